Source: an optimization exercise on an open RTL-to-GDS flow (aim: small area). Production flows keep margins and buffers that such runs may drop.
Function was checked by simulation only, so behaviour that the tests miss may differ from the original.
Runs are listed by start time; runs that overlapped did not see each other's results, and the first one shown may already differ from the original design.
The series may have gaps, and a smaller design here may also do less where the tests do not look.
No driver is modelled on the clock port, so clocking that relies on it looks cheaper here than on a real chip.

==> flow/design.v <==
`default_nettype none
module timer_core (
    input wire clk,
    input wire reset_n,
    input wire [31 : 0] prescaler_init,
    input wire [31 : 0] timer_init,
    input wire          start,
    input wire          stop,
    output wire [31 : 0] curr_timer,
    output wire          running
);
  localparam CTRL_IDLE = 1'h0;
  localparam CTRL_RUNNING = 1'h1;
  reg [31 : 0] prescaler_reg;
  reg [31 : 0] prescaler_new;
  reg          prescaler_we;
  reg          prescaler_set;
  reg          prescaler_dec;
  reg [31 : 0] timer_reg;
  reg [31 : 0] timer_new;
  reg          timer_we;
  reg          timer_set;
  reg          timer_dec;
  reg          core_ctrl_reg;
  reg          core_ctrl_new;
  reg          core_ctrl_we;
  assign curr_timer = timer_reg;
  assign running    = core_ctrl_reg;
  always @(posedge clk) begin : reg_update
    if (!reset_n) begin
      prescaler_reg <= 32'h0;
      timer_reg     <= 32'h0;
      core_ctrl_reg <= CTRL_IDLE;
    end
    else begin
      if (prescaler_we) begin
        prescaler_reg <= prescaler_new;
      end
      if (timer_we) begin
        timer_reg <= timer_new;
      end
      if (core_ctrl_we) begin
        core_ctrl_reg <= core_ctrl_new;
      end
    end
  end   
  always @* begin : prescaler_ctr
    prescaler_new = 32'h0;
    prescaler_we  = 1'h0;
    if (prescaler_set) begin
      prescaler_new = prescaler_init;
      prescaler_we  = 1'h1;
    end
    else if (prescaler_dec) begin
      prescaler_new = prescaler_reg - 1'h1;
      prescaler_we  = 1'h1;
    end
  end
  always @* begin : timer_ctr
    timer_new = 32'h0;
    timer_we  = 1'h0;
    if (timer_set) begin
      timer_new = timer_init;
      timer_we  = 1'h1;
    end
    else if (timer_dec) begin
      timer_new = timer_reg - 1'h1;
      timer_we  = 1'h1;
    end
  end
  always @* begin : core_ctrl
    prescaler_set = 1'h0;
    prescaler_dec = 1'h0;
    timer_set     = 1'h0;
    timer_dec     = 1'h0;
    core_ctrl_new = CTRL_IDLE;
    core_ctrl_we  = 1'h0;
    case (core_ctrl_reg)
      CTRL_IDLE: begin
        if (start) begin
          prescaler_set = 1'h1;
          timer_set     = 1'h1;
          core_ctrl_new = CTRL_RUNNING;
          core_ctrl_we  = 1'h1;
        end
      end
      CTRL_RUNNING: begin
        if (stop) begin
          core_ctrl_new = CTRL_IDLE;
          core_ctrl_we  = 1'h1;
        end
        else begin
          if (prescaler_reg[31 : 1] == 0) begin   
            if (timer_reg[31 : 1] == 0) begin   
              core_ctrl_new = CTRL_IDLE;
              core_ctrl_we  = 1'h1;
            end
            else begin
              prescaler_set = 1'h1;
              timer_dec     = 1'h1;
            end
          end
          else begin
            prescaler_dec = 1'h1;
          end
        end
      end
      default: begin
      end
    endcase   
  end   
endmodule   
`default_nettype none
module timer (
    input wire clk,
    input wire reset_n,
    input wire cs,
    input wire we,
    input  wire [ 7 : 0] address,
    input  wire [31 : 0] write_data,
    output wire [31 : 0] read_data,
    output wire          ready
);
  localparam ADDR_CTRL = 8'h08;
  localparam CTRL_START_BIT = 0;
  localparam CTRL_STOP_BIT = 1;
  localparam ADDR_STATUS = 8'h09;
  localparam STATUS_RUNNING_BIT = 0;
  localparam ADDR_PRESCALER = 8'h0a;
  localparam ADDR_TIMER = 8'h0b;
  reg  [31 : 0] prescaler_reg;
  reg           prescaler_we;
  reg  [31 : 0] timer_reg;
  reg           timer_we;
  reg           start_reg;
  reg           start_new;
  reg           stop_reg;
  reg           stop_new;
  reg  [31 : 0] tmp_read_data;
  reg           tmp_ready;
  wire          core_running;
  wire [31 : 0] core_curr_timer;
  assign read_data = tmp_read_data;
  assign ready     = tmp_ready;
  timer_core core (
      .clk(clk),
      .reset_n(reset_n),
      .prescaler_init(prescaler_reg),
      .timer_init(timer_reg),
      .start(start_reg),
      .stop(stop_reg),
      .curr_timer(core_curr_timer),
      .running(core_running)
  );
  always @(posedge clk) begin : reg_update
    if (!reset_n) begin
      start_reg     <= 1'h0;
      stop_reg      <= 1'h0;
      prescaler_reg <= 32'h0;
      timer_reg     <= 32'h0;
    end
    else begin
      start_reg <= start_new;
      stop_reg  <= stop_new;
      if (prescaler_we) begin
        prescaler_reg <= write_data;
      end
      if (timer_we) begin
        timer_reg <= write_data;
      end
    end
  end   
  always @* begin : api
    start_new     = 1'h0;
    stop_new      = 1'h0;
    prescaler_we  = 1'h0;
    timer_we      = 1'h0;
    tmp_read_data = 32'h0;
    tmp_ready     = 1'h0;
    if (cs) begin
      tmp_ready = 1'h1;
      if (we) begin
        if (address == ADDR_CTRL) begin
          start_new = write_data[CTRL_START_BIT];
          stop_new  = write_data[CTRL_STOP_BIT];
        end
        if (!core_running) begin
          if (address == ADDR_PRESCALER) begin
            prescaler_we = 1'h1;
          end
          if (address == ADDR_TIMER) begin
            timer_we = 1'h1;
          end
        end
      end
      else begin
        if (address == ADDR_STATUS) begin
          tmp_read_data[STATUS_RUNNING_BIT] = core_running;
        end
        if (address == ADDR_PRESCALER) begin
          tmp_read_data = prescaler_reg;
        end
        if (address == ADDR_TIMER) begin
          if (!core_running) begin
            tmp_read_data = timer_reg;
          end
          else begin
            tmp_read_data = core_curr_timer;
          end
        end
      end
    end
  end   
endmodule   
==> flow/run.sh <==
#!/bin/bash
# synth_recipe.tcl (not shown) runs the flow's synth.tcl, then flattens the netlist and writes it again
# the make line also repeats each setting of config.mk as NAME=value (left out here)
make -C /OpenROAD-flow-scripts/flow DESIGN_CONFIG=/design/flow/config.mk WORK_HOME=/design/flow/orfs CLKGATE_MAP_FILE= SYNTH_SCRIPT=/design/flow/synth_recipe.tcl finish
==> flow/config.mk <==
export PLATFORM = sky130hd
export DESIGN_NAME = timer
export DESIGN_NICKNAME = timer
export VERILOG_FILES = /design/flow/design.v
export SDC_FILE = /design/flow/constraint.sdc
export NUM_CORES = 4
export LEC_CHECK = 0
export CAP_MARGIN = 20
export CORE_MARGIN = 2
export CORE_UTILIZATION = 40
export SLEW_MARGIN = 20
==> flow/constraint.sdc <==
create_clock -name core_clock -period 5.0 [get_ports {clk}]
set_input_delay 1.0000 -clock core_clock [delete_from_list [all_inputs] [get_ports {clk}]]
set_output_delay 1.0000 -clock core_clock [all_outputs]
set_load 0.01 [all_outputs]
==> results.py, run 1 <==
metrics = {
    "logic_synthesis": {
        "synth_most_common_cell": "nand2_1",
        "netlist_instances": 888,
        "synthArstFlopShare_pct": 0,
        "synth_top_area_share_pct": 38.34,
        "syn_area_mm2": 0.006840,
        "netlist_top_cells_count": "nand2_1, dfxtp_1, a21oi_1",
        "ys_types": 65,
        "yosys-top-cells-area": "dfxtp_1, nand2_1, a21oi_1",
        "seq_area_frac_synth_pct": 38.34,
        "synth_edf_count": 0,
        "ys_warn_count": 2,
        "avgSynthCellArea_um2": 7.703,
        "synthFlopType": "dfxtp_1",
        "ys_ff_latch": 131,
        "synth_largest_area_cell": "dfxtp_1",
    },
    "clocking": {
        "clk_path_buf_depth": 2,
        "cts_hold_buf": 0,
        "postCtsSetupRepairBufs": 0,
        "clock-sinks": 131,
        "clk_latency_ns": 0.42,
        "htreeDepth": 4,
        "cts_root_buffer": "clkbuf_16",
        "cts_buffers": 17,
        "cts_tree": "built",
        "clk_pin_slew_ns": 0.05,
        "cts-resized-gates": 0,
    },
    "grt": {
        "gr-total-overflow": 0,
        "grt_pass1_wl_um": 35760,
        "antenna_found_initial": 0,
        "track_usage_pct": 25.52,
        "grt_pass1_vias": 6406,
        "grt_max_degree": 47,
    },
    "final_layout": {
        "stdcell_area_mm2": 0.008419,
        "nets": 988,
        "drive_gt1_share_pct": 8.168,
        "antenna_cells": 0,
        "area_growth_syn_to_layout_pct": 23.08,
    },
    "routing": {
        "drt_iter0_markers": 540,
        "drt_pre_antenna_iters": 5,
        "viasPerCell": 5.733,
        "wl_um": 22720,
        "via_count": 6736,
        "drc_errors": 0,
        "post_drt_wl_per_cell_um": 19.33,
        "ant_nets": 0,
    },
    "die": {
        "fp.coreArea_mm2": 0.01664,
        "die_area_mm2": 0.01816,
        "die_y_um": 134.8,
        "initial_core_util_pct": 41.10,
        "die_x_um": 134.8,
        "fp-row-count": 47,
        "pin_count": 77,
    },
    "sta": {
        "whs_ns": 0.4675,
        "slew_headroom_pct": 23.28,
        "tightest_slew_ns": 1.145,
        "rsz0062_at_grt": "false",
        "fmax_mhz": 250.1,
        "slew_viol_final": 0,
        "setup_viol": 0,
        "fin_crit_sh_pct": 79.98,
        "hold_viol": 0,
        "setup_tns_ns": 0,
        "fin_skew_ns": 0.008413,
        "min_period_ns": 3.999,
    },
    "place": {
        "placed_cell_area_mm2": 0.007781,
        "dpl.hpwl_um": 15650,
        "gp_congestion": 0.8883,
        "io_buffers": 76,
    },
    "worst_setup_path": {
        "critical_path_class": "in2out",
        "ff2ff_path_depth": 7,
        "rrSetupSlack_ns": 1.61,
        "cp_max_fo": 31,
        "worstSetupEndpointType": "output pin",
        "r2r-end": "core.prescaler_reg[4]",
        "crit_arrival_ns": 3.00,
        "cp.required_ns": 4.00,
        "start_kind": "input pin",
        "reg2reg_from": "core.timer_reg[8]",
    },
    "hold_path": {
        "worst_hold_startpoint": "timer_reg[31]",
        "hold_class": "reg2reg",
        "min_delay_path_depth": 2,
        "holdPathEnd": "timer_reg[31]",
    },
    "outcome": {
        "status": "complete, no violations",
    },
    "flow_run": {
        "drv_cap": 0,
    },
}
[stage by stage]
stage                     std cells  setup WS (ns)  utilization (%)
final                          1175          1.001            50.59
after global routing           1175         0.7967            50.59
after CTS                      1175         0.9857            50.59
after detailed placement       1143         0.9906            46.76
after global placement         1143          1.040            46.76
after floorplan                 888          2.000                -
[per-layer routing]
layer	track usage (%)	routed length, um	share of wire (%)	vias to the layer above
met5	0	0	0	-
met4	7.427	403	1.8	0
met3	5.255	1291	5.7	27
met2	40.89	10490	46	213
met1	34.75	10530	46	3184
li1	-	-	-	3312
[critical path, cell delays in order]
cell and delay (ns):
clkdlybuf4s50_1 0.40, nor3_1 0.18, nand4_1 0.16, nor2_1 0.12, nand2_1 0.06, buf_4 0.25
a211oi_1 0.23, clkdlybuf4s50_1 0.59
[logic make-up after synthesis]
logic type | count (synthesis) | share of synthesized area [%]
compound gates | 264 | 25.04
xor+xnor | 17 | 2.177
fa+ha+maj | 2 | 0.3658
buf+inv | 69 | 4.152
flops | 131 | 38.34
mux | 31 | 4.536
simple gates | 374 | 25.39
[placed cells by master (no fill, tap or decap), drive strengths merged, types with 11 or more instances in the layout]
| cell | instances |
|---|---|
| dfxtp | 131 |
| nor2 | 68 |
| nand3 | 13 |
| a22oi | 11 |
| nor4 | 19 |
| a31oi | 14 |
| a211oi | 32 |
| nand2 | 181 |
| clkdlybuf4s50 | 75 |
| clkbuf | 23 |
| o21ai | 31 |
| xnor2 | 13 |
| buf | 21 |
| o211ai | 13 |
| or3 | 16 |
| nor3 | 33 |
| mux2i | 31 |
| a21oi | 110 |
[layout make-up]
type | instances | area [um^2]
well taps | 220 | 275.3
inverters | 8 | 30.03
clock inverters | 9 | 150.1
fillers | 1647 | 8223
multi-input cells | 688 | 3946
flip-flops and latches | 131 | 2624
repair buffers | 96 | 905.9
clock buffers | 23 | 488.0
[worst max path at each step]
stage / startpoint / end / cells after the start
final: address[5] / read_data[30] / 8
after detailed placement: address[5] / read_data[4] / 8
after floorplan: address[5] / read_data[10] / 6
after global routing: address[4] / read_data[31] / 8
after CTS: address[5] / read_data[25] / 8
after global placement: address[5] / read_data[30] / 8
Power of run 1 is not shown: the default activity estimate is doubtful for this run.
==> run 2: changes to the inputs <==
==> flow/design.v (replaced) <==
`default_nettype none
module timer (
    input wire clk,
    input wire reset_n,
    input wire cs,
    input wire we,
    input  wire [ 7 : 0] address,
    input  wire [31 : 0] write_data,
    output wire [31 : 0] read_data,
    output wire          ready
);
  localparam ADDR_CTRL = 8'h08;
  localparam ADDR_STATUS = 8'h09;
  localparam ADDR_PRESCALER = 8'h0a;
  localparam ADDR_TIMER = 8'h0b;
  reg  [31 : 0] prescaler_reg;
  reg           prescaler_valid;
  reg  [31 : 0] timer_reg;
  reg           timer_valid;
  reg  [31 : 0] prescaler_ctr;
  reg           prescaler_ctr_valid;
  reg  [31 : 0] timer_ctr;
  reg           timer_ctr_valid;
  reg           running_reg;
  reg           pending_reg;
  wire          wr = cs & we;
  wire          rd = cs & ~we;
  wire          wr_ctrl = wr & (address == ADDR_CTRL);
  wire          wr_prescaler = wr & (address == ADDR_PRESCALER) & ~running_reg;
  wire          wr_timer = wr & (address == ADDR_TIMER) & ~running_reg;
  wire          start = pending_reg & ~running_reg;
  wire          stop = pending_reg & running_reg;
  wire          tick = ~prescaler_ctr_valid | (prescaler_ctr[31 : 1] == 31'h0);
  wire          last = ~timer_ctr_valid | (timer_ctr[31 : 1] == 31'h0);
  wire          cont = running_reg & ~stop & ~(tick & last);
  wire          running_new = running_reg ? cont : start;
  wire [31 : 0] timer_new = wr_timer ? write_data : timer_reg;
  always @(posedge clk) begin
    if (wr_prescaler) prescaler_reg <= write_data;
    timer_reg <= timer_new;
    if (!running_reg || tick) begin
      prescaler_ctr       <= prescaler_reg;
      prescaler_ctr_valid <= prescaler_valid;
    end
    else prescaler_ctr <= prescaler_ctr - 1'h1;
    if (!running_new) timer_ctr <= timer_new;
    else if (running_reg && tick) timer_ctr <= timer_ctr - 1'h1;
    if (!reset_n) begin
      prescaler_valid <= 1'h0;
      timer_valid     <= 1'h0;
      timer_ctr_valid <= 1'h0;
      running_reg     <= 1'h0;
      pending_reg     <= 1'h0;
    end
    else begin
      prescaler_valid <= prescaler_valid | wr_prescaler;
      timer_valid     <= timer_valid | wr_timer;
      if (!running_new) timer_ctr_valid <= timer_valid | wr_timer;
      running_reg     <= running_new;
      pending_reg     <= wr_ctrl & (running_new ? write_data[1] : write_data[0]);
    end
  end
  wire sel_status = rd & (address == ADDR_STATUS);
  wire sel_prescaler = rd & (address == ADDR_PRESCALER) & prescaler_valid;
  wire sel_timer = rd & (address == ADDR_TIMER) & timer_ctr_valid;
  assign read_data = ({32{sel_prescaler}} & prescaler_reg) |
                     ({32{sel_timer}} & timer_ctr) |
                     {31'h0, sel_status & running_reg};
  assign ready = cs;
endmodule   
==> run 2 against run 1 <==
Final cell count is 28% lower. Clock skew hardly changed. Still clean on timing, DRC and antenna. Flip-flop and latch count rose by 3. First-iteration DRC count shrank 59%. Count of clock-buffer cells in the layout rose by 6. Fmax fell by 13%. Routed wire length shrank 32%. Synthesized cell count down 40%. Sequential share of layout area up 11 points. Hold slack better by 0.0040 ns. Die area shrank 7.2%.
==> results.py, run 2 <==
metrics = {
    "outcome": {
        "status": "complete, no violations",
    },
    "logic_synthesis": {
        "netlist_top_cells_count": "dfxtp_1, edfxtp_1, nand2_1",
        "synth_largest_area_cell": "edfxtp_1",
        "synthArstFlopShare_pct": 0,
        "ys_ff_latch": 134,
        "synth_edf_count": 65,
        "seq_area_frac_synth_pct": 52.62,
        "ys_types": 51,
        "synth_most_common_cell": "dfxtp_1",
        "avgSynthCellArea_um2": 11.89,
        "synth_top_area_share_pct": 30.81,
        "syn_area_mm2": 0.006335,
        "synthFlopType": "dfxtp_1",
        "yosys-top-cells-area": "edfxtp_1, dfxtp_1, mux2_4",
        "netlist_instances": 533,
        "ys_warn_count": 1,
    },
    "clocking": {
        "htreeDepth": 4,
        "cts_hold_buf": 0,
        "clk_path_buf_depth": 2,
        "cts_root_buffer": "clkbuf_16",
        "clock-sinks": 134,
        "cts-resized-gates": 0,
        "clk_pin_slew_ns": 0.05,
        "cts_tree": "built",
        "clk_latency_ns": 0.42,
        "cts_buffers": 17,
        "postCtsSetupRepairBufs": 0,
    },
    "hold_path": {
        "hold_class": "reg2reg",
    },
    "worst_setup_path": {
        "cp_max_fo": 32,
        "slowest_stage": "clkdlybuf4s50_1",
        "critPathBufInv": 3,
        "crit_arrival_ns": 3.58,
        "max_stage_delay_ns": 0.55,
        "cp.required_ns": 4.00,
        "critPathTopFamily": "buffers and inverters",
        "worstSetupEndpointType": "output pin",
        "critical_path_class": "in2out",
        "path_cells": "clkdlybuf4s50_1 > nor4_1 > nand4_1 > nor4b_2 > buf_4 > a22o_1 > clkdlybuf4s50_1",
        "start_kind": "input pin",
        "cp_common_cell": "clkdlybuf4s50_1",
    },
    "sta": {
        "slew_headroom_pct": 29.85,
        "min_period_ns": 4.584,
        "fin_skew_ns": 0.008454,
        "hold_viol": 0,
        "fin_crit_sh_pct": 91.68,
        "rsz0062_at_grt": "false",
        "setup_viol": 0,
        "fmax_mhz": 218.2,
        "setup_tns_ns": 0,
        "tightest_slew_ns": 1.043,
        "slew_viol_final": 0,
    },
    "grt": {
        "gr-total-overflow": 0,
        "grt_pass1_wl_um": 24800,
        "grt_pass1_vias": 4604,
        "antenna_found_initial": 0,
        "grt_max_degree": 62,
        "track_usage_pct": 19.42,
    },
    "routing": {
        "viasPerCell": 5.333,
        "wl_um": 15520,
        "drt_pre_antenna_iters": 4,
        "drc_errors": 0,
        "ant_nets": 0,
        "drt_iter0_markers": 222,
        "post_drt_wl_per_cell_um": 18.42,
        "via_count": 4496,
    },
    "die": {
        "die_x_um": 129.8,
        "fp-row-count": 46,
        "initial_core_util_pct": 40.47,
        "die_area_mm2": 0.01686,
        "pin_count": 77,
        "fp.coreArea_mm2": 0.01566,
        "die_y_um": 129.8,
    },
    "final_layout": {
        "nets": 660,
        "multi_input_area_mm2": 0.002877,
        "mostFrequentLayoutCell": "clkdlybuf4s50_1",
        "drive_gt1_share_pct": 18.18,
        "fillers": 1403,
        "antenna_cells": 0,
        "area_growth_syn_to_layout_pct": 25.04,
        "regArea_mm2": 0.003333,
        "final_cell_mix": "clkdlybuf4s50_1, dfxtp_1, edfxtp_1",
    },
    "place": {
        "io_buffers": 76,
        "dpl.hpwl_um": 10410,
        "gp_congestion": 0.7664,
    },
    "flow_run": {
        "drv_cap": 0,
    },
}
## run 2: cell count changes in the layout (fill, tap and decap cells not counted), moves of 29 or more
cell      delta
a211oi_1    -30
a21oi_1    -109
dfxtp_1     -61
edfxtp_1    +65
mux2_2      +36
mux2_4      +29
mux2i_1     -30
nand2_1    -132
nor2_1      -45
xor2_1      +43
## run 2: metal layers
metal | part of all wire (%) | vias to the layer above | GRT usage (%)
met4 | 2.0 | 0 | 7.843
met1 | 45 | 2238 | 25.52
met5 | 0 | - | 0
li1 | - | 2146 | -
met3 | 3.8 | 26 | 4.141
met2 | 49 | 86 | 31.38
## run 2: layout make-up
class / count / share of cell area (%)
multi-input cells: 365 / 36.31
clock inverters: 3 / 0.4897
well taps: 216 / 3.412
clock buffers: 29 / 6.713
flip-flops and latches: 134 / 42.08
inverters: 11 / 0.5370
repair buffers: 85 / 10.46
## run 2: through the flow
step	instance area [um^2]	instances	setup slack [ns]	hold WS [ns]	util, %
4_1_cts	7921	843	0.3780	0.4730	50.60
5_1_grt	7921	843	0.1938	0.4850	50.60
3_5_place_dp	7351	811	0.3819	0.4607	46.95
6_report	7921	843	0.4160	0.4715	50.60
2_1_floorplan	6341	533	0.8163	0.4228	-
3_3_place_gp	7351	811	0.4439	0.4546	46.95
## run 2: cells by family after synthesis
kind of cell	after synthesis	share of synthesized area, %
AO/OA/AOI/OAI	75	8.730
multiplexers	66	13.43
flip-flops	134	52.62
AND/OR/NAND/NOR	165	14.42
adder cells (fa/ha/maj)	2	0.3950
XOR/XNOR	57	7.881
buffers and inverters	34	2.528
## run 2: final timing paths
check,from,endpoint,slack [ns],depth (start not counted)
worst max register to register,timer_ctr[15],timer_ctr[21],1.32,6
worst max-delay path,address[5],read_data[27],0.42,7
worst min register to register,timer_reg[28],timer_reg[28],0.47,1
worst min-delay path,timer_reg[28],timer_reg[28],0.47,1
Power of run 2 is not shown: the default activity estimate is doubtful for this run.
==> run 3: changes to the inputs <==
==> flow/flow/run.sh (new file) <==
#!/bin/bash
# Standard ORFS layout with smaller port buffers and a lighter clock tree.
set -euo pipefail
HERE=$(pwd)
export BUFFER_PORTS_ARGS="-buffer_cell sky130_fd_sc_hd__buf_1"
export CTS_ARGS="-sink_clustering_enable -repair_clock_nets -buf_list sky130_fd_sc_hd__clkbuf_8 -root_buf sky130_fd_sc_hd__clkbuf_8 -dont_use_dummy_load -sink_clustering_size 40"
if [[ -f flow/post_resize.tcl ]]; then export POST_RESIZE_TCL=$HERE/flow/post_resize.tcl; fi
bash standard.sh > standard.log 2>&1
==> flow/standard.sh (new file) <==
#!/bin/bash
# synth_recipe.tcl (not shown) runs the flow's synth.tcl, then flattens the netlist and writes it again
# the make line also repeats each setting of config.mk as NAME=value (left out here)
make -C /OpenROAD-flow-scripts/flow DESIGN_CONFIG=/design/flow/config.mk WORK_HOME=/design/flow/orfs CLKGATE_MAP_FILE= SYNTH_SCRIPT=/design/flow/synth_recipe.tcl "${@:-finish}"
removed: flow/run.sh
==> run 3 against run 2 <==
Critical endpoint is now read_data[14]. Routed wire length is 0.65% lower. Non-clock buffer count unchanged. First-iteration DRC count rose by 30%. Critical path depth stayed put. Flip-flop and latch count stayed put.
==> results.py, run 3 <==
metrics = {
    "outcome": {
        "status": "complete, no violations",
    },
    "die": {
        "pin_count": 77,
        "fp-row-count": 46,
        "initial_core_util_pct": 40.47,
        "die_area_mm2": 0.01686,
        "die_y_um": 129.8,
        "die_x_um": 129.8,
        "fp.coreArea_mm2": 0.01566,
    },
    "sta": {
        "fmax_mhz": 258.9,
        "whs_ns": 0.4665,
        "rsz0062_at_grt": "false",
        "setup_ws_ns": 1.138,
        "fin_crit_sh_pct": 77.24,
        "slew_headroom_pct": 25.52,
        "tightest_slew_ns": 1.108,
        "min_period_ns": 3.862,
        "slew_viol_final": 0,
        "hold_viol": 0,
        "setup_viol": 0,
        "fin_skew_ns": 0.01961,
        "setup_tns_ns": 0,
    },
    "grt": {
        "track_usage_pct": 18.73,
        "grt_pass1_vias": 4371,
        "grt_pass1_wl_um": 23580,
        "gr-total-overflow": 0,
        "grt_max_degree": 62,
        "antenna_found_initial": 0,
    },
    "logic_synthesis": {
        "synthMuxAreaShare_pct": 13.43,
        "yosys-top-cells-area": "edfxtp_1, dfxtp_1, mux2_4",
        "ys_ff_latch": 134,
        "yosys.area_share.simple_pct": 14.42,
        "synth_fa_ha_area_share_pct": 0.3950,
        "synth_top_family_by_area": "simple AND/OR/NAND/NOR gates",
        "seq_area_frac_synth_pct": 52.62,
        "synthArstFlopShare_pct": 0,
        "ys_warn_count": 1,
        "synthFlopType": "dfxtp_1",
        "synth_edf_count": 65,
        "synth_largest_area_cell": "edfxtp_1",
        "ys_types": 51,
        "synth_top_area_share_pct": 30.81,
        "netlist_top_cells_count": "dfxtp_1, edfxtp_1, nand2_1",
        "synth_most_common_cell": "dfxtp_1",
        "syn_area_mm2": 0.006335,
        "synthXorXnorAreaFrac_pct": 7.881,
        "synth_compound_area_share_pct": 8.730,
        "netlist_instances": 533,
        "avgSynthCellArea_um2": 11.89,
    },
    "final_layout": {
        "multi_input_area_mm2": 0.002877,
        "antenna_cells": 0,
        "mostFrequentLayoutCell": "buf_1",
        "drive_gt1_share_pct": 17.48,
        "nets": 660,
        "fillers": 1492,
        "final_cell_mix": "buf_1, dfxtp_1, edfxtp_1",
        "fin_util_pct": 45.41,
        "regArea_mm2": 0.003333,
        "area_growth_syn_to_layout_pct": 12.23,
    },
    "place": {
        "gp_congestion": 0.7905,
        "io_buffers": 76,
        "place_ws_ns": 1.127,
        "dpl.hpwl_um": 10680,
    },
    "worst_setup_path": {
        "worstSetupEndpointType": "output pin",
        "cp.required_ns": 4.00,
        "cp_max_fo": 17,
        "critical_path_class": "in2out",
        "crit_arrival_ns": 2.86,
        "cp-startpoint": "address[5]",
        "reg2reg_from": "timer_ctr[15]",
        "start_kind": "input pin",
        "ff2ff_path_depth": 6,
    },
    "hold_path": {
        "min_delay_path_depth": 0,
        "worst_hold_startpoint": "prescaler_valid",
        "hold_class": "reg2reg",
    },
    "clocking": {
        "htreeDepth": 4,
        "cts-resized-gates": 0,
        "cts_hold_buf": 0,
        "cts_buffers": 17,
        "cts_root_buffer": "clkbuf_8",
        "clk_pin_slew_ns": 0.07,
        "clk_latency_ns": 0.45,
        "cts_tree": "built",
        "clock-sinks": 134,
        "clk_path_buf_depth": 2,
        "postCtsSetupRepairBufs": 0,
    },
    "routing": {
        "drt_pre_antenna_iters": 5,
        "drt_iter0_markers": 289,
        "post_drt_wl_per_cell_um": 18.63,
        "ant_nets": 0,
        "via_count": 4432,
        "drc_errors": 0,
        "wl_um": 15420,
        "viasPerCell": 5.353,
    },
    "flow_run": {
        "drv_cap": 0,
    },
}
run 3: cell counts after synthesis:
No cell type changed its count.
run 3: worst max-delay path, stage by stage:
cell and delay [ns]:
buf_1 0.07, nor4_1 0.31, nand4_1 0.30, nor4b_2 0.44
buf_4 0.34, a22o_1 0.22, buf_1 0.17
run 3: through the flow:
| step | area (um^2) | std cells |
|---|---|---|
| 3_3_place_gp | 6875 | 811 |
| 6_report | 7109 | 828 |
| 2_1_floorplan | 6341 | 533 |
| 4_1_cts | 7109 | 828 |
| 5_1_grt | 7109 | 828 |
| 3_5_place_dp | 6875 | 811 |
run 3: worst paths after layout:
path,endpoint,slack [ns]
max,read_data[14],1.14
min,prescaler_ctr_valid,0.47
max reg2reg,timer_ctr[23],1.42
min reg2reg,prescaler_ctr_valid,0.47
run 3: cell families after synthesis:
logic type      after synthesis
buf+inv                      34
mux                          66
compound gates               75
simple gates                165
xor+xnor                     57
fa+ha+maj                     2
flops                       134
run 3: area by class of cell:
type,count,share of cell area (%)
clock buffers,17,3.291
repair buffers,85,4.963
inverters,11,0.5984
well taps,216,3.801
flip-flops and latches,134,46.88
multi-input cells,365,40.46
run 3: layer usage:
| layer | routed length (um) | vias up | GRT usage, % |
|---|---|---|---|
| li1 | - | 2135 | - |
| met1 | 6930 | 2176 | 24.17 |
| met2 | 7549 | 100 | 30.67 |
| met3 | 650 | 21 | 4.715 |
| met4 | 293 | 0 | 6.641 |
| met5 | 0 | - | 0 |
Power of run 3 is not shown: the default activity estimate is doubtful for this run.
==> run 4: changes to the inputs <==
==> flow/flow/post_resize.tcl (new file) <==
# Downsize cells off the critical paths to recover area.
repair_timing -recover_power 100 -setup_margin 0.3
==> run 4 against run 3 <==
Global-route usage is essentially flat. Count of clock-buffer cells in the layout is the same. Flip-flop and latch count is the same. Via count shrank 0.11%. Worst setup slack lost 0.22 ns. Die area is the same. Highest routed layer unchanged. Sequential share of layout area grew 0.61 points. Area after synthesis is the same. Fmax shrank 5.5%. Still clean. Critical endpoint is now read_data[27]. First-iteration DRC count shrank 11%.
==> results.py, run 4 <==
metrics = {
    "outcome": {
        "status": "complete, no violations",
    },
    "logic_synthesis": {
        "avgSynthCellArea_um2": 11.89,
        "synth_edf_count": 65,
        "synthArstFlopShare_pct": 0,
        "netlist_top_cells_count": "dfxtp_1, edfxtp_1, nand2_1",
        "synthMuxAreaShare_pct": 13.43,
        "synth_top_area_share_pct": 30.81,
        "ys_types": 51,
        "synth_compound_area_share_pct": 8.730,
        "ys_warn_count": 1,
        "syn_area_mm2": 0.006335,
        "netlist_instances": 533,
        "yosys-top-cells-area": "edfxtp_1, dfxtp_1, mux2_4",
        "ys_ff_latch": 134,
        "synth_top_family_by_area": "simple AND/OR/NAND/NOR gates",
        "synthFlopType": "dfxtp_1",
        "synth_most_common_cell": "dfxtp_1",
        "synth_largest_area_cell": "edfxtp_1",
        "yosys.area_share.simple_pct": 14.42,
        "synthXorXnorAreaFrac_pct": 7.881,
        "synth_fa_ha_area_share_pct": 0.3950,
        "seq_area_frac_synth_pct": 52.62,
    },
    "place": {
        "gp_congestion": 0.7905,
        "placedCellCount": 811,
        "io_buffers": 76,
        "dpl.hpwl_um": 10590,
    },
    "clocking": {
        "cts_root_buffer": "clkbuf_8",
        "clk_path_buf_depth": 2,
        "cts-resized-gates": 0,
        "clock-sinks": 134,
        "cts_hold_buf": 0,
        "htreeDepth": 4,
        "cts_tree": "built",
        "postCtsSetupRepairBufs": 0,
        "clk_latency_ns": 0.45,
        "clk_pin_slew_ns": 0.07,
        "cts_buffers": 17,
    },
    "worst_setup_path": {
        "crit_arrival_ns": 3.09,
        "cp.required_ns": 4.00,
        "cp_max_fo": 17,
        "start_kind": "input pin",
        "ff2ff_path_depth": 7,
        "worstSetupEndpointType": "output pin",
        "critical_path_class": "in2out",
    },
    "flow_run": {
        "drv_cap": 0,
    },
    "final_layout": {
        "antenna_cells": 0,
        "drive_gt1_share_pct": 12.87,
        "area_growth_syn_to_layout_pct": 10.78,
        "mostFrequentLayoutCell": "buf_1",
        "fillers": 1528,
        "final_cell_mix": "buf_1, dfxtp_1, edfxtp_1",
        "nets": 662,
        "stdcell_count": 830,
    },
    "grt": {
        "track_usage_pct": 18.69,
        "grt_pass1_wl_um": 23670,
        "met1_usage_pct": 24.49,
        "use_met3_pct": 3.608,
        "grt_max_degree": 62,
        "gr-total-overflow": 0,
        "grt_pass1_vias": 4421,
        "top_usage_layer": "met2",
        "antenna_found_initial": 0,
        "grt.met2_usage_pct": 30.37,
    },
    "routing": {
        "viasPerCell": 5.334,
        "drt_iter0_markers": 256,
        "ant_nets": 0,
        "post_drt_wl_per_cell_um": 18.52,
        "drt_pre_antenna_iters": 4,
        "wl_um": 15370,
        "via_count": 4427,
        "drc_errors": 0,
    },
    "sta": {
        "hold_viol": 0,
        "slew_headroom_pct": 24.01,
        "fin_skew_ns": 0.02373,
        "fmax_mhz": 244.7,
        "setup_tns_ns": 0,
        "rsz0062_at_grt": "false",
        "fin_crit_sh_pct": 81.72,
        "setup_viol": 0,
        "min_period_ns": 4.086,
        "tightest_slew_ns": 1.130,
        "slew_viol_final": 0,
    },
    "die": {
        "die_y_um": 129.8,
        "pin_count": 77,
        "fp.coreArea_mm2": 0.01566,
        "fp-row-count": 46,
        "die_x_um": 129.8,
        "initial_core_util_pct": 40.47,
        "die_area_mm2": 0.01686,
    },
    "hold_path": {
        "hold_class": "reg2reg",
        "min_delay_path_depth": 1,
    },
}
-- run 4: cell count changes in the layout (fill, tap and decap cells not counted), moves of 2 or more --
cell      before  now
mux2_1         0   27
buf_12         0    2
clkbuf_2       0    3
buf_4          9    5
mux2_4        29    1
-- run 4: cell type report --
cell class                      count  area, um^2  share of cell area [%]
Inverter                           11       42.54                  0.6062
Timing Repair Buffer               87       382.9                   5.456
Tap cell                          216       270.3                   3.851
Clock buffer                       17       234.0                   3.334
Multi-Input combinational cell    365        2755                   39.26
Sequential cell                   134        3333                   47.50
-- run 4: per-stage QoR --
step	utilization (%)	cell area [um^2]	hold slack, ns	setup WS (ns)
2_1_floorplan	-	6341	0.4228	0.8163
3_3_place_gp	43.92	6875	0.4526	1.111
3_5_place_dp	42.97	6728	0.4537	0.6017
4_1_cts	44.47	6962	0.4694	0.5353
5_1_grt	44.83	7018	0.4813	0.7513
6_report	44.83	7018	0.4668	0.9138
-- run 4: metal layers --
| layer | vias to the layer above | wire length, um | part of all wire, % |
|---|---|---|---|
| li1 | 2135 | - | - |
| met1 | 2175 | 6801 | 44 |
| met2 | 99 | 7419 | 48 |
| met3 | 18 | 895 | 5.8 |
| met4 | 0 | 254 | 1.7 |
| met5 | - | 0 | 0 |
-- run 4: worst paths after layout --
path,start,to,slack [ns]
max,address[5],read_data[27],0.91
min,timer_reg[30],timer_reg[30],0.47
max reg2reg,prescaler_ctr[13],timer_ctr[19],1.23
min reg2reg,timer_reg[30],timer_reg[30],0.47
-- run 4: cell families after synthesis --
kind of cell / Yosys count
simple gates: 165
mux: 66
fa+ha+maj: 2
buf+inv: 34
xor+xnor: 57
flops: 134
compound gates: 75
-- run 4: critical path: stages --
cell and delay (ns):
buf_1 0.07, nor4_1 0.31, nand4_1 0.27, nor4b_1 0.67, buf_4 0.38, a22o_1 0.21
buf_1 0.17
Power of run 4 is not shown: the default activity estimate is doubtful for this run.
==> run 5: changes to the inputs <==
--- a/flow/design.v
+++ b/flow/design.v
@@ -37,2 +37,8 @@
   wire [31 : 0] timer_new = wr_timer ? write_data : timer_reg;
+  reg  [31 : 0] timer_flip;
+  integer i;
+  always @* begin
+    timer_flip[0] = running_reg & tick;
+    for (i = 1; i < 32; i = i + 1) timer_flip[i] = timer_flip[i-1] & ~timer_ctr[i-1];
+  end
   always @(posedge clk) begin
@@ -46,3 +52,3 @@
     if (!running_new) timer_ctr <= timer_new;
-    else if (running_reg && tick) timer_ctr <= timer_ctr - 1'h1;
+    else timer_ctr <= timer_ctr - {31'h0, running_reg & tick};
     if (!reset_n) begin
==> run 5 against run 4 <==
Critical path depth increased by 5. Die area decreased by 6.6%. Worst setup slack got worse by 0.39 ns. Global-route usage about the same. Highest routed layer unchanged. Final cell count decreased by 3.4%. Routed wire length decreased by 8.8%. Non-clock buffer count decreased by 2. Still clean. Sequential share of layout area decreased by 1.8 points. Hold slack improved by 0.0014 ns. Critical endpoint is now timer_ctr[30]. Core utilization increased by 0.75 points. Largest cell class unchanged. Flip-flop and latch count unchanged.
==> results.py, run 5 <==
metrics = {
    "clocking": {
        "clock-sinks": 134,
        "cts_buffers": 17,
        "postCtsSetupRepairBufs": 0,
        "clk_latency_ns": 0.45,
        "cts_tree": "built",
        "clk_pin_slew_ns": 0.07,
        "clk_path_buf_depth": 2,
        "cts_root_buffer": "clkbuf_8",
        "cts_hold_buf": 0,
        "htreeDepth": 4,
    },
    "die": {
        "die_x_um": 125.5,
        "pin_count": 77,
        "fp.coreArea_mm2": 0.01448,
        "die_area_mm2": 0.01574,
        "fp-row-count": 44,
        "initial_core_util_pct": 40.76,
        "die_y_um": 125.5,
    },
    "logic_synthesis": {
        "synthArstFlopShare_pct": 0,
        "synth_edf_count": 33,
        "avgSynthCellArea_um2": 10.89,
        "yosys-top-cells-area": "dfxtp_1, edfxtp_1, mux2_2",
        "synth_top_area_share_pct": 34.26,
        "syn_area_mm2": 0.005902,
        "netlist_instances": 542,
        "ys_warn_count": 1,
        "synth_most_common_cell": "dfxtp_1",
        "synthFlopType": "dfxtp_1",
        "ys_ff_latch": 134,
        "netlist_top_cells_count": "dfxtp_1, mux2_2, nand2_1",
        "ys_types": 47,
        "seq_area_frac_synth_pct": 51.05,
        "synth_largest_area_cell": "dfxtp_1",
    },
    "sta": {
        "slew_viol_final": 0,
        "setup_viol": 0,
        "hold_viol": 0,
        "setup_tns_ns": 0,
        "fin_crit_sh_pct": 89.62,
        "fmax_mhz": 223.2,
        "rsz0062_at_grt": "false",
        "min_period_ns": 4.481,
        "tightest_slew_ns": 0.9028,
        "slew_headroom_pct": 39.81,
        "fin_skew_ns": 0.01550,
    },
    "place": {
        "io_buffers": 76,
        "placed_cell_area_mm2": 0.006327,
        "gp_congestion": 0.8341,
        "dpl.hpwl_um": 9853,
    },
    "routing": {
        "drc_errors": 0,
        "drt_pre_antenna_iters": 4,
        "drt_iter0_markers": 254,
        "via_count": 4322,
        "post_drt_wl_per_cell_um": 17.49,
        "viasPerCell": 5.389,
        "wl_um": 14020,
        "ant_nets": 0,
    },
    "final_layout": {
        "mostFrequentLayoutCell": "dfxtp_1",
        "antenna_cells": 0,
        "nets": 667,
        "area_growth_syn_to_layout_pct": 11.81,
        "final_cell_mix": "dfxtp_1, buf_1, mux2_2",
        "stdcell_area_mm2": 0.006599,
        "drive_gt1_share_pct": 15.70,
        "fillers": 1416,
    },
    "hold_path": {
        "worst_hold_startpoint": "timer_reg[25]",
        "hold_class": "reg2reg",
    },
    "worst_setup_path": {
        "critical_path_class": "reg2reg",
        "crit_arrival_ns": 4.81,
        "endpoint": "timer_ctr[30]",
        "cp.required_ns": 5.33,
        "cp-startpoint": "prescaler_ctr[7]",
        "r2r-end": "timer_ctr[30]",
        "start_kind": "register",
        "cp_max_fo": 7,
        "reg2reg_from": "prescaler_ctr[7]",
        "worstSetupEndpointType": "register",
        "ff2ff_path_depth": 12,
        "rrSetupSlack_ns": 0.52,
    },
    "grt": {
        "grt_pass1_wl_um": 22820,
        "antenna_found_initial": 0,
        "grt_pass1_vias": 4434,
        "gr-total-overflow": 0,
        "track_usage_pct": 18.67,
        "grt_max_degree": 46,
    },
    "outcome": {
        "status": "complete, no violations",
    },
    "flow_run": {
        "drv_cap": 0,
    },
}
run 5: changes by cell type after synthesis, moves of 5 or more:
cell / delta
dfxtp_1: +32
edfxtp_1: -32
mux2_4: -29
mux2_2: +28
xnor2_1: +15
xor2_1: -14
nor3_1: +8
nand4_1: -7
nor2_1: +6
nand2_1: +5
run 5: logic make-up after synthesis:
group | synth area share, %
mux | 13.31
flops | 51.05
fa+ha+maj | 0.6361
xor+xnor | 8.607
simple gates | 14.76
buf+inv | 2.798
compound gates | 8.841
run 5: per-stage QoR:
step	utilization, %	cells	setup slack (ns)	hold WS [ns]
after floorplan	-	542	1.131	0.4228
after global placement	43.99	784	0.7174	0.4510
after detailed placement	43.70	784	0.3992	0.4532
after CTS	45.32	801	0.3842	0.4697
after global routing	45.58	802	0.1814	0.4921
final	45.58	802	0.5191	0.4683
run 5: how the worst min path moves through the flow:
stage	to	slack [ns]	cells after the start
6_report	timer_reg[25]	0.47	1
5_1_grt	timer_reg[18]	0.49	1
4_1_cts	timer_reg[25]	0.47	1
3_5_place_dp	prescaler_ctr_valid	0.45	0
3_3_place_gp	timer_reg[6]	0.45	1
2_1_floorplan	prescaler_ctr_valid	0.42	0
run 5: routing by layer:
| metal | track usage (%) | share of wire, % |
|---|---|---|
| met2 | 29.38 | 47 |
| met3 | 4.108 | 3.5 |
| met5 | 0 | 0 |
| met4 | 8.954 | 2.4 |
| met1 | 24.43 | 47 |
run 5: what timing repair did:
action | 4_1_cts | 5_1_grt
hold endpoints to repair | 0 | 0
endpoints found under the setup margin | 0 | 1
resized for setup | 0 | 1
run 5: layout make-up:
type	instances	area, um^2	share of cell area, %
Sequential cell	134	3013	45.66
Multi-Input combinational cell	373	2726	41.32
Timing Repair Buffer	85	361.6	5.480
Clock buffer	17	234.0	3.546
Tap cell	184	230.2	3.489
Inverter	9	33.78	0.5119
run 5: critical path: stages (launching register included):
cell and delay, ns:
dfxtp_1 0.33, or4_1 0.56, or4_1 0.67, o41ai_2 0.53
and2_0 0.19, ha_1 0.19, ha_1 0.28, nor2b_1 0.46
nand3_1 0.19, or3_1 0.34, nor4_1 0.24, xor2_1 0.11
mux2_2 0.27
Power of run 5 is not shown: the default activity estimate is doubtful for this run.
==> run 6: changes to the inputs <==
--- a/flow/config.mk
+++ b/flow/config.mk
@@ -7,5 +7,5 @@
 export LEC_CHECK = 0
-export CAP_MARGIN = 20
+export CAP_MARGIN = 5
 export CORE_MARGIN = 2
-export CORE_UTILIZATION = 40
-export SLEW_MARGIN = 20
+export CORE_UTILIZATION = 70
+export SLEW_MARGIN = 5
==> run 6 against run 5 <==
First-iteration DRC count is 3.9% higher. Design area is 1.1% lower. Clock skew is 0.019 ns higher. Core utilization is 34 points higher. Flip-flop and latch count stayed put. Fmax is 0.77% higher. Worst setup slack better by 0.034 ns. Via count is 2.4% higher. Global-route usage is 12 points higher. Die area is 42% lower. Critical endpoint unchanged. Still clean. Count of clock-buffer cells in the layout stayed put.
==> results.py, run 6 <==
metrics = {
    "final_layout": {
        "fin_util_pct": 79.83,
        "antenna_cells": 0,
        "mostFrequentLayoutCell": "dfxtp_1",
        "nets": 669,
        "drive_gt1_share_pct": 15.32,
        "area_growth_syn_to_layout_pct": 10.58,
        "final_cell_mix": "dfxtp_1, buf_1, mux2_2",
        "fillers": 574,
    },
    "worst_setup_path": {
        "crit_arrival_ns": 4.76,
        "rrSetupSlack_ns": 0.55,
        "worstSetupEndpointType": "register",
        "critical_path_class": "reg2reg",
        "reg2reg_from": "prescaler_ctr[7]",
        "r2r-end": "timer_ctr[30]",
        "start_kind": "register",
        "cp.required_ns": 5.32,
        "ff2ff_path_depth": 12,
        "cp_max_fo": 7,
    },
    "sta": {
        "min_period_ns": 4.447,
        "hold_viol": 0,
        "tightest_slew_ns": 1.306,
        "setup_tns_ns": 0,
        "fmax_mhz": 224.9,
        "slew_viol_final": 0,
        "setup_viol": 0,
        "fin_skew_ns": 0.03473,
        "slew_headroom_pct": 12.93,
        "fin_crit_sh_pct": 88.93,
        "whs_ns": 0.4657,
        "rsz0062_at_grt": "false",
    },
    "clocking": {
        "cts_root_buffer": "clkbuf_8",
        "clock-sinks": 134,
        "htreeDepth": 4,
        "clk_latency_ns": 0.44,
        "cts_hold_buf": 0,
        "cts_buffers": 17,
        "clk_pin_slew_ns": 0.08,
        "cts-resized-gates": 0,
        "clk_path_buf_depth": 2,
        "cts_tree": "built",
        "postCtsSetupRepairBufs": 0,
    },
    "hold_path": {
        "holdPathEnd": "timer_valid",
        "hold_class": "reg2reg",
        "min_delay_path_depth": 2,
        "worst_hold_startpoint": "timer_valid",
    },
    "routing": {
        "drt_iter0_markers": 264,
        "post_drt_wl_per_cell_um": 19.06,
        "wl_um": 13820,
        "viasPerCell": 6.103,
        "drc_errors": 0,
        "drt_pre_antenna_iters": 6,
        "via_count": 4425,
        "ant_nets": 0,
    },
    "logic_synthesis": {
        "synth_top_area_share_pct": 34.26,
        "seq_area_frac_synth_pct": 51.05,
        "synth_largest_area_cell": "dfxtp_1",
        "netlist_top_cells_count": "dfxtp_1, mux2_2, nand2_1",
        "netlist_instances": 542,
        "syn_area_mm2": 0.005902,
        "ys_ff_latch": 134,
        "synthFlopType": "dfxtp_1",
        "ys_warn_count": 1,
        "synth_most_common_cell": "dfxtp_1",
        "synth_edf_count": 33,
        "avgSynthCellArea_um2": 10.89,
        "synthArstFlopShare_pct": 0,
        "yosys-top-cells-area": "dfxtp_1, edfxtp_1, mux2_2",
        "ys_types": 47,
    },
    "grt": {
        "antenna_found_initial": 0,
        "grt_pass1_vias": 4294,
        "track_usage_pct": 31.05,
        "grt_max_degree": 57,
        "gr-total-overflow": 0,
        "grt_pass1_wl_um": 21240,
    },
    "die": {
        "die_area_mm2": 0.009181,
        "initial_core_util_pct": 72.19,
        "die_y_um": 95.82,
        "fp-row-count": 33,
        "fp.coreArea_mm2": 0.008175,
        "pin_count": 77,
        "die_x_um": 95.82,
    },
    "outcome": {
        "status": "complete, no violations",
    },
    "place": {
        "dpl.hpwl_um": 9411,
        "io_buffers": 76,
        "gp_congestion": 0.8271,
    },
    "flow_run": {
        "drv_cap": 0,
    },
}
run 6: cell counts after synthesis:
Identical to the previous run, type by type.
run 6: kinds of logic after synthesis:
logic type / share of synthesized area, %
AND/OR/NAND/NOR: 14.76
adder cells (fa/ha/maj): 0.6361
XOR/XNOR: 8.607
buffers and inverters: 2.798
AO/OA/AOI/OAI: 8.841
multiplexers: 13.31
flip-flops: 51.05
run 6: routing by layer:
layer | track usage, % | vias up | wire length [um]
li1 | - | 2095 | -
met1 | 42.42 | 2121 | 6162
met2 | 48.72 | 184 | 6483
met3 | 5.951 | 25 | 936
met4 | 12.50 | 0 | 236
met5 | 0 | - | 0
run 6: worst max-delay path by stage:
| stage | startpoint | endpoint | slack (ns) | cells after the start |
|---|---|---|---|---|
| 5_1_grt | prescaler_ctr[7] | timer_ctr[30] | 0.23 | 12 |
| 6_report | prescaler_ctr[7] | timer_ctr[30] | 0.55 | 12 |
| 2_1_floorplan | prescaler_ctr[7] | timer_ctr[30] | 1.13 | 13 |
| 3_3_place_gp | prescaler_ctr[7] | timer_ctr[30] | 0.82 | 12 |
| 3_5_place_dp | prescaler_ctr[7] | timer_ctr[11] | 0.37 | 7 |
| 4_1_cts | prescaler_ctr[7] | timer_ctr[20] | 0.35 | 7 |
run 6: area by class of cell:
class                      instances  area, um^2  area share [%]
sequential                       134        3013           46.17
multi-input combinational        373        2719           41.66
timing repair buffer              87       395.4           6.058
clock buffer                      17       234.0           3.585
tap                              105       131.4           2.013
inverter                           9       33.78          0.5176
run 6: metrics by stage:
step	std cells	setup slack [ns]	instance area [um^2]
3_5_place_dp	706	0.3690	6226
2_1_floorplan	542	1.131	5908
3_3_place_gp	706	0.8207	6279
6_report	725	0.5533	6526
5_1_grt	725	0.2294	6526
4_1_cts	723	0.3473	6460
run 6: worst max-delay path, stage by stage (launching register included):
cell	delay [ns]
dfxtp_1	0.33
or4_1	0.58
or4_1	0.66
o41ai_1	0.53
and2_1	0.19
ha_1	0.19
ha_1	0.27
nor2b_1	0.43
nand3_1	0.18
or3_1	0.35
nor4_1	0.25
xor2_1	0.11
mux2_2	0.27
Power of run 6 is not shown: the default activity estimate is doubtful for this run.
==> run 7: changes to the inputs <==
==> flow/flow/run.sh (replaced) <==
#!/bin/bash
# Standard ORFS layout (standard.sh) with these changes:
#  - synthesis maps logic with an area-oriented ABC script (flow/synth.tcl, flow/area.abc);
#  - ports are buffered with buf_1;
#  - a lighter clock tree (clkbuf_8, no dummy loads);
#  - after placement repair, cells off the critical paths are downsized (flow/post_resize.tcl).
set -euo pipefail
HERE=$(pwd)
export AREA_ABC_SCRIPT=$HERE/flow/area.abc
export BUFFER_PORTS_ARGS="-buffer_cell sky130_fd_sc_hd__buf_1"
export CTS_ARGS="-sink_clustering_enable -repair_clock_nets -buf_list sky130_fd_sc_hd__clkbuf_8 -root_buf sky130_fd_sc_hd__clkbuf_8 -dont_use_dummy_load -sink_clustering_size 40"
export POST_RESIZE_TCL=$HERE/flow/post_resize.tcl
sed "s#SYNTH_SCRIPT=[^ ]*#SYNTH_SCRIPT=$HERE/flow/synth.tcl#" standard.sh > my_standard.sh
grep -q "SYNTH_SCRIPT=$HERE/flow/synth.tcl" my_standard.sh
bash my_standard.sh > standard.log 2>&1
==> flow/flow/area.abc (new file) <==
&get -n
&st
&syn2
&dch
&nf -R 1000
&st
&syn2
&dch
&nf -R 1000
&put
topo
stime -c
==> flow/flow/synth.tcl (new file) <==
# synth_recipe.tcl with one change: ABC maps the logic with flow/area.abc, an area-oriented
# script, instead of ORFS's speed script. Registers are mapped before ABC, so they stay the
# same as in the standard synthesis.
proc synth {args} { yosys synth -nofsm -noshare {*}$args }
proc abc {args} {
  set i [lsearch -exact $args -script]
  if { $i >= 0 } { lset args [expr {$i + 1}] $::env(AREA_ABC_SCRIPT) }
  yosys abc {*}$args
}
source $::env(SCRIPTS_DIR)/synth.tcl
# left out here: clear keep_hierarchy, flatten, clean up, hide names made inside functions, write 1_2_yosys.v
--- a/flow/config.mk
+++ b/flow/config.mk
@@ -7,5 +7,5 @@
 export LEC_CHECK = 0
-export CAP_MARGIN = 5
+export CAP_MARGIN = 20
 export CORE_MARGIN = 2
-export CORE_UTILIZATION = 70
-export SLEW_MARGIN = 5
+export CORE_UTILIZATION = 40
+export SLEW_MARGIN = 20
==> run 7 against run 6 <==
Synthesized cell count grew 9.6%. Count of clock-buffer cells in the layout is the same. Die area increased by 60%. Hold slack worse by 0.024 ns. Area after synthesis fell by 6.9%. Register-to-register slack gained 0.19 ns.
==> results.py, run 7 <==
metrics = {
    "final_layout": {
        "stdcell_count": 871,
        "nets": 744,
        "fillers": 1304,
        "stdcell_area_mm2": 0.006334,
        "area_growth_syn_to_layout_pct": 15.28,
        "final_cell_mix": "nand2_1, dfxtp_1, nor2_1",
        "drive_gt1_share_pct": 4.029,
        "mostFrequentLayoutCell": "nand2_1",
        "antenna_cells": 0,
    },
    "place": {
        "io_buffers": 76,
        "placedCellCount": 852,
        "dpl.hpwl_um": 9540,
        "gp_congestion": 0.8207,
        "placed_cell_area_mm2": 0.006032,
    },
    "logic_synthesis": {
        "netlist_instances": 594,
        "ys_types": 38,
        "ys_ff_latch": 134,
        "synthFlopType": "dfxtp_1",
        "synth_edf_count": 33,
        "avgSynthCellArea_um2": 9.249,
        "synth_most_common_cell": "nand2_1",
        "synth_top_area_share_pct": 36.80,
        "ys_warn_count": 1,
        "synth_largest_area_cell": "dfxtp_1",
        "synthArstFlopShare_pct": 0,
        "netlist_top_cells_count": "nand2_1, dfxtp_1, nor2_1",
        "syn_area_mm2": 0.005494,
        "yosys-top-cells-area": "dfxtp_1, edfxtp_1, nand2_1",
        "seq_area_frac_synth_pct": 54.84,
    },
    "die": {
        "initial_core_util_pct": 41.16,
        "fp-row-count": 42,
        "die_area_mm2": 0.01469,
        "die_y_um": 121.2,
        "die_x_um": 121.2,
        "pin_count": 77,
        "fp.coreArea_mm2": 0.01335,
    },
    "outcome": {
        "status": "complete, no violations",
    },
    "grt": {
        "antenna_found_initial": 0,
        "grt_pass1_vias": 4553,
        "grt_max_degree": 42,
        "gr-total-overflow": 0,
        "grt_pass1_wl_um": 22560,
        "track_usage_pct": 19.90,
    },
    "routing": {
        "via_count": 4550,
        "post_drt_wl_per_cell_um": 15.67,
        "drt_iter0_markers": 355,
        "drc_errors": 0,
        "drt_pre_antenna_iters": 6,
        "viasPerCell": 5.224,
        "wl_um": 13650,
        "ant_nets": 0,
    },
    "sta": {
        "tightest_slew_ns": 0.9754,
        "fmax_mhz": 234.8,
        "rsz0062_at_grt": "false",
        "fin_skew_ns": 0.02844,
        "fin_crit_sh_pct": 85.19,
        "slew_headroom_pct": 34.97,
        "slew_viol_final": 0,
        "hold_viol": 0,
        "setup_tns_ns": 0,
        "min_period_ns": 4.259,
        "setup_viol": 0,
    },
    "flow_run": {
        "drv_cap": 0,
    },
    "worst_setup_path": {
        "crit_arrival_ns": 4.59,
        "path_cells": "or3_1 > nor4_1 > nand3_1 > o21ai_0 > clkinv_1 > nor2_1 > ha_1 > ha_1 > nor3b_1 > nand2_1 > nor2_1 > nand3_1 > nor4_1 > xnor2_1 > o21ai_0",
        "slowest_stage": "nor3b_1",
        "cp_max_fo": 5,
        "max_stage_delay_ns": 0.49,
        "cp.required_ns": 5.33,
        "start_kind": "register",
        "critical_path_class": "reg2reg",
        "worstSetupEndpointType": "register",
    },
    "clocking": {
        "cts_hold_buf": 0,
        "clk_latency_ns": 0.45,
        "clk_pin_slew_ns": 0.07,
        "postCtsSetupRepairBufs": 0,
        "clk_path_buf_depth": 2,
        "cts_buffers": 17,
        "cts-resized-gates": 0,
        "cts_root_buffer": "clkbuf_8",
        "clock-sinks": 134,
        "cts_tree": "built",
        "htreeDepth": 4,
    },
    "hold_path": {
        "hold_class": "reg2reg",
    },
}
## run 7: changes by cell type after synthesis, moves of 9 or more
cell      delta
nand2_1     +76
mux2_2      -64
nor2_1      +55
a21oi_1     +38
xor2_1      -20
clkbuf_1    -16
a31oi_1     +11
clkinv_1    +10
o21ai_0     -10
xnor2_1     +10
inv_1        -9
nor4_1       -9
## run 7: logic make-up after synthesis
| logic type | Yosys count | share of synthesized area [%] |
|---|---|---|
| AOI/OAI and AO/OA | 116 | 13.80 |
| xor gates and xnor gates | 48 | 7.652 |
| buffers and inverters | 11 | 0.8200 |
| adders and majority gates | 3 | 0.6833 |
| and+or+nand+nor | 281 | 22.02 |
| muxes | 1 | 0.1822 |
| DFF | 134 | 54.84 |
## run 7: cell type report
class	instances	area (um^2)	share of cell area [%]
repair buffers	85	381.6	6.025
inverters	10	37.54	0.5927
well taps	176	220.2	3.477
multi-input cells	449	2447	38.64
flip-flops and latches	134	3013	47.57
clock buffers	17	234.0	3.694
## run 7: worst paths after layout
kind | startpoint | endpoint | slack, ns | cells past startpoint
min reg2reg | timer_reg[11] | timer_reg[11] | 0.44 | 2
min | timer_reg[11] | timer_reg[11] | 0.44 | 2
max | prescaler_ctr[10] | timer_ctr[30] | 0.74 | 15
max reg2reg | prescaler_ctr[10] | timer_ctr[30] | 0.74 | 15
## run 7: critical path, delay by kind of cell (launching register included)
family	cells	cell delay (ns)
AND/OR/NAND/NOR	9	2.62
AO/OA/AOI/OAI	2	0.56
flip-flops	1	0.33
buffers and inverters	1	0.12
adder cells (fa/ha/maj)	2	0.35
XOR/XNOR	1	0.15
## run 7: metal layers
metal | vias to the layer above | wire (um) | track usage (%)
met5 | - | 0 | 0
met4 | 0 | 168 | 6.968
met3 | 13 | 585 | 5.263
met2 | 91 | 6492 | 31.81
met1 | 2150 | 6402 | 26.05
li1 | 2296 | - | -
## run 7: metrics by stage
stage	setup WS [ns]	hold WS (ns)	util (%)
final	0.7406	0.4418	47.45
after global routing	0.2854	0.4649	47.45
after CTS	0.4334	0.4412	46.94
after detailed placement	0.4340	0.4283	45.19
after global placement	0.8303	0.4202	45.46
after floorplan	-0.4062	0.4109	-
Power of run 7 is not shown: the default activity estimate is doubtful for this run.
==> run 8: changes to the inputs <==
--- a/flow/flow/run.sh
+++ b/flow/flow/run.sh
@@ -4,3 +4,4 @@
 #  - ports are buffered with buf_1;
-#  - a lighter clock tree (clkbuf_8, no dummy loads);
+#  - a hand-built clock tree (flow/cts_tree.tcl): one clkbuf_8 root driving
+#    CLOCK_TREE_LEAVES clkbuf_8 leaves, each driving one cluster of flip-flops;
 #  - after placement repair, cells off the critical paths are downsized (flow/post_resize.tcl).
@@ -10,3 +11,6 @@
 export BUFFER_PORTS_ARGS="-buffer_cell sky130_fd_sc_hd__buf_1"
-export CTS_ARGS="-sink_clustering_enable -repair_clock_nets -buf_list sky130_fd_sc_hd__clkbuf_8 -root_buf sky130_fd_sc_hd__clkbuf_8 -dont_use_dummy_load -sink_clustering_size 40"
+export CLOCK_TREE_LEAVES=10
+export PRE_CTS_TCL=$HERE/flow/cts_tree.tcl
+# TritonCTS then only looks at the clock port's net, which has a single sink, and skips it.
+export CTS_ARGS="-clk_nets clk -buf_list sky130_fd_sc_hd__clkbuf_8"
 export POST_RESIZE_TCL=$HERE/flow/post_resize.tcl
==> flow/flow/cts_tree.tcl (new file) <==
# PRE_CTS hook: build the clock tree by hand. The flip-flops are split into
# CLOCK_TREE_LEAVES k-means clusters of about equal size; each cluster gets a clkbuf_8 at its
# centre, and one clkbuf_8 root at the centre of the leaves drives them all, so the clock
# port drives a single cell pin. TritonCTS then finds no clock net left to buffer.
proc manual_clock_tree { nb cell rootcell } {
  set block [ord::get_db_block]
  set clknet [$block findNet clk]
  set sinks {}
  foreach it [$clknet getITerms] {
    set inst [$it getInst]
    set bb [$inst getBBox]
    lappend sinks [list $it [expr {([$bb xMin] + [$bb xMax]) / 2}] [expr {([$bb yMin] + [$bb yMax]) / 2}]]
  }
  set n [llength $sinks]
  set srt [lsort -integer -command {apply {{a b} {expr {([lindex $a 1]+[lindex $a 2]) - ([lindex $b 1]+[lindex $b 2])}}}} $sinks]
  set cen {}
  for {set g 0} {$g < $nb} {incr g} {
    set s [lindex $srt [expr {(2 * $g + 1) * $n / (2 * $nb)}]]
    lappend cen [list [lindex $s 1] [lindex $s 2]]
  }
  set cap [expr {($n + $nb - 1) / $nb + 2}]
  for {set iter 0} {$iter < 30} {incr iter} {
    # balanced assignment: nearest centre first, with a size cap per cluster
    set pairs {}
    set i 0
    foreach s $sinks {
      set g 0
      foreach c $cen {
        set d [expr {abs([lindex $s 1] - [lindex $c 0]) + abs([lindex $s 2] - [lindex $c 1])}]
        lappend pairs [list $d $i $g]
        incr g
      }
      incr i
    }
    set pairs [lsort -integer -index 0 $pairs]
    set asg [lrepeat $n -1]
    set cnt [lrepeat $nb 0]
    foreach p $pairs {
      lassign $p d i g
      if {[lindex $asg $i] >= 0} continue
      if {[lindex $cnt $g] >= $cap} continue
      lset asg $i $g
      lset cnt $g [expr {[lindex $cnt $g] + 1}]
    }
    set newcen {}
    for {set g 0} {$g < $nb} {incr g} {
      set sx 0; set sy 0; set k 0
      for {set i 0} {$i < $n} {incr i} {
        if {[lindex $asg $i] == $g} {
          set s [lindex $sinks $i]
          set sx [expr {$sx + [lindex $s 1]}]; set sy [expr {$sy + [lindex $s 2]}]; incr k
        }
      }
      if {$k > 0} { lappend newcen [list [expr {$sx / $k}] [expr {$sy / $k}]] } else { lappend newcen [lindex $cen $g] }
    }
    set cen $newcen
  }
  set master [[ord::get_db] findMaster $cell]
  set rx 0; set ry 0
  for {set g 0} {$g < $nb} {incr g} {
    set buf [odb::dbInst_create $block $master "clkbuf_leaf_$g"]
    set net [odb::dbNet_create $block "clknet_leaf_$g"]
    $net setSigType CLOCK
    $buf setLocation [lindex $cen $g 0] [lindex $cen $g 1]
    $buf setPlacementStatus PLACED
    [$buf findITerm X] connect $net
    set rx [expr {$rx + [lindex $cen $g 0]}]; set ry [expr {$ry + [lindex $cen $g 1]}]
  }
  set root [odb::dbInst_create $block [[ord::get_db] findMaster $rootcell] "clkbuf_root"]
  set rnet [odb::dbNet_create $block "clknet_root"]
  $rnet setSigType CLOCK
  $root setLocation [expr {$rx / $nb}] [expr {$ry / $nb}]
  $root setPlacementStatus PLACED
  [$root findITerm X] connect $rnet
  for {set g 0} {$g < $nb} {incr g} {
    [[$block findInst "clkbuf_leaf_$g"] findITerm A] connect $rnet
  }
  for {set i 0} {$i < $n} {incr i} {
    set it [lindex $sinks $i 0]
    $it disconnect
    $it connect [$block findNet "clknet_leaf_[lindex $asg $i]"]
  }
  [$root findITerm A] connect $clknet
  puts "manual clock tree: $n sinks, $nb leaves, cluster sizes $cnt"
}

manual_clock_tree $::env(CLOCK_TREE_LEAVES) sky130_fd_sc_hd__clkbuf_8 sky130_fd_sc_hd__clkbuf_8
--- a/flow/config.mk
+++ b/flow/config.mk
@@ -7,5 +7,5 @@
 export LEC_CHECK = 0
-export CAP_MARGIN = 20
+export CAP_MARGIN = 0
 export CORE_MARGIN = 2
 export CORE_UTILIZATION = 40
-export SLEW_MARGIN = 20
+export SLEW_MARGIN = 0
==> run 8 against run 7 <==
Fmax rose by 2.6%. Worst setup slack better by 0.11 ns. Register-to-register slack improved by 0.11 ns. Critical path type unchanged. Synthesized cell count unchanged. Core utilization down 0.76 points. Routed wire length down 0.37%. First-iteration DRC count decreased by 19%. Via count is 0.77% lower.
==> results.py, run 8 <==
metrics = {
    "outcome": {
        "status": "complete, no violations",
    },
    "worst_setup_path": {
        "reg2reg_from": "prescaler_ctr[10]",
        "slowest_stage": "nor3b_1",
        "critical_path_class": "reg2reg",
        "ff2ff_path_depth": 15,
        "rrSetupSlack_ns": 0.85,
        "crit_arrival_ns": 4.42,
        "cp_max_fo": 5,
        "path_cells": "or3_1 > nor4_1 > nand3_1 > o21ai_0 > clkinv_1 > nor2_1 > ha_1 > ha_1 > nor3b_1 > nand2_1 > nor2_1 > nand3_1 > nor4_1 > xnor2_1 > o21ai_0",
        "cp.required_ns": 5.27,
        "r2r-end": "timer_ctr[30]",
        "worstSetupEndpointType": "register",
        "start_kind": "register",
        "max_stage_delay_ns": 0.48,
    },
    "logic_synthesis": {
        "ys_types": 38,
        "avgSynthCellArea_um2": 9.249,
        "synth_compound_area_share_pct": 13.80,
        "seq_area_frac_synth_pct": 54.84,
        "synthArstFlopShare_pct": 0,
        "synthFlopType": "dfxtp_1",
        "yosys.area_share.simple_pct": 22.02,
        "ys_ff_latch": 134,
        "synth_top_area_share_pct": 36.80,
        "synth_most_common_cell": "nand2_1",
        "synth_fa_ha_area_share_pct": 0.6832,
        "synth_largest_area_cell": "dfxtp_1",
        "synthMuxAreaShare_pct": 0.1822,
        "yosys-top-cells-area": "dfxtp_1, edfxtp_1, nand2_1",
        "netlist_instances": 594,
        "ys_warn_count": 1,
        "synth_edf_count": 33,
        "synthXorXnorAreaFrac_pct": 7.652,
        "syn_area_mm2": 0.005494,
        "synth_top_family_by_area": "simple AND/OR/NAND/NOR gates",
        "netlist_top_cells_count": "nand2_1, dfxtp_1, nor2_1",
    },
    "routing": {
        "via_count": 4515,
        "drt_pre_antenna_iters": 5,
        "drt_iter0_markers": 289,
        "wl_um": 13600,
        "ant_nets": 0,
        "post_drt_wl_per_cell_um": 15.72,
        "drc_errors": 0,
        "viasPerCell": 5.220,
    },
    "hold_path": {
        "worst_hold_startpoint": "timer_reg[9]",
        "hold_class": "reg2reg",
        "min_delay_path_depth": 2,
        "holdPathEnd": "timer_reg[9]",
    },
    "die": {
        "initial_core_util_pct": 41.16,
        "pin_count": 77,
        "fp.coreArea_mm2": 0.01335,
        "die_area_mm2": 0.01469,
        "fp-row-count": 42,
        "die_x_um": 121.2,
        "die_y_um": 121.2,
    },
    "place": {
        "dpl.hpwl_um": 9540,
        "io_buffers": 76,
        "gp_congestion": 0.8207,
        "place_ws_ns": 0.4340,
    },
    "sta": {
        "min_period_ns": 4.153,
        "slew_viol_final": 0,
        "rsz0062_at_grt": "false",
        "setup_ws_ns": 0.8466,
        "fin_skew_ns": 0.03003,
        "slew_headroom_pct": 11.95,
        "setup_viol": 0,
        "setup_tns_ns": 0,
        "hold_viol": 0,
        "fmax_mhz": 240.8,
        "fin_crit_sh_pct": 83.07,
        "tightest_slew_ns": 1.321,
    },
    "grt": {
        "grt_max_degree": 42,
        "track_usage_pct": 18.44,
        "antenna_found_initial": 0,
        "grt_pass1_wl_um": 22410,
        "grt_pass1_vias": 4536,
        "gr-total-overflow": 0,
    },
    "flow_run": {
        "drv_cap": 0,
    },
    "final_layout": {
        "mostFrequentLayoutCell": "nand2_1",
        "fillers": 1327,
        "antenna_cells": 0,
        "drive_gt1_share_pct": 3.048,
        "multi_input_area_mm2": 0.002442,
        "nets": 738,
        "final_cell_mix": "nand2_1, dfxtp_1, nor2_1",
        "regArea_mm2": 0.003013,
        "area_growth_syn_to_layout_pct": 13.44,
    },
    "clocking": {
        "cts_hold_buf": 0,
        "cts-resized-gates": 0,
        "clk_pin_slew_ns": 0.10,
        "postCtsSetupRepairBufs": 0,
        "clk_latency_ns": 0.41,
    },
}
## run 8: cell counts after synthesis
Identical to the previous run, type by type.
## run 8: worst max path at each step
stage	startpoint	to	cells after the start
finish	prescaler_ctr[10]	timer_ctr[30]	15
global route	prescaler_ctr[10]	timer_ctr[30]	15
CTS	address[2]	read_data[19]	9
detailed placement	address[2]	read_data[19]	9
global placement	prescaler_ctr[10]	timer_ctr[28]	15
floorplan	address[2]	read_data[10]	6
## run 8: critical path, delay by kind of cell (launching register included)
| kind | cells | cell delay [ns] |
|---|---|---|
| simple gates | 9 | 2.60 |
| compound gates | 2 | 0.45 |
| fa+ha+maj | 2 | 0.36 |
| flops | 1 | 0.34 |
| xor+xnor | 1 | 0.15 |
| buf+inv | 1 | 0.11 |
## run 8: kinds of logic (layout without fill, tap and decap cells)
family,after synthesis,in the layout
DFF,134,134
AOI/OAI and AO/OA,116,116
muxes,1,1
adders and majority gates,3,3
xor gates and xnor gates,48,48
and+or+nand+nor,281,281
buffers and inverters,11,106
## run 8: final cells by class
| cell class | instances | area share [%] |
|---|---|---|
| Tap cell | 176 | 3.533 |
| Buffer | 11 | 2.429 |
| Timing Repair Buffer | 85 | 5.902 |
| Multi-Input combinational cell | 449 | 39.19 |
| Inverter | 10 | 0.6023 |
| Sequential cell | 134 | 48.34 |
## run 8: stage by stage
stage	hold WS (ns)	instances	util, %	cell area (um^2)
2_1_floorplan	0.4109	594	-	5494
3_3_place_gp	0.4202	852	45.46	6068
3_5_place_dp	0.4283	852	45.19	6032
4_1_cts	0.4298	863	46.33	6183
5_1_grt	0.4696	865	46.69	6232
6_report	0.4457	865	46.69	6232
## run 8: layer usage
| layer | vias up | global-route usage, % | part of all wire [%] |
|---|---|---|---|
| li1 | 2282 | - | - |
| met1 | 2132 | 25.74 | 47 |
| met2 | 85 | 32.02 | 48 |
| met3 | 16 | 1.551 | 4.0 |
| met4 | 0 | 2.514 | 1.2 |
| met5 | - | 0 | 0 |
Power of run 8 is not shown: the default activity estimate is doubtful for this run.
==> run 9: changes to the inputs <==
--- a/flow/config.mk
+++ b/flow/config.mk
@@ -7,5 +7,5 @@
 export LEC_CHECK = 0
-export CAP_MARGIN = 0
+export CAP_MARGIN = 20
 export CORE_MARGIN = 2
 export CORE_UTILIZATION = 40
-export SLEW_MARGIN = 0
+export SLEW_MARGIN = 20
==> run 9 against run 8 <==
Still clean on timing, DRC and antenna. First-iteration DRC count increased by 12%. Fmax down 3.1%. Area after synthesis unchanged. Final cell count unchanged.
==> results.py, run 9 <==
metrics = {
    "grt": {
        "track_usage_pct": 18.44,
        "grt_max_degree": 42,
        "antenna_found_initial": 0,
        "gr-total-overflow": 0,
        "grt_pass1_wl_um": 22410,
        "grt_pass1_vias": 4536,
    },
    "logic_synthesis": {
        "synth_largest_area_cell": "dfxtp_1",
        "synthArstFlopShare_pct": 0,
        "seq_area_frac_synth_pct": 54.84,
        "syn_area_mm2": 0.005494,
        "synth_top_area_share_pct": 36.80,
        "synth_most_common_cell": "nand2_1",
        "synth_edf_count": 33,
        "synthFlopType": "dfxtp_1",
        "ys_warn_count": 1,
        "netlist_top_cells_count": "nand2_1, dfxtp_1, nor2_1",
        "ys_ff_latch": 134,
        "ys_types": 38,
        "netlist_instances": 594,
        "avgSynthCellArea_um2": 9.249,
        "yosys-top-cells-area": "dfxtp_1, edfxtp_1, nand2_1",
    },
    "die": {
        "die_area_mm2": 0.01469,
        "initial_core_util_pct": 41.16,
        "die_y_um": 121.2,
        "fp-row-count": 42,
        "fp.coreArea_mm2": 0.01335,
        "pin_count": 77,
        "die_x_um": 121.2,
    },
    "sta": {
        "fmax_mhz": 233.2,
        "whs_ns": 0.4456,
        "slew_viol_final": 0,
        "fin_skew_ns": 0.02975,
        "slew_headroom_pct": 36.14,
        "tightest_slew_ns": 0.9579,
        "hold_viol": 0,
        "rsz0062_at_grt": "false",
        "setup_viol": 0,
        "fin_crit_sh_pct": 85.76,
        "min_period_ns": 4.288,
    },
    "clocking": {
        "clk_pin_slew_ns": 0.10,
        "cts_hold_buf": 0,
        "postCtsSetupRepairBufs": 0,
        "cts-resized-gates": 0,
        "clk_latency_ns": 0.41,
    },
    "worst_setup_path": {
        "start_kind": "register",
        "crit_arrival_ns": 4.55,
        "rrSetupSlack_ns": 0.71,
        "max_stage_delay_ns": 0.48,
        "critPathBufInv": 1,
        "cp.required_ns": 5.27,
        "critical_path_class": "reg2reg",
        "slowest_stage": "o21ai_0",
        "path_cells": "or3_1 > nor4_1 > nand3_1 > o21ai_0 > clkinv_1 > nor2_1 > ha_1 > ha_1 > nor3b_1 > nand2_1 > nor2_1 > nand3_1 > nor4_1 > xnor2_1 > o21ai_0",
        "worstSetupEndpointType": "register",
        "cp_max_fo": 5,
        "critPathTopFamily": "simple AND/OR/NAND/NOR gates",
    },
    "final_layout": {
        "drive_gt1_share_pct": 3.193,
        "final_cell_mix": "nand2_1, dfxtp_1, nor2_1",
        "antenna_cells": 0,
        "area_growth_syn_to_layout_pct": 13.78,
        "nets": 738,
        "mostFrequentLayoutCell": "nand2_1",
        "fin_util_pct": 46.83,
        "stdcell_count": 865,
    },
    "place": {
        "gp_congestion": 0.8207,
        "dpl.hpwl_um": 9540,
        "placedCellCount": 852,
        "io_buffers": 76,
    },
    "outcome": {
        "status": "complete, no violations",
    },
    "routing": {
        "via_count": 4515,
        "routed-wl-met2_um": 6465,
        "wl_met1_um": 6382,
        "viasPerCell": 5.220,
        "ant_nets": 0,
        "route.met3.wl_um": 565,
        "post_drt_wl_per_cell_um": 15.70,
        "drc_errors": 0,
        "wl_um": 13580,
        "top_layer": "met4",
        "drt_pre_antenna_iters": 5,
        "drt_iter0_markers": 323,
    },
    "flow_run": {
        "drv_cap": 0,
    },
    "hold_path": {
        "hold_class": "reg2reg",
    },
}
run 9: cell count changes in the layout (fill, tap and decap cells not counted):
cell / before / now
buf_16: 1 / 2
buf_8: 1 / 0
clkbuf_1: 2 / 1
clkbuf_2: 2 / 3
nor2_2: 2 / 1
nor2_4: 0 / 1
run 9: cell type report:
type	count	area, um^2
fill	1322	7097
tap	176	220.2
inverter	10	37.54
multi-input combinational	449	2447
timing repair buffer	85	381.6
buffer	11	151.4
sequential	134	3013
run 9: cells by family after synthesis:
| family | after synthesis | share of synthesized area (%) |
|---|---|---|
| AO/OA/AOI/OAI | 116 | 13.80 |
| multiplexers | 1 | 0.1822 |
| adder cells (fa/ha/maj) | 3 | 0.6833 |
| buffers and inverters | 11 | 0.8200 |
| AND/OR/NAND/NOR | 281 | 22.02 |
| XOR/XNOR | 48 | 7.652 |
| flip-flops | 134 | 54.84 |
run 9: path summary, 6_finish.rpt:
kind                                        start       endpoint  cells after the start
worst min-delay path                 timer_reg[9]   timer_reg[9]                      2
worst max-delay path            prescaler_ctr[10]  timer_ctr[28]                     15
worst max register to register  prescaler_ctr[10]  timer_ctr[28]                     15
worst min register to register       timer_reg[9]   timer_reg[9]                      2
run 9: worst register-to-register path, stage by stage, from the launching register on:
cell and delay [ns]:
dfxtp_1 0.34, or3_1 0.40, nor4_1 0.38, nand3_1 0.17, o21ai_0 0.48, clkinv_1 0.13, nor2_1 0.11, ha_1 0.17
ha_1 0.19, nor3b_1 0.48, nand2_1 0.31, nor2_1 0.26, nand3_1 0.22, nor4_1 0.30, xnor2_1 0.15, o21ai_0 0.08
run 9: per-stage QoR:
step,TNS (ns),cell area [um^2],setup WS [ns]
after global placement,0,6068,0.8303
after global routing,0,6251,0.2096
after CTS,0,6183,0.4333
after detailed placement,0,6032,0.4340
final,0,6251,0.7119
after floorplan,-25.60,5494,-0.4062
run 9: layer usage:
layer	vias to the layer above	track usage [%]
li1	2293	-
met4	0	2.514
met2	79	32.02
met1	2127	25.74
met5	-	0
met3	16	1.551
Power of run 9 is not shown: the default activity estimate is doubtful for this run.
==> run 10: changes to the inputs <==
--- a/flow/config.mk
+++ b/flow/config.mk
@@ -7,5 +7,6 @@
 export LEC_CHECK = 0
-export CAP_MARGIN = 20
+export CAP_MARGIN = 0
 export CORE_MARGIN = 2
 export CORE_UTILIZATION = 40
-export SLEW_MARGIN = 20
+export GPL_TIMING_DRIVEN = 0
+export SLEW_MARGIN = 0
==> run 10 against run 9 <==
Die area is the same. Synthesized cell count unchanged. Register-to-register slack worse by 0.02 ns. Sequential share of layout area barely moved. Area after synthesis unchanged. Design area about the same. Highest routed layer unchanged. Global-route usage is 0.88 points lower.
==> results.py, run 10 <==
metrics = {
    "logic_synthesis": {
        "yosys-top-cells-area": "dfxtp_1, edfxtp_1, nand2_1",
        "synth_largest_area_cell": "dfxtp_1",
        "ys_types": 38,
        "synth_most_common_cell": "nand2_1",
        "avgSynthCellArea_um2": 9.249,
        "seq_area_frac_synth_pct": 54.84,
        "synth_top_area_share_pct": 36.80,
        "synth_compound_area_share_pct": 13.80,
        "synthMuxAreaShare_pct": 0.1822,
        "synth_top_family_by_area": "simple AND/OR/NAND/NOR gates",
        "synth_fa_ha_area_share_pct": 0.6832,
        "synthXorXnorAreaFrac_pct": 7.652,
        "syn_area_mm2": 0.005494,
        "synthFlopType": "dfxtp_1",
        "synth_edf_count": 33,
        "ys_warn_count": 1,
        "yosys.area_share.simple_pct": 22.02,
        "synthArstFlopShare_pct": 0,
        "netlist_instances": 594,
        "ys_ff_latch": 134,
        "netlist_top_cells_count": "nand2_1, dfxtp_1, nor2_1",
    },
    "routing": {
        "ant_nets": 0,
        "viasPerCell": 5.081,
        "drt_pre_antenna_iters": 4,
        "via_count": 4400,
        "wl_um": 13080,
        "drc_errors": 0,
        "post_drt_wl_per_cell_um": 15.10,
        "drt_iter0_markers": 250,
    },
    "worst_setup_path": {
        "max_stage_delay_ns": 0.45,
        "cp.required_ns": 5.30,
        "slowest_stage": "nor4_1",
        "worstSetupEndpointType": "register",
        "start_kind": "register",
        "path_cells": "or3_1 > nor4_1 > nand3_1 > o21ai_0 > clkinv_1 > nor2_1 > ha_1 > ha_1 > nor3b_2 > nand2_1 > nor2_1 > nand3_1 > nor4_1 > xnor2_1 > o21ai_0",
        "critical_path_class": "reg2reg",
        "cp_max_fo": 5,
        "crit_arrival_ns": 4.61,
    },
    "sta": {
        "setup_viol": 0,
        "whs_ns": 0.4427,
        "slew_viol_final": 0,
        "setup_ws_ns": 0.6951,
        "fin_skew_ns": 0.03173,
        "fin_crit_sh_pct": 86.10,
        "rsz0062_at_grt": "false",
        "tightest_slew_ns": 0.9202,
        "min_period_ns": 4.305,
        "hold_viol": 0,
        "fmax_mhz": 232.3,
        "slew_headroom_pct": 38.18,
    },
    "clocking": {
        "clk_latency_ns": 0.41,
        "cts_hold_buf": 0,
        "clk_pin_slew_ns": 0.10,
    },
    "final_layout": {
        "nets": 739,
        "fin_util_pct": 46.80,
        "mostFrequentLayoutCell": "nand2_1",
        "stdcell_area_mm2": 0.006247,
        "antenna_cells": 0,
        "drive_gt1_share_pct": 3.768,
        "regArea_mm2": 0.003013,
        "fillers": 1366,
        "final_cell_mix": "nand2_1, dfxtp_1, nor2_1",
        "multi_input_area_mm2": 0.002475,
        "area_growth_syn_to_layout_pct": 13.71,
    },
    "grt": {
        "track_usage_pct": 17.56,
        "grt_pass1_wl_um": 21240,
        "grt_max_degree": 42,
        "gr-total-overflow": 0,
        "antenna_found_initial": 0,
        "grt_pass1_vias": 4293,
    },
    "place": {
        "placed_cell_area_mm2": 0.006073,
        "io_buffers": 76,
        "gp_congestion": 0.7743,
        "dpl.hpwl_um": 9223,
        "place_ws_ns": 0.4250,
    },
    "die": {
        "die_y_um": 121.2,
        "pin_count": 77,
        "fp-row-count": 42,
        "die_area_mm2": 0.01469,
        "fp.coreArea_mm2": 0.01335,
        "die_x_um": 121.2,
        "initial_core_util_pct": 41.16,
    },
    "flow_run": {
        "drv_cap": 0,
    },
    "hold_path": {
        "hold_class": "reg2reg",
    },
    "outcome": {
        "status": "complete, no violations",
    },
}
## run 10: cell counts after synthesis
Identical to the previous run, type by type.
## run 10: path summary, 6_finish.rpt
| check | start | end | slack, ns | cells past startpoint |
|---|---|---|---|---|
| worst max-delay path | prescaler_ctr[9] | timer_ctr[28] | 0.70 | 15 |
| worst min-delay path | timer_reg[2] | timer_reg[2] | 0.44 | 2 |
| worst max register to register | prescaler_ctr[9] | timer_ctr[28] | 0.70 | 15 |
| worst min register to register | timer_reg[2] | timer_reg[2] | 0.44 | 2 |
## run 10: cell families after synthesis
| group | after synthesis |
|---|---|
| AND/OR/NAND/NOR | 281 |
| flip-flops | 134 |
| AO/OA/AOI/OAI | 116 |
| XOR/XNOR | 48 |
| buffers and inverters | 11 |
| adder cells (fa/ha/maj) | 3 |
| multiplexers | 1 |
## run 10: per-stage QoR
step	TNS, ns	instances
floorplan	-25.60	594
global placement	-185.70	846
detailed placement	0	855
CTS	0	866
global route	0	866
finish	0	866
## run 10: cell type report
cell class	count	share of cell area [%]
Multi-Input combinational cell	449	39.62
Timing Repair Buffer	85	5.488
Inverter	10	0.6008
Buffer	12	2.544
Sequential cell	134	48.23
Tap cell	176	3.525
## run 10: critical path, delay by kind of cell, from the launching register on
kind,cells,cell delay (ns)
AO/OA/AOI/OAI,2,0.51
AND/OR/NAND/NOR,9,2.71
adder cells (fa/ha/maj),2,0.37
buffers and inverters,1,0.12
flip-flops,1,0.35
XOR/XNOR,1,0.15
## run 10: what timing repair did
item / in CTS / in global routing
resized for setup: 0 / 1
buffers inserted: 0 / 0
setup endpoints to repair: 0 / 1
## run 10: per-layer routing
layer | up-vias | track usage [%] | part of all wire [%]
li1 | 2280 | - | -
met1 | 2035 | 24.59 | 47
met2 | 76 | 30.27 | 47
met3 | 9 | 1.786 | 4.5
met4 | 0 | 2.155 | 1.1
met5 | - | 0 | 0
Power of run 10 is not shown: the default activity estimate is doubtful for this run.
==> run 11: changes to the inputs <==
--- a/flow/flow/run.sh
+++ b/flow/flow/run.sh
@@ -6,3 +6,3 @@
 #    CLOCK_TREE_LEAVES clkbuf_8 leaves, each driving one cluster of flip-flops;
-#  - after placement repair, cells off the critical paths are downsized (flow/post_resize.tcl).
+
 set -euo pipefail
@@ -15,3 +15,3 @@
 export CTS_ARGS="-clk_nets clk -buf_list sky130_fd_sc_hd__clkbuf_8"
-export POST_RESIZE_TCL=$HERE/flow/post_resize.tcl
+
 sed "s#SYNTH_SCRIPT=[^ ]*#SYNTH_SCRIPT=$HERE/flow/synth.tcl#" standard.sh > my_standard.sh
--- a/flow/config.mk
+++ b/flow/config.mk
@@ -10,3 +10,2 @@
 export CORE_UTILIZATION = 40
-export GPL_TIMING_DRIVEN = 0
 export SLEW_MARGIN = 0
removed: flow/flow/post_resize.tcl
==> run 11 against run 10 <==
Still clean. Routed wire length increased by 3.4%. Flip-flop and latch count unchanged. Synthesized cell count unchanged. Hold slack improved by 0.0040 ns. Register-to-register slack improved by 0.02 ns. Via count increased by 1.4%. Clock skew decreased by 0.0027 ns. Core utilization decreased by 0.21 points. Design area decreased by 0.44%. Final cell count decreased by 0.35%.
==> results.py, run 11 <==
metrics = {
    "sta": {
        "slew_viol_final": 0,
        "setup_ws_ns": 0.7134,
        "slew_headroom_pct": 45.11,
        "min_period_ns": 4.287,
        "tightest_slew_ns": 0.8233,
        "fin_crit_sh_pct": 85.73,
        "hold_viol": 0,
        "setup_viol": 0,
        "rsz0062_at_grt": "false",
        "fmax_mhz": 233.3,
        "fin_skew_ns": 0.02905,
    },
    "routing": {
        "via_count": 4463,
        "ant_nets": 0,
        "drt_pre_antenna_iters": 4,
        "post_drt_wl_per_cell_um": 15.67,
        "drc_errors": 0,
        "wl_um": 13530,
        "viasPerCell": 5.171,
        "drt_iter0_markers": 358,
    },
    "place": {
        "placedCellCount": 852,
        "gp_congestion": 0.8207,
        "dpl.hpwl_um": 9551,
        "io_buffers": 76,
        "place_ws_ns": 0.7449,
    },
    "flow_run": {
        "drv_cap": 0,
    },
    "logic_synthesis": {
        "netlist_top_cells_count": "nand2_1, dfxtp_1, nor2_1",
        "ys_ff_latch": 134,
        "yosys-top-cells-area": "dfxtp_1, edfxtp_1, nand2_1",
        "ys_warn_count": 1,
        "synth_largest_area_cell": "dfxtp_1",
        "synth_top_area_share_pct": 36.80,
        "synthArstFlopShare_pct": 0,
        "seq_area_frac_synth_pct": 54.84,
        "netlist_instances": 594,
        "avgSynthCellArea_um2": 9.249,
        "syn_area_mm2": 0.005494,
        "synth_most_common_cell": "nand2_1",
        "ys_types": 38,
        "synthFlopType": "dfxtp_1",
        "synth_edf_count": 33,
    },
    "worst_setup_path": {
        "reg2reg_from": "prescaler_ctr[10]",
        "cp_max_fo": 5,
        "critPathBufInv": 1,
        "worstSetupEndpointType": "register",
        "max_stage_delay_ns": 0.47,
        "cp-startpoint": "prescaler_ctr[10]",
        "crit_arrival_ns": 4.57,
        "cp.required_ns": 5.28,
        "critical_path_class": "reg2reg",
        "start_kind": "register",
        "slowest_stage": "o21ai_0",
        "critPathTopFamily": "simple AND/OR/NAND/NOR gates",
        "path_cells": "or3_1 > nor4_1 > nand3_1 > o21ai_0 > clkinv_1 > nor2_1 > ha_1 > ha_1 > nor3b_1 > nand2_1 > nor2_1 > nand3_1 > nor4_1 > xnor2_1 > o21ai_0",
    },
    "clocking": {
        "clk_latency_ns": 0.42,
        "cts_hold_buf": 0,
        "cts-resized-gates": 0,
        "clk_pin_slew_ns": 0.10,
        "postCtsSetupRepairBufs": 0,
    },
    "die": {
        "fp-row-count": 42,
        "die_x_um": 121.2,
        "fp.coreArea_mm2": 0.01335,
        "die_area_mm2": 0.01469,
        "die_y_um": 121.2,
        "pin_count": 77,
        "initial_core_util_pct": 41.16,
    },
    "grt": {
        "antenna_found_initial": 0,
        "grt_max_degree": 42,
        "grt_pass1_vias": 4476,
        "track_usage_pct": 18.41,
        "gr-total-overflow": 0,
        "grt_pass1_wl_um": 22290,
    },
    "final_layout": {
        "mostFrequentLayoutCell": "nand2_1",
        "final_cell_mix": "nand2_1, dfxtp_1, nor2_1",
        "drive_gt1_share_pct": 3.348,
        "antenna_cells": 0,
        "nets": 736,
        "area_growth_syn_to_layout_pct": 13.21,
        "stdcell_count": 863,
    },
    "hold_path": {
        "worst_hold_startpoint": "timer_reg[9]",
        "hold_class": "reg2reg",
    },
    "outcome": {
        "status": "complete, no violations",
    },
}
[run 11: worst paths after layout]
check	end	slack, ns	cells past startpoint
setup reg to reg	timer_ctr[28]	0.71	15
hold / removal	timer_reg[9]	0.45	2
setup / recovery	timer_ctr[28]	0.71	15
hold reg to reg	timer_reg[9]	0.45	2
[run 11: stage by stage]
| step | TNS (ns) | hold slack (ns) | utilization (%) | instance area (um^2) |
|---|---|---|---|---|
| after floorplan | -25.60 | 0.4109 | - | 5494 |
| after global placement | 0 | 0.4202 | 45.46 | 6068 |
| after detailed placement | 0 | 0.4286 | 45.46 | 6068 |
| after CTS | 0 | 0.4300 | 46.60 | 6220 |
| after global routing | 0 | 0.4676 | 46.60 | 6220 |
| final | 0 | 0.4467 | 46.60 | 6220 |
[run 11: layer usage]
| layer | vias to the layer above | GRT usage (%) | share of wire, % |
|---|---|---|---|
| met5 | - | 0 | 0 |
| met4 | 0 | 2.227 | 1.2 |
| met3 | 12 | 1.786 | 4.0 |
| met2 | 75 | 31.60 | 47 |
| met1 | 2103 | 25.98 | 47 |
| li1 | 2273 | - | - |
[run 11: cell families after synthesis]
kind of cell,synth area share [%]
AO/OA/AOI/OAI,13.80
XOR/XNOR,7.652
adder cells (fa/ha/maj),0.6833
buffers and inverters,0.8200
flip-flops,54.84
multiplexers,0.1822
AND/OR/NAND/NOR,22.02
[run 11: cell type report]
cell class	count	area, um^2
Sequential cell	134	3013
Inverter	10	37.54
Multi-Input combinational cell	449	2460
Fill cell	1345	7128
Tap cell	176	220.2
Buffer	11	151.4
Timing Repair Buffer	83	337.8
[run 11: worst register-to-register path: stages (launching register included)]
cell	delay, ns
dfxtp_1	0.34
or3_1	0.40
nor4_1	0.39
nand3_1	0.16
o21ai_0	0.47
clkinv_1	0.12
nor2_1	0.11
ha_1	0.18
ha_1	0.19
nor3b_1	0.46
nand2_1	0.30
nor2_1	0.27
nand3_1	0.22
nor4_1	0.30
xnor2_1	0.15
o21ai_0	0.08
Power of run 11 is not shown: the default activity estimate is doubtful for this run.
==> run 12: changes to the inputs <==
--- a/flow/flow/run.sh
+++ b/flow/flow/run.sh
@@ -6,3 +6,3 @@
 #    CLOCK_TREE_LEAVES clkbuf_8 leaves, each driving one cluster of flip-flops;
-
+#  - after placement repair, cells off the critical paths are downsized (flow/post_resize.tcl).
 set -euo pipefail
@@ -11,3 +11,3 @@
 export BUFFER_PORTS_ARGS="-buffer_cell sky130_fd_sc_hd__buf_1"
-export CLOCK_TREE_LEAVES=10
+export CLOCK_TREE_LEAVES=8
 export PRE_CTS_TCL=$HERE/flow/cts_tree.tcl
@@ -15,3 +15,3 @@
 export CTS_ARGS="-clk_nets clk -buf_list sky130_fd_sc_hd__clkbuf_8"
-
+export POST_RESIZE_TCL=$HERE/flow/post_resize.tcl
 sed "s#SYNTH_SCRIPT=[^ ]*#SYNTH_SCRIPT=$HERE/flow/synth.tcl#" standard.sh > my_standard.sh
==> flow/flow/post_resize.tcl (new file) <==
# Downsize cells off the critical paths to recover area.
repair_timing -recover_power 100 -setup_margin 0.3
==> run 12 against run 11 <==
Flip-flop and latch count stayed put. Fmax grew 2.3%. Global-route usage grew 0.063 points. Routed wire length grew 0.51%. Final cell count is the same. Hold slack improved by 0.0015 ns. Core utilization shrank 0.11 points. Critical path type unchanged. Critical path depth did not move. Area after synthesis unchanged. Register-to-register slack improved by 0.098 ns. Die area stayed put.
==> results.py, run 12 <==
metrics = {
    "hold_path": {
        "hold_class": "reg2reg",
    },
    "outcome": {
        "status": "complete, no violations",
    },
    "sta": {
        "setup_viol": 0,
        "fmax_mhz": 238.8,
        "whs_ns": 0.4482,
        "fin_skew_ns": 0.02866,
        "rsz0062_at_grt": "false",
        "fin_crit_sh_pct": 83.76,
        "slew_viol_final": 0,
        "setup_ws_ns": 0.8118,
        "hold_viol": 0,
        "tightest_slew_ns": 1.306,
        "min_period_ns": 4.188,
        "slew_headroom_pct": 12.94,
    },
    "die": {
        "die_y_um": 121.2,
        "die_x_um": 121.2,
        "fp.coreArea_mm2": 0.01335,
        "pin_count": 77,
        "initial_core_util_pct": 41.16,
        "fp-row-count": 42,
        "die_area_mm2": 0.01469,
    },
    "worst_setup_path": {
        "critical_path_class": "reg2reg",
        "max_stage_delay_ns": 0.48,
        "path_cells": "or3_1 > nor4_1 > nand3_1 > o21ai_0 > clkinv_1 > nor2_1 > ha_1 > ha_1 > nor3b_1 > nand2_1 > nor2_1 > nand3_1 > nor4_1 > xnor2_1 > o21ai_0",
        "crit_arrival_ns": 4.46,
        "worstSetupEndpointType": "register",
        "start_kind": "register",
        "slowest_stage": "nor3b_1",
        "cp_max_fo": 5,
        "cp.required_ns": 5.27,
    },
    "grt": {
        "track_usage_pct": 18.47,
        "grt_pass1_vias": 4481,
        "gr-total-overflow": 0,
        "antenna_found_initial": 0,
        "grt_max_degree": 42,
        "grt_pass1_wl_um": 22430,
    },
    "clocking": {
        "cts-resized-gates": 0,
        "clk_latency_ns": 0.40,
        "postCtsSetupRepairBufs": 0,
        "cts_hold_buf": 0,
        "clk_pin_slew_ns": 0.11,
    },
    "final_layout": {
        "area_growth_syn_to_layout_pct": 12.94,
        "mostFrequentLayoutCell": "nand2_1",
        "fin_util_pct": 46.48,
        "nets": 736,
        "final_cell_mix": "nand2_1, dfxtp_1, nor2_1",
        "antenna_cells": 0,
        "drive_gt1_share_pct": 2.766,
    },
    "flow_run": {
        "drv_cap": 0,
    },
    "logic_synthesis": {
        "ys_ff_latch": 134,
        "synth_top_area_share_pct": 36.80,
        "synthMuxAreaShare_pct": 0.1822,
        "synthArstFlopShare_pct": 0,
        "ys_warn_count": 1,
        "avgSynthCellArea_um2": 9.249,
        "synthXorXnorAreaFrac_pct": 7.652,
        "synth_top_family_by_area": "simple AND/OR/NAND/NOR gates",
        "syn_area_mm2": 0.005494,
        "yosys.area_share.simple_pct": 22.02,
        "ys_types": 38,
        "synth_compound_area_share_pct": 13.80,
        "netlist_instances": 594,
        "synth_most_common_cell": "nand2_1",
        "synth_largest_area_cell": "dfxtp_1",
        "synthFlopType": "dfxtp_1",
        "yosys-top-cells-area": "dfxtp_1, edfxtp_1, nand2_1",
        "synth_fa_ha_area_share_pct": 0.6832,
        "seq_area_frac_synth_pct": 54.84,
        "netlist_top_cells_count": "nand2_1, dfxtp_1, nor2_1",
        "synth_edf_count": 33,
    },
    "routing": {
        "ant_nets": 0,
        "drc_errors": 0,
        "drt_iter0_markers": 288,
        "drt_pre_antenna_iters": 5,
        "wl_um": 13600,
        "via_count": 4478,
        "viasPerCell": 5.189,
        "post_drt_wl_per_cell_um": 15.75,
    },
    "place": {
        "gp_congestion": 0.8207,
        "dpl.hpwl_um": 9540,
        "io_buffers": 76,
        "place_ws_ns": 0.4340,
    },
}
-- run 12: cell count changes in the layout (fill, tap and decap cells not counted), moves of 2 or more --
cell      before  now
buf_4          7    3
clkbuf_1       0    2
clkbuf_2       0    2
clkbuf_8      11    9
nor4b_1        1    3
nor4b_2        2    0
-- run 12: logic make-up (layout without fill, tap and decap cells) --
logic type      Yosys count  in the layout
compound gates          116            116
xor+xnor                 48             48
fa+ha+maj                 3              3
buf+inv                  11            104
flops                   134            134
mux                       1              1
simple gates            281            281
-- run 12: layer usage --
layer  vias up  track usage (%)  part of all wire (%)
met5         -                0                     0
met4         0            1.940                   1.1
met3        12            1.692                   3.9
met2        80            31.88                    47
met1      2103            26.10                    48
li1       2283                -                     -
-- run 12: path summary, 6_finish.rpt --
check                    startpoint  slack (ns)  depth (start not counted)       endpoint
hold / removal         timer_reg[8]        0.45                          2   timer_reg[8]
hold reg to reg        timer_reg[8]        0.45                          2   timer_reg[8]
setup reg to reg  prescaler_ctr[10]        0.81                         15  timer_ctr[30]
setup / recovery  prescaler_ctr[10]        0.81                         15  timer_ctr[30]
-- run 12: layout make-up --
cell class / instances / area, um^2
Buffer: 9 / 123.9
Fill cell: 1331 / 7143
Timing Repair Buffer: 85 / 367.9
Tap cell: 176 / 220.2
Multi-Input combinational cell: 449 / 2442
Sequential cell: 134 / 3013
Inverter: 10 / 37.54
-- run 12: worst max-delay path, delay by kind of cell (launching register included) --
family	cells	cell delay, ns
DFF	1	0.35
buffers and inverters	1	0.11
xor gates and xnor gates	1	0.15
and+or+nand+nor	9	2.65
adders and majority gates	2	0.36
AOI/OAI and AO/OA	2	0.45
-- run 12: stage by stage --
stage / std cells / area (um^2) / setup TNS [ns]
final: 863 / 6205 / 0
after floorplan: 594 / 5494 / -25.60
after global routing: 863 / 6205 / 0
after CTS: 861 / 6156 / 0
after global placement: 852 / 6068 / 0
after detailed placement: 852 / 6032 / 0
Power of run 12 is not shown: the default activity estimate is doubtful for this run.
==> run 13: changes to the inputs <==
--- a/flow/flow/run.sh
+++ b/flow/flow/run.sh
@@ -6,3 +6,3 @@
 #    CLOCK_TREE_LEAVES clkbuf_8 leaves, each driving one cluster of flip-flops;
-#  - after placement repair, cells off the critical paths are downsized (flow/post_resize.tcl).
+
 set -euo pipefail
@@ -11,3 +11,3 @@
 export BUFFER_PORTS_ARGS="-buffer_cell sky130_fd_sc_hd__buf_1"
-export CLOCK_TREE_LEAVES=8
+export CLOCK_TREE_LEAVES=9
 export PRE_CTS_TCL=$HERE/flow/cts_tree.tcl
@@ -15,3 +15,3 @@
 export CTS_ARGS="-clk_nets clk -buf_list sky130_fd_sc_hd__clkbuf_8"
-export POST_RESIZE_TCL=$HERE/flow/post_resize.tcl
+
 sed "s#SYNTH_SCRIPT=[^ ]*#SYNTH_SCRIPT=$HERE/flow/synth.tcl#" standard.sh > my_standard.sh
removed: flow/flow/post_resize.tcl
==> run 13 against run 12 <==
Flip-flop and latch count unchanged. Clock skew increased by 0.00078 ns. Fmax decreased by 1.2%. Critical path depth unchanged. Final cell count decreased by 0.12%.
==> results.py, run 13 <==
metrics = {
    "logic_synthesis": {
        "yosys-top-cells-area": "dfxtp_1, edfxtp_1, nand2_1",
        "ys_warn_count": 1,
        "syn_area_mm2": 0.005494,
        "synth_largest_area_cell": "dfxtp_1",
        "synth_edf_count": 33,
        "synthFlopType": "dfxtp_1",
        "synth_most_common_cell": "nand2_1",
        "avgSynthCellArea_um2": 9.249,
        "ys_ff_latch": 134,
        "ys_types": 38,
        "netlist_instances": 594,
        "netlist_top_cells_count": "nand2_1, dfxtp_1, nor2_1",
        "seq_area_frac_synth_pct": 54.84,
        "synth_top_area_share_pct": 36.80,
        "synthArstFlopShare_pct": 0,
    },
    "sta": {
        "tightest_slew_ns": 0.8448,
        "slew_viol_final": 0,
        "min_period_ns": 4.238,
        "fin_skew_ns": 0.02944,
        "setup_ws_ns": 0.7623,
        "setup_viol": 0,
        "fmax_mhz": 236.0,
        "hold_viol": 0,
        "rsz0062_at_grt": "false",
        "fin_crit_sh_pct": 84.75,
        "slew_headroom_pct": 43.68,
    },
    "clocking": {
        "clk_pin_slew_ns": 0.10,
        "clk_latency_ns": 0.43,
        "cts-resized-gates": 0,
        "cts_hold_buf": 0,
        "postCtsSetupRepairBufs": 0,
    },
    "final_layout": {
        "fin_util_pct": 46.49,
        "area_growth_syn_to_layout_pct": 12.96,
        "drive_gt1_share_pct": 3.207,
        "nets": 735,
        "mostFrequentLayoutCell": "nand2_1",
        "antenna_cells": 0,
        "final_cell_mix": "nand2_1, dfxtp_1, nor2_1",
        "stdcell_area_mm2": 0.006206,
    },
    "routing": {
        "route.met3.wl_um": 434,
        "post_drt_wl_per_cell_um": 15.91,
        "routed-wl-met2_um": 6456,
        "wl_um": 13720,
        "via_count": 4508,
        "drc_errors": 0,
        "drt_pre_antenna_iters": 4,
        "top_layer": "met4",
        "drt_iter0_markers": 305,
        "wl_met1_um": 6545,
        "ant_nets": 0,
        "viasPerCell": 5.230,
    },
    "place": {
        "dpl.hpwl_um": 9551,
        "io_buffers": 76,
        "place_ws_ns": 0.7449,
        "gp_congestion": 0.8207,
        "placed_cell_area_mm2": 0.006068,
    },
    "grt": {
        "antenna_found_initial": 0,
        "track_usage_pct": 18.56,
        "grt_pass1_vias": 4494,
        "grt_pass1_wl_um": 22400,
        "grt_max_degree": 42,
        "gr-total-overflow": 0,
    },
    "hold_path": {
        "hold_class": "reg2reg",
    },
    "worst_setup_path": {
        "start_kind": "register",
        "cp_max_fo": 5,
        "crit_arrival_ns": 4.54,
        "worstSetupEndpointType": "register",
        "critical_path_class": "reg2reg",
        "cp.required_ns": 5.30,
    },
    "die": {
        "die_y_um": 121.2,
        "initial_core_util_pct": 41.16,
        "die_x_um": 121.2,
        "pin_count": 77,
        "die_area_mm2": 0.01469,
        "fp.coreArea_mm2": 0.01335,
        "fp-row-count": 42,
    },
    "outcome": {
        "status": "complete, no violations",
    },
    "flow_run": {
        "drv_cap": 0,
    },
}
run 13: cell count changes in the layout (fill, tap and decap cells not counted), sizes merged:
cell,change
clkbuf,-3
buf,+2
run 13: kinds of logic (layout without fill, tap and decap cells):
| logic type | count (synthesis) | in the layout | share of synthesized area [%] |
|---|---|---|---|
| flops | 134 | 134 | 54.84 |
| mux | 1 | 1 | 0.1822 |
| fa+ha+maj | 3 | 3 | 0.6833 |
| buf+inv | 11 | 103 | 0.8200 |
| compound gates | 116 | 116 | 13.80 |
| simple gates | 281 | 281 | 22.02 |
| xor+xnor | 48 | 48 | 7.652 |
run 13: path summary, 6_finish.rpt:
path	start	endpoint	slack, ns	cells after the start
worst max-delay path	prescaler_ctr[10]	timer_ctr[28]	0.76	15
worst min-delay path	timer_reg[8]	timer_reg[8]	0.45	2
worst max register to register	prescaler_ctr[10]	timer_ctr[28]	0.76	15
worst min register to register	timer_reg[8]	timer_reg[8]	0.45	2
run 13: critical path, stage by stage, from the launching register on:
cell	delay, ns
dfxtp_1	0.34
or3_1	0.40
nor4_1	0.38
nand3_1	0.16
o21ai_0	0.47
clkinv_1	0.12
nor2_1	0.11
ha_1	0.18
ha_1	0.19
nor3b_1	0.46
nand2_1	0.30
nor2_1	0.26
nand3_1	0.22
nor4_1	0.30
xnor2_1	0.15
o21ai_0	0.08
run 13: per-stage QoR:
| stage | setup TNS (ns) | instances | hold slack, ns |
|---|---|---|---|
| floorplan | -25.60 | 594 | 0.4109 |
| CTS | 0 | 862 | 0.4300 |
| detailed placement | 0 | 852 | 0.4286 |
| finish | 0 | 862 | 0.4489 |
| global placement | 0 | 852 | 0.4202 |
| global route | 0 | 862 | 0.4716 |
run 13: layer usage:
| layer | vias up | GRT usage, % |
|---|---|---|
| met4 | 0 | 3.592 |
| met1 | 2147 | 26.01 |
| met5 | - | 0 |
| met3 | 16 | 1.410 |
| li1 | 2275 | - |
| met2 | 70 | 31.71 |
run 13: layout make-up:
cell class                 instances  area [um^2]
buffer                            10        137.6
timing repair buffer              83        337.8
inverter                          10        37.54
multi-input combinational        449         2460
fill                            1349         7142
sequential                       134         3013
tap                              176        220.2
Power of run 13 is not shown: the default activity estimate is doubtful for this run.
==> run 14: changes to the inputs <==
--- a/flow/flow/run.sh
+++ b/flow/flow/run.sh
@@ -11,3 +11,3 @@
 export BUFFER_PORTS_ARGS="-buffer_cell sky130_fd_sc_hd__buf_1"
-export CLOCK_TREE_LEAVES=9
+export CLOCK_TREE_LEAVES=8
 export PRE_CTS_TCL=$HERE/flow/cts_tree.tcl
==> run 14 against run 13 <==
Routed wire length shrank 1.1%. Register-to-register slack about the same. Area after synthesis did not move. Core utilization shrank 0.10 points. Critical path depth unchanged. Fmax down 0.16%. Highest routed layer unchanged. Hold slack about the same. Synthesized cell count unchanged. Final cell count decreased by 0.12%. Sequential share of layout area grew 0.11 points. Flip-flop and latch count unchanged. Worst setup slack worse by 0.0070 ns.
==> results.py, run 14 <==
metrics = {
    "outcome": {
        "status": "complete, no violations",
    },
    "routing": {
        "wl_um": 13570,
        "viasPerCell": 5.214,
        "ant_nets": 0,
        "via_count": 4489,
        "drt_pre_antenna_iters": 4,
        "drt_iter0_markers": 308,
        "drc_errors": 0,
        "post_drt_wl_per_cell_um": 15.76,
    },
    "sta": {
        "tightest_slew_ns": 0.8415,
        "whs_ns": 0.4490,
        "min_period_ns": 4.245,
        "fmax_mhz": 235.6,
        "fin_crit_sh_pct": 84.89,
        "fin_skew_ns": 0.02151,
        "slew_viol_final": 0,
        "hold_viol": 0,
        "rsz0062_at_grt": "false",
        "slew_headroom_pct": 43.90,
        "setup_viol": 0,
    },
    "grt": {
        "gr-total-overflow": 0,
        "grt_pass1_wl_um": 22220,
        "track_usage_pct": 18.32,
        "grt_pass1_vias": 4485,
        "antenna_found_initial": 0,
        "grt_max_degree": 42,
    },
    "place": {
        "io_buffers": 76,
        "gp_congestion": 0.8207,
        "dpl.hpwl_um": 9551,
        "placedCellCount": 852,
    },
    "logic_synthesis": {
        "synth_edf_count": 33,
        "netlist_top_cells_count": "nand2_1, dfxtp_1, nor2_1",
        "synth_top_area_share_pct": 36.80,
        "synth_largest_area_cell": "dfxtp_1",
        "synth_most_common_cell": "nand2_1",
        "ys_ff_latch": 134,
        "ys_types": 38,
        "yosys-top-cells-area": "dfxtp_1, edfxtp_1, nand2_1",
        "netlist_instances": 594,
        "ys_warn_count": 1,
        "synthFlopType": "dfxtp_1",
        "avgSynthCellArea_um2": 9.249,
        "seq_area_frac_synth_pct": 54.84,
        "syn_area_mm2": 0.005494,
        "synthArstFlopShare_pct": 0,
    },
    "worst_setup_path": {
        "slowest_stage": "o21ai_0",
        "worstSetupEndpointType": "register",
        "path_cells": "or3_1 > nor4_1 > nand3_1 > o21ai_0 > clkinv_1 > nor2_1 > ha_1 > ha_1 > nor3b_1 > nand2_1 > nor2_1 > nand3_1 > nor4_1 > xnor2_1 > o21ai_0",
        "critPathTopFamily": "simple AND/OR/NAND/NOR gates",
        "crit_arrival_ns": 4.53,
        "critPathBufInv": 1,
        "cp.required_ns": 5.28,
        "critical_path_class": "reg2reg",
        "cp_max_fo": 5,
        "max_stage_delay_ns": 0.47,
        "start_kind": "register",
    },
    "final_layout": {
        "final_cell_mix": "nand2_1, dfxtp_1, nor2_1",
        "antenna_cells": 0,
        "nets": 734,
        "stdcell_count": 861,
        "mostFrequentLayoutCell": "nand2_1",
        "area_growth_syn_to_layout_pct": 12.71,
        "drive_gt1_share_pct": 3.066,
    },
    "die": {
        "die_area_mm2": 0.01469,
        "fp.coreArea_mm2": 0.01335,
        "die_y_um": 121.2,
        "die_x_um": 121.2,
        "initial_core_util_pct": 41.16,
        "fp-row-count": 42,
        "pin_count": 77,
    },
    "clocking": {
        "postCtsSetupRepairBufs": 0,
        "clk_latency_ns": 0.41,
        "cts_hold_buf": 0,
        "clk_pin_slew_ns": 0.10,
        "cts-resized-gates": 0,
    },
    "flow_run": {
        "drv_cap": 0,
    },
    "hold_path": {
        "hold_class": "reg2reg",
    },
}
## run 14: cell counts after synthesis
No cell type changed its count.
## run 14: logic make-up after synthesis
| logic type | share of synthesized area (%) |
|---|---|
| fa+ha+maj | 0.6833 |
| xor+xnor | 7.652 |
| compound gates | 13.80 |
| simple gates | 22.02 |
| buf+inv | 0.8200 |
| flops | 54.84 |
| mux | 0.1822 |
## run 14: through the flow
stage	cell area [um^2]	setup WS, ns	setup TNS, ns	util [%]
3_3_place_gp	6068	0.8303	0	45.46
3_5_place_dp	6068	0.7449	0	45.46
6_report	6192	0.7553	0	46.39
5_1_grt	6192	0.2115	0	46.39
4_1_cts	6192	0.7454	0	46.39
2_1_floorplan	5494	-0.4062	-25.60	-
## run 14: worst paths after layout
check	startpoint	end	slack, ns	cells past startpoint
max reg2reg	prescaler_ctr[10]	timer_ctr[30]	0.76	15
min reg2reg	timer_reg[8]	timer_reg[8]	0.45	2
max	prescaler_ctr[10]	timer_ctr[30]	0.76	15
min	timer_reg[8]	timer_reg[8]	0.45	2
## run 14: area by class of cell
class                      count  area (um^2)
buffer                         9        123.9
fill                        1341         7156
inverter                      10        37.54
multi-input combinational    449         2460
sequential                   134         3013
tap                          176        220.2
timing repair buffer          83        337.8
## run 14: tightest hold or removal path: cells and delay by family, from the launching register on
| kind | cells | cell delay (ns) |
|---|---|---|
| simple gates | 2 | 0.09 |
| flops | 1 | 0.31 |
## run 14: routing by layer
| layer | routed length, um | part of all wire [%] | global-route usage, % |
|---|---|---|---|
| met5 | 0 | 0 | 0 |
| met4 | 176 | 1.3 | 2.802 |
| met3 | 463 | 3.4 | 1.692 |
| met2 | 6442 | 47 | 31.53 |
| met1 | 6486 | 48 | 25.59 |
Power of run 14 is not shown: the default activity estimate is doubtful for this run.
==> run 15: changes to the inputs <==
--- a/flow/flow/run.sh
+++ b/flow/flow/run.sh
@@ -3,2 +3,3 @@
 #  - synthesis maps logic with an area-oriented ABC script (flow/synth.tcl, flow/area.abc);
+#  - floorplan skips its wire-load-model timing repair;
 #  - ports are buffered with buf_1;
@@ -10,2 +11,5 @@
 export AREA_ABC_SCRIPT=$HERE/flow/area.abc
+# Floorplan: only remove synthesis buffers; its timing repair sizes cells up against
+# wire-load estimates that placement shows are not needed.
+export REMOVE_ABC_BUFFERS=1
 export BUFFER_PORTS_ARGS="-buffer_cell sky130_fd_sc_hd__buf_1"
==> run 15 against run 14 <==
Clock skew is 0.0028 ns higher. Fmax rose by 7.8%. Largest cell class unchanged. Core utilization rose by 0.27 points.
==> results.py, run 15 <==
metrics = {
    "outcome": {
        "status": "complete, no violations",
    },
    "place": {
        "gp_congestion": 0.8007,
        "io_buffers": 76,
        "placedCellCount": 857,
        "dpl.hpwl_um": 10030,
        "place_ws_ns": 1.038,
    },
    "die": {
        "initial_core_util_pct": 41.16,
        "fp.coreArea_mm2": 0.01335,
        "die_y_um": 121.2,
        "die_area_mm2": 0.01469,
        "pin_count": 77,
        "die_x_um": 121.2,
        "fp-row-count": 42,
    },
    "sta": {
        "min_period_ns": 3.937,
        "setup_ws_ns": 1.063,
        "slew_headroom_pct": 38.31,
        "setup_viol": 0,
        "fin_crit_sh_pct": 78.74,
        "setup_tns_ns": 0,
        "fin_skew_ns": 0.02432,
        "tightest_slew_ns": 0.9192,
        "rsz0062_at_grt": "false",
        "fmax_mhz": 254.0,
        "hold_viol": 0,
        "slew_viol_final": 0,
    },
    "grt": {
        "grt_max_degree": 37,
        "grt_pass1_vias": 4419,
        "gr-total-overflow": 0,
        "antenna_found_initial": 0,
        "grt_pass1_wl_um": 22090,
        "track_usage_pct": 18.43,
    },
    "routing": {
        "drt_pre_antenna_iters": 4,
        "ant_nets": 0,
        "drt_iter0_markers": 244,
        "viasPerCell": 5.214,
        "wl_um": 13790,
        "drc_errors": 0,
        "via_count": 4515,
        "post_drt_wl_per_cell_um": 15.92,
    },
    "hold_path": {
        "min_delay_path_depth": 2,
        "worst_hold_startpoint": "timer_reg[27]",
        "hold_class": "reg2reg",
        "holdPathEnd": "timer_reg[27]",
    },
    "logic_synthesis": {
        "ys_types": 38,
        "netlist_instances": 594,
        "synthArstFlopShare_pct": 0,
        "synth_edf_count": 33,
        "synth_largest_area_cell": "dfxtp_1",
        "syn_area_mm2": 0.005494,
        "ys_warn_count": 1,
        "avgSynthCellArea_um2": 9.249,
        "netlist_top_cells_count": "nand2_1, dfxtp_1, nor2_1",
        "synth_most_common_cell": "nand2_1",
        "synthFlopType": "dfxtp_1",
        "seq_area_frac_synth_pct": 54.84,
        "ys_ff_latch": 134,
        "synth_top_area_share_pct": 36.80,
        "yosys-top-cells-area": "dfxtp_1, edfxtp_1, nand2_1",
    },
    "final_layout": {
        "mostFrequentLayoutCell": "nand2_1",
        "area_growth_syn_to_layout_pct": 13.37,
        "nets": 739,
        "drive_gt1_share_pct": 3.623,
        "fin_util_pct": 46.66,
        "antenna_cells": 0,
        "stdcell_count": 866,
        "final_cell_mix": "nand2_1, dfxtp_1, nor2_1",
    },
    "worst_setup_path": {
        "crit_arrival_ns": 4.21,
        "reg2reg_from": "prescaler_ctr[10]",
        "cp_max_fo": 5,
        "rrSetupSlack_ns": 1.06,
        "worstSetupEndpointType": "register",
        "start_kind": "register",
        "cp.required_ns": 5.27,
        "critical_path_class": "reg2reg",
        "ff2ff_path_depth": 16,
        "r2r-end": "timer_ctr[30]",
    },
    "clocking": {
        "cts_hold_buf": 0,
        "postCtsSetupRepairBufs": 0,
        "cts-resized-gates": 0,
        "clk_pin_slew_ns": 0.09,
        "clk_latency_ns": 0.40,
    },
    "flow_run": {
        "drv_cap": 0,
    },
}
run 15: cell counts after synthesis:
Identical to the previous run, type by type.
run 15: metrics by stage:
stage	instance area, um^2	hold WS, ns
3_5_place_dp	6105	0.4276
5_1_grt	6228	0.4736
6_report	6228	0.4467
2_1_floorplan	5487	0.4109
4_1_cts	6228	0.4279
3_3_place_gp	6105	0.4204
run 15: how the worst max path moves through the flow:
stage | start | end | slack [ns] | cells past startpoint
floorplan | address[2] | read_data[10] | -0.41 | 6
global placement | prescaler_ctr[10] | timer_ctr[28] | 1.13 | 16
detailed placement | prescaler_ctr[10] | timer_ctr[30] | 1.04 | 16
CTS | prescaler_ctr[10] | timer_ctr[30] | 1.02 | 16
global route | prescaler_ctr[10] | timer_ctr[30] | 0.67 | 16
finish | prescaler_ctr[10] | timer_ctr[30] | 1.06 | 16
run 15: final cells by class:
| type | count | area, um^2 |
|---|---|---|
| fillers | 1343 | 7119 |
| flip-flops and latches | 134 | 3013 |
| multi-input cells | 449 | 2459 |
| repair buffers | 88 | 375.4 |
| well taps | 176 | 220.2 |
| plain buffers | 9 | 123.9 |
| inverters | 10 | 37.54 |
run 15: worst max-delay path: stages, from the launching register on:
cell and delay (ns):
dfxtp_1 0.34, or3_1 0.41, nor4_1 0.40, nand3_1 0.17
o21ai_0 0.47, clkinv_1 0.13, nor2_1 0.12, ha_1 0.18
ha_1 0.18, nor3b_1 0.19, buf_4 0.16, nand2_1 0.09
nor2_1 0.25, nand3_1 0.22, nor4_1 0.30, xnor2_1 0.16
o21ai_0 0.08
run 15: kinds of logic (layout without fill, tap and decap cells):
group | count (synthesis) | count (layout) | synth area share [%]
compound gates | 116 | 116 | 13.80
buf+inv | 11 | 107 | 0.8200
mux | 1 | 1 | 0.1822
xor+xnor | 48 | 48 | 7.652
simple gates | 281 | 281 | 22.02
flops | 134 | 134 | 54.84
fa+ha+maj | 3 | 3 | 0.6833
run 15: layer usage:
layer  vias up  routed length (um)  track usage, %
li1       2273                   -               -
met1      2156                6454           25.55
met2        84                6644           32.41
met3         2                 645           1.739
met4         0                  40           1.796
met5         -                   0               0
Power of run 15 is not shown: the default activity estimate is doubtful for this run.
==> run 16: changes to the inputs <==
--- a/flow/design.v
+++ b/flow/design.v
@@ -1 +1,20 @@
+`default_nettype none
+module timer_sel (
+    input  wire          sel,
+    input  wire          sel_n,
+    input  wire [31 : 0] a,
+    input  wire [31 : 0] b,
+    output wire [31 : 0] y
+);
+  assign y = ({32{sel}} & a) | ({32{sel_n}} & b);
+endmodule   
+module timer_sel_n (
+    input  wire          sel,
+    input  wire          sel_n,
+    input  wire [31 : 0] a,
+    input  wire [31 : 0] b,
+    output wire [31 : 0] y
+);
+  assign y = ~(({32{sel}} & a) | ({32{sel_n}} & b));
+endmodule   
 `default_nettype none
@@ -19,3 +38,3 @@
   reg           timer_valid;
-  reg  [31 : 0] prescaler_ctr;
+  reg  [31 : 0] prescaler_ctr_n;   
   reg           prescaler_ctr_valid;
@@ -32,3 +51,3 @@
   wire          stop = pending_reg & running_reg;
-  wire          tick = ~prescaler_ctr_valid | (prescaler_ctr[31 : 1] == 31'h0);
+  wire          tick = ~prescaler_ctr_valid | (&prescaler_ctr_n[31 : 1]);
   wire          last = ~timer_ctr_valid | (timer_ctr[31 : 1] == 31'h0);
@@ -36,3 +55,27 @@
   wire          running_new = running_reg ? cont : start;
-  wire [31 : 0] timer_new = wr_timer ? write_data : timer_reg;
+  wire          prescaler_load = ~running_reg | tick;
+  wire [31 : 0] prescaler_ctr_n_new;
+  timer_sel_n prescaler_ctr_sel (
+      .sel(prescaler_load),
+      .sel_n(~prescaler_load),
+      .a(prescaler_reg),
+      .b(~(prescaler_ctr_n + 32'h1)),
+      .y(prescaler_ctr_n_new)
+  );
+  wire [31 : 0] prescaler_new;
+  timer_sel prescaler_new_sel (
+      .sel(wr_prescaler),
+      .sel_n(~wr_prescaler),
+      .a(write_data),
+      .b(prescaler_reg),
+      .y(prescaler_new)
+  );
+  wire [31 : 0] timer_new;
+  timer_sel timer_new_sel (
+      .sel(wr_timer),
+      .sel_n(~wr_timer),
+      .a(write_data),
+      .b(timer_reg),
+      .y(timer_new)
+  );
   reg  [31 : 0] timer_flip;
@@ -44,9 +87,6 @@
   always @(posedge clk) begin
-    if (wr_prescaler) prescaler_reg <= write_data;
+    prescaler_reg <= prescaler_new;
     timer_reg <= timer_new;
-    if (!running_reg || tick) begin
-      prescaler_ctr       <= prescaler_reg;
-      prescaler_ctr_valid <= prescaler_valid;
-    end
-    else prescaler_ctr <= prescaler_ctr - 1'h1;
+    prescaler_ctr_n <= prescaler_ctr_n_new;
+    if (prescaler_load) prescaler_ctr_valid <= prescaler_valid;
     if (!running_new) timer_ctr <= timer_new;
--- a/flow/flow/run.sh
+++ b/flow/flow/run.sh
@@ -3,3 +3,2 @@
 #  - synthesis maps logic with an area-oriented ABC script (flow/synth.tcl, flow/area.abc);
-#  - floorplan skips its wire-load-model timing repair;
 #  - ports are buffered with buf_1;
@@ -11,5 +10,2 @@
 export AREA_ABC_SCRIPT=$HERE/flow/area.abc
-# Floorplan: only remove synthesis buffers; its timing repair sizes cells up against
-# wire-load estimates that placement shows are not needed.
-export REMOVE_ABC_BUFFERS=1
 export BUFFER_PORTS_ARGS="-buffer_cell sky130_fd_sc_hd__buf_1"
--- a/flow/config.mk
+++ b/flow/config.mk
@@ -11 +11,2 @@
 export SLEW_MARGIN = 0
+export SYNTH_HIERARCHICAL = 1
==> run 16 against run 15 <==
Still clean. Via count is 0.29% lower. Routed wire length is 3.1% higher. Final cell count shrank 7.5%. Synthesized cell count fell by 10%. Flip-flop and latch count unchanged. First-iteration DRC count up 7.4%. Design area fell by 2.3%. Global-route usage is 1.1 points higher. Largest cell class unchanged.
==> results.py, run 16 <==
metrics = {
    "final_layout": {
        "antenna_cells": 0,
        "fillers": 1321,
        "regArea_mm2": 0.002693,
        "mostFrequentLayoutCell": "dfxtp_1",
        "multi_input_area_mm2": 0.002655,
        "nets": 674,
        "area_growth_syn_to_layout_pct": 13.51,
        "final_cell_mix": "dfxtp_1, a22o_1, buf_1",
        "drive_gt1_share_pct": 3.200,
    },
    "worst_setup_path": {
        "cp_common_cell": "nand3_1",
        "crit_arrival_ns": 4.23,
        "worstSetupEndpointType": "register",
        "r2r-end": "timer_ctr[31]",
        "cp_max_fo": 5,
        "path_cells": "and3_1 > nand3_1 > nor2_1 > nand3_1 > clkinv_1 > nand3_1 > o21a_1 > nor2b_1 > ha_1 > nand3_1 > or3_1 > or4_1 > nor3_1 > nand2_1 > or3_1 > xor2_1 > a21oi_1",
        "cp.required_ns": 5.33,
        "rrSetupSlack_ns": 1.10,
        "slowest_stage": "or4_1",
        "ff2ff_path_depth": 17,
        "critical_path_class": "reg2reg",
        "start_kind": "register",
        "max_stage_delay_ns": 0.45,
        "reg2reg_from": "prescaler_ctr_n[12]",
    },
    "clocking": {
        "clk_latency_ns": 0.40,
        "postCtsSetupRepairBufs": 0,
        "cts-resized-gates": 0,
        "cts_hold_buf": 0,
        "clk_pin_slew_ns": 0.09,
    },
    "sta": {
        "slew_viol_final": 0,
        "fin_skew_ns": 0.02834,
        "fin_crit_sh_pct": 77.99,
        "slew_headroom_pct": 23.95,
        "setup_tns_ns": 0,
        "rsz0062_at_grt": "false",
        "hold_viol": 0,
        "min_period_ns": 3.899,
        "tightest_slew_ns": 1.117,
        "setup_viol": 0,
        "fmax_mhz": 256.5,
    },
    "routing": {
        "via_count": 4502,
        "ant_nets": 0,
        "drt_iter0_markers": 262,
        "drt_pre_antenna_iters": 4,
        "post_drt_wl_per_cell_um": 17.75,
        "viasPerCell": 5.620,
        "route.met3.wl_um": 664,
        "routed-wl-met2_um": 6438,
        "top_layer": "met4",
        "wl_met1_um": 6926,
        "wl_um": 14220,
        "drc_errors": 0,
    },
    "hold_path": {
        "min_delay_path_depth": 1,
        "holdPathEnd": "timer_valid",
        "hold_class": "reg2reg",
        "worst_hold_startpoint": "timer_valid",
    },
    "place": {
        "gp_congestion": 0.7882,
        "dpl.hpwl_um": 9687,
        "io_buffers": 76,
    },
    "logic_synthesis": {
        "syn_area_mm2": 0.005361,
        "synthArstFlopShare_pct": 0,
        "netlist_top_cells_count": "dfxtp_1, a22o_1, nor2_1",
        "seq_area_frac_synth_pct": 50.22,
        "synthFlopType": "dfxtp_1",
        "synth_largest_area_cell": "dfxtp_1",
        "yosys-top-cells-area": "dfxtp_1, a22o_1, a22oi_1",
        "netlist_instances": 533,
        "ys_types": 36,
        "synth_top_area_share_pct": 49.66,
        "ys_warn_count": 7,
        "synth_edf_count": 1,
        "synth_most_common_cell": "dfxtp_1",
        "ys_ff_latch": 134,
        "avgSynthCellArea_um2": 10.06,
    },
    "grt": {
        "gr-total-overflow": 0,
        "grt_pass1_wl_um": 23250,
        "antenna_found_initial": 0,
        "track_usage_pct": 19.48,
        "grt_max_degree": 37,
        "grt_pass1_vias": 4630,
    },
    "die": {
        "die_y_um": 119.8,
        "fp.coreArea_mm2": 0.01319,
        "pin_count": 77,
        "initial_core_util_pct": 40.65,
        "die_area_mm2": 0.01435,
        "fp-row-count": 42,
        "die_x_um": 119.8,
    },
    "flow_run": {
        "drv_cap": 0,
    },
    "outcome": {
        "status": "complete, no violations",
    },
}
## run 16: routing by layer
metal  vias to the layer above  global-route usage [%]
li1                       2208                       -
met2                       111                   33.54
met3                        18                   2.044
met4                         0                   3.309
met1                      2165                   26.88
met5                         -                       0
## run 16: kinds of logic after synthesis
kind of cell    Yosys count  synth area share [%]
mux                       3                0.5834
xor+xnor                 52                 8.495
buf+inv                  14                 1.050
compound gates          169                 24.55
flops                   134                 50.22
simple gates            158                 14.40
fa+ha+maj                 3                0.7002
## run 16: how the worst max path moves through the flow
| stage | start | slack, ns | endpoint | depth (start not counted) |
|---|---|---|---|---|
| after detailed placement | prescaler_ctr_n[12] | 1.12 | timer_ctr[31] | 17 |
| after CTS | prescaler_ctr_n[12] | 1.09 | timer_ctr[31] | 17 |
| after global routing | prescaler_ctr_n[12] | 0.74 | timer_ctr[30] | 20 |
| final | prescaler_ctr_n[12] | 1.10 | timer_ctr[31] | 17 |
| after global placement | prescaler_ctr_n[12] | 1.19 | timer_ctr[31] | 17 |
| after floorplan | address[2] | 0.44 | prescaler_reg[0] | 7 |
## run 16: area by class of cell
type	count	share of cell area, %
timing repair buffer	84	5.674
buffer	9	2.035
sequential	134	44.24
inverter	13	0.8018
tap	176	3.618
multi-input combinational	385	43.63
## run 16: modules after synthesis, one instance, submodules excluded
module,times used,area [um^2]
timer_sel,2,280.3
timer,1,4561
timer_sel_n,1,240.2
## run 16: critical path: cells and delay by family, from the launching register on
family	cells	cell delay [ns]
XOR/XNOR	1	0.15
AND/OR/NAND/NOR	12	2.67
flip-flops	1	0.39
adder cells (fa/ha/maj)	1	0.23
buffers and inverters	1	0.06
AO/OA/AOI/OAI	2	0.35
## run 16: metrics by stage
stage / setup WS, ns / util [%] / cells / hold slack (ns) / area (um^2)
floorplan: 0.4395 / - / 533 / 0.4225 / 5374
global placement: 1.193 / 45.20 / 792 / 0.4433 / 5962
detailed placement: 1.118 / 45.20 / 792 / 0.4480 / 5962
CTS: 1.087 / 46.14 / 801 / 0.4480 / 6086
global route: 0.7430 / 46.14 / 801 / 0.4898 / 6086
finish: 1.101 / 46.14 / 801 / 0.4668 / 6086
Power of run 16 is not shown: the default activity estimate is doubtful for this run.
==> run 17: changes to the inputs <==
--- a/flow/flow/run.sh
+++ b/flow/flow/run.sh
@@ -4,3 +4,3 @@
 #  - ports are buffered with buf_1;
-#  - a hand-built clock tree (flow/cts_tree.tcl): one clkbuf_8 root driving
+#  - a hand-built clock tree (flow/cts_tree.tcl): one clkbuf_4 root driving
 #    CLOCK_TREE_LEAVES clkbuf_8 leaves, each driving one cluster of flip-flops;
==> flow/flow/area.abc (replaced) <==
&get -n
&st
&syn3
&dch
&nf -R 1000
&st
&syn3
&dch
&nf -R 1000
&put
topo
stime -c
--- a/flow/flow/cts_tree.tcl
+++ b/flow/flow/cts_tree.tcl
@@ -2,3 +2,3 @@
 # CLOCK_TREE_LEAVES k-means clusters of about equal size; each cluster gets a clkbuf_8 at its
-# centre, and one clkbuf_8 root at the centre of the leaves drives them all, so the clock
+# centre, and one clkbuf_4 root at the centre of the leaves drives them all, so the clock
 # port drives a single cell pin. TritonCTS then finds no clock net left to buffer.
@@ -86,2 +86,2 @@
 
-manual_clock_tree $::env(CLOCK_TREE_LEAVES) sky130_fd_sc_hd__clkbuf_8 sky130_fd_sc_hd__clkbuf_8
+manual_clock_tree $::env(CLOCK_TREE_LEAVES) sky130_fd_sc_hd__clkbuf_8 sky130_fd_sc_hd__clkbuf_4
==> run 17 against run 16 <==
Critical path depth grew 5. Area after synthesis is 1.2% lower. Synthesized cell count decreased by 1.5%. Critical endpoint is now timer_ctr[28]. Sequential share of layout area decreased by 0.53 points. Final cell count grew 0.50%. Fmax decreased by 17%. First-iteration DRC count is 25% higher.
==> results.py, run 17 <==
metrics = {
    "final_layout": {
        "nets": 677,
        "final_cell_mix": "dfxtp_1, a22o_1, buf_1",
        "drive_gt1_share_pct": 7.643,
        "mostFrequentLayoutCell": "dfxtp_1",
        "area_growth_syn_to_layout_pct": 16.39,
        "stdcell_area_mm2": 0.006166,
    },
    "place": {
        "io_buffers": 76,
        "dpl.hpwl_um": 9476,
        "place_ws_ns": 0.01584,
        "placed_cell_area_mm2": 0.005956,
        "gp_congestion": 0.7983,
    },
    "worst_setup_path": {
        "crit_arrival_ns": 5.09,
        "path_cells": "and4_4 > nand4_1 > nor2_2 > and4_1 > nand3_1 > nor2_2 > and4_1 > nand3_1 > nor2_2 > nand4_1 > o31a_1 > nor2b_1 > ha_2 > ha_1 > nor3b_4 > nand3_2 > nor3_2 > nand3_2 > or4_4 > o31ai_1 > o211ai_1 > o21a_1",
        "critical_path_class": "reg2reg",
        "cp_common_cell": "nor2_2",
        "max_stage_delay_ns": 0.47,
        "start_kind": "register",
        "cp_max_fo": 4,
        "cp.required_ns": 5.41,
        "worstSetupEndpointType": "register",
        "rrSetupSlack_ns": 0.32,
        "slowest_stage": "or4_4",
    },
    "grt": {
        "grt_max_degree": 36,
        "gr-total-overflow": 0,
        "grt_pass1_vias": 4352,
        "grt_pass1_wl_um": 22940,
        "antenna_found_initial": 0,
        "track_usage_pct": 19.18,
    },
    "sta": {
        "tightest_slew_ns": 0.9041,
        "fin_skew_ns": 0.02315,
        "slew_headroom_pct": 38.44,
        "min_period_ns": 4.682,
        "hold_viol": 0,
        "setup_viol": 0,
        "setup_tns_ns": 0,
        "fmax_mhz": 213.6,
        "fin_crit_sh_pct": 93.63,
        "setup_ws_ns": 0.3185,
        "slew_viol_final": 0,
    },
    "flow_run": {
        "drv_cap": 0,
    },
    "logic_synthesis": {
        "netlist_top_cells_count": "dfxtp_1, a22o_1, nor2_1",
        "synth_most_common_cell": "dfxtp_1",
        "synthFlopType": "dfxtp_1",
        "netlist_instances": 525,
        "synth_largest_area_cell": "dfxtp_1",
        "synth_top_area_share_pct": 50.26,
        "ys_warn_count": 7,
        "seq_area_frac_synth_pct": 50.83,
        "ys_ff_latch": 134,
        "ys_types": 35,
        "yosys-top-cells-area": "dfxtp_1, a22o_1, xor2_1",
        "synth_edf_count": 1,
        "synthArstFlopShare_pct": 0,
        "avgSynthCellArea_um2": 10.09,
        "syn_area_mm2": 0.005298,
    },
    "hold_path": {
        "hold_class": "reg2reg",
    },
    "clocking": {
        "clk_pin_slew_ns": 0.11,
        "clk_latency_ns": 0.50,
        "cts_hold_buf": 0,
    },
    "die": {
        "die_area_mm2": 0.01418,
        "die_y_um": 119.1,
        "die_x_um": 119.1,
        "fp-row-count": 42,
        "pin_count": 77,
        "fp.coreArea_mm2": 0.01309,
        "initial_core_util_pct": 40.49,
    },
    "routing": {
        "drt_iter0_markers": 327,
        "ant_nets": 0,
        "post_drt_wl_per_cell_um": 17.54,
        "via_count": 4529,
        "wl_um": 14120,
        "drc_errors": 0,
        "drt_pre_antenna_iters": 6,
        "viasPerCell": 5.626,
    },
    "outcome": {
        "status": "complete, no violations",
    },
}
==> run 17: cell types whose count changed in the layout (fill, tap and decap cells not counted), sizes merged, moves of 3 or more <==
cell,delta
or3,-3
and3,-4
buf,+11
nor3,+3
nand2,+3
o31ai,+4
nor4,-4
==> run 17: layout make-up <==
type                            count  area [um^2]
Buffer                              9        117.6
Multi-Input combinational cell    379         2661
Fill cell                        1256         6919
Sequential cell                   134         2695
Inverter                           11        41.29
Timing Repair Buffer               95        427.9
Antenna cell                        1        2.502
Tap cell                          176        220.2
==> run 17: kinds of logic (layout without fill, tap and decap cells) <==
family / after synthesis / after routing / synth area share, %
AOI/OAI and AO/OA: 173 / 173 / 25.30
and+or+nand+nor: 149 / 149 / 13.27
DFF: 134 / 134 / 50.83
xor gates and xnor gates: 52 / 52 / 8.597
buffers and inverters: 12 / 115 / 0.9212
adders and majority gates: 3 / 3 / 0.7086
muxes: 2 / 2 / 0.3779
other: 0 / 1 / 0
==> run 17: Yosys stat by module, one instance, submodules excluded <==
module / cell area, um^2 / flops+latches / cells / copies in the design
timer_sel_n: 240.2 / 0 / 32 / 1
timer_sel: 280.3 / 0 / 32 / 2
timer: 4497 / 134 / 429 / 1
==> run 17: repair_timing <==
item / in CTS / in global routing
pin swaps: 0 / 6
setup endpoints to repair: 3 / 7
cloned: 0 / 0
resized for setup: 2 / 16
setup buffers: 0 / 4
endpoints found under the hold margin: 0 / 0
==> run 17: worst paths after layout <==
path | startpoint | end | cells after the start
worst max register to register | prescaler_ctr_n[9] | timer_ctr[28] | 22
worst min register to register | timer_reg[11] | timer_reg[11] | 1
worst max-delay path | prescaler_ctr_n[9] | timer_ctr[28] | 22
worst min-delay path | timer_reg[11] | timer_reg[11] | 1
==> run 17: layer usage <==
layer	part of all wire (%)	GRT usage [%]	wire length, um
met1	47	27.40	6600
met2	46	32.54	6501
met3	5.4	1.724	758
met4	1.8	2.232	256
met5	0	0	0
==> run 17: stage by stage <==
| step | util [%] | hold WS, ns | std cells |
|---|---|---|---|
| detailed placement | 45.52 | 0.4537 | 791 |
| CTS | 46.50 | 0.4587 | 800 |
| global route | 47.10 | 0.4939 | 804 |
| global placement | 45.52 | 0.4491 | 791 |
| finish | 47.12 | 0.4811 | 805 |
| floorplan | - | 0.4225 | 525 |
==> run 17: worst max-delay path: cells and delay by family (launching register included) <==
family / cells / cell delay [ns]
AOI/OAI and AO/OA: 4 / 0.85
adders and majority gates: 2 / 0.37
DFF: 1 / 0.37
and+or+nand+nor: 16 / 3.01
Power of run 17 is not shown: the default activity estimate is doubtful for this run.
==> run 18: changes to the inputs <==
--- a/flow/design.v
+++ b/flow/design.v
@@ -19,2 +19,19 @@
 endmodule   
+module timer_hold_n (
+    input  wire          sel,
+    input  wire [31 : 0] a,
+    input  wire [31 : 0] q,
+    output wire [31 : 0] y
+);
+  assign y = ~(({32{sel}} & a) | ({32{~sel}} & ~q));
+endmodule   
+module timer_read (
+    input  wire          sel_a_n,
+    input  wire [31 : 0] a_n,
+    input  wire          sel_b_n,
+    input  wire [31 : 0] b_n,
+    output wire [31 : 0] y
+);
+  assign y = ~(({32{sel_a_n}} | a_n) & ({32{sel_b_n}} | b_n));
+endmodule   
 `default_nettype none
@@ -34,3 +51,3 @@
   localparam ADDR_TIMER = 8'h0b;
-  reg  [31 : 0] prescaler_reg;
+  reg  [31 : 0] prescaler_reg_n;   
   reg           prescaler_valid;
@@ -38,5 +55,5 @@
   reg           timer_valid;
-  reg  [31 : 0] prescaler_ctr_n;   
+  reg  [31 : 0] prescaler_ctr;
   reg           prescaler_ctr_valid;
-  reg  [31 : 0] timer_ctr;
+  reg  [31 : 0] timer_ctr_n;   
   reg           timer_ctr_valid;
@@ -51,8 +68,15 @@
   wire          stop = pending_reg & running_reg;
-  wire          tick = ~prescaler_ctr_valid | (&prescaler_ctr_n[31 : 1]);
-  wire          last = ~timer_ctr_valid | (timer_ctr[31 : 1] == 31'h0);
+  wire          tick = ~prescaler_ctr_valid | (prescaler_ctr[31 : 1] == 31'h0);
+  wire          last = ~timer_ctr_valid | (&timer_ctr_n[31 : 1]);
   wire          cont = running_reg & ~stop & ~(tick & last);
   wire          running_new = running_reg ? cont : start;
+  wire [31 : 0] prescaler_reg_n_new;
+  timer_hold_n prescaler_reg_sel (
+      .sel(wr_prescaler),
+      .a(write_data),
+      .q(prescaler_reg_n),
+      .y(prescaler_reg_n_new)
+  );
   wire          prescaler_load = ~running_reg | tick;
-  wire [31 : 0] prescaler_ctr_n_new;
+  wire [31 : 0] prescaler_ctr_new;
   timer_sel_n prescaler_ctr_sel (
@@ -60,13 +84,5 @@
       .sel_n(~prescaler_load),
-      .a(prescaler_reg),
-      .b(~(prescaler_ctr_n + 32'h1)),
-      .y(prescaler_ctr_n_new)
-  );
-  wire [31 : 0] prescaler_new;
-  timer_sel prescaler_new_sel (
-      .sel(wr_prescaler),
-      .sel_n(~wr_prescaler),
-      .a(write_data),
-      .b(prescaler_reg),
-      .y(prescaler_new)
+      .a(prescaler_reg_n),
+      .b(~(prescaler_ctr - 32'h1)),
+      .y(prescaler_ctr_new)
   );
@@ -80,15 +96,17 @@
   );
-  reg  [31 : 0] timer_flip;
-  integer i;
-  always @* begin
-    timer_flip[0] = running_reg & tick;
-    for (i = 1; i < 32; i = i + 1) timer_flip[i] = timer_flip[i-1] & ~timer_ctr[i-1];
-  end
+  wire          timer_dec = running_reg & tick;
+  wire [31 : 0] timer_ctr_n_new;
+  timer_sel_n timer_ctr_sel (
+      .sel(running_new),
+      .sel_n(~running_new),
+      .a(~(timer_ctr_n + {31'h0, timer_dec})),
+      .b(timer_new),
+      .y(timer_ctr_n_new)
+  );
   always @(posedge clk) begin
-    prescaler_reg <= prescaler_new;
-    timer_reg <= timer_new;
-    prescaler_ctr_n <= prescaler_ctr_n_new;
+    prescaler_reg_n <= prescaler_reg_n_new;
+    timer_reg       <= timer_new;
+    prescaler_ctr   <= prescaler_ctr_new;
+    timer_ctr_n     <= timer_ctr_n_new;
     if (prescaler_load) prescaler_ctr_valid <= prescaler_valid;
-    if (!running_new) timer_ctr <= timer_new;
-    else timer_ctr <= timer_ctr - {31'h0, running_reg & tick};
     if (!reset_n) begin
@@ -111,5 +129,11 @@
   wire sel_timer = rd & (address == ADDR_TIMER) & timer_ctr_valid;
-  assign read_data = ({32{sel_prescaler}} & prescaler_reg) |
-                     ({32{sel_timer}} & timer_ctr) |
-                     {31'h0, sel_status & running_reg};
+  wire [31 : 0] read_regs;
+  timer_read read_sel (
+      .sel_a_n(~sel_prescaler),
+      .a_n(prescaler_reg_n),
+      .sel_b_n(~sel_timer),
+      .b_n(timer_ctr_n),
+      .y(read_regs)
+  );
+  assign read_data = read_regs | {31'h0, sel_status & running_reg};
   assign ready = cs;
--- a/flow/flow/run.sh
+++ b/flow/flow/run.sh
@@ -4,3 +4,3 @@
 #  - ports are buffered with buf_1;
-#  - a hand-built clock tree (flow/cts_tree.tcl): one clkbuf_4 root driving
+#  - a hand-built clock tree (flow/cts_tree.tcl): one clkbuf_8 root driving
 #    CLOCK_TREE_LEAVES clkbuf_8 leaves, each driving one cluster of flip-flops;
==> flow/flow/area.abc (replaced) <==
&get -n
&st
&syn2
&dch
&nf -R 1000
&st
&syn2
&dch
&nf -R 1000
&put
topo
stime -c
--- a/flow/flow/cts_tree.tcl
+++ b/flow/flow/cts_tree.tcl
@@ -2,3 +2,3 @@
 # CLOCK_TREE_LEAVES k-means clusters of about equal size; each cluster gets a clkbuf_8 at its
-# centre, and one clkbuf_4 root at the centre of the leaves drives them all, so the clock
+# centre, and one clkbuf_8 root at the centre of the leaves drives them all, so the clock
 # port drives a single cell pin. TritonCTS then finds no clock net left to buffer.
@@ -86,2 +86,2 @@
 
-manual_clock_tree $::env(CLOCK_TREE_LEAVES) sky130_fd_sc_hd__clkbuf_8 sky130_fd_sc_hd__clkbuf_4
+manual_clock_tree $::env(CLOCK_TREE_LEAVES) sky130_fd_sc_hd__clkbuf_8 sky130_fd_sc_hd__clkbuf_8
==> run 18 against run 17 <==
Still clean. Worst setup slack better by 0.39 ns. Design area is 3.4% lower. Die area is 1.1% lower. Sequential share of layout area is 1.5 points higher. First-iteration DRC count is 28% lower. Final cell count is 0.50% lower. Hold slack better by 0.00067 ns. Global-route usage is 0.73 points lower. Fmax is 9.2% higher. Flip-flop and latch count stayed put. Critical path type unchanged.
==> results.py, run 18 <==
metrics = {
    "logic_synthesis": {
        "syn_area_mm2": 0.005236,
        "synth_most_common_cell": "dfxtp_1",
        "synthFlopType": "dfxtp_1",
        "synthArstFlopShare_pct": 0,
        "netlist_instances": 535,
        "synth_largest_area_cell": "dfxtp_1",
        "seq_area_frac_synth_pct": 51.42,
        "ys_ff_latch": 134,
        "ys_types": 35,
        "avgSynthCellArea_um2": 9.787,
        "netlist_top_cells_count": "dfxtp_1, a22oi_1, nor2_1",
        "yosys-top-cells-area": "dfxtp_1, a22oi_1, a22o_1",
        "synth_top_area_share_pct": 50.85,
        "synth_edf_count": 1,
        "ys_warn_count": 7,
    },
    "grt": {
        "antenna_found_initial": 0,
        "gr-total-overflow": 0,
        "grt_max_degree": 66,
        "grt_pass1_wl_um": 21970,
        "grt_pass1_vias": 4386,
        "track_usage_pct": 18.45,
    },
    "routing": {
        "via_count": 4396,
        "viasPerCell": 5.488,
        "wl_um": 13440,
        "drt_pre_antenna_iters": 5,
        "ant_nets": 0,
        "post_drt_wl_per_cell_um": 16.77,
        "drt_iter0_markers": 237,
        "drc_errors": 0,
    },
    "outcome": {
        "status": "complete, no violations",
    },
    "sta": {
        "rsz0062_at_grt": "false",
        "fin_crit_sh_pct": 85.78,
        "slew_headroom_pct": 50.40,
        "min_period_ns": 4.289,
        "tightest_slew_ns": 0.7420,
        "fmax_mhz": 233.2,
        "hold_viol": 0,
        "whs_ns": 0.4818,
        "setup_tns_ns": 0,
        "slew_viol_final": 0,
        "setup_viol": 0,
        "fin_skew_ns": 0.02173,
    },
    "worst_setup_path": {
        "ff2ff_path_depth": 14,
        "crit_arrival_ns": 4.63,
        "start_kind": "register",
        "critical_path_class": "reg2reg",
        "worstSetupEndpointType": "register",
        "path_cells": "or4_1 > or3_1 > nor4_1 > nand2_1 > o41ai_1 > and2_0 > ha_1 > nand2_1 > nor2_1 > and2_0 > and3_1 > nand3_1 > xor2_1 > a22oi_1",
        "slowest_stage": "or4_1",
        "cp.required_ns": 5.34,
        "cp_max_fo": 5,
        "max_stage_delay_ns": 0.56,
    },
    "clocking": {
        "postCtsSetupRepairBufs": 0,
        "cts-resized-gates": 0,
        "clk_pin_slew_ns": 0.11,
        "clk_latency_ns": 0.41,
        "cts_hold_buf": 0,
    },
    "final_layout": {
        "nets": 678,
        "mostFrequentLayoutCell": "dfxtp_1",
        "fillers": 1332,
        "stdcell_area_mm2": 0.005956,
        "antenna_cells": 0,
        "area_growth_syn_to_layout_pct": 13.74,
        "final_cell_mix": "dfxtp_1, buf_1, a22oi_1",
        "drive_gt1_share_pct": 3.339,
    },
    "place": {
        "dpl.hpwl_um": 9378,
        "gp_congestion": 0.8030,
        "placed_cell_area_mm2": 0.005832,
        "io_buffers": 76,
    },
    "die": {
        "fp-row-count": 41,
        "die_area_mm2": 0.01402,
        "die_y_um": 118.4,
        "pin_count": 77,
        "initial_core_util_pct": 41.16,
        "fp.coreArea_mm2": 0.01272,
        "die_x_um": 118.4,
    },
    "hold_path": {
        "hold_class": "reg2reg",
        "min_delay_path_depth": 1,
    },
    "flow_run": {
        "drv_cap": 0,
    },
}
run 18: changes by cell type in the layout (fill, tap and decap cells not counted), moves of 8 or more:
cell / delta
a22oi_1: +32
a22o_1: -63
o22ai_1: +32
buf_4: -9
a21oi_1: +12
a31oi_1: -8
run 18: worst paths after layout:
path / startpoint / end / slack [ns]
worst min-delay path: timer_valid / timer_valid / 0.48
worst max register to register: prescaler_ctr[9] / timer_ctr_n[19] / 0.71
worst min register to register: timer_valid / timer_valid / 0.48
worst max-delay path: prescaler_ctr[9] / timer_ctr_n[19] / 0.71
run 18: layer usage:
metal	up-vias	routed length (um)	track usage (%)
li1	2193	-	-
met1	2099	6411	25.13
met2	84	6304	32.26
met3	20	464	1.737
met4	0	255	3.051
met5	-	0	0
run 18: area by class of cell:
cell class	count	area (um^2)	share of cell area, %
Sequential cell	134	2693	45.21
Multi-Input combinational cell	388	2519	42.29
Timing Repair Buffer	86	360.3	6.050
Tap cell	172	215.2	3.613
Buffer	9	123.9	2.080
Inverter	12	45.04	0.7563
run 18: per-module statistics from Yosys (local to each module, per instance):
module / flops+latches / copies in the design / cells inside
timer: 134 / 1 / 343
timer_hold_n: 0 / 1 / 64
timer_sel: 0 / 1 / 32
timer_sel_n: 0 / 2 / 32
timer_read: 0 / 1 / 32
run 18: logic make-up (layout without fill, tap and decap cells):
kind of cell               Yosys count  count (layout)  share of synthesized area [%]
and+or+nand+nor                    152             152                          13.74
muxes                                3               3                         0.5735
xor gates and xnor gates            56              56                          9.367
AOI/OAI and AO/OA                  174             174                          23.18
DFF                                134             134                          51.42
buffers and inverters               13             107                          1.004
adders and majority gates            3               3                         0.7169
run 18: worst max-delay path: cells and delay by family (launching register included):
family | cells | cell delay [ns]
AND/OR/NAND/NOR | 10 | 2.84
AO/OA/AOI/OAI | 2 | 0.64
flip-flops | 1 | 0.37
adder cells (fa/ha/maj) | 1 | 0.22
XOR/XNOR | 1 | 0.15
run 18: metrics by stage:
| step | setup WS, ns | utilization (%) | std cells |
|---|---|---|---|
| 2_1_floorplan | 0.2892 | - | 535 |
| 4_1_cts | 0.6725 | 46.81 | 801 |
| 6_report | 0.7112 | 46.81 | 801 |
| 5_1_grt | 0.2371 | 46.81 | 801 |
| 3_5_place_dp | 0.6698 | 45.84 | 792 |
| 3_3_place_gp | 0.8410 | 45.84 | 792 |
Power of run 18 is not shown: the default activity estimate is doubtful for this run.
==> run 19: changes to the inputs <==
--- a/flow/flow/run.sh
+++ b/flow/flow/run.sh
@@ -4,3 +4,3 @@
 #  - ports are buffered with buf_1;
-#  - a hand-built clock tree (flow/cts_tree.tcl): one clkbuf_8 root driving
+#  - a hand-built clock tree (flow/cts_tree.tcl): one clkbuf_4 root driving
 #    CLOCK_TREE_LEAVES clkbuf_8 leaves, each driving one cluster of flip-flops;
==> flow/flow/area.abc (replaced) <==
&get -n
&st
&syn3
&dch
&nf -R 1000
&st
&syn3
&dch
&nf -R 1000
&put
topo
stime -c
--- a/flow/flow/cts_tree.tcl
+++ b/flow/flow/cts_tree.tcl
@@ -2,3 +2,3 @@
 # CLOCK_TREE_LEAVES k-means clusters of about equal size; each cluster gets a clkbuf_8 at its
-# centre, and one clkbuf_8 root at the centre of the leaves drives them all, so the clock
+# centre, and one clkbuf_4 root at the centre of the leaves drives them all, so the clock
 # port drives a single cell pin. TritonCTS then finds no clock net left to buffer.
@@ -86,2 +86,2 @@
 
-manual_clock_tree $::env(CLOCK_TREE_LEAVES) sky130_fd_sc_hd__clkbuf_8 sky130_fd_sc_hd__clkbuf_8
+manual_clock_tree $::env(CLOCK_TREE_LEAVES) sky130_fd_sc_hd__clkbuf_8 sky130_fd_sc_hd__clkbuf_4
==> run 19 against run 18 <==
Flip-flop and latch count stayed put. First-iteration DRC count up 11%. Sequential share of layout area up 0.40 points. Area after synthesis down 0.50%. Clock skew grew 0.020 ns. Critical path depth fell by 1. Via count is 1.1% higher. Critical path type unchanged.
==> results.py, run 19 <==
metrics = {
    "outcome": {
        "status": "complete, no violations",
    },
    "worst_setup_path": {
        "start_kind": "register",
        "critPathTopFamily": "simple AND/OR/NAND/NOR gates",
        "critPathBufInv": 0,
        "worstSetupEndpointType": "register",
        "cp.required_ns": 5.44,
        "path_cells": "or4_1 > or3_1 > or3_1 > o41ai_1 > and2_0 > ha_1 > and3_1 > nand2_1 > nor3_1 > and3_1 > nand2_1 > xor2_1 > a22oi_1",
        "critical_path_class": "reg2reg",
        "max_stage_delay_ns": 0.57,
        "cp_max_fo": 6,
        "slowest_stage": "or4_1",
        "crit_arrival_ns": 4.60,
    },
    "die": {
        "die_area_mm2": 0.01395,
        "die_x_um": 118.1,
        "fp.coreArea_mm2": 0.01267,
        "die_y_um": 118.1,
        "initial_core_util_pct": 41.12,
        "fp-row-count": 41,
        "pin_count": 77,
    },
    "routing": {
        "post_drt_wl_per_cell_um": 17.49,
        "ant_nets": 0,
        "drt_iter0_markers": 262,
        "via_count": 4444,
        "viasPerCell": 5.625,
        "top_layer": "met4",
        "routed-wl-met2_um": 6776,
        "wl_um": 13820,
        "wl_met1_um": 6237,
        "drc_errors": 0,
        "route.met3.wl_um": 623,
        "drt_pre_antenna_iters": 4,
    },
    "sta": {
        "rsz0062_at_grt": "false",
        "setup_viol": 0,
        "fmax_mhz": 240.4,
        "slew_headroom_pct": 22.01,
        "hold_viol": 0,
        "setup_tns_ns": 0,
        "tightest_slew_ns": 1.163,
        "fin_crit_sh_pct": 83.20,
        "min_period_ns": 4.160,
        "fin_skew_ns": 0.04148,
        "slew_viol_final": 0,
    },
    "logic_synthesis": {
        "yosys-top-cells-area": "dfxtp_1, a22oi_1, a22o_1",
        "synth_largest_area_cell": "dfxtp_1",
        "netlist_top_cells_count": "dfxtp_1, a22oi_1, nor2_1",
        "synth_edf_count": 1,
        "netlist_instances": 526,
        "ys_ff_latch": 134,
        "ys_types": 38,
        "synth_top_area_share_pct": 51.10,
        "synth_most_common_cell": "dfxtp_1",
        "synthFlopType": "dfxtp_1",
        "syn_area_mm2": 0.005210,
        "seq_area_frac_synth_pct": 51.68,
        "ys_warn_count": 7,
        "avgSynthCellArea_um2": 9.905,
        "synthArstFlopShare_pct": 0,
    },
    "clocking": {
        "clk_latency_ns": 0.52,
        "postCtsSetupRepairBufs": 0,
        "clk_pin_slew_ns": 0.11,
        "cts-resized-gates": 0,
        "cts_hold_buf": 0,
    },
    "grt": {
        "grt_max_degree": 66,
        "grt_pass1_wl_um": 22390,
        "track_usage_pct": 19.08,
        "gr-total-overflow": 0,
        "grt_pass1_vias": 4401,
        "antenna_found_initial": 1,
    },
    "place": {
        "dpl.hpwl_um": 9158,
        "io_buffers": 76,
        "placed_cell_area_mm2": 0.005783,
        "gp_congestion": 0.8224,
    },
    "final_layout": {
        "nets": 666,
        "final_cell_mix": "dfxtp_1, buf_1, a22oi_1",
        "mostFrequentLayoutCell": "dfxtp_1",
        "stdcell_area_mm2": 0.005903,
        "area_growth_syn_to_layout_pct": 13.30,
        "drive_gt1_share_pct": 2.917,
    },
    "hold_path": {
        "hold_class": "reg2reg",
    },
    "flow_run": {
        "drv_cap": 0,
    },
}
==> run 19: cell types whose count changed in the layout (fill, tap and decap cells not counted), sizes merged, moves of 3 or more <==
cell | previous run | this run
xor2 | 26 | 21
nor2 | 60 | 56
buf | 86 | 83
or3 | 2 | 6
nand2 | 29 | 20
clkinv | 12 | 8
nand3 | 13 | 17
nand2b | 0 | 3
==> run 19: final cells by class <==
cell class / count / area, um^2
repair buffers: 83 / 337.8
inverters: 8 / 30.03
well taps: 172 / 215.2
flip-flops and latches: 134 / 2693
multi-input cells: 383 / 2507
plain buffers: 9 / 117.6
diodes: 1 / 2.502
fillers: 1258 / 6768
==> run 19: per-layer routing <==
metal / global-route usage, % / vias to the layer above
li1: - / 2180
met5: 0 / -
met2: 34.21 / 97
met1: 25.36 / 2154
met4: 2.485 / 0
met3: 1.890 / 13
==> run 19: cells by family (layout without fill, tap and decap cells) <==
family	Yosys count	count (layout)	share of synthesized area, %
AO/OA/AOI/OAI	177	177	23.85
other	0	1	0
adder cells (fa/ha/maj)	3	3	0.7205
flip-flops	134	134	51.68
multiplexers	2	2	0.3843
XOR/XNOR	52	52	8.742
buffers and inverters	9	100	0.7205
AND/OR/NAND/NOR	149	149	13.90
==> run 19: worst paths after layout <==
check	slack (ns)	depth (start not counted)	to	startpoint
setup / recovery	0.84	13	timer_ctr_n[19]	prescaler_ctr[17]
setup reg to reg	0.84	13	timer_ctr_n[19]	prescaler_ctr[17]
hold reg to reg	0.48	1	timer_reg[2]	timer_reg[2]
hold / removal	0.48	1	timer_reg[2]	timer_reg[2]
==> run 19: modules after synthesis (local to each module, per instance) <==
module | copies in the design | cells inside | cell area [um^2] | flip-flops and latches
timer_read | 1 | 32 | 200.2 | 0
timer | 1 | 334 | 3969 | 134
timer_sel | 1 | 32 | 280.3 | 0
timer_sel_n | 2 | 32 | 240.2 | 0
timer_hold_n | 1 | 64 | 280.3 | 0
==> run 19: per-stage QoR <==
| stage | instances | util (%) | setup slack (ns) | hold WS (ns) |
|---|---|---|---|---|
| 4_1_cts | 789 | 46.57 | 0.8635 | 0.4587 |
| 2_1_floorplan | 526 | - | 0.2887 | 0.4305 |
| 6_report | 790 | 46.59 | 0.8400 | 0.4831 |
| 3_5_place_dp | 780 | 45.64 | 0.8838 | 0.4525 |
| 3_3_place_gp | 780 | 45.64 | 0.9833 | 0.4528 |
| 5_1_grt | 789 | 46.57 | 0.3986 | 0.5034 |
Power of run 19 is not shown: the default activity estimate is doubtful for this run.
==> run 20: changes to the inputs <==
--- a/flow/flow/run.sh
+++ b/flow/flow/run.sh
@@ -4,3 +4,3 @@
 #  - ports are buffered with buf_1;
-#  - a hand-built clock tree (flow/cts_tree.tcl): one clkbuf_4 root driving
+#  - a hand-built clock tree (flow/cts_tree.tcl): one clkbuf_8 root driving
 #    CLOCK_TREE_LEAVES clkbuf_8 leaves, each driving one cluster of flip-flops;
--- a/flow/flow/cts_tree.tcl
+++ b/flow/flow/cts_tree.tcl
@@ -2,3 +2,3 @@
 # CLOCK_TREE_LEAVES k-means clusters of about equal size; each cluster gets a clkbuf_8 at its
-# centre, and one clkbuf_4 root at the centre of the leaves drives them all, so the clock
+# centre, and one clkbuf_8 root at the centre of the leaves drives them all, so the clock
 # port drives a single cell pin. TritonCTS then finds no clock net left to buffer.
@@ -86,2 +86,2 @@
 
-manual_clock_tree $::env(CLOCK_TREE_LEAVES) sky130_fd_sc_hd__clkbuf_8 sky130_fd_sc_hd__clkbuf_4
+manual_clock_tree $::env(CLOCK_TREE_LEAVES) sky130_fd_sc_hd__clkbuf_8 sky130_fd_sc_hd__clkbuf_8
==> run 20 against run 19 <==
Still clean. Worst setup slack got worse by 0.0083 ns. Global-route usage barely moved. Via count shrank 0.70%. First-iteration DRC count shrank 8.8%. Register-to-register slack barely moved. Flip-flop and latch count is the same.
==> results.py, run 20 <==
metrics = {
    "outcome": {
        "status": "complete, no violations",
    },
    "place": {
        "gp_congestion": 0.8224,
        "io_buffers": 76,
        "dpl.hpwl_um": 9158,
    },
    "logic_synthesis": {
        "synth_top_area_share_pct": 51.10,
        "synthArstFlopShare_pct": 0,
        "syn_area_mm2": 0.005210,
        "netlist_instances": 526,
        "ys_ff_latch": 134,
        "synth_largest_area_cell": "dfxtp_1",
        "netlist_top_cells_count": "dfxtp_1, a22oi_1, nor2_1",
        "yosys-top-cells-area": "dfxtp_1, a22oi_1, a22o_1",
        "seq_area_frac_synth_pct": 51.68,
        "synth_most_common_cell": "dfxtp_1",
        "ys_warn_count": 7,
        "ys_types": 38,
        "avgSynthCellArea_um2": 9.905,
        "synth_edf_count": 1,
        "synthFlopType": "dfxtp_1",
    },
    "sta": {
        "fin_skew_ns": 0.03949,
        "rsz0062_at_grt": "false",
        "setup_tns_ns": 0,
        "hold_viol": 0,
        "fin_crit_sh_pct": 83.37,
        "slew_viol_final": 0,
        "fmax_mhz": 239.9,
        "setup_viol": 0,
        "slew_headroom_pct": 22.35,
        "min_period_ns": 4.168,
        "tightest_slew_ns": 1.158,
    },
    "routing": {
        "via_count": 4413,
        "drc_errors": 0,
        "wl_um": 13820,
        "viasPerCell": 5.593,
        "drt_pre_antenna_iters": 4,
        "drt_iter0_markers": 239,
        "ant_nets": 0,
        "post_drt_wl_per_cell_um": 17.51,
    },
    "grt": {
        "grt_pass1_vias": 4401,
        "antenna_found_initial": 0,
        "grt_pass1_wl_um": 22380,
        "met1_usage_pct": 25.36,
        "top_usage_layer": "met2",
        "gr-total-overflow": 0,
        "track_usage_pct": 19.07,
        "grt_max_degree": 66,
        "grt.met2_usage_pct": 34.21,
        "use_met3_pct": 1.890,
    },
    "final_layout": {
        "area_growth_syn_to_layout_pct": 13.38,
        "drive_gt1_share_pct": 2.917,
        "final_cell_mix": "dfxtp_1, buf_1, a22oi_1",
        "nets": 666,
        "antenna_cells": 0,
        "mostFrequentLayoutCell": "dfxtp_1",
    },
    "worst_setup_path": {
        "path_cells": "or4_1 > or3_1 > or3_1 > o41ai_1 > and2_0 > ha_1 > and3_1 > nand2_1 > nor3_1 > and3_1 > nand3_1 > xor2_1 > a22oi_1",
        "worstSetupEndpointType": "register",
        "start_kind": "register",
        "critPathTopFamily": "simple AND/OR/NAND/NOR gates",
        "ff2ff_path_depth": 13,
        "critPathBufInv": 0,
        "cp_max_fo": 6,
        "slowest_stage": "or4_1",
        "critical_path_class": "reg2reg",
        "r2r-end": "timer_ctr_n[20]",
        "cp.required_ns": 5.35,
        "reg2reg_from": "prescaler_ctr[17]",
        "rrSetupSlack_ns": 0.83,
        "crit_arrival_ns": 4.51,
        "max_stage_delay_ns": 0.57,
    },
    "hold_path": {
        "holdPathEnd": "timer_reg[11]",
        "min_delay_path_depth": 1,
        "hold_class": "reg2reg",
        "worst_hold_startpoint": "timer_reg[11]",
    },
    "clocking": {
        "clk_latency_ns": 0.42,
        "cts-resized-gates": 0,
        "cts_hold_buf": 0,
        "postCtsSetupRepairBufs": 0,
        "clk_pin_slew_ns": 0.11,
    },
    "die": {
        "fp.coreArea_mm2": 0.01267,
        "pin_count": 77,
        "fp-row-count": 41,
        "die_y_um": 118.1,
        "die_x_um": 118.1,
        "initial_core_util_pct": 41.12,
        "die_area_mm2": 0.01395,
    },
    "flow_run": {
        "drv_cap": 0,
    },
}
[run 20: stage by stage]
stage | std cells | utilization, % | worst slack, ns | hold slack (ns) | cell area [um^2]
2_1_floorplan | 526 | - | 0.2887 | 0.4305 | 5220
3_3_place_gp | 780 | 45.64 | 0.9833 | 0.4528 | 5783
3_5_place_dp | 780 | 45.64 | 0.8838 | 0.4525 | 5783
4_1_cts | 789 | 46.62 | 0.8635 | 0.4587 | 5907
5_1_grt | 789 | 46.62 | 0.3989 | 0.5032 | 5907
6_report | 789 | 46.62 | 0.8317 | 0.4812 | 5907
[run 20: logic make-up after synthesis]
logic type               count (synthesis)  synth area share [%]
multiplexers                             2                0.3843
adder cells (fa/ha/maj)                  3                0.7205
AO/OA/AOI/OAI                          177                 23.85
flip-flops                             134                 51.68
buffers and inverters                    9                0.7205
AND/OR/NAND/NOR                        149                 13.90
XOR/XNOR                                52                 8.742
[run 20: area by class of cell]
| class | count | area, um^2 |
|---|---|---|
| Buffer | 9 | 123.9 |
| Fill cell | 1260 | 6764 |
| Inverter | 8 | 30.03 |
| Multi-Input combinational cell | 383 | 2507 |
| Sequential cell | 134 | 2693 |
| Tap cell | 172 | 215.2 |
| Timing Repair Buffer | 83 | 337.8 |
[run 20: worst max path at each step]
stage	from	to	slack (ns)	cells after the start
after floorplan	address[2]	prescaler_reg_n[29]	0.29	5
after global placement	prescaler_ctr[17]	timer_ctr_n[20]	0.98	13
after detailed placement	prescaler_ctr[17]	timer_ctr_n[20]	0.88	13
after CTS	prescaler_ctr[17]	timer_ctr_n[20]	0.86	13
after global routing	prescaler_ctr[17]	timer_ctr_n[20]	0.40	13
final	prescaler_ctr[17]	timer_ctr_n[20]	0.83	13
[run 20: layer usage]
metal | vias to the layer above | part of all wire, %
met2 | 82 | 49
li1 | 2180 | -
met3 | 14 | 4.6
met5 | - | 0
met1 | 2137 | 45
met4 | 0 | 1.4
[run 20: per-module statistics from Yosys (local to each module, per instance)]
module	copies in the design	cell area, um^2	cells inside
timer_read	1	200.2	32
timer	1	3969	334
timer_sel_n	2	240.2	32
timer_hold_n	1	280.3	64
timer_sel	1	280.3	32
[run 20: worst reg2reg max path, stage by stage, from the launching register on]
cell	delay (ns)
dfxtp_1	0.37
or4_1	0.57
or3_1	0.36
or3_1	0.38
o41ai_1	0.46
and2_0	0.23
ha_1	0.27
and3_1	0.24
nand2_1	0.17
nor3_1	0.35
and3_1	0.29
nand3_1	0.11
xor2_1	0.15
a22oi_1	0.17
Power of run 20 is not shown: the default activity estimate is doubtful for this run.
==> run 21: changes to the inputs <==
--- a/flow/design.v
+++ b/flow/design.v
@@ -17,3 +17,3 @@
 );
-  assign y = ~(({32{sel}} & a) | ({32{sel_n}} & b));
+  assign y = ~(({32{sel_n}} | a) & ({32{sel}} | b));
 endmodule   
--- a/flow/config.mk
+++ b/flow/config.mk
@@ -9,3 +9,3 @@
 export CORE_MARGIN = 2
-export CORE_UTILIZATION = 40
+export CORE_UTILIZATION = 60
 export SLEW_MARGIN = 0
==> run 21 against run 20 <==
Still clean on timing, DRC and antenna. Core utilization grew 23 points. Worst setup slack better by 0.094 ns. First-iteration DRC count is 23% lower. Area after synthesis is 1.5% lower. Clock skew shrank 0.013 ns. Routed wire length decreased by 6.7%. Hold slack about the same. Highest routed layer unchanged.
==> results.py, run 21 <==
metrics = {
    "final_layout": {
        "stdcell_area_mm2": 0.005751,
        "antenna_cells": 0,
        "final_cell_mix": "dfxtp_1, o22ai_1, buf_1",
        "nets": 667,
        "area_growth_syn_to_layout_pct": 12.10,
        "mostFrequentLayoutCell": "dfxtp_1",
        "fillers": 707,
        "drive_gt1_share_pct": 3.074,
    },
    "die": {
        "die_y_um": 96.47,
        "fp-row-count": 33,
        "die_x_um": 96.47,
        "fp.coreArea_mm2": 0.008258,
        "pin_count": 77,
        "die_area_mm2": 0.009306,
        "initial_core_util_pct": 62.12,
    },
    "worst_setup_path": {
        "crit_arrival_ns": 4.39,
        "endpoint": "timer_ctr_n[20]",
        "r2r-end": "timer_ctr_n[20]",
        "cp_max_fo": 6,
        "reg2reg_from": "prescaler_ctr[17]",
        "cp-startpoint": "prescaler_ctr[17]",
        "cp.required_ns": 5.32,
        "start_kind": "register",
        "ff2ff_path_depth": 13,
        "rrSetupSlack_ns": 0.93,
        "worstSetupEndpointType": "register",
        "critical_path_class": "reg2reg",
    },
    "logic_synthesis": {
        "ys_ff_latch": 134,
        "synth_fa_ha_area_share_pct": 0.7317,
        "yosys.area_share.simple_pct": 14.12,
        "synth_edf_count": 1,
        "synthArstFlopShare_pct": 0,
        "synthFlopType": "dfxtp_1",
        "syn_area_mm2": 0.005130,
        "yosys-top-cells-area": "dfxtp_1, o22ai_1, a22o_1",
        "synthXorXnorAreaFrac_pct": 8.878,
        "synth_compound_area_share_pct": 22.66,
        "netlist_top_cells_count": "dfxtp_1, o22ai_1, nor2_1",
        "synth_largest_area_cell": "dfxtp_1",
        "synth_top_family_by_area": "compound AO/OA/AOI/OAI gates",
        "ys_warn_count": 7,
        "synthMuxAreaShare_pct": 0.3902,
        "seq_area_frac_synth_pct": 52.49,
        "netlist_instances": 526,
        "synth_top_area_share_pct": 51.90,
        "synth_most_common_cell": "dfxtp_1",
        "ys_types": 37,
        "avgSynthCellArea_um2": 9.753,
    },
    "clocking": {
        "clk_pin_slew_ns": 0.10,
        "postCtsSetupRepairBufs": 0,
        "clk_latency_ns": 0.40,
        "cts_hold_buf": 0,
        "cts-resized-gates": 0,
    },
    "sta": {
        "fin_crit_sh_pct": 81.49,
        "setup_viol": 0,
        "setup_tns_ns": 0,
        "min_period_ns": 4.074,
        "fin_skew_ns": 0.02685,
        "slew_headroom_pct": 25.95,
        "slew_viol_final": 0,
        "hold_viol": 0,
        "tightest_slew_ns": 1.104,
        "fmax_mhz": 245.4,
        "rsz0062_at_grt": "false",
    },
    "grt": {
        "track_usage_pct": 27.05,
        "grt_pass1_vias": 4090,
        "antenna_found_initial": 0,
        "gr-total-overflow": 0,
        "grt_pass1_wl_um": 19810,
        "grt_max_degree": 36,
    },
    "place": {
        "gp_congestion": 0.8272,
        "io_buffers": 76,
        "placed_cell_area_mm2": 0.005627,
        "dpl.hpwl_um": 8572,
    },
    "routing": {
        "drt_pre_antenna_iters": 4,
        "ant_nets": 0,
        "wl_met1_um": 5899,
        "top_layer": "met4",
        "route.met3.wl_um": 926,
        "viasPerCell": 6.214,
        "via_count": 4493,
        "post_drt_wl_per_cell_um": 17.83,
        "routed-wl-met2_um": 5875,
        "wl_um": 12890,
        "drc_errors": 0,
        "drt_iter0_markers": 183,
    },
    "outcome": {
        "status": "complete, no violations",
    },
    "flow_run": {
        "drv_cap": 0,
    },
    "hold_path": {
        "hold_class": "reg2reg",
    },
}
## run 21: cell types whose count changed after synthesis
cell	previous run	this run
a22oi_1	64	0
o22ai_1	32	96
## run 21: worst min path at each step
stage,startpoint,endpoint,slack [ns],cells after the start
final,timer_reg[29],timer_reg[29],0.48,1
after global routing,timer_reg[31],timer_reg[31],0.49,1
after CTS,timer_reg[31],timer_reg[31],0.46,1
after detailed placement,timer_reg[11],timer_reg[11],0.45,1
after global placement,timer_valid,timer_valid,0.45,1
after floorplan,prescaler_valid,prescaler_ctr_valid,0.43,0
## run 21: cell families (layout without fill, tap and decap cells)
logic type	after synthesis	after routing
and+or+nand+nor	149	149
DFF	134	134
AOI/OAI and AO/OA	177	177
muxes	2	2
xor gates and xnor gates	52	52
buffers and inverters	9	101
adders and majority gates	3	3
## run 21: metrics by stage
stage | utilization (%) | setup WS [ns] | instances | hold slack, ns
6_report | 69.64 | 0.9255 | 723 | 0.4808
5_1_grt | 69.64 | 0.4739 | 723 | 0.4925
4_1_cts | 69.64 | 0.9319 | 723 | 0.4588
3_5_place_dp | 68.14 | 0.9385 | 714 | 0.4531
3_3_place_gp | 68.14 | 1.033 | 714 | 0.4510
2_1_floorplan | - | 0.2887 | 526 | 0.4305
## run 21: critical path, stage by stage, from the launching register on
cell,delay [ns]
dfxtp_1,0.36
or4_1,0.55
or3_1,0.35
or3_1,0.37
o41ai_1,0.44
and2_0,0.23
ha_1,0.29
and3_1,0.24
nand2_1,0.17
nor3_1,0.32
and3_1,0.28
nand3_1,0.11
xor2_1,0.15
o22ai_1,0.13
## run 21: layout make-up
cell class | instances | area, um^2 | share of cell area [%]
sequential | 134 | 2693 | 46.82
multi-input combinational | 383 | 2427 | 42.21
timing repair buffer | 84 | 345.3 | 6.005
tap | 105 | 131.4 | 2.285
buffer | 9 | 123.9 | 2.154
inverter | 8 | 30.03 | 0.5222
## run 21: layer usage
| metal | GRT usage, % | vias up |
|---|---|---|
| li1 | - | 2185 |
| met1 | 38.08 | 2129 |
| met2 | 44.33 | 166 |
| met3 | 3.491 | 13 |
| met4 | 6.808 | 0 |
| met5 | 0 | - |
## run 21: per-module statistics from Yosys, one instance, submodules excluded
| module | copies in the design | cell area, um^2 | flops+latches | cells |
|---|---|---|---|---|
| timer | 1 | 3969 | 134 | 334 |
| timer_hold_n | 1 | 280.3 | 0 | 64 |
| timer_read | 1 | 200.2 | 0 | 32 |
| timer_sel | 1 | 280.3 | 0 | 32 |
| timer_sel_n | 2 | 200.2 | 0 | 32 |
Power of run 21 is not shown: the default activity estimate is doubtful for this run.
==> run 22: changes to the inputs <==
--- a/flow/config.mk
+++ b/flow/config.mk
@@ -9,3 +9,3 @@
 export CORE_MARGIN = 2
-export CORE_UTILIZATION = 60
+export CORE_UTILIZATION = 40
 export SLEW_MARGIN = 0
==> run 22 against run 21 <==
Fmax decreased by 1.8%. First-iteration DRC count increased by 31%. Clock skew decreased by 0.0060 ns. Critical path type unchanged.
==> results.py, run 22 <==
metrics = {
    "outcome": {
        "status": "complete, no violations",
    },
    "flow_run": {
        "drv_cap": 0,
    },
    "clocking": {
        "cts_hold_buf": 0,
        "clk_latency_ns": 0.40,
        "postCtsSetupRepairBufs": 0,
        "cts-resized-gates": 0,
        "clk_pin_slew_ns": 0.11,
    },
    "grt": {
        "grt_pass1_wl_um": 21600,
        "antenna_found_initial": 0,
        "grt_max_degree": 66,
        "grt_pass1_vias": 4304,
        "track_usage_pct": 19.34,
        "gr-total-overflow": 0,
    },
    "worst_setup_path": {
        "start_kind": "register",
        "cp.required_ns": 5.32,
        "worstSetupEndpointType": "register",
        "rrSetupSlack_ns": 0.85,
        "r2r-end": "timer_ctr_n[20]",
        "reg2reg_from": "prescaler_ctr[17]",
        "crit_arrival_ns": 4.47,
        "critical_path_class": "reg2reg",
        "cp_max_fo": 6,
        "ff2ff_path_depth": 13,
    },
    "place": {
        "dpl.hpwl_um": 9191,
        "io_buffers": 76,
        "gp_congestion": 0.8636,
    },
    "final_layout": {
        "fillers": 1241,
        "nets": 667,
        "drive_gt1_share_pct": 3.074,
        "fin_util_pct": 46.42,
        "area_growth_syn_to_layout_pct": 13.73,
        "antenna_cells": 0,
        "final_cell_mix": "dfxtp_1, o22ai_1, buf_1",
        "mostFrequentLayoutCell": "dfxtp_1",
    },
    "sta": {
        "setup_tns_ns": 0,
        "fin_crit_sh_pct": 83.00,
        "tightest_slew_ns": 0.9884,
        "slew_viol_final": 0,
        "slew_headroom_pct": 33.70,
        "hold_viol": 0,
        "setup_viol": 0,
        "fin_skew_ns": 0.02087,
        "min_period_ns": 4.150,
        "rsz0062_at_grt": "false",
        "fmax_mhz": 241.0,
    },
    "logic_synthesis": {
        "ys_ff_latch": 134,
        "synthArstFlopShare_pct": 0,
        "synthFlopType": "dfxtp_1",
        "synth_most_common_cell": "dfxtp_1",
        "synth_largest_area_cell": "dfxtp_1",
        "seq_area_frac_synth_pct": 52.49,
        "ys_types": 37,
        "synth_top_area_share_pct": 51.90,
        "synth_edf_count": 1,
        "netlist_top_cells_count": "dfxtp_1, o22ai_1, nor2_1",
        "ys_warn_count": 7,
        "netlist_instances": 526,
        "yosys-top-cells-area": "dfxtp_1, o22ai_1, a22o_1",
        "syn_area_mm2": 0.005130,
        "avgSynthCellArea_um2": 9.753,
    },
    "routing": {
        "wl_um": 13510,
        "drc_errors": 0,
        "via_count": 4391,
        "post_drt_wl_per_cell_um": 17.09,
        "drt_iter0_markers": 240,
        "viasPerCell": 5.558,
        "ant_nets": 0,
        "drt_pre_antenna_iters": 4,
    },
    "hold_path": {
        "min_delay_path_depth": 1,
        "worst_hold_startpoint": "prescaler_reg_n[27]",
        "holdPathEnd": "prescaler_ctr[27]",
        "hold_class": "reg2reg",
    },
    "die": {
        "fp-row-count": 41,
        "fp.coreArea_mm2": 0.01257,
        "die_y_um": 117.2,
        "pin_count": 77,
        "die_area_mm2": 0.01375,
        "initial_core_util_pct": 40.82,
        "die_x_um": 117.2,
    },
}
run 22: how the worst max path moves through the flow:
stage	from	endpoint	slack, ns	depth (start not counted)
floorplan	address[2]	prescaler_reg_n[29]	0.29	5
global placement	prescaler_ctr[17]	timer_ctr_n[20]	1.01	13
detailed placement	prescaler_ctr[17]	timer_ctr_n[20]	0.94	13
CTS	prescaler_ctr[17]	timer_ctr_n[20]	0.92	13
global route	prescaler_ctr[17]	timer_ctr_n[20]	0.53	13
finish	prescaler_ctr[17]	timer_ctr_n[20]	0.85	13
run 22: cells by family (layout without fill, tap and decap cells):
kind of cell,Yosys count,count (layout),synth area share [%]
compound gates,177,177,22.66
xor+xnor,52,52,8.878
fa+ha+maj,3,3,0.7318
buf+inv,9,101,0.7318
flops,134,134,52.49
mux,2,2,0.3903
simple gates,149,149,14.12
run 22: layer usage:
metal | vias to the layer above | track usage (%) | wire, um
met4 | 0 | 2.588 | 174
met3 | 13 | 1.905 | 600
met2 | 91 | 34.33 | 6613
li1 | 2178 | - | -
met1 | 2109 | 26.18 | 6115
met5 | - | 0 | 0
run 22: per-module statistics from Yosys, one instance, submodules excluded:
module | cell area (um^2) | cells inside | times used
timer | 3969 | 334 | 1
timer_hold_n | 280.3 | 64 | 1
timer_read | 200.2 | 32 | 1
timer_sel | 280.3 | 32 | 1
timer_sel_n | 200.2 | 32 | 2
run 22: worst max-delay path, stage by stage (launching register included):
cell,delay [ns]
dfxtp_1,0.36
or4_1,0.57
or3_1,0.36
or3_1,0.38
o41ai_1,0.43
and2_0,0.23
ha_1,0.28
and3_1,0.25
nand2_1,0.17
nor3_1,0.35
and3_1,0.30
nand3_1,0.11
xor2_1,0.15
o22ai_1,0.14
run 22: cell type report:
cell class                 count  area [um^2]  share of cell area (%)
sequential                   134         2693                   46.15
inverter                       8        30.03                  0.5147
tap                          172        215.2                   3.689
buffer                         9        123.9                   2.123
timing repair buffer          84        345.3                   5.919
multi-input combinational    383         2427                   41.60
run 22: per-stage QoR:
stage / setup WS (ns) / area (um^2) / hold WS (ns) / std cells
6_report: 0.8500 / 5834 / 0.4832 / 790
5_1_grt: 0.5256 / 5834 / 0.4945 / 790
4_1_cts: 0.9236 / 5834 / 0.4592 / 790
3_5_place_dp: 0.9424 / 5710 / 0.4560 / 781
3_3_place_gp: 1.007 / 5710 / 0.4504 / 781
2_1_floorplan: 0.2887 / 5140 / 0.4305 / 526
Power of run 22 is not shown: the default activity estimate is doubtful for this run.
==> run 23: changes to the inputs <==
--- a/flow/flow/run.sh
+++ b/flow/flow/run.sh
@@ -3,2 +3,3 @@
 #  - synthesis maps logic with an area-oriented ABC script (flow/synth.tcl, flow/area.abc);
+#  - floorplan skips its wire-load-model timing repair;
 #  - ports are buffered with buf_1;
@@ -10,2 +11,5 @@
 export AREA_ABC_SCRIPT=$HERE/flow/area.abc
+# Floorplan: only remove synthesis buffers; its timing repair sizes cells up against
+# wire-load estimates that placement shows are not needed.
+export REMOVE_ABC_BUFFERS=1
 export BUFFER_PORTS_ARGS="-buffer_cell sky130_fd_sc_hd__buf_1"
==> run 23 against run 22 <==
Sequential share of layout area fell by 0.059 points. Clock skew increased by 0.014 ns. Critical path depth stayed put. Worst setup slack worse by 0.036 ns. First-iteration DRC count is 22% higher.
==> results.py, run 23 <==
metrics = {
    "outcome": {
        "status": "complete, no violations",
    },
    "worst_setup_path": {
        "reg2reg_from": "prescaler_ctr[17]",
        "r2r-end": "timer_ctr_n[20]",
        "cp_max_fo": 6,
        "start_kind": "register",
        "rrSetupSlack_ns": 0.81,
        "ff2ff_path_depth": 13,
        "crit_arrival_ns": 4.51,
        "worstSetupEndpointType": "register",
        "critical_path_class": "reg2reg",
        "cp.required_ns": 5.33,
    },
    "sta": {
        "fin_skew_ns": 0.03524,
        "hold_viol": 0,
        "slew_viol_final": 0,
        "whs_ns": 0.4782,
        "tightest_slew_ns": 1.149,
        "min_period_ns": 4.186,
        "slew_headroom_pct": 23.27,
        "setup_viol": 0,
        "rsz0062_at_grt": "false",
        "fin_crit_sh_pct": 83.72,
        "fmax_mhz": 238.9,
    },
    "grt": {
        "grt_pass1_vias": 4308,
        "grt_pass1_wl_um": 21940,
        "track_usage_pct": 19.64,
        "grt_max_degree": 35,
        "gr-total-overflow": 0,
        "antenna_found_initial": 0,
    },
    "logic_synthesis": {
        "ys_types": 37,
        "avgSynthCellArea_um2": 9.753,
        "netlist_top_cells_count": "dfxtp_1, o22ai_1, nor2_1",
        "yosys-top-cells-area": "dfxtp_1, o22ai_1, a22o_1",
        "synth_most_common_cell": "dfxtp_1",
        "seq_area_frac_synth_pct": 52.49,
        "synthArstFlopShare_pct": 0,
        "synth_top_area_share_pct": 51.90,
        "netlist_instances": 526,
        "ys_ff_latch": 134,
        "synthFlopType": "dfxtp_1",
        "synth_largest_area_cell": "dfxtp_1",
        "synth_edf_count": 1,
        "ys_warn_count": 7,
        "syn_area_mm2": 0.005130,
    },
    "place": {
        "io_buffers": 76,
        "gp_congestion": 0.8202,
        "placed_cell_area_mm2": 0.005718,
        "dpl.hpwl_um": 9291,
    },
    "routing": {
        "post_drt_wl_per_cell_um": 17.25,
        "ant_nets": 0,
        "drt_pre_antenna_iters": 5,
        "drt_iter0_markers": 292,
        "via_count": 4406,
        "viasPerCell": 5.570,
        "drc_errors": 0,
        "wl_um": 13640,
    },
    "final_layout": {
        "mostFrequentLayoutCell": "dfxtp_1",
        "antenna_cells": 0,
        "final_cell_mix": "dfxtp_1, o22ai_1, buf_1",
        "nets": 668,
        "fillers": 1245,
        "stdcell_area_mm2": 0.005842,
        "area_growth_syn_to_layout_pct": 13.88,
        "drive_gt1_share_pct": 3.231,
    },
    "hold_path": {
        "holdPathEnd": "prescaler_ctr[29]",
        "min_delay_path_depth": 1,
        "hold_class": "reg2reg",
        "worst_hold_startpoint": "prescaler_reg_n[29]",
    },
    "die": {
        "die_area_mm2": 0.01375,
        "pin_count": 77,
        "die_x_um": 117.2,
        "initial_core_util_pct": 40.82,
        "die_y_um": 117.2,
        "fp.coreArea_mm2": 0.01257,
        "fp-row-count": 41,
    },
    "flow_run": {
        "drv_cap": 0,
    },
    "clocking": {
        "postCtsSetupRepairBufs": 0,
        "clk_pin_slew_ns": 0.11,
        "cts_hold_buf": 0,
        "cts-resized-gates": 0,
        "clk_latency_ns": 0.42,
    },
}
## run 23: routing by layer
metal | track usage (%) | up-vias | part of all wire [%]
met2 | 34.21 | 82 | 47
met1 | 26.96 | 2108 | 47
met3 | 1.493 | 25 | 3.9
met4 | 3.686 | 0 | 2.0
met5 | 0 | - | 0
li1 | - | 2191 | -
## run 23: metrics by stage
stage	instances	setup WS (ns)	TNS, ns	util, %
finish	791	0.8139	0	46.48
global route	791	0.4881	0	46.48
CTS	791	0.8645	0	46.48
detailed placement	782	0.8872	0	45.50
global placement	782	0.9823	0	45.50
floorplan	525	-1.602	-49.66	-
## run 23: per-module statistics from Yosys, one instance, submodules excluded
| module | cell area [um^2] | flip-flops and latches |
|---|---|---|
| timer | 3969 | 134 |
| timer_hold_n | 280.3 | 0 |
| timer_read | 200.2 | 0 |
| timer_sel | 280.3 | 0 |
| timer_sel_n | 200.2 | 0 |
## run 23: worst max path at each step
stage / start / to / slack (ns) / cells past startpoint
finish: prescaler_ctr[17] / timer_ctr_n[20] / 0.81 / 13
global route: prescaler_ctr[17] / timer_ctr_n[20] / 0.49 / 13
CTS: prescaler_ctr[17] / timer_ctr_n[20] / 0.86 / 13
detailed placement: prescaler_ctr[17] / timer_ctr_n[20] / 0.89 / 13
floorplan: address[2] / prescaler_reg_n[29] / -1.60 / 5
global placement: prescaler_ctr[17] / timer_ctr_n[20] / 0.98 / 13
## run 23: logic make-up (layout without fill, tap and decap cells)
logic type	Yosys count	after routing	share of synthesized area [%]
flops	134	134	52.49
buf+inv	9	102	0.7318
mux	2	2	0.3903
fa+ha+maj	3	3	0.7318
xor+xnor	52	52	8.878
simple gates	149	149	14.12
compound gates	177	177	22.66
## run 23: final cells by class
class                           instances  area (um^2)  share of cell area [%]
Buffer                                  9        123.9                   2.120
Inverter                                8        30.03                  0.5140
Multi-Input combinational cell        383         2427                   41.55
Sequential cell                       134         2693                   46.09
Tap cell                              172        215.2                   3.684
Timing Repair Buffer                   85        352.8                   6.040
## run 23: worst max-delay path, stage by stage (launching register included)
cell and delay [ns]:
dfxtp_1 0.36, or4_1 0.58, or3_1 0.36, or3_1 0.37, o41ai_1 0.46, and2_0 0.22
ha_1 0.28, and3_1 0.25, nand2_1 0.17, nor3_1 0.34, and3_1 0.29, nand3_1 0.11
xor2_1 0.15, o22ai_1 0.15
Power of run 23 is not shown: the default activity estimate is doubtful for this run.

static timing again, ports no longer ideal:
The flow's constraints put no driver on any port. The routed layouts listed below were extracted and timed again, unchanged, in two steps.
Step 1 sets driving cells, clkbuf_16 on the clock port and buf_2 on the other inputs (assumed; they add their load-dependent delay and slew).
Step 2 also shifts input and output timing later by t, the mid clock arrival at the registers, as if the neighbouring blocks saw the same clock.
Slacks: ideal / step 1 / step 2; pairs: ideal / step 1.
run | t (ns) | slack for setup (ns) | hold slack, ns | worst setup path at the end | worst register clock-pin slew, ns
run 1 | 0.465 | 1.001 / 0.979 / 0.979 | 0.468 / 0.468 / 0.468 | input to output | 0.06 / 0.06
run 2 | 0.460 | 0.416 / 0.384 / 0.384 | 0.471 / 0.471 / 0.471 | input to output | 0.06 / 0.06
run 3 | 0.472 | 1.138 / 1.110 / 1.110 | 0.466 / 0.466 / 0.466 | input to output | 0.08 / 0.08
run 4 | 0.472 | 0.914 / 0.887 / 0.887 | 0.467 / 0.467 / 0.467 | input to output | 0.08 / 0.08
run 5 | 0.476 | 0.519 / 0.519 / 0.519 | 0.468 / 0.468 / 0.468 | register to register | 0.07 / 0.07
run 6 | 0.453 | 0.553 / 0.553 / 0.553 | 0.466 / 0.466 / 0.466 | register to register | 0.08 / 0.08
run 7 | 0.471 | 0.741 / 0.741 / 0.741 | 0.442 / 0.442 / 0.442 | register to register | 0.08 / 0.08
run 8 | 0.429 | 0.847 / 0.847 / 0.847 | 0.446 / 0.446 / 0.446 | register to register | 0.10 / 0.10
run 9 | 0.428 | 0.712 / 0.712 / 0.712 | 0.446 / 0.446 / 0.446 | register to register | 0.10 / 0.10
run 10 | 0.430 | 0.695 / 0.695 / 0.695 | 0.443 / 0.443 / 0.443 | register to register | 0.10 / 0.10
run 11 | 0.433 | 0.713 / 0.713 / 0.713 | 0.447 / 0.447 / 0.447 | register to register | 0.10 / 0.10
run 12 | 0.419 | 0.812 / 0.812 / 0.812 | 0.448 / 0.448 / 0.448 | register to register | 0.12 / 0.12
run 13 | 0.444 | 0.762 / 0.762 / 0.762 | 0.449 / 0.449 / 0.449 | register to register | 0.12 / 0.12
run 14 | 0.427 | 0.755 / 0.755 / 0.755 | 0.449 / 0.449 / 0.449 | register to register | 0.12 / 0.12
run 15 | 0.419 | 1.063 / 1.063 / 1.063 | 0.447 / 0.447 / 0.447 | register to register | 0.11 / 0.11
run 16 | 0.424 | 1.101 / 1.101 / 1.101 | 0.467 / 0.467 / 0.467 | register to register | 0.11 / 0.11
run 17 | 0.528 | 0.318 / 0.318 / 0.318 | 0.481 / 0.481 / 0.481 | register to register | 0.11 / 0.11
run 18 | 0.435 | 0.711 / 0.711 / 0.711 | 0.482 / 0.482 / 0.482 | register to register | 0.11 / 0.11
run 19 | 0.536 | 0.840 / 0.840 / 0.840 | 0.483 / 0.483 / 0.483 | register to register | 0.12 / 0.12
run 20 | 0.435 | 0.832 / 0.832 / 0.832 | 0.481 / 0.481 / 0.481 | register to register | 0.12 / 0.12
run 21 | 0.421 | 0.926 / 0.926 / 0.926 | 0.481 / 0.481 / 0.481 | register to register | 0.11 / 0.11
run 22 | 0.426 | 0.850 / 0.850 / 0.850 | 0.483 / 0.483 / 0.483 | register to register | 0.11 / 0.11
run 23 | 0.430 | 0.814 / 0.814 / 0.814 | 0.478 / 0.478 / 0.478 | register to register | 0.12 / 0.12
After both steps every run listed still meets setup and hold. For run 2, which loses most, drivers alone change the setup slack by -0.032 ns; drivers and shift together by -0.032 ns.
